What follows belongs to an exercise in optimizing a design on an open flow for a short achievable clock period and few clock cycles; a production flow would make more cautious choices. Only simulation tests tie the RTL to the original design; equivalence was not proved. Runs are listed by start time; runs that overlapped did not see each other's results, and the first one shown may already differ from the original design. The series may have gaps, and a smaller design here may also do less where the tests do not look. Power figures rest on the tool's default switching activity, not on a simulated workload.

[design/flow/config.mk]
export PLATFORM = sky130hd
export DESIGN_NAME = arm_cpu
export DESIGN_NICKNAME = arm_cpu
export VERILOG_FILES = /design/flow/design.v
export SDC_FILE = /design/flow/constraint.sdc
export NUM_CORES = 4
export LEC_CHECK = 0
export CAP_MARGIN = 20
export CORE_MARGIN = 2
export CORE_UTILIZATION = 40
export SLEW_MARGIN = 20
[design/flow/constraint.sdc]
create_clock -name core_clock -period 11.0 [get_ports {clk}]
set_input_delay 2.2000 -clock core_clock [delete_from_list [all_inputs] [get_ports {clk}]]
set_output_delay 2.2000 -clock core_clock [all_outputs]
set_load 0.01 [all_outputs]
[design/flow/design.v]
`timescale 1ns / 1ps
module alu(
	input wire [31:0] SrcA,
	input wire [31:0] SrcB,
	input wire [1:0] ALUControl,
	output reg [31:0] ALUResult,
	output wire [3:0] ALUFlags
    );
	wire [32:0] sum;
	assign sum = {1'b0, SrcA} + {1'b0, (ALUControl[0] ? ~SrcB : SrcB)} + {32'b0, ALUControl[0]};
	always @(*)
	case (ALUControl)
				2'b00	:	 
								ALUResult = sum[31:0];
				2'b01	:	 
								ALUResult = sum[31:0];
				2'b10	:	 
								ALUResult = SrcA & SrcB;
				2'b11	:	 
								ALUResult = SrcA | SrcB;
	endcase 
	assign ALUFlags[0] = ~ALUControl[1] & 
								(ALUResult[31] ^ SrcA[31]) &
								~(ALUControl[0] ^ SrcA[31] ^ SrcB[31]) ;		 
	assign ALUFlags[1] = ~ALUControl[1] & sum[32];													 
 	assign ALUFlags[2] = (ALUResult == 0)? 1'b1 : 1'b0;					 
	assign ALUFlags[3] = ALUResult[31];											 
endmodule
`timescale 1ns / 1ps
module alu_decoder(
	input wire [4:0] Funct,				 
	input wire ALUOp,						 
	output reg [1:0] ALUControl,		 
	output reg [1:0] FlagW				 
    );
	always @(*)
	if (ALUOp == 0)
		begin
			ALUControl = 2'b00;
			FlagW = 2'b00;
		end
	else
		case (Funct[4:1])		 
			4'b0100	:	 
							begin
								ALUControl = 2'b00;
								FlagW = (Funct[0])? 2'b11 : 2'b00;
							end
			4'b0010	:	 
							begin
								ALUControl = 2'b01;
								FlagW = (Funct[0])? 2'b11 : 2'b00;
							end	
			4'b0000	:	 
							begin
								ALUControl = 2'b10;
								FlagW = (Funct[0])? 2'b10 : 2'b00;
							end	
			4'b1100	:	 
							begin
								ALUControl = 2'b11;
								FlagW = (Funct[0])? 2'b10 : 2'b00;
							end
			default	:	 
							begin
								ALUControl = 2'b00;
								FlagW = 2'b00;
							end
		endcase
endmodule
`timescale 1ns / 1ps
module main_decoder(
	input wire [1:0] Op,					 
	input wire [5:0] Funct,		 
   output reg Branch,			 
	output reg MemtoReg,
	output reg MemW,				 
	output reg ALUSrc,
	output reg [1:0] ImmSrc,
	output reg RegW,				 
	output reg [1:0] RegSrc,
	output reg ALUOp
	 );
	always @(*)
		case (Op)
				2'b00	:	 
							if ( ~Funct[5] )	 
								begin
									Branch	=	1'b0;
									MemtoReg	=	1'b0;
									MemW		=	1'b0;
									ALUSrc	=	1'b0;
									ImmSrc	=	2'b00;
									RegW		=	1'b1;
									RegSrc	=	2'b00;
									ALUOp		=	1'b1;
								end
							else					 
								begin
									Branch	=	1'b0;
									MemtoReg	=	1'b0;
									MemW		=	1'b0;
									ALUSrc	=	1'b1;
									ImmSrc	=	2'b00;
									RegW		=	1'b1;
									RegSrc	=	2'b00;
									ALUOp		=	1'b1;
								end
				2'b01	:	 
							if ( ~Funct[0] )	 
								begin
									Branch	=	1'b0;
									MemtoReg	=	1'b0;
									MemW		=	1'b1;
									ALUSrc	=	1'b1;
									ImmSrc	=	2'b01;
									RegW		=	1'b0;
									RegSrc	=	2'b10;
									ALUOp		=	1'b0;
								end
							else					 
								begin
									Branch	=	1'b0;
									MemtoReg	=	1'b1;
									MemW		=	1'b0;
									ALUSrc	=	1'b1;
									ImmSrc	=	2'b01;
									RegW		=	1'b1;
									RegSrc	=	2'b00;
									ALUOp		=	1'b0;
								end
				2'b10	:	 
							begin
								Branch	=	1'b1;
								MemtoReg	=	1'b0;
								MemW		=	1'b0;
								ALUSrc	=	1'b1;
								ImmSrc	=	2'b10;
								RegW		=	1'b0;
								RegSrc	=	2'b01;
								ALUOp		=	1'b0;
							end
				default :	
							begin
								Branch	=	1'b0;
								MemtoReg	=	1'b0;
								MemW		=	1'b0;
								ALUSrc	=	1'b0;
								ImmSrc	=	2'b00;
								RegW		=	1'b0;
								RegSrc	=	2'b00;
								ALUOp		=	1'b0;
							end
		endcase
endmodule
`timescale 1ns / 1ps
module decoder(
	input wire [3:0] Rd,
	input wire [1:0] Op,
	input wire [5:0] Funct,
	output wire PCSrcD,
	output wire RegWriteD,
	output wire MemtoRegD,	
	output wire MemWriteD,
	output wire [1:0] ALUControlD,
	output wire BranchD,
	output wire ALUSrcD,
	output wire [1:0] FlagWriteD,
	output wire [1:0] ImmSrcD,
	output wire [1:0] RegSrcD
	);
	wire ALUOp;
	main_decoder MainDecoder 
	(
		.Op			(Op),
		.Funct		(Funct),
		.Branch		(BranchD),
		.MemtoReg	(MemtoRegD),
		.MemW			(MemWriteD),
		.ALUSrc		(ALUSrcD),
		.ImmSrc		(ImmSrcD),
		.RegW			(RegWriteD),
		.RegSrc		(RegSrcD),
		.ALUOp		(ALUOp)
	);
	alu_decoder ALUDecoder
	(
		.Funct		(Funct[4:0]),
		.ALUOp		(ALUOp),
		.ALUControl	(ALUControlD),
		.FlagW		(FlagWriteD)
	);
	assign PCSrcD = ((Rd == 4'd15) & RegWriteD) | BranchD;
	endmodule
`timescale 1ns / 1ps
module conditional_logic(
	input wire clk,
	input wire PCS,
	input wire RegW,
	input wire MemW,
	input wire [1:0] FlagW,
	input wire [3:0] Cond,
	input wire [3:0] ALUFlags,
	output wire PCSrc,
	output wire RegWrite,
	output wire MemWrite
    );
	wire [1:0] FlagWrite;
	reg [3:0] Flags;
	reg CondEx;
	assign FlagWrite = FlagW & {2{CondEx}};
	always @(posedge clk)
	begin
		if ( FlagWrite[0] )
			Flags[1:0] <= ALUFlags[1:0];
		if	( FlagWrite[1] )
			Flags[3:2] <= ALUFlags[3:2];
	end
	wire N, Z, C, V, ge;
	assign {N, Z, C, V} = Flags;
	assign ge = (N == V);
	always @(*)
		case (Cond)
			4'b0000	:	CondEx = Z;				 
			4'b0001	:	CondEx = ~Z;			 
			4'b0010	:	CondEx = C;				 
			4'b0011	:	CondEx = ~C;			 
			4'b0100	:	CondEx = N;				 
			4'b0101	:	CondEx = ~N;			 
			4'b0110	:	CondEx = V;				 
			4'b0111	:	CondEx = ~V;			 
			4'b1000	:	CondEx = ~Z & C;		 
			4'b1001	:	CondEx = Z | ~C;		 
			4'b1010	:	CondEx = ge;			 
			4'b1011	:	CondEx = ~ge;			 
			4'b1100	:	CondEx = ~Z & ge;		 
			4'b1101	:	CondEx = Z | ~ge;		 
			4'b1110	:	CondEx = 1'b1;			 
			default	:	CondEx = 1'b0;			 
		endcase
	assign PCSrc    = PCS  & CondEx;
	assign RegWrite = RegW & CondEx;
	assign MemWrite = MemW & CondEx;
endmodule
`timescale 1ns / 1ps
module control_unit(
	input wire clk,
	input wire [3:0] Cond,
	input wire [1:0] Op,
	input wire [5:0] Funct,
	input wire [3:0] Rd,
	input wire [3:0] ALUFlags,
	output wire PCSrc,
	output wire RegWrite,
	output wire MemWrite,
	output wire MemtoReg,
	output wire ALUSrc,
	output wire [1:0] ImmSrc,
	output wire [1:0] RegSrc,
	output wire [1:0] ALUControl
    );
	wire PCS;
	wire RegW;
	wire MemW;
	wire [1:0] FlagW;
	decoder Decoder
	(
		.Rd				(Rd),
		.Op				(Op),
		.Funct			(Funct),
		.PCSrcD			(PCS),
		.RegWriteD		(RegW),
		.MemtoRegD		(MemtoReg),
		.MemWriteD		(MemW),
		.ALUControlD	(ALUControl),
		.BranchD			(),
		.ALUSrcD			(ALUSrc),
		.FlagWriteD		(FlagW),
		.ImmSrcD			(ImmSrc),
		.RegSrcD			(RegSrc)
	);
	conditional_logic ConditionalLogic
	(
		.clk			(clk),
		.PCS			(PCS),
		.RegW			(RegW),
		.MemW			(MemW),
		.FlagW		(FlagW),
		.Cond			(Cond),
		.ALUFlags	(ALUFlags),
		.PCSrc		(PCSrc),
		.RegWrite	(RegWrite),
		.MemWrite	(MemWrite)
	);
endmodule
`timescale 1ns / 1ps
module extend(
	input wire [1:0] ImmSrc,			 
	input wire [23:0] Instr,			 
	output reg [31:0] ExtImm			 
    );
	always @(*)
	case (ImmSrc)
		2'b00	:	 
					ExtImm[31:0] = {{24{1'b0}}, Instr[7:0]};
		2'b01	:	 
					ExtImm[31:0] = {{20{1'b0}}, Instr[11:0]};
		2'b10	:	 
					ExtImm[31:0] = {{6{Instr[23]}}, Instr[23:0], 2'b00};
		default:  
					ExtImm[31:0] = 32'h00000000;		
	endcase 
endmodule
`timescale 1ns / 1ps
module regfile(
	input wire clk,
	input wire WE3,						 
	input wire [3:0] A1, A2, A3,		 
	input wire [31:0] WD3, R15,		 
	output wire [31:0] RD1, RD2			 
    );
	reg [31:0] registers[14:0];
	always @(posedge clk)
	if (WE3 && (A3 != 4'd15))
		registers[A3] <= WD3;
	assign RD1 = (A1 == 4'd15) ? R15 : registers[A1];
	assign RD2 = (A2 == 4'd15) ? R15 : registers[A2];
endmodule
`timescale 1ns / 1ps
module datapath(
	input wire clk,
	input wire reset,
	input wire [1:0] RegSrc,
	input wire RegWrite,
	input wire [1:0] ImmSrc,
	input wire ALUSrc,
	input wire [1:0] ALUControl,
	input wire MemtoReg,
	input wire PCSrc,
	output wire [3:0] ALUFlags,
	output reg [31:0] PC,
	input wire [31:0] Instr,
	output wire [31:0] ALUResult,
	output wire [31:0] WriteData,
	input wire [31:0] ReadData
    );
	wire [31:0] PCNext, PCPlus4, PCPlus8;
	wire [31:0] ExtImm, SrcA, SrcB, Result;
	wire [3:0] RA1, RA2;
	assign PCPlus4 = PC + 32'd4;
	assign PCPlus8 = PCPlus4 + 32'd4;
	assign PCNext = PCSrc ? Result : PCPlus4;
	always @(posedge clk)
		if (reset)
			PC <= 32'd0;
		else
			PC <= PCNext;
	assign RA1 = RegSrc[0] ? 4'd15 : Instr[19:16];
	assign RA2 = RegSrc[1] ? Instr[15:12] : Instr[3:0];
	regfile RF
	(
		.clk		(clk),
		.WE3		(RegWrite),
		.A1		(RA1),
		.A2		(RA2),
		.A3		(Instr[15:12]),
		.WD3		(Result),
		.R15		(PCPlus8),
		.RD1		(SrcA),
		.RD2		(WriteData)
	);
	extend Ext
	(
		.ImmSrc	(ImmSrc),
		.Instr	(Instr[23:0]),
		.ExtImm	(ExtImm)
	);
	assign SrcB = ALUSrc ? ExtImm : WriteData;
	alu ALU
	(
		.SrcA			(SrcA),
		.SrcB			(SrcB),
		.ALUControl	(ALUControl),
		.ALUResult	(ALUResult),
		.ALUFlags	(ALUFlags)
	);
	assign Result = MemtoReg ? ReadData : ALUResult;
endmodule
`timescale 1ns / 1ps
module arm_cpu(
	input wire clk,
	input wire reset,
	output wire [31:0] PC,
	input wire [31:0] Instr,
	output wire MemWrite,
	output wire [31:0] DataAdr,
	output wire [31:0] WriteData,
	input wire [31:0] ReadData
    );
	wire [3:0] ALUFlags;
	wire RegWrite, ALUSrc, MemtoReg, PCSrc;
	wire [1:0] RegSrc, ImmSrc, ALUControl;
	control_unit ControlUnit
	(
		.clk			(clk),
		.Cond			(Instr[31:28]),
		.Op			(Instr[27:26]),
		.Funct		(Instr[25:20]),
		.Rd			(Instr[15:12]),
		.ALUFlags	(ALUFlags),
		.PCSrc		(PCSrc),
		.RegWrite	(RegWrite),
		.MemWrite	(MemWrite),
		.MemtoReg	(MemtoReg),
		.ALUSrc		(ALUSrc),
		.ImmSrc		(ImmSrc),
		.RegSrc		(RegSrc),
		.ALUControl	(ALUControl)
	);
	datapath DataPath
	(
		.clk			(clk),
		.reset		(reset),
		.RegSrc		(RegSrc),
		.RegWrite	(RegWrite),
		.ImmSrc		(ImmSrc),
		.ALUSrc		(ALUSrc),
		.ALUControl	(ALUControl),
		.MemtoReg	(MemtoReg),
		.PCSrc		(PCSrc),
		.ALUFlags	(ALUFlags),
		.PC			(PC),
		.Instr		(Instr),
		.ALUResult	(DataAdr),
		.WriteData	(WriteData),
		.ReadData	(ReadData)
	);
endmodule
[design/flow/run.sh]
#!/bin/bash
# synth_recipe.tcl (not shown) runs the flow's synth.tcl, then flattens the netlist and writes it again
# the make line also repeats each setting of config.mk as NAME=value (left out here)
make -C /OpenROAD-flow-scripts/flow DESIGN_CONFIG=/design/flow/config.mk WORK_HOME=/design/flow/orfs CLKGATE_MAP_FILE= SYNTH_SCRIPT=/design/flow/synth_recipe.tcl finish
==> impl_metrics.toml, run 1 <==
[outcome]
status = "complete, no violations"

[logic_synthesis]
avgSynthCellArea_um2 = 9.88
yosys_warnings = 7
synth-main-ff-cell = "edfxtp_1"
synth_fp_nets = 3282
netlist_area_um2 = 31400
synth_seq_cells = 516
synth_cell_types = 93
synth_edf_count = 484
synthArstFlopShare_pct = 0
seq_area_frac_synth_pct = 48.4
netlist_instances = 3176

[floorplan]
die_w_um = 284
core_area_um2 = 77600
fp.dieH_um = 284
start_util_pct = 40.4
dieArea_um2 = 80700
rows = 102
pin_count = 163

[placement]
place.port_buffers = 162
post-place-cells = 4530
gp_congestion = 1.00
postPlaceCellArea_um2 = 36700
hpwlAfterDp_um = 106000

[route]
wire_per_inst_um = 31.6
num_vias = 29938
drt_iter0_drc = 4154
drt_first_pass_iters = 8
drt.antenna.violating_nets = 0
drc = 0
routed_wl_um = 147000
via_per_inst = 6.45

[layout]
layout_common_cells = "edfxtp_1, nand2_1, buf_4"
finalNetCount = 3662
fin_area_um2 = 38900
layout-drive-gt1-share_pct = 19.5
final_util_pct = 50.1
layout_commonest_cell = "edfxtp_1"
layoutNonFillerInstCount = 4644
fillers = 7043
area_growth_pct = 23.8

[setup_path]
worstSetupStartpointType = "primary input"
slowest_stage = "clkdlybuf4s50_1"
critPathKind = "primary input to output pin"
cp_data_arrival_time_ns = 8.60
path_max_fanout = 11
cp_top_family = "compound AO/OA/AOI/OAI gates"
endpoint_kind = "output pin"
path_buf_inv = 10
crit_top_cell = "buf_4"
max_stage_delay_ns = 0.55
worstPathRequired_ns = 8.80

[timing]
max_slew_margin_pct = 20.9
timing.fmax_mhz = 92.6
hold_viol_final = 0
slew_violations = 0
fin_crit_sh_pct = 98.2
whs_ns = 0.601
fin_skew_ns = 0.0241
fin_crit_ns = 10.80
tightest_slew_ns = 1.18
setup_violations = 0

[clocking]
cts_tree = "done"
h-tree-depth = 2
cts_buffers = 56
cts-root-buf = "clkbuf_16"
cts.path.max_buffers = 3
cts_sinks = 516
cts.clk_slew.worst_paths_ns = 0.06
worstSkewPairLatency_ns = 0.64

[pwr]
power_density_nw_per_um2 = 181
swShare_pct = 35.5
p_int_mw = 4.54
p_clk_share_pct = 28.0
power_frac_seq_pct = 36.0
leakagePower_nw = 14.1
peakVddDrop_mv = 0.123
p_sw_mw = 2.50
p_comb_share_pct = 36.0

[global_route]
grt_pass1_wl_um = 205000
grt_usage_pct = 35.0
grt_max_degree = 52
grt-ovfl-total = 0
grt_pass1_vias = 28271
antenna_found_initial = 7

[worst_hold_path]
min_path_type = "flip-flop to flip-flop"

[flow_run]
cap_violations = 0
-- sequential cells by signal, summed over array words and instances, names as in the netlist --
name / count
DataPath.PC: 32
ControlUnit.ConditionalLogic.Flags: 4
DataPath.RF.registers: 480
-- stage by stage --
stage	worst slack, ns	power [mW]	TNS [ns]
floorplan	0.811	3.67	0
global placement	-0.260	4.98	-0.324
finish	0.200	7.04	0
CTS	0.00697	6.97	0
global route	-0.0211	7.24	-0.0398
detailed placement	-0.320	5.01	-0.504
-- worst register-to-register path: cells and delay by family (launching register included) --
family	cells	cell delay [ns]
AND/OR/NAND/NOR	7	1.62
XOR/XNOR	3	1.03
flip-flops	1	0.41
adder cells (fa/ha/maj)	2	1.06
AO/OA/AOI/OAI	11	2.72
buffers and inverters	3	0.95
-- layout make-up --
| class | count | area, µm² | area share [%] |
|---|---|---|---|
| Multi-Input combinational cell | 2367 | 15400 | 39.6 |
| Sequential cell | 516 | 15200 | 39.1 |
| Timing Repair Buffer | 570 | 4940 | 12.7 |
| Clock buffer | 62 | 1450 | 3.72 |
| Tap cell | 1040 | 1300 | 3.35 |
| Clock inverter | 41 | 442 | 1.14 |
| Inverter | 45 | 169 | 0.435 |
| Antenna cell | 3 | 7.51 | 0.0193 |
-- repair_timing --
action	CTS	global route
pin swaps	2	4
endpoints found under the setup margin	6	11
hold buffers	0	0
gates resized for setup	12	21
setup buffers	4	3
endpoints found under the hold margin	0	0
gates cloned	0	1
-- worst paths after layout --
path	startpoint	endpoint	slack [ns]	depth (start not counted)
worst min register to register	DataPath.PC[1]	DataPath.PC[1]	0.60	2
worst max register to register	DataPath.PC[2]	DataPath.PC[30]	3.16	26
worst max-delay path	Instr[27]	DataAdr[29]	0.20	30
worst min-delay path	DataPath.PC[1]	DataPath.PC[1]	0.60	2
-- kinds of logic after synthesis --
| group | Yosys count | share of synthesized area [%] |
|---|---|---|
| multiplexers | 202 | 7.20 |
| adder cells (fa/ha/maj) | 54 | 2.08 |
| AO/OA/AOI/OAI | 891 | 18.9 |
| buffers and inverters | 293 | 3.76 |
| XOR/XNOR | 105 | 2.93 |
| flip-flops | 516 | 48.4 |
| AND/OR/NAND/NOR | 1115 | 16.8 |
-- cell usage after synthesis, types with 30 or more instances --
master	n	area (µm²)
edfxtp_1	484	14500
nand2_1	464	1740
nor2_1	226	848
o21ai_0	207	1040
clkbuf_1	165	619
a21oi_1	134	671
nand3_1	110	551
mux2i_1	103	1030
a211oi_1	99	743
mux2_2	89	1000
a31oi_1	84	526
xnor2_1	75	657
o22ai_1	73	457
nor3_1	61	305
inv_1	42	158
and3_1	41	257
buf_2	41	205
ha_1	39	488
buf_1	34	128
a21o_1	33	248
nor2b_1	33	206
dfxtp_1	32	641
nand4_1	31	194
xor2_1	30	263
-- metal layers --
layer,GRT usage [%],vias to the layer above,share of wire [%]
li1,-,12784,-
met2,53.3,2043,44
met4,18.7,2,6.1
met1,46.9,14709,39
met3,6.89,400,11
met5,0,-,0.0089
-- power groups by stage --
stage	registers [mW]	clock network (mW)	logic, mW
floorplan	2.56	0	1.11
global placement	2.58	0	2.41
detailed placement	2.58	0	2.43
CTS	2.54	1.98	2.45
global route	2.54	2.05	2.64
finish	2.54	1.97	2.53
Testbench counts, summed over its fixed seeds: cycles 11,877.
==> run 2: changes to the inputs <==
==> design/flow/design.v (replaced) <==
`timescale 1ns / 1ps
module arm_cpu(
	input wire clk,
	input wire reset,
	output wire [31:0] PC,
	input wire [31:0] Instr,
	output wire MemWrite,
	output wire [31:0] DataAdr,
	output wire [31:0] WriteData,
	input wire [31:0] ReadData
    );
	function cond_ok(input [3:0] c, input [3:0] f);
		reg n, z, cf, v;
		begin
			{n, z, cf, v} = f;
			case (c)
				4'b0000: cond_ok = z;
				4'b0001: cond_ok = ~z;
				4'b0010: cond_ok = cf;
				4'b0011: cond_ok = ~cf;
				4'b0100: cond_ok = n;
				4'b0101: cond_ok = ~n;
				4'b0110: cond_ok = v;
				4'b0111: cond_ok = ~v;
				4'b1000: cond_ok = cf & ~z;
				4'b1001: cond_ok = ~cf | z;
				4'b1010: cond_ok = (n == v);
				4'b1011: cond_ok = (n != v);
				4'b1100: cond_ok = ~z & (n == v);
				4'b1101: cond_ok = z | (n != v);
				4'b1110: cond_ok = 1'b1;
				default: cond_ok = 1'b0;
			endcase
		end
	endfunction
	reg [31:0] rf [0:14];
	reg [3:0]  flags;		 
	reg [31:0] pc_f;
	reg        d_valid;
	reg [31:0] d_ir, d_pc;
	reg        e_valid;
	reg [3:0]  e_cond, e_rd;
	reg        e_wr, e_ld, e_st, e_br;
	reg        e_sub, e_and, e_orr, e_fnz, e_fcv;
	reg [31:0] e_a, e_b, e_s;
	reg        e_fa, e_fb, e_fs;
	reg        e_bres, e_bpred;
	reg [31:0] e_balt;
	reg        m_we, m_ld, m_st;
	reg [3:0]  m_rd;
	reg [31:0] m_res, m_sd;
	wire [31:0] m_wd = m_ld ? ReadData : m_res;
	wire [3:0] d_cond = d_ir[31:28];
	wire [1:0] d_op   = d_ir[27:26];
	wire       d_I    = d_ir[25];
	wire [3:0] d_cmd  = d_ir[24:21];
	wire       d_S    = d_ir[20];
	wire [3:0] d_rn   = d_ir[19:16];
	wire [3:0] d_rd   = d_ir[15:12];
	wire [3:0] d_rm   = d_ir[3:0];
	wire d_isdp  = (d_op == 2'b00);
	wire d_ismem = (d_op == 2'b01);
	wire d_isbr  = (d_op == 2'b10);
	wire d_ld    = d_ismem &  d_S;
	wire d_st    = d_ismem & ~d_S;
	wire d_rreg  = d_isdp & ~d_I;		 
	wire d_cadd = (d_cmd == 4'b0100);
	wire d_csub = (d_cmd == 4'b0010);
	wire d_cand = (d_cmd == 4'b0000);
	wire d_corr = (d_cmd == 4'b1100);
	wire [3:0] d_ra2 = d_st ? d_rd : d_rm;
	wire [31:0] d_pc8 = d_pc + 32'd8;
	wire [31:0] d_rd1 = (d_rn == 4'd15) ? d_pc8 :
	                    (m_we && m_rd == d_rn) ? m_wd : rf[d_rn];
	wire [31:0] d_rd2 = (d_ra2 == 4'd15) ? d_pc8 :
	                    (m_we && m_rd == d_ra2) ? m_wd : rf[d_ra2];
	wire [31:0] d_imm = d_isdp ? {24'b0, d_ir[7:0]} : {20'b0, d_ir[11:0]};
	wire stall = d_valid & e_valid & e_ld &
	             (((d_isdp | d_ismem) & (e_rd == d_rn)) | (d_rreg & (e_rd == d_rm)));
	wire e_fwd_ok = e_valid & e_wr;
	wire d_fa = e_fwd_ok & (e_rd == d_rn) & (d_rn != 4'd15);
	wire d_fb = e_fwd_ok & d_rreg & (e_rd == d_rm) & (d_rm != 4'd15);
	wire d_fs = e_fwd_ok & d_st & (e_rd == d_rd) & (d_rd != 4'd15);
	wire [31:0] d_tgt = d_pc8 + {{6{d_ir[23]}}, d_ir[23:0], 2'b00};
	wire d_brv = d_valid & d_isbr & ~(&d_ir[23:0]);	 
	wire flags_pend = e_valid & e_fnz;
	wire d_ck = cond_ok(d_cond, flags);
	wire d_redir = d_brv & (flags_pend ? d_ir[23] : d_ck);
	wire e_ck   = cond_ok(e_cond, flags);
	wire e_exec = e_valid & e_ck;
	wire [31:0] A  = (e_fa & m_we) ? m_res : e_a;
	wire [31:0] B  = (e_fb & m_we) ? m_res : e_b;
	wire [31:0] SD = (e_fs & m_we) ? m_wd  : e_s;
	wire [31:0] Bx  = B ^ {32{e_sub}};
	wire [32:0] sum = {1'b0, A} + {1'b0, Bx} + {32'b0, e_sub};
	wire [31:0] res = e_and ? (A & B) : e_orr ? (A | B) : sum[31:0];
	wire fN = res[31];
	wire fZ = ~|res;
	wire fC = sum[32];
	wire fV = (A[31] == Bx[31]) & (sum[31] != A[31]);
	wire e_redir = e_valid & e_br & ~e_bres & (e_ck != e_bpred);
	always @(posedge clk) begin
		if (reset)
			pc_f <= 32'd0;
		else if (e_redir)
			pc_f <= e_balt;
		else if (stall)
			pc_f <= pc_f;
		else if (d_redir)
			pc_f <= d_tgt;
		else
			pc_f <= pc_f + 32'd4;
		if (reset | e_redir)
			d_valid <= 1'b0;
		else if (!stall)
			d_valid <= ~d_redir;
		if (!stall) begin
			d_ir <= Instr;
			d_pc <= pc_f;
		end
		if (reset | e_redir | stall)
			e_valid <= 1'b0;
		else
			e_valid <= d_valid;
		e_cond  <= d_cond;
		e_rd    <= d_rd;
		e_wr    <= d_isdp | d_ld;
		e_ld    <= d_ld;
		e_st    <= d_st;
		e_br    <= d_isbr & ~(&d_ir[23:0]);
		e_sub   <= d_isdp & d_csub;
		e_and   <= d_isdp & d_cand;
		e_orr   <= d_isdp & d_corr;
		e_fnz   <= d_isdp & d_S & (d_cadd | d_csub | d_cand | d_corr);
		e_fcv   <= d_isdp & d_S & (d_cadd | d_csub);
		e_a     <= d_rd1;
		e_b     <= d_rreg ? d_rd2 : d_imm;
		e_s     <= d_rd2;
		e_fa    <= d_fa;
		e_fb    <= d_fb;
		e_fs    <= d_fs;
		e_bres  <= ~flags_pend;
		e_bpred <= d_redir;
		e_balt  <= d_redir ? (d_pc + 32'd4) : d_tgt;
		if (reset) begin
			m_we <= 1'b0;
			m_st <= 1'b0;
		end else begin
			m_we <= e_exec & e_wr;
			m_st <= e_exec & e_st;
		end
		m_ld  <= e_ld;
		m_rd  <= e_rd;
		m_res <= res;
		m_sd  <= SD;
		if (e_exec & e_fnz)
			flags[3:2] <= {fN, fZ};
		if (e_exec & e_fcv)
			flags[1:0] <= {fC, fV};
		if (m_we && m_rd != 4'd15)
			rf[m_rd] <= m_wd;
	end
	assign PC        = pc_f;
	assign MemWrite  = m_st;
	assign DataAdr   = m_res;
	assign WriteData = m_sd;
endmodule
==> run 2 against run 1 <==
- still clean on timing, DRC and antenna
- first-iteration DRC count fell by 24%
- clock power rose by 55%
- final cell count rose by 3.0%
- cell area rose by 19%
- critical path depth fell by 13
- combinational power fell by 51%
- fmax rose by 70%
- routed wire length fell by 13%
- global-route usage fell by 11 points
- synthesized cell count rose by 4.4%
- power rose by 13%
- largest cell class is now registers
==> impl_metrics.toml, run 2 <==
[outcome]
status = "complete, no violations"

[timing]
slew_violations = 0
tightest_slew_ns = 1.13
final.setup.worst_slack_ns = 4.65
setup_tns_ns = 0
rsz0062_at_grt = "false"
hold_viol_final = 0
fin_crit_ns = 6.35
max_slew_margin_pct = 24.0
timing.fmax_mhz = 158
fin_crit_sh_pct = 57.7
fin_skew_ns = 0.0240
whs_ns = 0.346
setup_violations = 0

[layout]
max_flop_register = "rf"
layoutNonFillerInstCount = 4784
fin_area_um2 = 46300
area_growth_pct = 15.1
final_util_pct = 46.4
layout_common_cells = "edfxtp_1, nand2_1, dfxtp_1"
largest_register_ffs = 480
layout-drive-gt1-share_pct = 14.5
layout_commonest_cell = "edfxtp_1"
finalNetCount = 3543

[logic_synthesis]
netlist_instances = 3317
synth_seq_cells = 807
synth-main-ff-cell = "edfxtp_1"
seq_area_frac_synth_pct = 53.8
synth_top_cell_area_share_pct = 40.9
synth_common_cells = "edfxtp_1, nand2_1, dfxtp_1, nor2_1, a21oi_1"
synth_area_leaders = "edfxtp_1, dfxtp_1, mux4_2"
synth_edf_count = 548
yosysTopAreaCell = "edfxtp_1"
yosys_warnings = 1
synthMostInstantiatedCell = "edfxtp_1"
synth_fp_nets = 3447
synthArstFlopShare_pct = 0
netlist_area_um2 = 40200
synth_cell_types = 92
avgSynthCellArea_um2 = 12.1

[setup_path]
crit_chain = "nand2_4 > mux2i_1 > xnor2_1 > inv_1 > fa_1 > nor2b_1 > o2111ai_1 > a32oi_1 > and2_1 > a22oi_2 > a21oi_2 > a21o_1 > a311oi_1 > or4_1 > or4_1 > or4_1 > nor4b_2"
rr_worst_depth = 17
critPathKind = "flip-flop to flip-flop"
cp_data_arrival_time_ns = 6.86
worstSetupStartpointType = "flip-flop"
max_stage_delay_ns = 0.84
worstReg2RegStart = "m_we"
endpoint_kind = "flip-flop"
r2r_slack_ns = 4.65
slowest_stage = "dfxtp_1"
r2r-end = "flags[2]"
path_max_fanout = 29
worstPathRequired_ns = 11.51
crit_top_cell = "or4_1"

[global_route]
grt_max_degree = 110
antenna_found_initial = 2
grt_pass1_wl_um = 185000
grt-ovfl-total = 0
grt_pass1_vias = 27336
grt_usage_pct = 24.4

[clocking]
post_cts_buffers = 0
ctsResizeCount = 0
postCtsHoldBufs = 0
cts_tree = "done"
worstSkewPairLatency_ns = 0.68
cts.clk_slew.worst_paths_ns = 0.06
cts_sinks = 807
cts-root-buf = "clkbuf_16"
cts.path.max_buffers = 3
cts_buffers = 86
h-tree-depth = 3

[route]
via_per_inst = 6.01
drt.antenna.violating_nets = 0
drt_first_pass_iters = 6
drt_iter0_drc = 3140
num_vias = 28763
wire_per_inst_um = 26.6
routed_wl_um = 127000
drc = 0

[floorplan]
pin_count = 163
core_area_um2 = 99900
dieArea_um2 = 103000
fp.dieH_um = 321
die_w_um = 321
rows = 116
start_util_pct = 40.3

[worst_hold_path]
min_path_type = "flip-flop to flip-flop"
min_path_cells = 0
min_to = "m_ld"
min_from = "e_ld"

[pwr]
leakagePower_nw = 16.6
peakVddDrop_mv = 0.128
p_total_mw = 7.96
power_density_nw_per_um2 = 172

[placement]
place.port_buffers = 162
post-place-cells = 4623
hpwlAfterDp_um = 81200
postPlaceCellArea_um2 = 43400
gp_congestion = 0.965
post-place-ws_ns = 4.37

[flow_run]
cap_violations = 0
run 2: cell types whose count changed in the layout (fill, tap and decap cells not counted), moves of 52 or more:
cell,change
a211oi_1,-52
a21oi_1,+99
buf_4,-327
dfxtp_1,+221
edfxtp_1,+64
mux2_2,-74
mux2i_1,+52
mux4_2,+214
nand2_1,-99
o22ai_1,-66
run 2: power breakdown:
group | switching, mW | leakage (nW) | internal (mW)
combinational | 0.750 | 7.94 | 0.482
sequential | 0.157 | 7.25 | 3.52
clock | 1.29 | 1.45 | 1.76
run 2: final cells by class:
type / instances / area, µm²
clock inverter: 51 / 631
sequential: 807 / 21700
antenna: 1 / 2.50
fill: 8909 / 53500
clock buffer: 109 / 2330
timing repair buffer: 224 / 2110
tap: 1298 / 1620
multi-input combinational: 2201 / 17600
inverter: 93 / 350
run 2: cells by family (layout without fill, tap and decap cells):
family                   after synthesis  after routing  share of synthesized area (%)
AO/OA/AOI/OAI                        672            672                           10.6
XOR/XNOR                             157            157                           3.42
adder cells (fa/ha/maj)               65             65                           2.06
buffers and inverters                309            477                           2.93
flip-flops                           807            807                           53.8
multiplexers                         398            398                           17.0
other                                  0              1                              0
AND/OR/NAND/NOR                      909            909                           10.3
run 2: critical path, delay by kind of cell (launching register included):
| family | cells | cell delay (ns) |
|---|---|---|
| and+or+nand+nor | 7 | 2.83 |
| AOI/OAI and AO/OA | 6 | 1.35 |
| DFF | 1 | 0.84 |
| adders and majority gates | 1 | 0.44 |
| muxes | 1 | 0.42 |
| xor gates and xnor gates | 1 | 0.19 |
| buffers and inverters | 1 | 0.09 |
run 2: per-layer routing:
metal	global-route usage [%]	wire [µm]
met1	33.3	52400
met4	9.92	4960
met5	0	7
met3	5.12	11600
met2	37.8	58100
run 2: how the worst max path moves through the flow:
stage               startpoint        to  slack, ns  cells after the start
floorplan                 m_we  flags[2]       5.70                     18
global placement          m_we  flags[2]       4.42                     17
detailed placement        m_we  flags[2]       4.37                     17
CTS                       m_we  flags[2]       4.34                     17
global route              m_we  flags[2]       4.39                     17
finish                    m_we  flags[2]       4.65                     17
Testbench counts for the RTL of run 2, summed over its fixed seeds: cycles 13,618.
==> run 3: changes to the inputs <==
--- a/design/flow/design.v
+++ b/design/flow/design.v
@@ -36,7 +36,20 @@
 	reg [31:0] rf [0:14];
 	reg [3:0]  flags;		 
+	reg rst;
+	always @(posedge clk)
+		rst <= reset;
 	reg [31:0] pc_f;
+	localparam NB = 8;
+	reg [NB-1:0] bt_v;
+	reg [29:0]   bt_tag [0:NB-1];
+	reg [29:0]   bt_tgt [0:NB-1];
+	reg [2:0]    bt_ptr;
+	reg          bu_set, bu_clr;		 
+	reg [NB-1:0] bu_hit;
+	reg [29:0]   bu_pc, bu_tgt;
 	reg        d_valid;
-	reg [31:0] d_ir, d_pc;
+	reg [31:0] d_ir, d_pc, d_pc4, d_pc8;
+	reg        d_fp;			 
+	reg [NB-1:0] d_hit;
 	reg        e_valid;
 	reg [3:0]  e_cond, e_rd;
@@ -44,11 +57,32 @@
 	reg        e_sub, e_and, e_orr, e_fnz, e_fcv;
 	reg [31:0] e_a, e_b, e_s;
-	reg        e_fa, e_fb, e_fs;
+	reg        e_fam, e_faw, e_fbm, e_fbw, e_fsm, e_fsw;
 	reg        e_bres, e_bpred;
 	reg [31:0] e_balt;
+	reg        e_fp;
+	reg [NB-1:0] e_hit;
+	reg [29:0] e_pc, e_tgt;
 	reg        m_we, m_ld, m_st;
 	reg [3:0]  m_rd;
 	reg [31:0] m_res, m_sd;
+	reg        w_we;
+	reg [3:0]  w_rd;
+	reg [31:0] w_data;
 	wire [31:0] m_wd = m_ld ? ReadData : m_res;
+	reg [NB-1:0] f_hit;
+	reg [29:0]   f_tgt;
+	integer bi;
+	always @(*) begin
+		f_tgt = 30'd0;
+		for (bi = 0; bi < NB; bi = bi + 1) begin
+			f_hit[bi] = bt_v[bi] & (bt_tag[bi] == pc_f[31:2]);
+			f_tgt = f_tgt | (bt_tgt[bi] & {30{f_hit[bi]}});
+		end
+	end
+	wire f_fp = |f_hit;
+	wire [31:0] pc_f4 = {pc_f[31:2] + 30'd1, pc_f[1:0]};
+	wire [31:0] pc_f8 = {pc_f[31:2] + 30'd2, pc_f[1:0]};
+	wire e_ck   = cond_ok(e_cond, flags);
+	wire e_exec = e_valid & e_ck;
 	wire [3:0] d_cond = d_ir[31:28];
 	wire [1:0] d_op   = d_ir[27:26];
@@ -70,36 +104,40 @@
 	wire d_corr = (d_cmd == 4'b1100);
 	wire [3:0] d_ra2 = d_st ? d_rd : d_rm;
-	wire [31:0] d_pc8 = d_pc + 32'd8;
 	wire [31:0] d_rd1 = (d_rn == 4'd15) ? d_pc8 :
-	                    (m_we && m_rd == d_rn) ? m_wd : rf[d_rn];
+	                    (w_we && w_rd == d_rn) ? w_data : rf[d_rn];
 	wire [31:0] d_rd2 = (d_ra2 == 4'd15) ? d_pc8 :
-	                    (m_we && m_rd == d_ra2) ? m_wd : rf[d_ra2];
+	                    (w_we && w_rd == d_ra2) ? w_data : rf[d_ra2];
 	wire [31:0] d_imm = d_isdp ? {24'b0, d_ir[7:0]} : {20'b0, d_ir[11:0]};
 	wire stall = d_valid & e_valid & e_ld &
 	             (((d_isdp | d_ismem) & (e_rd == d_rn)) | (d_rreg & (e_rd == d_rm)));
-	wire e_fwd_ok = e_valid & e_wr;
-	wire d_fa = e_fwd_ok & (e_rd == d_rn) & (d_rn != 4'd15);
-	wire d_fb = e_fwd_ok & d_rreg & (e_rd == d_rm) & (d_rm != 4'd15);
-	wire d_fs = e_fwd_ok & d_st & (e_rd == d_rd) & (d_rd != 4'd15);
-	wire [31:0] d_tgt = d_pc8 + {{6{d_ir[23]}}, d_ir[23:0], 2'b00};
+	wire e_wrx = e_exec & e_wr;
+	wire d_fam = e_wrx & (e_rd == d_rn) & (d_rn != 4'd15);
+	wire d_fbm = e_wrx & d_rreg & (e_rd == d_rm) & (d_rm != 4'd15);
+	wire d_fsm = e_wrx & d_st & (e_rd == d_rd) & (d_rd != 4'd15);
+	wire d_faw = m_we & (m_rd == d_rn) & (d_rn != 4'd15);
+	wire d_fbw = m_we & d_rreg & (m_rd == d_rm) & (d_rm != 4'd15);
+	wire d_fsw = m_we & d_st & (m_rd == d_rd) & (d_rd != 4'd15);
+	wire [31:0] d_tgt = {d_pc8[31:2] + {{6{d_ir[23]}}, d_ir[23:0]}, d_pc8[1:0]};
 	wire d_brv = d_valid & d_isbr & ~(&d_ir[23:0]);	 
 	wire flags_pend = e_valid & e_fnz;
 	wire d_ck = cond_ok(d_cond, flags);
-	wire d_redir = d_brv & (flags_pend ? d_ir[23] : d_ck);
-	wire e_ck   = cond_ok(e_cond, flags);
-	wire e_exec = e_valid & e_ck;
-	wire [31:0] A  = (e_fa & m_we) ? m_res : e_a;
-	wire [31:0] B  = (e_fb & m_we) ? m_res : e_b;
-	wire [31:0] SD = (e_fs & m_we) ? m_wd  : e_s;
+	wire d_dir = d_brv & (flags_pend ? (d_fp | d_ir[23]) : d_ck);
+	wire d_redir = d_valid & (d_dir != d_fp);
+	wire [31:0] d_npc = d_dir ? d_tgt : d_pc4;
+	wire [31:0] A  = e_fam ? m_res : e_faw ? w_data : e_a;
+	wire [31:0] B  = e_fbm ? m_res : e_fbw ? w_data : e_b;
+	wire [31:0] SD = e_fsm ? m_wd  : e_fsw ? w_data : e_s;
 	wire [31:0] Bx  = B ^ {32{e_sub}};
 	wire [32:0] sum = {1'b0, A} + {1'b0, Bx} + {32'b0, e_sub};
 	wire [31:0] res = e_and ? (A & B) : e_orr ? (A | B) : sum[31:0];
 	wire fN = res[31];
-	wire fZ = ~|res;
+	wire [31:0] zk = {A[30:0] | Bx[30:0], e_sub};
+	wire fZs = &(~(A ^ Bx ^ zk));		 
+	wire fZ = e_and ? ~|(A & B) : e_orr ? ~|(A | B) : fZs;
 	wire fC = sum[32];
 	wire fV = (A[31] == Bx[31]) & (sum[31] != A[31]);
 	wire e_redir = e_valid & e_br & ~e_bres & (e_ck != e_bpred);
 	always @(posedge clk) begin
-		if (reset)
+		if (rst)
 			pc_f <= 32'd0;
 		else if (e_redir)
@@ -108,16 +146,22 @@
 			pc_f <= pc_f;
 		else if (d_redir)
-			pc_f <= d_tgt;
+			pc_f <= d_npc;
+		else if (f_fp)
+			pc_f <= {f_tgt, 2'b00};
 		else
-			pc_f <= pc_f + 32'd4;
-		if (reset | e_redir)
+			pc_f <= pc_f4;
+		if (rst | e_redir)
 			d_valid <= 1'b0;
 		else if (!stall)
 			d_valid <= ~d_redir;
 		if (!stall) begin
-			d_ir <= Instr;
-			d_pc <= pc_f;
-		end
-		if (reset | e_redir | stall)
+			d_ir  <= Instr;
+			d_pc  <= pc_f;
+			d_pc4 <= pc_f4;
+			d_pc8 <= pc_f8;
+			d_fp  <= f_fp;
+			d_hit <= f_hit;
+		end
+		if (rst | e_redir | stall)
 			e_valid <= 1'b0;
 		else
@@ -137,15 +181,42 @@
 		e_b     <= d_rreg ? d_rd2 : d_imm;
 		e_s     <= d_rd2;
-		e_fa    <= d_fa;
-		e_fb    <= d_fb;
-		e_fs    <= d_fs;
+		e_fam   <= d_fam;
+		e_faw   <= d_faw;
+		e_fbm   <= d_fbm;
+		e_fbw   <= d_fbw;
+		e_fsm   <= d_fsm;
+		e_fsw   <= d_fsw;
 		e_bres  <= ~flags_pend;
-		e_bpred <= d_redir;
-		e_balt  <= d_redir ? (d_pc + 32'd4) : d_tgt;
-		if (reset) begin
+		e_bpred <= d_dir;
+		e_balt  <= d_dir ? d_pc4 : d_tgt;
+		e_fp    <= d_fp;
+		e_hit   <= d_hit;
+		e_pc    <= d_pc[31:2];
+		e_tgt   <= d_tgt[31:2];
+		if (rst) begin
+			bu_set <= 1'b0;
+			bu_clr <= 1'b0;
+		end else begin
+			bu_set <= e_valid & e_br &  e_ck & ~e_fp;
+			bu_clr <= e_valid & e_br & ~e_ck &  e_fp;
+		end
+		bu_hit <= e_hit;
+		bu_pc  <= e_pc;
+		bu_tgt <= e_tgt;
+		if (rst) begin
+			bt_v   <= {NB{1'b0}};
+			bt_ptr <= 3'd0;
+		end else if (bu_set) begin
+			bt_v[bt_ptr]   <= 1'b1;
+			bt_tag[bt_ptr] <= bu_pc;
+			bt_tgt[bt_ptr] <= bu_tgt;
+			bt_ptr <= bt_ptr + 3'd1;
+		end else if (bu_clr)
+			bt_v <= bt_v & ~bu_hit;
+		if (rst) begin
 			m_we <= 1'b0;
 			m_st <= 1'b0;
 		end else begin
-			m_we <= e_exec & e_wr;
+			m_we <= e_wrx;
 			m_st <= e_exec & e_st;
 		end
@@ -158,6 +229,12 @@
 		if (e_exec & e_fcv)
 			flags[1:0] <= {fC, fV};
-		if (m_we && m_rd != 4'd15)
-			rf[m_rd] <= m_wd;
+		if (rst)
+			w_we <= 1'b0;
+		else
+			w_we <= m_we;
+		w_rd   <= m_rd;
+		w_data <= m_wd;
+		if (w_we && w_rd != 4'd15)
+			rf[w_rd] <= w_data;
 	end
 	assign PC        = pc_f;
==> design/flow/flow/run.sh (new file) <==
#!/bin/bash
cp standard.sh standard_sh.txt 2>/dev/null
export SETUP_SLACK_MARGIN=8
bash standard.sh > standard.log 2>&1
==> design/flow/standard.sh (new file) <==
#!/bin/bash
# synth_recipe.tcl (not shown) runs the flow's synth.tcl, then flattens the netlist and writes it again
# the make line also repeats each setting of config.mk as NAME=value (left out here)
make -C /OpenROAD-flow-scripts/flow DESIGN_CONFIG=/design/flow/config.mk WORK_HOME=/design/flow/orfs CLKGATE_MAP_FILE= SYNTH_SCRIPT=/design/flow/synth_recipe.tcl "${@:-finish}"
removed: design/flow/run.sh
==> run 3 against run 2 <==
- cell area is 86% higher
- global-route usage is 4.0 points higher
- non-clock buffer count is 584 higher
- combinational power is 44% higher
- critical path depth is 1 lower
- clock power is 78% higher
- first-iteration DRC count is 93% higher
- via count is 66% higher
- final cell count is 64% higher
- clock skew is 0.0080 ns higher
- power is 80% higher
- largest cell class unchanged
- highest routed layer unchanged
==> impl_metrics.toml, run 3 <==
[global_route]
grtUsageMet3_pct = 6.95
grt_pass1_vias = 45935
grt_pass1_wl_um = 343000
grtUsageMet1_pct = 35.8
grt-ovfl-total = 0
grt_max_degree = 66
met2_usage_pct = 44.4
antenna_found_initial = 12
busiest_layer = "met2"
grt_usage_pct = 28.4

[layout]
max_flop_register = "rf"
layout_common_cells = "edfxtp_1, nand2_1, buf_4"
final_util_pct = 51.6
largest_register_ffs = 480
finalNetCount = 5688
fin_area_um2 = 86000
layout_commonest_cell = "edfxtp_1"
area_growth_pct = 28.6
layoutNonFillerInstCount = 7864
layout-drive-gt1-share_pct = 32.4
reg_top3 = "rf (480), bt_tag (240), bt_tgt (240)"

[logic_synthesis]
synth_top_cell_area_share_pct = 49.2
yosys_warnings = 1
avgSynthCellArea_um2 = 13.7
synth_edf_count = 1096
synth_cell_types = 85
synth_area_leaders = "edfxtp_1, dfxtp_1, mux4_2"
synth-main-ff-cell = "edfxtp_1"
synthArstFlopShare_pct = 0
netlist_instances = 4872
synthMostInstantiatedCell = "edfxtp_1"
seq_area_frac_synth_pct = 62.7
synth_fp_nets = 5037
synth_common_cells = "edfxtp_1, dfxtp_1, nand2_1"
yosysTopAreaCell = "edfxtp_1"
synth_seq_cells = 1546
netlist_area_um2 = 66900

[floorplan]
start_util_pct = 40.1
pin_count = 163
rows = 150
die_w_um = 413
fp.dieH_um = 413
core_area_um2 = 167000
dieArea_um2 = 171000

[pwr]
power_density_nw_per_um2 = 166
peakVddDrop_mv = 0.192
leakagePower_nw = 30.5
p_total_mw = 14.3

[timing]
fin_skew_ns = 0.0319
final.setup.worst_slack_ns = 7.10
rsz0062_at_grt = "true"
timing.fmax_mhz = 257
fin_crit_ns = 3.90
whs_ns = 0.317
max_slew_margin_pct = 26.9
setup_tns_ns = 0
tightest_slew_ns = 1.10
setup_violations = 0
slew_violations = 0
hold_viol_final = 0
fin_crit_sh_pct = 35.4

[setup_path]
cp_top_family = "compound AO/OA/AOI/OAI gates"
max_stage_delay_ns = 0.42
path_buf_inv = 1
slowest_stage = "dfxtp_4"
crit_chain = "buf_12 > mux2i_1 > nor2_1 > a21oi_2 > xnor2_1 > ha_2 > a21o_1 > a21o_1 > a21o_1 > a21o_1 > a21o_1 > a21oi_1 > o21ai_1 > o41a_1 > a21o_1 > mux2_4"
endpoint_kind = "flip-flop"
worstPathRequired_ns = 11.57
crit_top_cell = "a21o_1"
worstSetupStartpointType = "flip-flop"
critPathKind = "flip-flop to flip-flop"
path_max_fanout = 8
cp_data_arrival_time_ns = 4.46

[route]
wire_per_inst_um = 31.5
via_per_inst = 6.05
drt.antenna.violating_nets = 0
routed_wl_um = 248000
drt_first_pass_iters = 8
num_vias = 47613
drc = 0
drt_iter0_drc = 6047

[flow_run]
cap_violations = 0

[clocking]
cts.clk_slew.worst_paths_ns = 0.06
cts_buffers = 154
h-tree-depth = 4
worstSkewPairLatency_ns = 0.84
cts_tree = "done"
cts_sinks = 1546
cts.path.max_buffers = 3
postCtsHoldBufs = 0
cts-root-buf = "clkbuf_16"

[outcome]
status = "complete, no violations"

[worst_hold_path]
min_path_type = "flip-flop to flip-flop"

[placement]
post-place-cells = 7025
hpwlAfterDp_um = 132000
place.port_buffers = 162
postPlaceCellArea_um2 = 71100
gp_congestion = 0.927
post-place-ws_ns = 6.07
run 3: cell count changes in the layout (fill, tap and decap cells not counted), moves of 56 or more:
cell / previous run / this run
a21oi_2: 2 / 78
dfxtp_1: 253 / 333
a21oi_1: 227 / 141
buf_12: 2 / 98
clkdlybuf4s50_1: 162 / 65
edfxtp_1: 548 / 1096
clkbuf_16: 86 / 163
nand4_1: 26 / 133
xnor2_1: 103 / 296
buf_4: 60 / 389
buf_6: 0 / 159
dfxtp_2: 4 / 60
run 3: worst reg2reg max path, stage by stage, from the launching register on:
cell     delay (ns)
dfxtp_4        0.42
buf_12         0.17
mux2i_1        0.22
nor2_1         0.07
a21oi_2        0.25
xnor2_1        0.19
ha_2           0.32
a21o_1         0.18
a21o_1         0.18
a21o_1         0.18
a21o_1         0.17
a21o_1         0.21
a21oi_1        0.15
o21ai_1        0.09
o41a_1         0.35
a21o_1         0.20
mux2_4         0.29
run 3: power breakdown:
group | internal (mW) | switching [mW] | total, mW | leakage, nW
combinational | 0.824 | 0.944 | 1.77 | 13.9
sequential | 6.65 | 0.435 | 7.09 | 14.1
clock | 3.06 | 2.38 | 5.44 | 2.55
total | 10.5 | 3.76 | 14.3 | 30.5
run 3: kinds of logic (layout without fill, tap and decap cells):
kind of cell | after synthesis | in the layout | share of synthesized area (%)
other | 0 | 3 | 0
buffers and inverters | 410 | 1194 | 2.60
xor gates and xnor gates | 448 | 448 | 5.86
AOI/OAI and AO/OA | 802 | 802 | 7.87
DFF | 1546 | 1546 | 62.7
muxes | 476 | 476 | 11.4
adders and majority gates | 99 | 99 | 1.87
and+or+nand+nor | 1091 | 1092 | 7.73
run 3: worst paths after layout:
check             startpoint        end  slack, ns  cells past startpoint
setup reg to reg       e_fbw   flags[0]       7.10                     16
hold / removal      e_hit[6]  bu_hit[6]       0.32                      0
setup / recovery       e_fbw   flags[0]       7.10                     16
hold reg to reg     e_hit[6]  bu_hit[6]       0.32                      0
run 3: metal layers:
layer	vias to the layer above	share of wire [%]
met4	14	6.9
met3	713	10
met2	3053	46
met5	-	0.036
li1	19796	-
met1	24037	37
run 3: repair_timing:
item	4_1_cts	5_1_grt
setup buffers	411	78
pin swaps	244	187
setup endpoints to repair	524	301
gates resized for setup	1218	250
gates cloned	52	5
endpoints found under the hold margin	0	0
run 3: layout make-up:
type,instances,area [µm²]
Clock inverter,74,888
Fill cell,13794,80600
Multi-Input combinational cell,2917,26000
Antenna cell,3,7.51
Sequential cell,1546,42200
Timing Repair Buffer,808,9440
Inverter,96,368
Clock buffer,216,4340
Tap cell,2204,2760
Testbench counts for the RTL of run 3, summed over its fixed seeds: cycles 12,832.
==> run 4: changes to the inputs <==
--- a/design/flow/design.v
+++ b/design/flow/design.v
@@ -1,2 +1,43 @@
+`timescale 1ns / 1ps
+module alu(
+	input wire [31:0] A,
+	input wire [31:0] Bx,		 
+	input wire        cin,		 
+	input wire        arith,	 
+	input wire        is_and,	 
+	output wire [31:0] Result,
+	output wire [3:0] Flags		 
+    );
+	wire [31:0] p = A ^ Bx;
+	wire [31:0] g = A & Bx;
+	wire [31:0] ga = g & {32{arith}};
+	wire [31:0] q = arith ? p : (is_and ? g : (g | p));
+	wire [32*6-1:0] G, P;
+	assign G[31:0] = {ga[31:1], ga[0] | (p[0] & cin & arith)};
+	assign P[31:0] = p;
+	genvar l, i;
+	generate
+		for (l = 0; l < 5; l = l + 1) begin : lvl
+			for (i = 0; i < 32; i = i + 1) begin : bt
+				if (i >= (1 << l)) begin
+					assign G[(l+1)*32+i] = G[l*32+i] | (P[l*32+i] & G[l*32+i-(1<<l)]);
+					assign P[(l+1)*32+i] = P[l*32+i] & P[l*32+i-(1<<l)];
+				end else begin
+					assign G[(l+1)*32+i] = G[l*32+i];
+					assign P[(l+1)*32+i] = P[l*32+i];
+				end
+			end
+		end
+	endgenerate
+	wire [32:0] c = {G[191:160], cin & arith};
+	assign Result = q ^ c[31:0];
+	wire [31:0] zk = {A[30:0] | Bx[30:0], cin};
+	wire zs = &(~(p ^ zk));
+	wire zl = ~|q;
+	assign Flags[3] = Result[31];
+	assign Flags[2] = arith ? zs : zl;
+	assign Flags[1] = c[32];
+	assign Flags[0] = (A[31] == Bx[31]) & (Result[31] != A[31]);
+endmodule
 `timescale 1ns / 1ps
 module arm_cpu(
@@ -51,11 +92,12 @@
 	reg [31:0] d_ir, d_pc, d_pc4, d_pc8;
 	reg        d_fp;			 
+	reg        d_hiok;			 
 	reg [NB-1:0] d_hit;
 	reg        e_valid;
 	reg [3:0]  e_cond, e_rd;
 	reg        e_wr, e_ld, e_st, e_br;
-	reg        e_sub, e_and, e_orr, e_fnz, e_fcv;
+	reg        e_sub, e_arith, e_and, e_fnz, e_fcv;
 	reg [31:0] e_a, e_b, e_s;
-	reg        e_fam, e_faw, e_fbm, e_fbw, e_fsm, e_fsw;
+	reg        e_am, e_bmp, e_bmn, e_be, e_fsm;
 	reg        e_bres, e_bpred;
 	reg [31:0] e_balt;
@@ -66,9 +108,10 @@
 	reg [3:0]  m_rd;
 	reg [31:0] m_res, m_sd;
-	reg        w_we;
+	reg        w_we, w_ld;
 	reg [3:0]  w_rd;
-	reg [31:0] w_data;
+	reg [31:0] w_res, w_rdata;
 	wire [31:0] m_wd = m_ld ? ReadData : m_res;
-	reg [NB-1:0] f_hit;
+	wire [31:0] w_data = w_ld ? w_rdata : w_res;
+	reg [NB-1:0] f_hit, f_hi;
 	reg [29:0]   f_tgt;
 	integer bi;
@@ -76,9 +119,11 @@
 		f_tgt = 30'd0;
 		for (bi = 0; bi < NB; bi = bi + 1) begin
-			f_hit[bi] = bt_v[bi] & (bt_tag[bi] == pc_f[31:2]);
+			f_hit[bi] = bt_v[bi] & (bt_tag[bi][9:0] == pc_f[11:2]);
+			f_hi[bi]  = (bt_tag[bi][29:10] == pc_f[31:12]);
 			f_tgt = f_tgt | (bt_tgt[bi] & {30{f_hit[bi]}});
 		end
 	end
 	wire f_fp = |f_hit;
+	wire f_hiok = &(~f_hit | f_hi);
 	wire [31:0] pc_f4 = {pc_f[31:2] + 30'd1, pc_f[1:0]};
 	wire [31:0] pc_f8 = {pc_f[31:2] + 30'd2, pc_f[1:0]};
@@ -105,36 +150,40 @@
 	wire [3:0] d_ra2 = d_st ? d_rd : d_rm;
 	wire [31:0] d_rd1 = (d_rn == 4'd15) ? d_pc8 :
+	                    (m_we && m_rd == d_rn) ? m_wd :
 	                    (w_we && w_rd == d_rn) ? w_data : rf[d_rn];
 	wire [31:0] d_rd2 = (d_ra2 == 4'd15) ? d_pc8 :
+	                    (m_we && m_rd == d_ra2) ? m_wd :
 	                    (w_we && w_rd == d_ra2) ? w_data : rf[d_ra2];
 	wire [31:0] d_imm = d_isdp ? {24'b0, d_ir[7:0]} : {20'b0, d_ir[11:0]};
 	wire stall = d_valid & e_valid & e_ld &
-	             (((d_isdp | d_ismem) & (e_rd == d_rn)) | (d_rreg & (e_rd == d_rm)));
+	             (((d_isdp | d_ismem) & (e_rd == d_rn)) | (d_rreg & (e_rd == d_rm)) |
+	              (d_st & (e_rd == d_rd)));
 	wire e_wrx = e_exec & e_wr;
 	wire d_fam = e_wrx & (e_rd == d_rn) & (d_rn != 4'd15);
 	wire d_fbm = e_wrx & d_rreg & (e_rd == d_rm) & (d_rm != 4'd15);
 	wire d_fsm = e_wrx & d_st & (e_rd == d_rd) & (d_rd != 4'd15);
-	wire d_faw = m_we & (m_rd == d_rn) & (d_rn != 4'd15);
-	wire d_fbw = m_we & d_rreg & (m_rd == d_rm) & (d_rm != 4'd15);
-	wire d_fsw = m_we & d_st & (m_rd == d_rd) & (d_rd != 4'd15);
 	wire [31:0] d_tgt = {d_pc8[31:2] + {{6{d_ir[23]}}, d_ir[23:0]}, d_pc8[1:0]};
 	wire d_brv = d_valid & d_isbr & ~(&d_ir[23:0]);	 
 	wire flags_pend = e_valid & e_fnz;
 	wire d_ck = cond_ok(d_cond, flags);
-	wire d_dir = d_brv & (flags_pend ? (d_fp | d_ir[23]) : d_ck);
-	wire d_redir = d_valid & (d_dir != d_fp);
+	wire d_fpok = d_fp & d_hiok;
+	wire d_dir = d_brv & (flags_pend ? (d_fpok | d_ir[23]) : d_ck);
+	wire d_redir = d_valid & ((d_dir != d_fp) | (d_fp & ~d_hiok));
 	wire [31:0] d_npc = d_dir ? d_tgt : d_pc4;
-	wire [31:0] A  = e_fam ? m_res : e_faw ? w_data : e_a;
-	wire [31:0] B  = e_fbm ? m_res : e_fbw ? w_data : e_b;
-	wire [31:0] SD = e_fsm ? m_wd  : e_fsw ? w_data : e_s;
-	wire [31:0] Bx  = B ^ {32{e_sub}};
-	wire [32:0] sum = {1'b0, A} + {1'b0, Bx} + {32'b0, e_sub};
-	wire [31:0] res = e_and ? (A & B) : e_orr ? (A | B) : sum[31:0];
-	wire fN = res[31];
-	wire [31:0] zk = {A[30:0] | Bx[30:0], e_sub};
-	wire fZs = &(~(A ^ Bx ^ zk));		 
-	wire fZ = e_and ? ~|(A & B) : e_orr ? ~|(A | B) : fZs;
-	wire fC = sum[32];
-	wire fV = (A[31] == Bx[31]) & (sum[31] != A[31]);
+	wire [31:0] A  = e_am ? m_res : e_a;
+	wire [31:0] Bx = ({32{e_bmp}} & m_res) | ({32{e_bmn}} & ~m_res) | ({32{e_be}} & e_b);
+	wire [31:0] SD = e_fsm ? m_res : e_s;
+	wire [31:0] res;
+	wire fN, fZ, fC, fV;
+	alu ALU
+	(
+		.A		(A),
+		.Bx		(Bx),
+		.cin		(e_sub),
+		.arith	(e_arith),
+		.is_and	(e_and),
+		.Result	(res),
+		.Flags	({fN, fZ, fC, fV})
+	);
 	wire e_redir = e_valid & e_br & ~e_bres & (e_ck != e_bpred);
 	always @(posedge clk) begin
@@ -161,4 +210,5 @@
 			d_pc8 <= pc_f8;
 			d_fp  <= f_fp;
+			d_hiok <= f_hiok;
 			d_hit <= f_hit;
 		end
@@ -174,21 +224,20 @@
 		e_br    <= d_isbr & ~(&d_ir[23:0]);
 		e_sub   <= d_isdp & d_csub;
-		e_and   <= d_isdp & d_cand;
-		e_orr   <= d_isdp & d_corr;
+		e_arith <= ~(d_isdp & (d_cand | d_corr));
+		e_and   <= d_cand;
 		e_fnz   <= d_isdp & d_S & (d_cadd | d_csub | d_cand | d_corr);
 		e_fcv   <= d_isdp & d_S & (d_cadd | d_csub);
 		e_a     <= d_rd1;
-		e_b     <= d_rreg ? d_rd2 : d_imm;
+		e_b     <= (d_rreg ? d_rd2 : d_imm) ^ {32{d_isdp & d_csub}};
 		e_s     <= d_rd2;
-		e_fam   <= d_fam;
-		e_faw   <= d_faw;
-		e_fbm   <= d_fbm;
-		e_fbw   <= d_fbw;
+		e_am    <= d_fam;
+		e_bmp   <= d_fbm & ~(d_isdp & d_csub);
+		e_bmn   <= d_fbm &  (d_isdp & d_csub);
+		e_be    <= ~d_fbm;
 		e_fsm   <= d_fsm;
-		e_fsw   <= d_fsw;
 		e_bres  <= ~flags_pend;
 		e_bpred <= d_dir;
 		e_balt  <= d_dir ? d_pc4 : d_tgt;
-		e_fp    <= d_fp;
+		e_fp    <= d_fpok;
 		e_hit   <= d_hit;
 		e_pc    <= d_pc[31:2];
@@ -233,6 +282,8 @@
 		else
 			w_we <= m_we;
-		w_rd   <= m_rd;
-		w_data <= m_wd;
+		w_rd    <= m_rd;
+		w_ld    <= m_ld;
+		w_res   <= m_res;
+		w_rdata <= ReadData;
 		if (w_we && w_rd != 4'd15)
 			rf[w_rd] <= w_data;
==> design/flow/flow/run.sh (replaced) <==
#!/bin/bash
# The standard layout, with:
#  - a tighter setup-repair margin (the repair keeps improving paths until their
#    slack at the design's period reaches the margin, or it runs out of moves)
#  - port buffers as plain buf_4 cells, and sizing not limited to same-footprint cells
export SETUP_SLACK_MARGIN=8
export BUFFER_PORTS_ARGS="-buffer_cell sky130_fd_sc_hd__buf_4"
bash standard.sh MATCH_CELL_FOOTPRINT=0 finish > standard.log 2>&1
==> run 4 against run 3 <==
- still clean on timing, DRC and antenna
- first-iteration DRC count grew 6.7%
- flip-flop and latch count grew 33
- global-route usage grew 0.23 points
- final cell count grew 6.0%
- area after synthesis grew 3.2%
- clock skew grew 0.0022 ns
- largest power group unchanged
- highest routed layer unchanged
==> impl_metrics.toml, run 4 <==
[route]
num_vias = 49909
wire_per_inst_um = 31.1
drc = 0
via_per_inst = 5.99
drt.antenna.violating_nets = 0
drt_first_pass_iters = 6
drt_iter0_drc = 6454
routed_wl_um = 259000

[timing]
tightest_slew_ns = 1.02
final.setup.worst_slack_ns = 7.37
hold_viol_final = 0
fin_crit_sh_pct = 33.0
setup_violations = 0
setup_tns_ns = 0
timing.fmax_mhz = 276
slew_violations = 0
max_slew_margin_pct = 32.1
fin_crit_ns = 3.63
rsz0062_at_grt = "true"
fin_skew_ns = 0.0341

[setup_path]
worstPathRequired_ns = 8.80
max_stage_delay_ns = 0.47
worstSetupStartpointType = "flip-flop"
path_buf_inv = 1
slowest_stage = "dfxtp_4"
endpoint_kind = "output pin"
crit_chain = "buf_6"
cp_top_family = "flip-flops"
cp_data_arrival_time_ns = 1.43
critPathKind = "flip-flop to output pin"
path_max_fanout = 3

[pwr]
p_sw_mw = 3.98
p_comb_share_pct = 14.9
p_int_mw = 10.9
p_total_mw = 14.9
peakVddDrop_mv = 0.169
p_clk_share_pct = 37.5
power_frac_seq_pct = 47.5
leakagePower_nw = 31.6
swShare_pct = 26.7
power_density_nw_per_um2 = 171

[layout]
largest_register_ffs = 480
max_flop_register = "rf"
final_util_pct = 50.9
layout-drive-gt1-share_pct = 30.1
layoutNonFillerInstCount = 8336
finalNetCount = 6055
layout_commonest_cell = "edfxtp_1"
multi_input_area_um2 = 27400
fillers = 14325
layout_common_cells = "edfxtp_1, nand2_1, buf_4"
area_growth_pct = 26.4
seq_area_um2 = 42900
reg_top3 = "rf (480), bt_tag (240), bt_tgt (240)"

[logic_synthesis]
synth_top_cell_area_share_pct = 47.7
synth_seq_cells = 1579
synth-main-ff-cell = "edfxtp_1"
yosys_warnings = 1
avgSynthCellArea_um2 = 13.0
seq_area_frac_synth_pct = 61.7
synth_cell_types = 101
synth_fp_nets = 5501
synth_edf_count = 1097
yosysTopAreaCell = "edfxtp_1"
synth_common_cells = "edfxtp_1, nand2_1, dfxtp_1"
netlist_area_um2 = 69000
netlist_instances = 5325
synthMostInstantiatedCell = "edfxtp_1"
synthArstFlopShare_pct = 0
synth_area_leaders = "edfxtp_1, dfxtp_1, mux4_2"

[global_route]
grt_max_degree = 66
grt_pass1_wl_um = 357000
grt-ovfl-total = 0
antenna_found_initial = 16
grt_usage_pct = 28.6
grt_pass1_vias = 47404

[floorplan]
die_w_um = 419
start_util_pct = 40.2
core_area_um2 = 172000
fp.dieH_um = 419
pin_count = 163
rows = 152
dieArea_um2 = 176000

[clocking]
cts.path.max_buffers = 3
cts_sinks = 1579
h-tree-depth = 4
cts.clk_slew.worst_paths_ns = 0.06
cts_tree = "done"
worstSkewPairLatency_ns = 0.81
cts-root-buf = "clkbuf_16"
cts_buffers = 159

[flow_run]
cap_violations = 0

[outcome]
status = "complete, no violations"

[placement]
gp_congestion = 0.900
place.port_buffers = 162
hpwlAfterDp_um = 147000
post-place-ws_ns = 6.31
post-place-cells = 7572

[worst_hold_path]
min_path_type = "flip-flop to flip-flop"
-- run 4: changes by cell type after synthesis, moves of 56 or more --
cell	delta
nand2_1	+259
a21oi_1	-110
mux2_2	+92
xnor2_1	-86
nor2_1	-81
a31oi_1	+79
clkbuf_1	+60
mux4_2	-59
xor2_1	+57
o21ai_0	+56
-- run 4: power groups by stage --
stage / combinational (mW) / clock [mW] / sequential, mW
6_report: 2.23 / 5.60 / 7.09
5_1_grt: 2.32 / 5.88 / 7.10
4_1_cts: 2.05 / 5.64 / 7.08
3_5_place_dp: 1.53 / 0 / 7.28
3_3_place_gp: 1.52 / 0 / 7.27
2_1_floorplan: 0.937 / 0 / 7.08
-- run 4: layout make-up --
class                      instances  area share [%]
sequential                      1579            49.1
multi-input combinational       3262            31.5
timing repair buffer             740            9.19
clock buffer                     226            5.34
tap                             2310            3.31
clock inverter                    72           0.858
inverter                         134           0.638
timing repair inverter             3          0.0344
antenna                           10          0.0287
-- run 4: cell families after synthesis --
family,share of synthesized area [%]
muxes,10.1
AOI/OAI and AO/OA,9.00
buffers and inverters,2.86
xor gates and xnor gates,5.32
adders and majority gates,2.00
DFF,61.7
and+or+nand+nor,9.05
-- run 4: metal layers --
metal	track usage (%)	wire, µm	up-vias
li1	-	-	21090
met1	35.9	94400	24901
met2	44.3	118000	3121
met3	6.04	25900	787
met4	19.9	21300	10
met5	0	58	-
-- run 4: path summary, 6_finish.rpt --
| path | slack [ns] | end | startpoint | cells after the start |
|---|---|---|---|---|
| min reg2reg | 0.32 | bu_pc[9] | e_pc[9] | 0 |
| min | 0.32 | bu_pc[9] | e_pc[9] | 0 |
| max | 7.37 | DataAdr[9] | m_res[9] | 1 |
| max reg2reg | 7.49 | e_b[4] | d_ir[27] | 14 |
-- run 4: through the flow --
stage / instance area, µm² / hold slack (ns)
6_report: 87200 / 0.325
5_1_grt: 87200 / 0.329
2_1_floorplan: 69200 / 0.310
4_1_cts: 85100 / 0.323
3_3_place_gp: 73100 / 0.310
3_5_place_dp: 73100 / 0.312
-- run 4: timing repair --
action,CTS,global route
cloned,40,9
buffers inserted,327,80
pin swaps,153,129
endpoints found under the setup margin,480,411
gates resized for setup,799,254
hold buffers,0,0
Testbench counts for the RTL of run 4, summed over its fixed seeds: cycles 12,843.
==> run 5: changes to the inputs <==
--- a/design/flow/design.v
+++ b/design/flow/design.v
@@ -77,21 +77,26 @@
 	reg [31:0] rf [0:14];
 	reg [3:0]  flags;		 
-	reg rst;
-	always @(posedge clk)
-		rst <= reset;
-	reg [31:0] pc_f;
+	wire rst = reset;
+	reg [31:0] pc_o;		 
+	reg [31:0] pc_n;		 
+	wire [31:0] pc_f = ~pc_n;
+	reg [31:0] adr_o;		 
 	localparam NB = 8;
 	reg [NB-1:0] bt_v;
 	reg [29:0]   bt_tag [0:NB-1];
 	reg [29:0]   bt_tgt [0:NB-1];
+	reg [3:0]    bt_cnd [0:NB-1];
 	reg [2:0]    bt_ptr;
 	reg          bu_set, bu_clr;		 
 	reg [NB-1:0] bu_hit;
 	reg [29:0]   bu_pc, bu_tgt;
+	reg [3:0]    bu_cnd;
 	reg        d_valid;
 	reg [31:0] d_ir, d_pc, d_pc4, d_pc8;
-	reg        d_fp;			 
-	reg        d_hiok;			 
+	reg        d_fb;			 
+	reg [3:0]  d_fbc;			 
 	reg [NB-1:0] d_hit;
+	reg        d_seq;			 
+	reg [29:0] d_ppc;			 
 	reg        e_valid;
 	reg [3:0]  e_cond, e_rd;
@@ -99,10 +104,15 @@
 	reg        e_sub, e_arith, e_and, e_fnz, e_fcv;
 	reg [31:0] e_a, e_b, e_s;
-	reg        e_am, e_bmp, e_bmn, e_be, e_fsm;
 	reg        e_bres, e_bpred;
-	reg [31:0] e_balt;
-	reg        e_fp;
+	reg [31:0] e_pc4, e_tgtf;
+	reg        e_fb, e_fclr, e_seq;
+	reg [3:0]  e_fbc;
+	reg [31:0] e_fall;
 	reg [NB-1:0] e_hit;
-	reg [29:0] e_pc, e_tgt;
+	reg [29:0] e_ppc;
+	reg        m_fb;
+	reg [3:0]  m_fbc;
+	reg [31:0] m_fall;
+	reg [NB-1:0] m_hit;
 	reg        m_we, m_ld, m_st;
 	reg [3:0]  m_rd;
@@ -113,21 +123,25 @@
 	wire [31:0] m_wd = m_ld ? ReadData : m_res;
 	wire [31:0] w_data = w_ld ? w_rdata : w_res;
-	reg [NB-1:0] f_hit, f_hi;
+	reg [NB-1:0] f_hit;
 	reg [29:0]   f_tgt;
+	reg [3:0]    f_cnd;
 	integer bi;
 	always @(*) begin
 		f_tgt = 30'd0;
+		f_cnd = 4'd0;
 		for (bi = 0; bi < NB; bi = bi + 1) begin
-			f_hit[bi] = bt_v[bi] & (bt_tag[bi][9:0] == pc_f[11:2]);
-			f_hi[bi]  = (bt_tag[bi][29:10] == pc_f[31:12]);
+			f_hit[bi] = bt_v[bi] & (bt_tag[bi] == pc_f[31:2]);
 			f_tgt = f_tgt | (bt_tgt[bi] & {30{f_hit[bi]}});
+			f_cnd = f_cnd | (bt_cnd[bi] & {4{f_hit[bi]}});
 		end
 	end
 	wire f_fp = |f_hit;
-	wire f_hiok = &(~f_hit | f_hi);
+	wire [31:0] f_npc = {f_tgt, 2'b00};
 	wire [31:0] pc_f4 = {pc_f[31:2] + 30'd1, pc_f[1:0]};
 	wire [31:0] pc_f8 = {pc_f[31:2] + 30'd2, pc_f[1:0]};
+	wire m_redir = m_fb & ~cond_ok(m_fbc, flags);
+	wire e_ok   = e_valid & ~m_redir;
 	wire e_ck   = cond_ok(e_cond, flags);
-	wire e_exec = e_valid & e_ck;
+	wire e_exec = e_ok & e_ck;
 	wire [3:0] d_cond = d_ir[31:28];
 	wire [1:0] d_op   = d_ir[27:26];
@@ -148,11 +162,26 @@
 	wire d_cand = (d_cmd == 4'b0000);
 	wire d_corr = (d_cmd == 4'b1100);
-	wire [3:0] d_ra2 = d_st ? d_rd : d_rm;
-	wire [31:0] d_rd1 = (d_rn == 4'd15) ? d_pc8 :
-	                    (m_we && m_rd == d_rn) ? m_wd :
-	                    (w_we && w_rd == d_rn) ? w_data : rf[d_rn];
-	wire [31:0] d_rd2 = (d_ra2 == 4'd15) ? d_pc8 :
-	                    (m_we && m_rd == d_ra2) ? m_wd :
-	                    (w_we && w_rd == d_ra2) ? w_data : rf[d_ra2];
+	wire d_m1 = (d_rn != 4'd15) & m_we & (m_rd == d_rn);
+	wire d_m2 = (d_rm != 4'd15) & m_we & (m_rd == d_rm);
+	wire d_m3 = (d_rd != 4'd15) & m_we & (m_rd == d_rd);
+	wire [31:0] d_o1 = (d_rn == 4'd15) ? d_pc8 :
+	                   (d_m1 & ~m_ld) ? m_res :
+	                   (w_we && w_rd == d_rn) ? w_data : rf[d_rn];
+	wire [31:0] d_o2 = (d_rm == 4'd15) ? d_pc8 :
+	                   (d_m2 & ~m_ld) ? m_res :
+	                   (w_we && w_rd == d_rm) ? w_data : rf[d_rm];
+	wire [31:0] d_o3 = (d_rd == 4'd15) ? d_pc8 :
+	                   (d_m3 & ~m_ld) ? m_res :
+	                   (w_we && w_rd == d_rd) ? w_data : rf[d_rd];
+	wire d_l1 = d_m1 & m_ld;
+	wire d_l2 = d_m2 & m_ld;
+	wire d_l3 = d_m3 & m_ld;
+	wire d_inv = d_isdp & d_csub;
+	wire [31:0] d_ob = (d_rreg ? d_o2 : d_imm) ^ {32{d_inv}};
+	wire d_lb = d_rreg & d_l2;
+	wire [31:0] d_rd1 = d_l1 ? ReadData : d_o1;
+	wire [31:0] d_rd3 = d_l3 ? ReadData : d_o3;
+	wire [31:0] d_b = ({32{d_lb & ~d_inv}} & ReadData) | ({32{d_lb & d_inv}} & ~ReadData) |
+	                  ({32{~d_lb}} & d_ob);
 	wire [31:0] d_imm = d_isdp ? {24'b0, d_ir[7:0]} : {20'b0, d_ir[11:0]};
 	wire stall = d_valid & e_valid & e_ld &
@@ -167,11 +196,13 @@
 	wire flags_pend = e_valid & e_fnz;
 	wire d_ck = cond_ok(d_cond, flags);
-	wire d_fpok = d_fp & d_hiok;
-	wire d_dir = d_brv & (flags_pend ? (d_fpok | d_ir[23]) : d_ck);
-	wire d_redir = d_valid & ((d_dir != d_fp) | (d_fp & ~d_hiok));
-	wire [31:0] d_npc = d_dir ? d_tgt : d_pc4;
-	wire [31:0] A  = e_am ? m_res : e_a;
-	wire [31:0] Bx = ({32{e_bmp}} & m_res) | ({32{e_bmn}} & ~m_res) | ({32{e_be}} & e_b);
-	wire [31:0] SD = e_fsm ? m_res : e_s;
+	wire d_dir = d_brv & (flags_pend ? d_ir[23] : d_ck);
+	wire d_psets = d_isdp & d_S & (d_cadd | d_csub | d_cand | d_corr);
+	wire d_fres  = ~flags_pend & ~d_psets;
+	wire d_fmis  = d_valid & d_fb & d_fres & ~cond_ok(d_fbc, flags);
+	wire d_redir = d_dir | d_fmis;
+	wire [31:0] d_npc = d_fmis ? d_pc8 : d_tgt;
+	wire [31:0] A  = e_a;
+	wire [31:0] Bx = e_b;
+	wire [31:0] SD = e_s;
 	wire [31:0] res;
 	wire fN, fZ, fC, fV;
@@ -186,19 +217,30 @@
 		.Flags	({fN, fZ, fC, fV})
 	);
-	wire e_redir = e_valid & e_br & ~e_bres & (e_ck != e_bpred);
+	wire e_redir = e_ok & e_br & ~e_bres & (e_ck != e_bpred);
+	wire [31:0] e_rpc = e_ck ? e_tgtf : e_pc4;
 	always @(posedge clk) begin
-		if (rst)
-			pc_f <= 32'd0;
-		else if (e_redir)
-			pc_f <= e_balt;
-		else if (stall)
-			pc_f <= pc_f;
-		else if (d_redir)
-			pc_f <= d_npc;
-		else if (f_fp)
-			pc_f <= {f_tgt, 2'b00};
-		else
-			pc_f <= pc_f4;
-		if (rst | e_redir)
+		if (rst) begin
+			pc_n <= ~32'd0;
+			pc_o <= 32'd0;
+		end else if (m_redir) begin
+			pc_n <= ~m_fall;
+			pc_o <= m_fall;
+		end else if (e_redir) begin
+			pc_n <= ~e_rpc;
+			pc_o <= e_rpc;
+		end else if (stall) begin
+			pc_n <= pc_n;
+			pc_o <= pc_o;
+		end else if (d_redir) begin
+			pc_n <= ~d_npc;
+			pc_o <= d_npc;
+		end else if (f_fp) begin
+			pc_n <= ~f_npc;
+			pc_o <= f_npc;
+		end else begin
+			pc_n <= ~pc_f4;
+			pc_o <= pc_f4;
+		end
+		if (rst | m_redir | e_redir)
 			d_valid <= 1'b0;
 		else if (!stall)
@@ -209,9 +251,11 @@
 			d_pc4 <= pc_f4;
 			d_pc8 <= pc_f8;
-			d_fp  <= f_fp;
-			d_hiok <= f_hiok;
+			d_fb  <= f_fp;
+			d_fbc <= f_cnd;
 			d_hit <= f_hit;
+			d_seq <= d_valid & ~d_isbr & ~d_fb;
+			d_ppc <= d_pc[31:2];
 		end
-		if (rst | e_redir | stall)
+		if (rst | m_redir | e_redir | stall)
 			e_valid <= 1'b0;
 		else
@@ -228,29 +272,36 @@
 		e_fnz   <= d_isdp & d_S & (d_cadd | d_csub | d_cand | d_corr);
 		e_fcv   <= d_isdp & d_S & (d_cadd | d_csub);
-		e_a     <= d_rd1;
-		e_b     <= (d_rreg ? d_rd2 : d_imm) ^ {32{d_isdp & d_csub}};
-		e_s     <= d_rd2;
-		e_am    <= d_fam;
-		e_bmp   <= d_fbm & ~(d_isdp & d_csub);
-		e_bmn   <= d_fbm &  (d_isdp & d_csub);
-		e_be    <= ~d_fbm;
-		e_fsm   <= d_fsm;
+		e_a     <= d_fam ? res : d_rd1;
+		e_b     <= d_fbm ? (res ^ {32{d_inv}}) : d_b;
+		e_s     <= d_fsm ? res : d_rd3;
 		e_bres  <= ~flags_pend;
 		e_bpred <= d_dir;
-		e_balt  <= d_dir ? d_pc4 : d_tgt;
-		e_fp    <= d_fpok;
+		e_pc4   <= d_pc4;
+		e_tgtf  <= d_tgt;
+		e_fb    <= d_fb & ~d_fres;
+		e_fclr  <= d_fmis;
+		e_fbc   <= d_fbc;
+		e_fall  <= d_pc8;
 		e_hit   <= d_hit;
-		e_pc    <= d_pc[31:2];
-		e_tgt   <= d_tgt[31:2];
+		e_seq   <= d_seq;
+		e_ppc   <= d_ppc;
+		if (rst)
+			m_fb <= 1'b0;
+		else
+			m_fb <= e_ok & e_fb;
+		m_fbc  <= e_fbc;
+		m_fall <= e_fall;
+		m_hit  <= e_hit;
 		if (rst) begin
 			bu_set <= 1'b0;
 			bu_clr <= 1'b0;
 		end else begin
-			bu_set <= e_valid & e_br &  e_ck & ~e_fp;
-			bu_clr <= e_valid & e_br & ~e_ck &  e_fp;
+			bu_set <= e_ok & e_br & e_ck & e_seq;
+			bu_clr <= m_redir | (e_ok & e_fclr);
 		end
-		bu_hit <= e_hit;
-		bu_pc  <= e_pc;
-		bu_tgt <= e_tgt;
+		bu_hit <= m_redir ? m_hit : e_hit;
+		bu_pc  <= e_ppc;
+		bu_tgt <= e_tgtf[31:2];
+		bu_cnd <= e_cond;
 		if (rst) begin
 			bt_v   <= {NB{1'b0}};
@@ -260,4 +311,5 @@
 			bt_tag[bt_ptr] <= bu_pc;
 			bt_tgt[bt_ptr] <= bu_tgt;
+			bt_cnd[bt_ptr] <= bu_cnd;
 			bt_ptr <= bt_ptr + 3'd1;
 		end else if (bu_clr)
@@ -273,4 +325,5 @@
 		m_rd  <= e_rd;
 		m_res <= res;
+		adr_o <= res & {32{e_ld | e_st}};
 		m_sd  <= SD;
 		if (e_exec & e_fnz)
@@ -289,7 +342,7 @@
 			rf[w_rd] <= w_data;
 	end
-	assign PC        = pc_f;
+	assign PC        = pc_o;
 	assign MemWrite  = m_st;
-	assign DataAdr   = m_res;
+	assign DataAdr   = adr_o;
 	assign WriteData = m_sd;
 endmodule
==> run 5 against run 4 <==
- sequential share of layout area down 0.95 points
- critical endpoint is now PC[2]
- clock skew increased by 0.038 ns
- still clean
- fmax increased by 1.4%
- first-iteration DRC count increased by 6.5%
- highest routed layer unchanged
- synthesized cell count increased by 8.1%
==> impl_metrics.toml, run 5 <==
[placement]
hpwlAfterDp_um = 173000
place.port_buffers = 162
postPlaceCellArea_um2 = 83400
post-place-cells = 8310
gp_congestion = 0.944
post-place-ws_ns = 6.28

[floorplan]
dieArea_um2 = 201000
pin_count = 163
start_util_pct = 40.4
core_area_um2 = 195000
die_w_um = 448
fp.dieH_um = 448
rows = 162

[logic_synthesis]
synth-main-ff-cell = "edfxtp_1"
synth_cell_types = 81
synthMostInstantiatedCell = "edfxtp_1"
yosys_warnings = 1
synthXorXnorAreaFrac_pct = 5.08
synth_common_cells = "edfxtp_1, dfxtp_1, nand2_1"
yosysTopAreaCell = "edfxtp_1"
synth_edf_count = 1163
seq_area_frac_synth_pct = 60.4
synthArstFlopShare_pct = 0
synth_fa_ha_area_share_pct = 1.63
synth_seq_cells = 1796
synth_fp_nets = 5925
synth_area_leaders = "edfxtp_1, dfxtp_1, mux4_2"
synthSimpleGateAreaFrac_pct = 6.73
synth_compound_area_share_pct = 8.72
netlist_area_um2 = 78900
synth.mux.area_fraction_pct = 14.8
synth_top_family_by_area = "multiplexers"
netlist_instances = 5757
synth_top_cell_area_share_pct = 44.3
avgSynthCellArea_um2 = 13.7

[layout]
fin_area_um2 = 99300
finalNetCount = 6465
reg_top3 = "rf (480), bt_tag (240), bt_tgt (240)"
largest_register_ffs = 480
area_growth_pct = 25.9
layoutNonFillerInstCount = 9090
fillers = 16162
layout-drive-gt1-share_pct = 32.3
layout_commonest_cell = "edfxtp_1"
final_util_pct = 50.8
max_flop_register = "rf"
layout_common_cells = "edfxtp_1, dfxtp_1, nand2_1"

[pwr]
peakVddDrop_mv = 0.179
leakagePower_nw = 36.2
power_density_nw_per_um2 = 164
p_total_mw = 16.3

[clocking]
worstSkewPairLatency_ns = 0.86
cts.clk_slew.worst_paths_ns = 0.06
postCtsHoldBufs = 0
h-tree-depth = 4
cts.path.max_buffers = 3
cts-root-buf = "clkbuf_16"
cts_buffers = 185
cts_sinks = 1796
cts_tree = "done"

[setup_path]
slowest_stage = "dfxtp_4"
critPathKind = "flip-flop to output pin"
path_buf_inv = 1
cp_data_arrival_time_ns = 1.38
endpoint_kind = "output pin"
worstSetupStartpointType = "flip-flop"
cp_top_family = "flip-flops"
max_stage_delay_ns = 0.40
crit_chain = "buf_6"
worstPathRequired_ns = 8.80
path_max_fanout = 2

[route]
via_per_inst = 6.13
drt.antenna.violating_nets = 0
met2_length_um = 137000
m1WireLength_um = 105000
num_vias = 55761
drt_first_pass_iters = 7
met3_length_um = 27900
wire_per_inst_um = 32.3
routed_wl_um = 293000
drc = 0
highest_layer = "met5"
drt_iter0_drc = 6876

[global_route]
antenna_found_initial = 24
grt_pass1_vias = 53756
grt_pass1_wl_um = 404000
grt_usage_pct = 28.3
grt_max_degree = 67
grt-ovfl-total = 0

[timing]
timing.fmax_mhz = 279
rsz0062_at_grt = "true"
fin_crit_ns = 3.58
whs_ns = 0.300
setup_tns_ns = 0
tightest_slew_ns = 1.41
setup_violations = 0
hold_viol_final = 0
fin_crit_sh_pct = 32.5
slew_violations = 0
max_slew_margin_pct = 5.79
final.setup.worst_slack_ns = 7.42
fin_skew_ns = 0.0722

[flow_run]
cap_violations = 0

[outcome]
status = "complete, no violations"

[worst_hold_path]
min_path_type = "flip-flop to flip-flop"
==> run 5: kinds of logic after synthesis <==
kind of cell / after synthesis
AND/OR/NAND/NOR: 1123
buffers and inverters: 546
adder cells (fa/ha/maj): 102
flip-flops: 1796
AO/OA/AOI/OAI: 1054
XOR/XNOR: 456
multiplexers: 680
==> run 5: timing repair <==
| item | 4_1_cts | 5_1_grt |
|---|---|---|
| setup buffers | 288 | 75 |
| pin swaps | 156 | 135 |
| gates cloned | 49 | 12 |
| endpoints found under the setup margin | 747 | 526 |
| endpoints found under the hold margin | 0 | 0 |
| gates resized for setup | 925 | 327 |
==> run 5: routing by layer <==
metal / vias to the layer above / track usage, %
met1: 28039 / 34.6
met5: - / 0
met2: 3605 / 45.6
met4: 10 / 18.8
li1: 23159 / -
met3: 948 / 5.68
==> run 5: cell type report <==
cell class                 count  area (µm²)  share of cell area [%]
clock buffer                 252        5090                    5.12
tap                         2624        3280                    3.31
sequential                  1796       47900                    48.2
timing repair buffer         721        8420                    8.48
clock inverter                93         982                   0.989
inverter                     167         681                   0.685
multi-input combinational   3426       33000                    33.2
antenna                       11        27.5                  0.0277
==> run 5: power breakdown <==
part           internal (mW)  switching, mW  leakage, nW
sequential              7.62          0.276         16.3
clock                   3.52           2.76         2.98
combinational          0.806           1.26         16.9
==> run 5: path summary, 6_finish.rpt <==
path | startpoint | to | slack [ns] | cells past startpoint
setup / recovery | pc_o[2] | PC[2] | 7.42 | 1
hold / removal | d_hit[3] | e_hit[3] | 0.30 | 0
setup reg to reg | flags[0] | e_b[28] | 7.59 | 13
hold reg to reg | d_hit[3] | e_hit[3] | 0.30 | 0
Testbench counts for the RTL of run 5, summed over its fixed seeds: cycles 12,188.
==> run 6: changes to the inputs <==
--- a/design/flow/design.v
+++ b/design/flow/design.v
@@ -107,4 +107,5 @@
 	reg [31:0] e_pc4, e_tgtf;
 	reg        e_fb, e_fclr, e_seq;
+	reg        e_psets, e_fbz;		 
 	reg [3:0]  e_fbc;
 	reg [31:0] e_fall;
@@ -142,4 +143,6 @@
 	wire m_redir = m_fb & ~cond_ok(m_fbc, flags);
 	wire e_ok   = e_valid & ~m_redir;
+	wire [31:0] e_zk = {e_a[30:0] | e_b[30:0], e_sub};
+	wire e_zp = e_arith ? &(~(e_a ^ e_b ^ e_zk)) : ~|(e_and ? (e_a & e_b) : (e_a | e_b));
 	wire e_ck   = cond_ok(e_cond, flags);
 	wire e_exec = e_ok & e_ck;
@@ -162,4 +165,5 @@
 	wire d_cand = (d_cmd == 4'b0000);
 	wire d_corr = (d_cmd == 4'b1100);
+	wire [31:0] d_imm = d_isdp ? {24'b0, d_ir[7:0]} : {20'b0, d_ir[11:0]};
 	wire d_m1 = (d_rn != 4'd15) & m_we & (m_rd == d_rn);
 	wire d_m2 = (d_rm != 4'd15) & m_we & (m_rd == d_rm);
@@ -184,5 +188,4 @@
 	wire [31:0] d_b = ({32{d_lb & ~d_inv}} & ReadData) | ({32{d_lb & d_inv}} & ~ReadData) |
 	                  ({32{~d_lb}} & d_ob);
-	wire [31:0] d_imm = d_isdp ? {24'b0, d_ir[7:0]} : {20'b0, d_ir[11:0]};
 	wire stall = d_valid & e_valid & e_ld &
 	             (((d_isdp | d_ismem) & (e_rd == d_rn)) | (d_rreg & (e_rd == d_rm)) |
@@ -196,8 +199,14 @@
 	wire flags_pend = e_valid & e_fnz;
 	wire d_ck = cond_ok(d_cond, flags);
-	wire d_dir = d_brv & (flags_pend ? d_ir[23] : d_ck);
+	wire e_znext = e_ck ? e_zp : flags[2];
+	wire d_zc = (d_cond[3:1] == 3'b000);
+	wire d_bres = ~flags_pend | d_zc;
+	wire d_ckx = ~flags_pend ? d_ck : (e_znext ^ d_cond[0]);
+	wire d_dir = d_brv & (d_bres ? d_ckx : d_ir[23]);
 	wire d_psets = d_isdp & d_S & (d_cadd | d_csub | d_cand | d_corr);
-	wire d_fres  = ~flags_pend & ~d_psets;
-	wire d_fmis  = d_valid & d_fb & d_fres & ~cond_ok(d_fbc, flags);
+	wire d_fbz   = (d_fbc[3:1] == 3'b000);
+	wire d_fres  = ~d_psets & (~flags_pend | d_fbz);
+	wire d_fck   = ~flags_pend ? cond_ok(d_fbc, flags) : (e_znext ^ d_fbc[0]);
+	wire d_fmis  = d_valid & d_fb & d_fres & ~d_fck;
 	wire d_redir = d_dir | d_fmis;
 	wire [31:0] d_npc = d_fmis ? d_pc8 : d_tgt;
@@ -217,6 +226,9 @@
 		.Flags	({fN, fZ, fC, fV})
 	);
-	wire e_redir = e_ok & e_br & ~e_bres & (e_ck != e_bpred);
-	wire [31:0] e_rpc = e_ck ? e_tgtf : e_pc4;
+	wire e_fchk = e_fb & (~e_psets | e_fbz);
+	wire e_fck  = ~e_psets ? cond_ok(e_fbc, flags) : ((e_ck ? e_zp : flags[2]) ^ e_fbc[0]);
+	wire e_fmis = e_ok & e_fchk & ~e_fck;
+	wire e_redir = (e_ok & e_br & ~e_bres & (e_ck != e_bpred)) | e_fmis;
+	wire [31:0] e_rpc = e_fmis ? e_fall : e_ck ? e_tgtf : e_pc4;
 	always @(posedge clk) begin
 		if (rst) begin
@@ -275,9 +287,11 @@
 		e_b     <= d_fbm ? (res ^ {32{d_inv}}) : d_b;
 		e_s     <= d_fsm ? res : d_rd3;
-		e_bres  <= ~flags_pend;
+		e_bres  <= d_bres;
 		e_bpred <= d_dir;
 		e_pc4   <= d_pc4;
 		e_tgtf  <= d_tgt;
 		e_fb    <= d_fb & ~d_fres;
+		e_psets <= d_psets;
+		e_fbz   <= d_fbz;
 		e_fclr  <= d_fmis;
 		e_fbc   <= d_fbc;
@@ -289,5 +303,5 @@
 			m_fb <= 1'b0;
 		else
-			m_fb <= e_ok & e_fb;
+			m_fb <= e_ok & e_fb & ~e_fchk;
 		m_fbc  <= e_fbc;
 		m_fall <= e_fall;
@@ -298,5 +312,5 @@
 		end else begin
 			bu_set <= e_ok & e_br & e_ck & e_seq;
-			bu_clr <= m_redir | (e_ok & e_fclr);
+			bu_clr <= m_redir | (e_ok & e_fclr) | e_fmis;
 		end
 		bu_hit <= m_redir ? m_hit : e_hit;
==> run 6 against run 5 <==
- flip-flop and latch count is 1 higher
- global-route usage is 0.42 points higher
- largest cell class unchanged
- worst setup slack worse by 0.067 ns
- clock skew is 0.019 ns lower
- synthesized cell count is 4.2% higher
- non-clock buffer count is 16 higher
- fmax is 1.8% lower
- clock power is 3% higher
==> impl_metrics.toml, run 6 <==
[clocking]
cts-root-buf = "clkbuf_16"
cts_buffers = 188
worstSkewPairLatency_ns = 0.89
h-tree-depth = 4
cts.path.max_buffers = 3
cts_sinks = 1797
cts_tree = "done"
cts.clk_slew.worst_paths_ns = 0.07

[floorplan]
fp.dieH_um = 452
dieArea_um2 = 204000
pin_count = 163
die_w_um = 452
rows = 164
core_area_um2 = 200000
start_util_pct = 40.2

[setup_path]
path_max_fanout = 19
worstPathRequired_ns = 11.75
crit_chain = "inv_2 > or4b_4 > nor4_4 > and4_4 > o31ai_4 > buf_4 > o311ai_4 > buf_6 > buf_6 > nor3_2 > a41o_1 > o211a_1 > a2bb2oi_2"
slowest_stage = "or4b_4"
endpoint_kind = "flip-flop"
max_stage_delay_ns = 0.61
cp_data_arrival_time_ns = 4.39
worstSetupStartpointType = "flip-flop"
critPathKind = "flip-flop to flip-flop"
crit_top_cell = "buf_6"

[route]
via_per_inst = 6.14
num_vias = 57485
wire_per_inst_um = 32.5
drc = 0
drt_first_pass_iters = 8
routed_wl_um = 304000
drt.antenna.violating_nets = 0
drt_iter0_drc = 7779

[global_route]
grt-ovfl-total = 0
grt_usage_pct = 28.8
grt_pass1_wl_um = 420000
grt_max_degree = 111
antenna_found_initial = 18
grt_pass1_vias = 55530

[logic_synthesis]
yosys_warnings = 1
seq_area_frac_synth_pct = 59.3
synth_area_leaders = "edfxtp_1, dfxtp_1, mux4_2"
synth_edf_count = 1163
synth-main-ff-cell = "edfxtp_1"
synth_fp_nets = 6166
netlist_instances = 5998
netlist_area_um2 = 80200
synth_seq_cells = 1797
synthArstFlopShare_pct = 0
yosysTopAreaCell = "edfxtp_1"
synth_top_cell_area_share_pct = 43.5
avgSynthCellArea_um2 = 13.4
synth_cell_types = 95
synthMostInstantiatedCell = "edfxtp_1"
synth_common_cells = "edfxtp_1, dfxtp_1, nand2_1"

[layout]
layout_common_cells = "edfxtp_1, dfxtp_1, nand2_1"
layout_commonest_cell = "edfxtp_1"
finalNetCount = 6708
layout-drive-gt1-share_pct = 30.6
max_flop_register = "rf"
largest_register_ffs = 480
layoutNonFillerInstCount = 9365
area_growth_pct = 25.5
reg_top3 = "rf (480), bt_tag (240), bt_tgt (240)"
final_util_pct = 50.4

[timing]
max_slew_margin_pct = 29.0
fin_crit_sh_pct = 33.1
slew_violations = 0
tightest_slew_ns = 1.06
rsz0062_at_grt = "true"
hold_viol_final = 0
timing.fmax_mhz = 274
final.setup.worst_slack_ns = 7.36
fin_crit_ns = 3.64
setup_tns_ns = 0
setup_violations = 0
fin_skew_ns = 0.0537

[outcome]
status = "complete, no violations"

[pwr]
peakVddDrop_mv = 0.186
leakagePower_nw = 36.1
p_total_mw = 16.4
power_density_nw_per_um2 = 163

[placement]
hpwlAfterDp_um = 179000
place.port_buffers = 162
post-place-ws_ns = 6.14
post-place-cells = 8550
gp_congestion = 0.966

[flow_run]
cap_violations = 0

[worst_hold_path]
min_path_type = "flip-flop to flip-flop"
==> run 6: kinds of logic after synthesis <==
logic type      Yosys count  synth area share, %
flops                  1797                 59.3
simple gates           1273                 7.52
fa+ha+maj               102                 1.60
xor+xnor                463                 5.05
mux                     651                 14.2
compound gates         1132                 9.48
buf+inv                 580                 2.85
==> run 6: final timing paths <==
check / end / slack, ns / startpoint / cells past startpoint
hold reg to reg: m_sd[15] / 0.30 / e_s[15] / 0
setup / recovery: pc_n[17] / 7.36 / e_arith / 13
hold / removal: m_sd[15] / 0.30 / e_s[15] / 0
setup reg to reg: pc_n[17] / 7.36 / e_arith / 13
==> run 6: layout make-up <==
| class | count | area (µm²) |
|---|---|---|
| inverters | 180 | 738 |
| diodes | 7 | 17.5 |
| repair buffers | 737 | 8520 |
| clock buffers | 250 | 5230 |
| well taps | 2656 | 3320 |
| clock inverters | 102 | 1070 |
| multi-input cells | 3634 | 33800 |
| repair inverters | 2 | 22.5 |
| flip-flops and latches | 1797 | 47900 |
| fillers | 16618 | 99000 |
==> run 6: timing repair <==
item                       4_1_cts  5_1_grt
buffers inserted               290       85
resized for setup              979      199
gates cloned                    63       18
pin swaps                      183       95
setup endpoints to repair      860      555
hold buffers                     0        0
==> run 6: metal layers <==
| metal | global-route usage, % | vias to the layer above | routed length, µm |
|---|---|---|---|
| met3 | 5.98 | 914 | 27700 |
| met1 | 34.7 | 29073 | 108000 |
| li1 | - | 24065 | - |
| met2 | 47.3 | 3429 | 146000 |
| met5 | 0 | - | 86 |
| met4 | 17.4 | 4 | 22400 |
==> run 6: metrics by stage <==
| step | hold slack (ns) | area, µm² |
|---|---|---|
| finish | 0.296 | 101000 |
| detailed placement | 0.312 | 84800 |
| global placement | 0.310 | 84800 |
| floorplan | 0.310 | 80800 |
| CTS | 0.287 | 98600 |
| global route | 0.295 | 101000 |
==> run 6: worst max-delay path: cells and delay by family (launching register included) <==
kind / cells / cell delay (ns)
AOI/OAI and AO/OA: 5 / 1.15
buffers and inverters: 4 / 0.78
DFF: 1 / 0.47
and+or+nand+nor: 4 / 1.08
==> run 6: where the power goes <==
part | switching [mW] | internal (mW)
clock network | 2.83 | 3.62
logic | 1.27 | 0.811
registers | 0.253 | 7.60
Testbench counts for the RTL of run 6, summed over its fixed seeds: cycles 11,962.
==> run 7: changes to the inputs <==
--- a/design/flow/config.mk
+++ b/design/flow/config.mk
@@ -8,4 +8,4 @@
 export CAP_MARGIN = 20
 export CORE_MARGIN = 2
-export CORE_UTILIZATION = 40
+export CORE_UTILIZATION = 55
 export SLEW_MARGIN = 20
==> run 7 against run 6 <==
- final cell count fell by 7.7%
- core utilization rose by 19 points
- via count rose by 2.4%
- cell area rose by 0.11%
- clock power rose by 0.6%
- critical path type unchanged
- clock skew fell by 0.0037 ns
- highest routed layer unchanged
==> impl_metrics.toml, run 7 <==
[clocking]
cts.clk_slew.worst_paths_ns = 0.06
cts-root-buf = "clkbuf_16"
postCtsHoldBufs = 0
cts_buffers = 184
cts.path.max_buffers = 3
worstSkewPairLatency_ns = 0.85
cts_tree = "done"
h-tree-depth = 4
cts_sinks = 1797

[layout]
layout_common_cells = "edfxtp_1, dfxtp_1, nand2_1"
finalNetCount = 6726
layout_commonest_cell = "edfxtp_1"
reg_top3 = "rf (480), bt_tag (240), bt_tgt (240)"
final_util_pct = 69.4
max_flop_register = "rf"
layoutNonFillerInstCount = 8641
area_growth_pct = 25.6
fillers = 9841
largest_register_ffs = 480
layout-drive-gt1-share_pct = 31.7

[logic_synthesis]
avgSynthCellArea_um2 = 13.4
synth_common_cells = "edfxtp_1, dfxtp_1, nand2_1"
synth_seq_cells = 1797
synth_top_family_by_area = "multiplexers"
synthXorXnorAreaFrac_pct = 5.05
synth_fp_nets = 6166
synth_cell_types = 95
synth-main-ff-cell = "edfxtp_1"
synthSimpleGateAreaFrac_pct = 7.52
synth.mux.area_fraction_pct = 14.2
seq_area_frac_synth_pct = 59.3
synth_edf_count = 1163
netlist_instances = 5998
synth_compound_area_share_pct = 9.48
synth_top_cell_area_share_pct = 43.5
yosys_warnings = 1
synth_area_leaders = "edfxtp_1, dfxtp_1, mux4_2"
synthMostInstantiatedCell = "edfxtp_1"
yosysTopAreaCell = "edfxtp_1"
synthArstFlopShare_pct = 0
netlist_area_um2 = 80200
synth_fa_ha_area_share_pct = 1.60

[timing]
setup_violations = 0
whs_ns = 0.309
fin_crit_ns = 4.22
rsz0062_at_grt = "true"
setup_tns_ns = 0
max_slew_margin_pct = 14.4
timing.fmax_mhz = 237
hold_viol_final = 0
fin_crit_sh_pct = 38.4
fin_skew_ns = 0.0501
slew_violations = 0
tightest_slew_ns = 1.28

[setup_path]
path_max_fanout = 8
crit_end = "pc_n[30]"
rr_worst_depth = 16
worstSetupStartpointType = "flip-flop"
r2r_slack_ns = 6.78
worstReg2RegStart = "e_b[0]"
cp_data_arrival_time_ns = 4.92
endpoint_kind = "flip-flop"
r2r-end = "pc_n[30]"
crit_start = "e_b[0]"
worstPathRequired_ns = 11.69
critPathKind = "flip-flop to flip-flop"

[placement]
gp_congestion = 0.986
hpwlAfterDp_um = 183000
post-place-cells = 7800
place.port_buffers = 162

[route]
drt_iter0_drc = 7995
drt_first_pass_iters = 8
drt.antenna.violating_nets = 0
num_vias = 58870
routed_wl_um = 313000
drc = 0
wire_per_inst_um = 36.2
via_per_inst = 6.81

[pwr]
p_total_mw = 16.5
power_density_nw_per_um2 = 164
leakagePower_nw = 36.4
peakVddDrop_mv = 0.149

[floorplan]
start_util_pct = 55.3
pin_count = 163
die_w_um = 386
dieArea_um2 = 149000
core_area_um2 = 145000
fp.dieH_um = 386
rows = 140

[flow_run]
cap_violations = 0

[outcome]
status = "complete, no violations"

[global_route]
grt_pass1_wl_um = 425000
grt_usage_pct = 41.1
grt_pass1_vias = 56350
antenna_found_initial = 18
grt-ovfl-total = 0
grt_max_degree = 79

[worst_hold_path]
min_path_type = "flip-flop to flip-flop"
[run 7: cell families (layout without fill, tap and decap cells)]
group,Yosys count,count (layout)
multiplexers,651,651
adder cells (fa/ha/maj),102,102
flip-flops,1797,1797
XOR/XNOR,463,463
AO/OA/AOI/OAI,1132,1133
AND/OR/NAND/NOR,1273,1285
other,0,11
buffers and inverters,580,1282
[run 7: final cells by class]
| type | instances | area [µm²] | share of cell area, % |
|---|---|---|---|
| sequential | 1797 | 47900 | 47.5 |
| clock inverter | 93 | 1110 | 1.10 |
| clock buffer | 248 | 5220 | 5.17 |
| tap | 1917 | 2400 | 2.38 |
| timing repair buffer | 756 | 8920 | 8.85 |
| multi-input combinational | 3634 | 34400 | 34.1 |
| timing repair inverter | 5 | 80.1 | 0.0794 |
| inverter | 180 | 754 | 0.748 |
| antenna | 11 | 27.5 | 0.0273 |
[run 7: worst min-delay path by stage]
| stage | from | end | slack, ns | cells after the start |
|---|---|---|---|---|
| CTS | e_s[3] | m_sd[3] | 0.30 | 0 |
| global placement | e_ppc[8] | bu_pc[8] | 0.31 | 0 |
| finish | e_s[3] | m_sd[3] | 0.31 | 0 |
| global route | e_s[3] | m_sd[3] | 0.30 | 0 |
| floorplan | e_ppc[0] | bu_pc[0] | 0.31 | 0 |
| detailed placement | e_ppc[14] | bu_pc[14] | 0.31 | 0 |
[run 7: where the power goes]
group	internal, mW	total, mW	leakage [nW]	switching [mW]
sequential	7.60	7.86	16.3	0.260
combinational	0.817	2.13	17.0	1.31
clock	3.75	6.49	3.07	2.74
total	12.2	16.5	36.4	4.31
[run 7: stage by stage]
step                      cell area, µm²  setup slack, ns
final                             101000             6.78
after global routing              101000             6.82
after CTS                          97700             7.27
after detailed placement           83800             6.15
after global placement             83800             6.16
after floorplan                    80800             6.25
[run 7: critical path, stage by stage, from the launching register on]
cell      delay (ns)
dfxtp_2         0.33
inv_2           0.05
buf_4           0.13
ha_1            0.21
xnor2_1         0.50
nor4_4          0.09
and4_4          0.27
o31ai_4         0.46
buf_6           0.17
buf_6           0.09
o211ai_1        0.09
buf_6           0.17
buf_6           0.14
o211ai_1        0.83
o221ai_1        0.27
nor2_1          0.20
a22oi_1         0.10
[run 7: routing by layer]
| metal | part of all wire, % | up-vias | global-route usage (%) |
|---|---|---|---|
| met1 | 34 | 29525 | 49.4 |
| li1 | - | 24110 | - |
| met2 | 45 | 4039 | 63.8 |
| met4 | 9.9 | 16 | 32.1 |
| met5 | 0.10 | - | 0 |
| met3 | 11 | 1180 | 10.2 |
[run 7: what timing repair did]
action	in CTS	in global routing
cloned	70	13
pin swaps	145	157
resized for setup	948	386
buffers inserted	276	130
setup endpoints to repair	900	711
hold endpoints to repair	0	0
==> run 8: changes to the inputs <==
--- a/design/flow/design.v
+++ b/design/flow/design.v
@@ -84,11 +84,11 @@
 	localparam NB = 8;
 	reg [NB-1:0] bt_v;
-	reg [29:0]   bt_tag [0:NB-1];
-	reg [29:0]   bt_tgt [0:NB-1];
+	reg [9:0]    bt_tag [0:NB-1];
+	reg [9:0]    bt_tgt [0:NB-1];
 	reg [3:0]    bt_cnd [0:NB-1];
 	reg [2:0]    bt_ptr;
 	reg          bu_set, bu_clr;		 
 	reg [NB-1:0] bu_hit;
-	reg [29:0]   bu_pc, bu_tgt;
+	reg [9:0]    bu_pc, bu_tgt;
 	reg [3:0]    bu_cnd;
 	reg        d_valid;
@@ -107,5 +107,4 @@
 	reg [31:0] e_pc4, e_tgtf;
 	reg        e_fb, e_fclr, e_seq;
-	reg        e_psets, e_fbz;		 
 	reg [3:0]  e_fbc;
 	reg [31:0] e_fall;
@@ -125,24 +124,22 @@
 	wire [31:0] w_data = w_ld ? w_rdata : w_res;
 	reg [NB-1:0] f_hit;
-	reg [29:0]   f_tgt;
+	reg [9:0]    f_tgt;
 	reg [3:0]    f_cnd;
 	integer bi;
 	always @(*) begin
-		f_tgt = 30'd0;
+		f_tgt = 10'd0;
 		f_cnd = 4'd0;
 		for (bi = 0; bi < NB; bi = bi + 1) begin
-			f_hit[bi] = bt_v[bi] & (bt_tag[bi] == pc_f[31:2]);
-			f_tgt = f_tgt | (bt_tgt[bi] & {30{f_hit[bi]}});
+			f_hit[bi] = bt_v[bi] & (bt_tag[bi] == pc_f[11:2]);
+			f_tgt = f_tgt | (bt_tgt[bi] & {10{f_hit[bi]}});
 			f_cnd = f_cnd | (bt_cnd[bi] & {4{f_hit[bi]}});
 		end
 	end
 	wire f_fp = |f_hit;
-	wire [31:0] f_npc = {f_tgt, 2'b00};
+	wire [31:0] f_npc = {pc_f[31:12], f_tgt, 2'b00};
 	wire [31:0] pc_f4 = {pc_f[31:2] + 30'd1, pc_f[1:0]};
 	wire [31:0] pc_f8 = {pc_f[31:2] + 30'd2, pc_f[1:0]};
 	wire m_redir = m_fb & ~cond_ok(m_fbc, flags);
 	wire e_ok   = e_valid & ~m_redir;
-	wire [31:0] e_zk = {e_a[30:0] | e_b[30:0], e_sub};
-	wire e_zp = e_arith ? &(~(e_a ^ e_b ^ e_zk)) : ~|(e_and ? (e_a & e_b) : (e_a | e_b));
 	wire e_ck   = cond_ok(e_cond, flags);
 	wire e_exec = e_ok & e_ck;
@@ -165,5 +162,4 @@
 	wire d_cand = (d_cmd == 4'b0000);
 	wire d_corr = (d_cmd == 4'b1100);
-	wire [31:0] d_imm = d_isdp ? {24'b0, d_ir[7:0]} : {20'b0, d_ir[11:0]};
 	wire d_m1 = (d_rn != 4'd15) & m_we & (m_rd == d_rn);
 	wire d_m2 = (d_rm != 4'd15) & m_we & (m_rd == d_rm);
@@ -188,4 +184,5 @@
 	wire [31:0] d_b = ({32{d_lb & ~d_inv}} & ReadData) | ({32{d_lb & d_inv}} & ~ReadData) |
 	                  ({32{~d_lb}} & d_ob);
+	wire [31:0] d_imm = d_isdp ? {24'b0, d_ir[7:0]} : {20'b0, d_ir[11:0]};
 	wire stall = d_valid & e_valid & e_ld &
 	             (((d_isdp | d_ismem) & (e_rd == d_rn)) | (d_rreg & (e_rd == d_rm)) |
@@ -199,14 +196,8 @@
 	wire flags_pend = e_valid & e_fnz;
 	wire d_ck = cond_ok(d_cond, flags);
-	wire e_znext = e_ck ? e_zp : flags[2];
-	wire d_zc = (d_cond[3:1] == 3'b000);
-	wire d_bres = ~flags_pend | d_zc;
-	wire d_ckx = ~flags_pend ? d_ck : (e_znext ^ d_cond[0]);
-	wire d_dir = d_brv & (d_bres ? d_ckx : d_ir[23]);
+	wire d_dir = d_brv & (flags_pend ? d_ir[23] : d_ck);
 	wire d_psets = d_isdp & d_S & (d_cadd | d_csub | d_cand | d_corr);
-	wire d_fbz   = (d_fbc[3:1] == 3'b000);
-	wire d_fres  = ~d_psets & (~flags_pend | d_fbz);
-	wire d_fck   = ~flags_pend ? cond_ok(d_fbc, flags) : (e_znext ^ d_fbc[0]);
-	wire d_fmis  = d_valid & d_fb & d_fres & ~d_fck;
+	wire d_fres  = ~flags_pend & ~d_psets;
+	wire d_fmis  = d_valid & d_fb & d_fres & ~cond_ok(d_fbc, flags);
 	wire d_redir = d_dir | d_fmis;
 	wire [31:0] d_npc = d_fmis ? d_pc8 : d_tgt;
@@ -226,9 +217,6 @@
 		.Flags	({fN, fZ, fC, fV})
 	);
-	wire e_fchk = e_fb & (~e_psets | e_fbz);
-	wire e_fck  = ~e_psets ? cond_ok(e_fbc, flags) : ((e_ck ? e_zp : flags[2]) ^ e_fbc[0]);
-	wire e_fmis = e_ok & e_fchk & ~e_fck;
-	wire e_redir = (e_ok & e_br & ~e_bres & (e_ck != e_bpred)) | e_fmis;
-	wire [31:0] e_rpc = e_fmis ? e_fall : e_ck ? e_tgtf : e_pc4;
+	wire e_redir = e_ok & e_br & ~e_bres & (e_ck != e_bpred);
+	wire [31:0] e_rpc = e_ck ? e_tgtf : e_pc4;
 	always @(posedge clk) begin
 		if (rst) begin
@@ -287,11 +275,9 @@
 		e_b     <= d_fbm ? (res ^ {32{d_inv}}) : d_b;
 		e_s     <= d_fsm ? res : d_rd3;
-		e_bres  <= d_bres;
+		e_bres  <= ~flags_pend;
 		e_bpred <= d_dir;
 		e_pc4   <= d_pc4;
 		e_tgtf  <= d_tgt;
 		e_fb    <= d_fb & ~d_fres;
-		e_psets <= d_psets;
-		e_fbz   <= d_fbz;
 		e_fclr  <= d_fmis;
 		e_fbc   <= d_fbc;
@@ -303,5 +289,5 @@
 			m_fb <= 1'b0;
 		else
-			m_fb <= e_ok & e_fb & ~e_fchk;
+			m_fb <= e_ok & e_fb;
 		m_fbc  <= e_fbc;
 		m_fall <= e_fall;
@@ -311,10 +297,10 @@
 			bu_clr <= 1'b0;
 		end else begin
-			bu_set <= e_ok & e_br & e_ck & e_seq;
-			bu_clr <= m_redir | (e_ok & e_fclr) | e_fmis;
+			bu_set <= e_ok & e_br & e_ck & e_seq & (e_ppc[29:10] == e_tgtf[31:12]);
+			bu_clr <= m_redir | (e_ok & e_fclr);
 		end
 		bu_hit <= m_redir ? m_hit : e_hit;
-		bu_pc  <= e_ppc;
-		bu_tgt <= e_tgtf[31:2];
+		bu_pc  <= e_ppc[9:0];
+		bu_tgt <= e_tgtf[11:2];
 		bu_cnd <= e_cond;
 		if (rst) begin
--- a/design/flow/config.mk
+++ b/design/flow/config.mk
@@ -8,4 +8,4 @@
 export CAP_MARGIN = 20
 export CORE_MARGIN = 2
-export CORE_UTILIZATION = 55
+export CORE_UTILIZATION = 40
 export SLEW_MARGIN = 20
==> run 8 against run 7 <==
- still clean
- flip-flop and latch count decreased by 361
- routed wire length decreased by 18%
- worst hold slack about the same
- power decreased by 17%
- count of clock-buffer cells in the layout decreased by 44
- clock skew about the same
- die area increased by 15%
- synthesized cell count decreased by 13%
- first-iteration DRC count decreased by 7.3%
- critical path type is now flip-flop to output pin
- highest routed layer unchanged
==> impl_metrics.toml, run 8 <==
[clocking]
cts.path.max_buffers = 3
cts_buffers = 154
cts_tree = "done"
h-tree-depth = 4
cts-root-buf = "clkbuf_16"
cts_sinks = 1436
worstSkewPairLatency_ns = 0.84
cts.clk_slew.worst_paths_ns = 0.06

[timing]
rsz0062_at_grt = "true"
fin_crit_ns = 3.55
tightest_slew_ns = 1.34
slew_violations = 0
setup_violations = 0
fin_skew_ns = 0.0502
timing.fmax_mhz = 281
setup_tns_ns = 0
max_slew_margin_pct = 10.1
whs_ns = 0.309
final.setup.worst_slack_ns = 7.45
fin_crit_sh_pct = 32.3
hold_viol_final = 0

[setup_path]
cp_data_arrival_time_ns = 1.35
r2r_slack_ns = 7.66
critPathKind = "flip-flop to output pin"
worstSetupStartpointType = "flip-flop"
crit_chain = "buf_6"
rr_worst_depth = 15
worst-path-stages = 1
path_buf_inv = 1
slowest_stage = "dfxtp_4"
crit_end = "PC[4]"
endpoint_kind = "output pin"
cp_top_family = "flip-flops"
crit_start = "pc_o[4]"
r2r-end = "e_a[23]"
path_max_fanout = 2
max_stage_delay_ns = 0.40
worstPathRequired_ns = 8.80
worstReg2RegStart = "flags[0]"

[logic_synthesis]
synthSimpleGateAreaFrac_pct = 7.65
synthArstFlopShare_pct = 0
synthMostInstantiatedCell = "edfxtp_1"
avgSynthCellArea_um2 = 12.8
synth_seq_cells = 1436
synth_fp_nets = 5391
synth_common_cells = "edfxtp_1, dfxtp_1, nand2_1"
synth_fa_ha_area_share_pct = 1.92
netlist_instances = 5223
synth-main-ff-cell = "edfxtp_1"
synth_cell_types = 97
synth_top_family_by_area = "multiplexers"
seq_area_frac_synth_pct = 55.6
synth_area_leaders = "edfxtp_1, dfxtp_1, mux4_2"
netlist_area_um2 = 66900
synthXorXnorAreaFrac_pct = 4.02
synth_top_cell_area_share_pct = 37.8
yosysTopAreaCell = "edfxtp_1"
synth_compound_area_share_pct = 10.4
synth_edf_count = 843
yosys_warnings = 1
synth.mux.area_fraction_pct = 17.2

[pwr]
leakagePower_nw = 30.7
peakVddDrop_mv = 0.155
power_density_nw_per_um2 = 163
p_total_mw = 13.7

[layout]
fillers = 13918
layout_common_cells = "edfxtp_1, dfxtp_1, nand2_1"
reg_top3 = "rf (480), bt_tag (80), bt_tgt (80)"
final_util_pct = 50.4
layout-drive-gt1-share_pct = 32.3
area_growth_pct = 25.5
layout_commonest_cell = "edfxtp_1"
largest_register_ffs = 480
finalNetCount = 5797
max_flop_register = "rf"

[route]
routed_wl_um = 257000
drt_first_pass_iters = 6
wire_per_inst_um = 32.3
drt.antenna.violating_nets = 0
via_per_inst = 6.35
num_vias = 50604
drc = 0
drt_iter0_drc = 7410

[flow_run]
cap_violations = 0

[placement]
place.port_buffers = 162
hpwlAfterDp_um = 145000
gp_congestion = 0.964
post-place-ws_ns = 6.49

[global_route]
grt_max_degree = 67
antenna_found_initial = 22
grt_pass1_vias = 47839
grt-ovfl-total = 0
grt_pass1_wl_um = 349000
grt_usage_pct = 28.6

[outcome]
status = "complete, no violations"

[worst_hold_path]
min_path_type = "flip-flop to flip-flop"
min_from = "e_fall[30]"

[floorplan]
fp.dieH_um = 413
pin_count = 163
core_area_um2 = 167000
rows = 150
start_util_pct = 40.2
dieArea_um2 = 171000
die_w_um = 413
run 8: changes by cell type after synthesis, sizes merged, moves of 44 or more:
cell    change
nand2     -100
o211ai     -83
xor2       -97
o221ai     +44
edfxtp    -320
xnor2      -59
a222oi     -67
run 8: area by class of cell:
class | instances | area [µm²] | share of cell area, %
well taps | 2204 | 2760 | 3.28
clock buffers | 204 | 4290 | 5.11
inverters | 189 | 778 | 0.927
multi-input cells | 3235 | 30800 | 36.7
diodes | 8 | 20.0 | 0.0238
flip-flops and latches | 1436 | 37400 | 44.6
repair inverters | 2 | 25.0 | 0.0298
repair buffers | 611 | 6860 | 8.16
clock inverters | 85 | 1000 | 1.19
run 8: power by group:
group	leakage [nW]	total [mW]	internal, mW	switching [mW]
clock network	2.58	5.44	3.12	2.32
registers	13.0	6.38	6.12	0.264
logic	15.1	1.86	0.731	1.13
total	30.7	13.7	9.97	3.72
run 8: cell families after synthesis:
family	Yosys count
compound gates	1057
mux	666
flops	1436
fa+ha+maj	102
buf+inv	565
xor+xnor	307
simple gates	1090
run 8: per-stage QoR:
step           std cells  instance area (µm²)
2_1_floorplan       5223                67100
3_3_place_gp        7302                70500
3_5_place_dp        7302                70500
4_1_cts             7842                80500
5_1_grt             7969                84000
6_report            7974                84000
run 8: what timing repair did:
item,in CTS,in global routing
gates resized for setup,625,460
cloned,42,20
pin swaps,112,109
setup endpoints to repair,665,419
hold endpoints to repair,0,0
buffers inserted,209,104
hold buffers,0,0
run 8: layer usage:
layer | share of wire, % | routed length (µm) | GRT usage, % | up-vias
met5 | 0.028 | 72 | 0 | -
met4 | 6.8 | 17600 | 14.8 | 10
met3 | 12 | 31400 | 8.02 | 896
met2 | 44 | 114000 | 44.1 | 3585
met1 | 37 | 94100 | 36.7 | 25337
li1 | - | - | - | 20776
run 8: worst min path at each step:
| stage | cells past startpoint | to |
|---|---|---|
| 4_1_cts | 0 | m_fall[30] |
| 3_5_place_dp | 0 | bu_pc[8] |
| 5_1_grt | 0 | bu_pc[7] |
| 2_1_floorplan | 0 | bu_pc[0] |
| 3_3_place_gp | 0 | bu_pc[4] |
| 6_report | 0 | m_fall[30] |
Testbench counts for the RTL of run 8, summed over its fixed seeds: cycles 12,188.
==> run 9: changes to the inputs <==
--- a/design/flow/config.mk
+++ b/design/flow/config.mk
@@ -8,4 +8,4 @@
 export CAP_MARGIN = 20
 export CORE_MARGIN = 2
-export CORE_UTILIZATION = 40
+export CORE_UTILIZATION = 30
 export SLEW_MARGIN = 20
==> run 9 against run 8 <==
- area after synthesis is the same
- still clean on timing, DRC and antenna
- largest cell class unchanged
- critical path type unchanged
- highest routed layer unchanged
- non-clock buffer count increased by 17
- die area up 33%
- core utilization fell by 12 points
- critical endpoint is now PC[7]
- count of clock-buffer cells in the layout is 6 lower
- final cell count grew 10%
- via count shrank 1.4%
- power grew 0.54%
- critical path depth unchanged
- clock skew rose by 0.031 ns
- flip-flop and latch count unchanged
==> impl_metrics.toml, run 9 <==
[logic_synthesis]
synthMostInstantiatedCell = "edfxtp_1"
synth_area_leaders = "edfxtp_1, dfxtp_1, mux4_2"
netlist_area_um2 = 66900
yosysTopAreaCell = "edfxtp_1"
synth_fp_nets = 5391
synth_cell_types = 97
synth_top_cell_area_share_pct = 37.8
synth_seq_cells = 1436
seq_area_frac_synth_pct = 55.6
netlist_instances = 5223
synth_common_cells = "edfxtp_1, dfxtp_1, nand2_1"
synth_edf_count = 843
synth-main-ff-cell = "edfxtp_1"
synthArstFlopShare_pct = 0
yosys_warnings = 1
avgSynthCellArea_um2 = 12.8

[floorplan]
dieArea_um2 = 227000
pin_count = 163
die_w_um = 476
rows = 173
start_util_pct = 30.1
fp.dieH_um = 476
core_area_um2 = 222000

[timing]
slew_violations = 0
setup_tns_ns = 0
setup_violations = 0
timing.fmax_mhz = 283
fin_crit_sh_pct = 32.1
fin_skew_ns = 0.0808
fin_crit_ns = 3.53
hold_viol_final = 0
rsz0062_at_grt = "true"
tightest_slew_ns = 1.02
final.setup.worst_slack_ns = 7.47
max_slew_margin_pct = 31.5

[placement]
place.port_buffers = 162
postPlaceCellArea_um2 = 71500
hpwlAfterDp_um = 148000
gp_congestion = 0.921
post-place-cells = 8086
post-place-ws_ns = 6.23

[setup_path]
slowest_stage = "dfxtp_4"
rr_worst_depth = 14
path_buf_inv = 1
worstPathRequired_ns = 8.80
worstSetupStartpointType = "flip-flop"
crit_chain = "buf_6"
max_stage_delay_ns = 0.36
path_max_fanout = 2
r2r-end = "pc_o[26]"
worstReg2RegStart = "d_pc[2]"
critPathKind = "flip-flop to output pin"
cp_data_arrival_time_ns = 1.33
endpoint_kind = "output pin"
worst-path-stages = 1
cp_top_family = "flip-flops"
r2r_slack_ns = 7.59

[layout]
layout_common_cells = "edfxtp_1, dfxtp_1, nand2_1"
multi_input_area_um2 = 30500
layout_commonest_cell = "edfxtp_1"
layoutNonFillerInstCount = 8771
layout-drive-gt1-share_pct = 31.7
reg_top3 = "rf (480), bt_tag (80), bt_tgt (80)"
largest_register_ffs = 480
max_flop_register = "rf"
fillers = 20672
seq_area_um2 = 37400
area_growth_pct = 26.2
fin_area_um2 = 84500
finalNetCount = 5810

[pwr]
p_clk_share_pct = 39.8
p_int_mw = 10.0
power_density_nw_per_um2 = 163
swShare_pct = 27.2
power_frac_seq_pct = 46.4
p_comb_share_pct = 13.9
peakVddDrop_mv = 0.180
p_sw_mw = 3.74
p_total_mw = 13.8
leakagePower_nw = 30.5

[clocking]
cts_sinks = 1436
cts-root-buf = "clkbuf_16"
cts_buffers = 153
postCtsHoldBufs = 0
cts.path.max_buffers = 3
cts_tree = "done"
worstSkewPairLatency_ns = 0.85
h-tree-depth = 4
cts.clk_slew.worst_paths_ns = 0.06

[worst_hold_path]
min_path_type = "flip-flop to flip-flop"
min_to = "e_pc4[24]"
min_path_cells = 0
min_from = "d_pc4[24]"

[route]
drc = 0
drt_first_pass_iters = 9
via_per_inst = 5.69
drt_iter0_drc = 7034
wire_per_inst_um = 28.8
drt.antenna.violating_nets = 0
routed_wl_um = 253000
num_vias = 49892

[global_route]
grt_pass1_wl_um = 349000
grt_pass1_vias = 48151
grt_max_degree = 71
grt-ovfl-total = 0
grt_usage_pct = 21.0
antenna_found_initial = 26

[outcome]
status = "complete, no violations"

[flow_run]
cap_violations = 0
## run 9: cell counts after synthesis
No cell type changed its count.
## run 9: power groups by stage
stage | Combinational [mW] | Clock (mW) | Sequential [mW]
finish | 1.91 | 5.47 | 6.38
global route | 2.00 | 5.72 | 6.40
CTS | 1.76 | 5.52 | 6.37
detailed placement | 1.47 | 0 | 6.51
global placement | 1.46 | 0 | 6.51
floorplan | 0.977 | 0 | 6.34
## run 9: final cells by class
class | instances | area share, %
timing repair buffer | 628 | 7.87
tap | 2975 | 4.41
sequential | 1436 | 44.3
inverter | 189 | 0.926
clock buffer | 198 | 5.05
antenna | 22 | 0.0652
clock inverter | 89 | 1.33
timing repair inverter | 2 | 0.0237
multi-input combinational | 3232 | 36.1
## run 9: what timing repair did
item	4_1_cts	5_1_grt
endpoints found under the setup margin	553	437
cloned	26	16
pin swaps	137	157
setup buffers	246	88
resized for setup	694	272
## run 9: cells by family (layout without fill, tap and decap cells)
group,after synthesis,in the layout,synth area share [%]
adders and majority gates,102,102,1.92
other,0,22,0
muxes,666,667,17.2
and+or+nand+nor,1090,1096,7.65
AOI/OAI and AO/OA,1057,1060,10.4
DFF,1436,1436,55.6
xor gates and xnor gates,307,307,4.02
buffers and inverters,565,1106,3.29
## run 9: worst max-delay path by stage
stage          startpoint            to  slack (ns)
5_1_grt           pc_o[7]         PC[7]        7.44
6_report          pc_o[7]         PC[7]        7.47
3_3_place_gp    flip-flop       e_s[28]        6.22
4_1_cts           pc_o[7]         PC[7]        7.42
2_1_floorplan       reset  bt_cnd[0][0]        7.35
3_5_place_dp    flip-flop       e_s[28]        6.23
## run 9: metrics by stage
step,hold WS [ns],util [%]
after floorplan,0.310,-
after global placement,0.310,32.2
after detailed placement,0.312,32.2
after CTS,0.295,37.0
after global routing,0.304,38.0
final,0.294,38.0
## run 9: layer usage
layer | vias up | GRT usage [%] | wire length (µm)
met3 | 733 | 4.52 | 25000
met2 | 3126 | 33.7 | 119000
met4 | 2 | 13.2 | 17100
met1 | 25226 | 25.8 | 92300
li1 | 20805 | - | -
met5 | - | 0 | 13
==> run 10: changes to the inputs <==
--- a/design/flow/design.v
+++ b/design/flow/design.v
@@ -107,4 +107,5 @@
 	reg [31:0] e_pc4, e_tgtf;
 	reg        e_fb, e_fclr, e_seq;
+	reg        e_psets, e_fbz;		 
 	reg [3:0]  e_fbc;
 	reg [31:0] e_fall;
@@ -142,4 +143,6 @@
 	wire m_redir = m_fb & ~cond_ok(m_fbc, flags);
 	wire e_ok   = e_valid & ~m_redir;
+	wire [31:0] e_zk = {e_a[30:0] | e_b[30:0], e_sub};
+	wire e_zp = e_arith ? &(~(e_a ^ e_b ^ e_zk)) : ~|(e_and ? (e_a & e_b) : (e_a | e_b));
 	wire e_ck   = cond_ok(e_cond, flags);
 	wire e_exec = e_ok & e_ck;
@@ -162,4 +165,5 @@
 	wire d_cand = (d_cmd == 4'b0000);
 	wire d_corr = (d_cmd == 4'b1100);
+	wire [31:0] d_imm = d_isdp ? {24'b0, d_ir[7:0]} : {20'b0, d_ir[11:0]};
 	wire d_m1 = (d_rn != 4'd15) & m_we & (m_rd == d_rn);
 	wire d_m2 = (d_rm != 4'd15) & m_we & (m_rd == d_rm);
@@ -184,5 +188,4 @@
 	wire [31:0] d_b = ({32{d_lb & ~d_inv}} & ReadData) | ({32{d_lb & d_inv}} & ~ReadData) |
 	                  ({32{~d_lb}} & d_ob);
-	wire [31:0] d_imm = d_isdp ? {24'b0, d_ir[7:0]} : {20'b0, d_ir[11:0]};
 	wire stall = d_valid & e_valid & e_ld &
 	             (((d_isdp | d_ismem) & (e_rd == d_rn)) | (d_rreg & (e_rd == d_rm)) |
@@ -196,8 +199,14 @@
 	wire flags_pend = e_valid & e_fnz;
 	wire d_ck = cond_ok(d_cond, flags);
-	wire d_dir = d_brv & (flags_pend ? d_ir[23] : d_ck);
+	wire e_znext = e_ck ? e_zp : flags[2];
+	wire d_zc = (d_cond[3:1] == 3'b000);
+	wire d_bres = ~flags_pend | d_zc;
+	wire d_ckx = ~flags_pend ? d_ck : (e_znext ^ d_cond[0]);
+	wire d_dir = d_brv & (d_bres ? d_ckx : d_ir[23]);
 	wire d_psets = d_isdp & d_S & (d_cadd | d_csub | d_cand | d_corr);
-	wire d_fres  = ~flags_pend & ~d_psets;
-	wire d_fmis  = d_valid & d_fb & d_fres & ~cond_ok(d_fbc, flags);
+	wire d_fbz   = (d_fbc[3:1] == 3'b000);
+	wire d_fres  = ~d_psets & (~flags_pend | d_fbz);
+	wire d_fck   = ~flags_pend ? cond_ok(d_fbc, flags) : (e_znext ^ d_fbc[0]);
+	wire d_fmis  = d_valid & d_fb & d_fres & ~d_fck;
 	wire d_redir = d_dir | d_fmis;
 	wire [31:0] d_npc = d_fmis ? d_pc8 : d_tgt;
@@ -217,6 +226,9 @@
 		.Flags	({fN, fZ, fC, fV})
 	);
-	wire e_redir = e_ok & e_br & ~e_bres & (e_ck != e_bpred);
-	wire [31:0] e_rpc = e_ck ? e_tgtf : e_pc4;
+	wire e_fchk = e_fb & (~e_psets | e_fbz);
+	wire e_fck  = ~e_psets ? cond_ok(e_fbc, flags) : ((e_ck ? e_zp : flags[2]) ^ e_fbc[0]);
+	wire e_fmis = e_ok & e_fchk & ~e_fck;
+	wire e_redir = (e_ok & e_br & ~e_bres & (e_ck != e_bpred)) | e_fmis;
+	wire [31:0] e_rpc = e_fmis ? e_fall : e_ck ? e_tgtf : e_pc4;
 	always @(posedge clk) begin
 		if (rst) begin
@@ -275,9 +287,11 @@
 		e_b     <= d_fbm ? (res ^ {32{d_inv}}) : d_b;
 		e_s     <= d_fsm ? res : d_rd3;
-		e_bres  <= ~flags_pend;
+		e_bres  <= d_bres;
 		e_bpred <= d_dir;
 		e_pc4   <= d_pc4;
 		e_tgtf  <= d_tgt;
 		e_fb    <= d_fb & ~d_fres;
+		e_psets <= d_psets;
+		e_fbz   <= d_fbz;
 		e_fclr  <= d_fmis;
 		e_fbc   <= d_fbc;
@@ -289,5 +303,5 @@
 			m_fb <= 1'b0;
 		else
-			m_fb <= e_ok & e_fb;
+			m_fb <= e_ok & e_fb & ~e_fchk;
 		m_fbc  <= e_fbc;
 		m_fall <= e_fall;
@@ -298,5 +312,5 @@
 		end else begin
 			bu_set <= e_ok & e_br & e_ck & e_seq & (e_ppc[29:10] == e_tgtf[31:12]);
-			bu_clr <= m_redir | (e_ok & e_fclr);
+			bu_clr <= m_redir | (e_ok & e_fclr) | e_fmis;
 		end
 		bu_hit <= m_redir ? m_hit : e_hit;
==> run 10 against run 9 <==
- area after synthesis is essentially flat
- clock skew shrank 0.024 ns
- final cell count decreased by 0.36%
- critical endpoint is now pc_n[25]
- synthesized cell count decreased by 0.11%
- worst hold slack better by 0.0078 ns
- clock power shrank 2%
- largest cell class unchanged
- sequential share of layout area shrank 0.30 points
- largest power group unchanged
==> impl_metrics.toml, run 10 <==
[outcome]
status = "complete, no violations"

[setup_path]
r2r_slack_ns = 7.20
slowest_stage = "or3_4"
critPathKind = "flip-flop to flip-flop"
worstPathRequired_ns = 11.74
crit_chain = "inv_2 > ha_4 > xor2_4 > nand4_1 > nor4_4 > buf_4 > a21oi_2 > a211oi_4 > a311o_2 > buf_12 > nand2_8 > or3_4 > o221a_1 > mux2_4 > o21ai_2"
max_stage_delay_ns = 0.49
path_max_fanout = 8
worstSetupStartpointType = "flip-flop"
endpoint_kind = "flip-flop"
cp_data_arrival_time_ns = 4.54

[logic_synthesis]
synthMostInstantiatedCell = "edfxtp_1"
synth_common_cells = "edfxtp_1, dfxtp_1, nand2_1"
synth_edf_count = 843
netlist_area_um2 = 66900
yosys_warnings = 1
synth_fp_nets = 5385
yosysTopAreaCell = "edfxtp_1"
netlist_instances = 5217
synth_area_leaders = "edfxtp_1, dfxtp_1, mux4_2"
synth_cell_types = 100
avgSynthCellArea_um2 = 12.8
synth_seq_cells = 1437
synth-main-ff-cell = "edfxtp_1"
synth_top_cell_area_share_pct = 37.9
synthArstFlopShare_pct = 0
seq_area_frac_synth_pct = 55.6

[clocking]
h-tree-depth = 4
cts_buffers = 153
postCtsHoldBufs = 0
cts.clk_slew.worst_paths_ns = 0.07
worstSkewPairLatency_ns = 0.84
cts_tree = "done"
cts_sinks = 1437
cts-root-buf = "clkbuf_16"
cts.path.max_buffers = 3

[layout]
finalNetCount = 5798
layout_common_cells = "edfxtp_1, nand2_1, dfxtp_1"
layout_commonest_cell = "edfxtp_1"
max_flop_register = "rf"
layout-drive-gt1-share_pct = 33.8
reg_top3 = "rf (480), bt_tag (80), bt_tgt (80)"
final_util_pct = 38.4
largest_register_ffs = 480
area_growth_pct = 27.5
fillers = 20450

[global_route]
grt-ovfl-total = 0
antenna_found_initial = 16
grt_max_degree = 74
grt_usage_pct = 21.8
grt_pass1_vias = 48349
grt_pass1_wl_um = 360000

[pwr]
p_comb_share_pct = 15.0
leakagePower_nw = 30.4
peakVddDrop_mv = 0.148
p_clk_share_pct = 38.9
swShare_pct = 27.5
p_total_mw = 13.8
power_density_nw_per_um2 = 161
power_frac_seq_pct = 46.1
p_sw_mw = 3.78
p_int_mw = 9.98

[route]
via_per_inst = 5.69
drt_iter0_drc = 6176
drt_first_pass_iters = 6
routed_wl_um = 256000
wire_per_inst_um = 29.3
num_vias = 49705
drc = 0
drt.antenna.violating_nets = 0

[floorplan]
fp.dieH_um = 476
die_w_um = 476
rows = 173
start_util_pct = 30.1
pin_count = 163
core_area_um2 = 222000
dieArea_um2 = 227000

[timing]
hold_viol_final = 0
setup_tns_ns = 0
fin_crit_sh_pct = 34.6
tightest_slew_ns = 1.02
rsz0062_at_grt = "true"
timing.fmax_mhz = 263
whs_ns = 0.302
setup_violations = 0
slew_violations = 0
max_slew_margin_pct = 31.3
fin_crit_ns = 3.80
fin_skew_ns = 0.0565

[placement]
gp_congestion = 0.940
hpwlAfterDp_um = 152000
place.port_buffers = 162

[flow_run]
cap_violations = 0

[worst_hold_path]
min_path_type = "flip-flop to flip-flop"
[run 10: logic make-up after synthesis]
| group | Yosys count | share of synthesized area (%) |
|---|---|---|
| AO/OA/AOI/OAI | 1092 | 10.5 |
| AND/OR/NAND/NOR | 1098 | 7.72 |
| adder cells (fa/ha/maj) | 102 | 1.92 |
| multiplexers | 641 | 16.9 |
| XOR/XNOR | 322 | 4.24 |
| flip-flops | 1437 | 55.6 |
| buffers and inverters | 525 | 3.08 |
[run 10: metrics by stage]
step / instances / setup WS, ns / cell area (µm²)
after floorplan: 5217 / 7.35 / 67900
after global placement: 8090 / 5.49 / 72200
after detailed placement: 8090 / 5.37 / 72200
after CTS: 8635 / 7.32 / 83300
after global routing: 8737 / 7.09 / 85300
final: 8739 / 7.20 / 85300
[run 10: worst max-delay path: cells and delay by family (launching register included)]
kind | cells | cell delay (ns)
AO/OA/AOI/OAI | 5 | 1.11
adder cells (fa/ha/maj) | 1 | 0.29
buffers and inverters | 3 | 0.39
AND/OR/NAND/NOR | 4 | 1.12
flip-flops | 1 | 0.35
multiplexers | 1 | 0.26
XOR/XNOR | 1 | 0.17
[run 10: layout make-up]
cell class | instances | area, µm² | area share [%]
Inverter | 163 | 663 | 0.778
Clock buffer | 217 | 4370 | 5.12
Sequential cell | 1437 | 37500 | 44.0
Timing Repair Buffer | 610 | 6510 | 7.63
Antenna cell | 4 | 10.0 | 0.0117
Clock inverter | 68 | 837 | 0.981
Tap cell | 2975 | 3720 | 4.36
Multi-Input combinational cell | 3265 | 31700 | 37.1
[run 10: path summary, 6_finish.rpt]
| path | depth (start not counted) | startpoint | end |
|---|---|---|---|
| max reg2reg | 15 | e_a[14] | pc_n[25] |
| max | 15 | e_a[14] | pc_n[25] |
| min reg2reg | 0 | d_ppc[18] | e_ppc[18] |
| min | 0 | d_ppc[18] | e_ppc[18] |
[run 10: repair_timing]
item / CTS / global route
gates cloned: 41 / 4
pin swaps: 175 / 137
setup buffers: 219 / 96
setup endpoints to repair: 437 / 392
gates resized for setup: 774 / 210
[run 10: power groups by stage]
| stage | clock network (mW) | registers [mW] | logic, mW |
|---|---|---|---|
| floorplan | 0 | 6.32 | 0.971 |
| global placement | 0 | 6.46 | 1.52 |
| detailed placement | 0 | 6.47 | 1.54 |
| CTS | 5.41 | 6.34 | 1.89 |
| global route | 5.62 | 6.36 | 2.15 |
| finish | 5.35 | 6.34 | 2.06 |
[run 10: metal layers]
| metal | global-route usage [%] | share of wire (%) | up-vias |
|---|---|---|---|
| li1 | - | - | 20771 |
| met1 | 27.5 | 37 | 25106 |
| met2 | 34.1 | 45 | 3109 |
| met3 | 5.51 | 10 | 711 |
| met4 | 12.5 | 6.7 | 8 |
| met5 | 0 | 0.023 | - |
Testbench counts for the RTL of run 10, summed over its fixed seeds: cycles 11,962.
==> run 11: changes to the inputs <==
==> design/flow/design.v: back to that of run 8 <==
--- a/design/flow/config.mk
+++ b/design/flow/config.mk
@@ -8,4 +8,4 @@
 export CAP_MARGIN = 20
 export CORE_MARGIN = 2
-export CORE_UTILIZATION = 30
+export CORE_UTILIZATION = 22
 export SLEW_MARGIN = 20
==> run 11 against run 10 <==
- first-iteration DRC count is 0.66% lower
- routed wire length is 3.2% higher
- fmax is 6.3% higher
- critical path type is now flip-flop to output pin
- sequential share of layout area is 0.82 points lower
- still clean on timing, DRC and antenna
- largest power group unchanged
==> impl_metrics.toml, run 11 <==
[clocking]
postCtsHoldBufs = 0
worstSkewPairLatency_ns = 0.85
h-tree-depth = 4
cts_sinks = 1436
cts.clk_slew.worst_paths_ns = 0.06
cts_buffers = 150
cts-root-buf = "clkbuf_16"
cts_tree = "done"
cts.path.max_buffers = 3

[route]
highest_layer = "met5"
via_per_inst = 5.16
met3_length_um = 26400
met2_length_um = 124000
num_vias = 50435
drc = 0
routed_wl_um = 265000
m1WireLength_um = 93000
wire_per_inst_um = 27.1
drt.antenna.violating_nets = 0
drt_iter0_drc = 6135
drt_first_pass_iters = 8

[setup_path]
path_buf_inv = 1
endpoint_kind = "output pin"
worstPathRequired_ns = 8.80
critPathKind = "flip-flop to output pin"
cp_top_family = "flip-flops"
rr_worst_depth = 16
cp_data_arrival_time_ns = 1.38
path_max_fanout = 2
worstReg2RegStart = "flags[0]"
crit_chain = "buf_6"
worst-path-stages = 1
r2r-end = "pc_n[10]"
crit_end = "PC[5]"
crit_start = "pc_o[5]"
r2r_slack_ns = 7.66
worstSetupStartpointType = "flip-flop"
slowest_stage = "dfxtp_4"
max_stage_delay_ns = 0.41

[logic_synthesis]
synth_common_cells = "edfxtp_1, dfxtp_1, nand2_1"
synthArstFlopShare_pct = 0
avgSynthCellArea_um2 = 12.8
synthMostInstantiatedCell = "edfxtp_1"
synth-main-ff-cell = "edfxtp_1"
synth_top_cell_area_share_pct = 37.8
seq_area_frac_synth_pct = 55.6
synth_cell_types = 97
synth_area_leaders = "edfxtp_1, dfxtp_1, mux4_2"
yosys_warnings = 1
synth_seq_cells = 1436
synth_edf_count = 843
yosysTopAreaCell = "edfxtp_1"
synth_fp_nets = 5391
netlist_area_um2 = 66900
netlist_instances = 5223

[floorplan]
rows = 202
die_w_um = 556
dieArea_um2 = 309000
start_util_pct = 22.1
fp.dieH_um = 556
core_area_um2 = 303000
pin_count = 163

[timing]
timing.fmax_mhz = 280
setup_tns_ns = 0
setup_violations = 0
fin_skew_ns = 0.0543
hold_viol_final = 0
rsz0062_at_grt = "true"
fin_crit_ns = 3.58
fin_crit_sh_pct = 32.5
tightest_slew_ns = 1.38
slew_violations = 0
final.setup.worst_slack_ns = 7.42
max_slew_margin_pct = 7.38

[layout]
layout-drive-gt1-share_pct = 33.3
finalNetCount = 5816
layout_common_cells = "edfxtp_1, dfxtp_1, nand2_1"
area_growth_pct = 29.8
largest_register_ffs = 480
reg_top3 = "rf (480), bt_tag (80), bt_tgt (80)"
max_flop_register = "rf"
layout_commonest_cell = "edfxtp_1"

[flow_run]
cap_violations = 0

[worst_hold_path]
min_path_type = "flip-flop to flip-flop"

[outcome]
status = "complete, no violations"

[pwr]
leakagePower_nw = 30.9
peakVddDrop_mv = 0.159
power_density_nw_per_um2 = 156

[placement]
place.port_buffers = 162
gp_congestion = 0.955
hpwlAfterDp_um = 157000
post-place-ws_ns = 6.23

[global_route]
grt_pass1_vias = 48925
grt_usage_pct = 16.0
antenna_found_initial = 24
grt_pass1_wl_um = 359000
grt-ovfl-total = 0
grt_max_degree = 92
## run 11: cell types whose count changed after synthesis, moves of 21 or more
cell,previous run,this run
a211oi_1,44,78
buf_1,74,47
clkbuf_1,251,277
inv_1,160,183
nand2_1,459,406
nor3_1,72,98
o211ai_1,161,55
o21ai_0,342,279
o21ai_1,16,39
o221ai_1,17,47
xnor2_1,163,184
xor2_1,157,123
## run 11: cell families (layout without fill, tap and decap cells)
family                   after synthesis  after routing  share of synthesized area (%)
AND/OR/NAND/NOR                     1090           1099                           7.65
multiplexers                         666            666                           17.2
AO/OA/AOI/OAI                       1057           1060                           10.4
adder cells (fa/ha/maj)              102            102                           1.92
other                                  0             13                              0
XOR/XNOR                             307            307                           4.02
buffers and inverters                565           1104                           3.29
flip-flops                          1436           1436                           55.6
## run 11: how the worst min path moves through the flow
stage / to / slack, ns / depth (start not counted) / startpoint
2_1_floorplan: bu_pc[0] / 0.31 / 0 / e_ppc[0]
3_3_place_gp: m_fall[24] / 0.31 / 0 / e_fall[24]
3_5_place_dp: m_fall[16] / 0.31 / 0 / e_fall[16]
4_1_cts: bu_pc[4] / 0.31 / 0 / e_ppc[4]
5_1_grt: m_fall[21] / 0.33 / 0 / e_fall[21]
6_report: bu_pc[4] / 0.31 / 0 / e_ppc[4]
## run 11: worst reg2reg max path: cells and delay by family (launching register included)
kind,cells,cell delay [ns]
AO/OA/AOI/OAI,7,1.25
XOR/XNOR,1,0.23
buffers and inverters,7,1.02
flip-flops,1,0.41
AND/OR/NAND/NOR,1,0.30
## run 11: where the power goes
| part | leakage (nW) | switching, mW | total, mW | internal, mW |
|---|---|---|---|---|
| logic | 15.3 | 1.18 | 1.96 | 0.780 |
| clock network | 2.50 | 2.32 | 5.25 | 2.93 |
| registers | 13.0 | 0.257 | 6.37 | 6.12 |
| total | 30.9 | 3.76 | 13.6 | 9.83 |
## run 11: through the flow
| step | power, mW | cells | hold WS (ns) | area [µm²] | utilization (%) |
|---|---|---|---|---|---|
| 3_3_place_gp | 7.98 | 9085 | 0.311 | 72700 | 24.0 |
| 5_1_grt | 14.0 | 9762 | 0.327 | 86900 | 28.7 |
| 3_5_place_dp | 8.01 | 9085 | 0.312 | 72700 | 24.0 |
| 4_1_cts | 13.5 | 9661 | 0.309 | 84200 | 27.8 |
| 2_1_floorplan | 7.32 | 5223 | 0.310 | 67100 | - |
| 6_report | 13.6 | 9765 | 0.311 | 86900 | 28.7 |
## run 11: repair_timing
item | CTS | global route
setup buffers | 266 | 75
cloned | 32 | 16
pin swaps | 149 | 101
setup endpoints to repair | 600 | 341
resized for setup | 840 | 375
## run 11: layout make-up
class | instances | area (µm²)
fill | 30146 | 216000
sequential | 1436 | 37500
multi-input combinational | 3234 | 31300
timing repair buffer | 635 | 7150
tap | 3978 | 4980
clock buffer | 197 | 4190
clock inverter | 81 | 958
inverter | 189 | 776
antenna | 13 | 32.5
timing repair inverter | 2 | 20.0
## run 11: per-layer routing
layer / vias to the layer above / track usage [%]
met5: - / 0
met4: 8 / 10.9
li1: 20840 / -
met2: 3453 / 26.1
met3: 875 / 3.16
met1: 25259 / 19.1
Testbench counts for the RTL of run 11, summed over its fixed seeds: cycles 12,188.
==> run 12: changes to the inputs <==
--- a/design/flow/config.mk
+++ b/design/flow/config.mk
@@ -8,4 +8,6 @@
 export CAP_MARGIN = 20
 export CORE_MARGIN = 2
-export CORE_UTILIZATION = 22
+export CORE_UTILIZATION = 30
+export CTS_CLUSTER_DIAMETER = 40
+export CTS_CLUSTER_SIZE = 10
 export SLEW_MARGIN = 20
==> run 12 against run 11 <==
- power rose by 11%
- combinational power down 3%
- critical path depth unchanged
- via count rose by 0.10%
- critical endpoint is now PC[6]
- core utilization is 10 points higher
- routed wire length down 3.0%
- highest routed layer unchanged
- global-route usage is 5.2 points higher
- sequential power hardly changed
- worst hold slack worse by 0.037 ns
- flip-flop and latch count unchanged
==> impl_metrics.toml, run 12 <==
[outcome]
status = "complete, no violations"

[pwr]
power_density_nw_per_um2 = 174
leakagePower_nw = 31.6
peakVddDrop_mv = 0.178
p_total_mw = 15.1

[layout]
area_growth_pct = 29.7
layout_commonest_cell = "edfxtp_1"
largest_register_ffs = 480
layout-drive-gt1-share_pct = 33.0
final_util_pct = 39.1
reg_top3 = "rf (480), bt_tag (80), bt_tgt (80)"
finalNetCount = 5868
max_flop_register = "rf"
layout_common_cells = "edfxtp_1, dfxtp_1, nand2_1"
layoutNonFillerInstCount = 8879

[logic_synthesis]
netlist_area_um2 = 66900
synth_seq_cells = 1436
synth_common_cells = "edfxtp_1, dfxtp_1, nand2_1"
synth_top_cell_area_share_pct = 37.8
synth_area_leaders = "edfxtp_1, dfxtp_1, mux4_2"
avgSynthCellArea_um2 = 12.8
synth_cell_types = 97
netlist_instances = 5223
synth_edf_count = 843
seq_area_frac_synth_pct = 55.6
yosysTopAreaCell = "edfxtp_1"
yosys_warnings = 1
synth_fp_nets = 5391
synthArstFlopShare_pct = 0
synth-main-ff-cell = "edfxtp_1"
synthMostInstantiatedCell = "edfxtp_1"

[clocking]
worstSkewPairLatency_ns = 0.88
cts.clk_slew.worst_paths_ns = 0.06
cts_tree = "done"
cts_buffers = 210
h-tree-depth = 4
cts_sinks = 1436
cts-root-buf = "clkbuf_16"
cts.path.max_buffers = 3

[floorplan]
die_w_um = 476
rows = 173
dieArea_um2 = 227000
start_util_pct = 30.1
fp.dieH_um = 476
core_area_um2 = 222000
pin_count = 163

[setup_path]
path_max_fanout = 2
crit_chain = "buf_6"
cp_data_arrival_time_ns = 1.36
path_buf_inv = 1
slowest_stage = "dfxtp_4"
max_stage_delay_ns = 0.36
critPathKind = "flip-flop to output pin"
worstPathRequired_ns = 8.80
worstSetupStartpointType = "flip-flop"
cp_top_family = "flip-flops"
endpoint_kind = "output pin"

[route]
num_vias = 50487
via_per_inst = 5.69
drc = 0
wire_per_inst_um = 28.9
drt.antenna.violating_nets = 0
drt_first_pass_iters = 6
drt_iter0_drc = 7072
routed_wl_um = 257000

[global_route]
grt-ovfl-total = 0
grt_pass1_wl_um = 352000
grt_usage_pct = 21.2
antenna_found_initial = 26
grt_pass1_vias = 48956
grt_max_degree = 71

[timing]
fin_skew_ns = 0.0916
slew_violations = 0
timing.fmax_mhz = 281
fin_crit_sh_pct = 32.4
setup_tns_ns = 0
hold_viol_final = 0
whs_ns = 0.274
fin_crit_ns = 3.56
setup_violations = 0
rsz0062_at_grt = "true"
tightest_slew_ns = 1.06
max_slew_margin_pct = 28.7

[worst_hold_path]
min_path_type = "flip-flop to flip-flop"

[placement]
hpwlAfterDp_um = 148000
post-place-cells = 8086
place.port_buffers = 162
gp_congestion = 0.921

[flow_run]
cap_violations = 0
[run 12: what timing repair did]
action | 4_1_cts | 5_1_grt
hold buffers | 0 | 0
pin swaps | 153 | 139
setup endpoints to repair | 558 | 421
gates cloned | 32 | 23
setup buffers | 239 | 83
gates resized for setup | 704 | 338
[run 12: where the power goes]
group          total (mW)  internal [mW]  leakage, nW  switching (mW)
logic                1.91          0.775         15.1            1.14
clock network        6.83           4.22         3.47            2.60
registers            6.39           6.13         13.0           0.262
total                15.1           11.1         31.6            4.00
[run 12: cell type report]
| type | count | area (µm²) |
|---|---|---|
| antenna | 17 | 42.5 |
| tap | 2975 | 3720 |
| clock buffer | 293 | 5800 |
| sequential | 1436 | 37400 |
| timing repair inverter | 2 | 20.0 |
| timing repair buffer | 629 | 6920 |
| clock inverter | 106 | 1450 |
| fill | 20466 | 135000 |
| multi-input combinational | 3232 | 30700 |
| inverter | 189 | 779 |
[run 12: worst paths after layout]
| kind | from | end | slack [ns] | cells after the start |
|---|---|---|---|---|
| min | d_ppc[21] | e_ppc[21] | 0.27 | 0 |
| min reg2reg | d_ppc[21] | e_ppc[21] | 0.27 | 0 |
| max | pc_o[6] | PC[6] | 7.44 | 1 |
| max reg2reg | d_ir[26] | pc_o[17] | 7.61 | 14 |
[run 12: logic make-up (layout without fill, tap and decap cells)]
kind of cell	count (synthesis)	in the layout	synth area share [%]
flops	1436	1436	55.6
simple gates	1090	1096	7.65
compound gates	1057	1060	10.4
mux	666	667	17.2
buf+inv	565	1219	3.29
xor+xnor	307	307	4.02
fa+ha+maj	102	102	1.92
other cells	0	17	0
[run 12: per-stage QoR]
step | worst slack (ns) | area, µm²
3_3_place_gp | 6.22 | 71500
3_5_place_dp | 6.23 | 71500
4_1_cts | 7.41 | 84100
5_1_grt | 7.41 | 86800
2_1_floorplan | 7.35 | 67100
6_report | 7.44 | 86800
[run 12: per-layer routing]
metal  vias to the layer above  part of all wire (%)  GRT usage [%]
met5                         -                 0.033              0
met4                        12                   7.0           13.2
met3                       832                    10           4.96
met2                      3283                    46           33.7
met1                     25370                    36           26.0
li1                      20990                     -              -
==> run 13: changes to the inputs <==
--- a/design/flow/config.mk
+++ b/design/flow/config.mk
@@ -8,6 +8,4 @@
 export CAP_MARGIN = 20
 export CORE_MARGIN = 2
-export CORE_UTILIZATION = 30
-export CTS_CLUSTER_DIAMETER = 40
-export CTS_CLUSTER_SIZE = 10
+export CORE_UTILIZATION = 35
 export SLEW_MARGIN = 20
==> run 13 against run 12 <==
- area after synthesis is the same
- worst hold slack gained 0.035 ns
- routed wire length is essentially flat
- worst setup slack gained 0.037 ns
- count of clock-buffer cells in the layout shrank 77
- global-route usage grew 3.6 points
==> impl_metrics.toml, run 13 <==
[outcome]
status = "complete, no violations"

[global_route]
grt-ovfl-total = 0
grt_pass1_wl_um = 349000
antenna_found_initial = 12
grt_pass1_vias = 47903
grt_max_degree = 94
grt_usage_pct = 24.8

[setup_path]
worstReg2RegStart = "d_pc8[3]"
cp_top_family = "flip-flops"
worstSetupStartpointType = "flip-flop"
worstPathRequired_ns = 8.80
path_buf_inv = 1
r2r_slack_ns = 7.64
cp_data_arrival_time_ns = 1.33
endpoint_kind = "output pin"
path_max_fanout = 2
slowest_stage = "dfxtp_4"
crit_chain = "buf_6"
rr_worst_depth = 15
max_stage_delay_ns = 0.39
critPathKind = "flip-flop to output pin"
r2r-end = "pc_o[24]"

[floorplan]
start_util_pct = 35.2
fp.dieH_um = 441
die_w_um = 441
dieArea_um2 = 195000
core_area_um2 = 190000
rows = 160
pin_count = 163

[logic_synthesis]
synth_seq_cells = 1436
synthArstFlopShare_pct = 0
synth_common_cells = "edfxtp_1, dfxtp_1, nand2_1"
synthMostInstantiatedCell = "edfxtp_1"
synth_cell_types = 97
yosysTopAreaCell = "edfxtp_1"
netlist_instances = 5223
avgSynthCellArea_um2 = 12.8
yosys_warnings = 1
netlist_area_um2 = 66900
synth_edf_count = 843
synth_area_leaders = "edfxtp_1, dfxtp_1, mux4_2"
synth_top_cell_area_share_pct = 37.8
seq_area_frac_synth_pct = 55.6
synth_fp_nets = 5391
synth-main-ff-cell = "edfxtp_1"

[layout]
layoutNonFillerInstCount = 8341
layout_commonest_cell = "edfxtp_1"
max_flop_register = "rf"
largest_register_ffs = 480
layout-drive-gt1-share_pct = 33.1
fin_area_um2 = 85200
finalNetCount = 5862
layout_common_cells = "edfxtp_1, dfxtp_1, nand2_1"
reg_top3 = "rf (480), bt_tag (80), bt_tgt (80)"
area_growth_pct = 27.2
final_util_pct = 44.8

[timing]
fin_skew_ns = 0.0604
setup_violations = 0
timing.fmax_mhz = 284
slew_violations = 0
hold_viol_final = 0
fin_crit_ns = 3.53
max_slew_margin_pct = 20.3
fin_crit_sh_pct = 32.0
setup_tns_ns = 0
rsz0062_at_grt = "true"
tightest_slew_ns = 1.19

[placement]
hpwlAfterDp_um = 149000
postPlaceCellArea_um2 = 70800
post-place-cells = 7600
gp_congestion = 0.937
place.port_buffers = 162

[route]
routed_wl_um = 257000
drc = 0
wire_per_inst_um = 30.8
via_per_inst = 6.03
drt.antenna.violating_nets = 0
drt_first_pass_iters = 5
num_vias = 50320
drt_iter0_drc = 6441

[clocking]
cts_tree = "done"
cts.clk_slew.worst_paths_ns = 0.06
cts_buffers = 155
postCtsHoldBufs = 0
worstSkewPairLatency_ns = 0.84
cts.path.max_buffers = 3
h-tree-depth = 4
cts_sinks = 1436
cts-root-buf = "clkbuf_16"

[worst_hold_path]
min_to = "m_sd[19]"
min_path_type = "flip-flop to flip-flop"
min_path_cells = 0
min_from = "e_s[19]"

[pwr]
power_density_nw_per_um2 = 162
peakVddDrop_mv = 0.158
leakagePower_nw = 31.1
p_total_mw = 13.8

[flow_run]
cap_violations = 0
==> run 13: area by class of cell <==
type | count | area [µm²]
multi-input combinational | 3233 | 31000
antenna | 4 | 10.0
timing repair buffer | 677 | 7490
fill | 16647 | 105000
clock buffer | 216 | 4420
clock inverter | 73 | 867
inverter | 189 | 776
sequential | 1436 | 37400
tap | 2511 | 3140
timing repair inverter | 2 | 20.0
==> run 13: repair_timing <==
action	4_1_cts	5_1_grt
gates resized for setup	706	406
cloned	39	27
pin swaps	130	120
buffers inserted	301	81
endpoints found under the setup margin	599	358
==> run 13: worst max path at each step <==
stage                  start            to  slack, ns  cells after the start
floorplan              reset  bt_cnd[0][0]       7.35                      3
global placement     pc_n[6]      pc_o[16]       6.41                     10
detailed placement  d_ir[12]      pc_o[23]       6.29                     10
CTS                 pc_o[22]        PC[22]       7.44                      1
global route        pc_o[22]        PC[22]       7.44                      1
finish              pc_o[22]        PC[22]       7.47                      1
==> run 13: layer usage <==
layer	vias to the layer above	global-route usage (%)	share of wire (%)
met3	787	5.26	10
li1	20925	-	-
met4	8	12.6	6.9
met2	3322	40.1	46
met1	25278	31.4	36
met5	-	0	0.025
==> run 13: power by group <==
group          switching (mW)  internal, mW  leakage [nW]  total [mW]
Clock                    2.30          3.10          2.57        5.40
Combinational            1.20         0.787          15.5        1.99
Sequential              0.260          6.12          13.0        6.38
Total                    3.76          10.0          31.1        13.8
==> run 13: metrics by stage <==
step,hold slack [ns],setup WS [ns]
floorplan,0.310,7.35
global placement,0.310,6.41
detailed placement,0.312,6.29
CTS,0.321,7.44
global route,0.325,7.44
finish,0.309,7.47
==> run 13: kinds of logic after synthesis <==
logic type | synth area share [%]
flops | 55.6
simple gates | 7.65
compound gates | 10.4
mux | 17.2
buf+inv | 3.29
xor+xnor | 4.02
fa+ha+maj | 1.92

==> re-timing with driven ports <==
The results above use ideal ports. As a check the final layouts listed here were re-extracted and re-timed, cells and wires unchanged. Step 1 (the two cells are an assumption about what drives the block):
set clk [get_ports {clk}]
set_driving_cell -lib_cell sky130_fd_sc_hd__clkbuf_16 $clk
set_driving_cell -lib_cell sky130_fd_sc_hd__buf_2 [delete_from_list [all_inputs] $clk]
Step 2 moves the port delays by t, midway between the first and last clock arrival at a register: inputs arrive t later, outputs are due t later. That takes back most of the time a late clock gives input paths. Three values: ideal ports, drivers, drivers and shift; two values: the first two.
run	t, ns	setup WS [ns]	worst register clock-pin slew, ns	worst data-port slew with drivers (ns)
run 1	0.692	0.200 / 0.170 / 0.170	0.07 / 0.07	0.07
run 2	0.748	4.652 / 4.652 / 4.652	0.07 / 0.07	0.08
run 3	0.903	7.104 / 7.104 / 7.104	0.07 / 0.07	0.10
run 4	0.884	7.374 / 7.288 / 7.424	0.07 / 0.07	0.11
run 5	0.925	7.422 / 7.326 / 7.084	0.07 / 0.07	0.31
run 6	0.942	7.355 / 7.300 / 6.791	0.07 / 0.07	0.28
run 7	0.901	6.777 / 6.777 / 6.777	0.07 / 0.07	0.23
run 8	0.907	7.446 / 7.355 / 6.944	0.08 / 0.08	0.22
run 9	0.906	7.465 / 7.370 / 7.184	0.07 / 0.07	0.25
run 10	0.906	7.197 / 7.197 / 7.124	0.07 / 0.07	0.29
run 11	0.916	7.424 / 7.334 / 6.951	0.07 / 0.07	0.25
run 12	0.926	7.438 / 7.348 / 7.201	0.06 / 0.06	0.27
run 13	0.901	7.475 / 7.386 / 7.197	0.07 / 0.07	0.22
After both steps setup and hold are still met in every run listed. The setup slack of run 6, which loses most, moves by -0.055 ns with the drivers and by -0.564 ns with both steps.
